What follows belongs to an exercise in optimizing a design on an open flow for small area; a production flow would make more cautious choices. At most, simulation tests tie the RTL to the original design; equivalence was not proved. Runs are listed by start time; runs that overlapped did not see each other's results, and the first one shown may already differ from the original design. Some runs may be left out. An edit can pass the tests and still lose a function that they never use. Function not checked in runs 8 to 13 and 17: the RTL went through the layout flow alone. The flow treats the clock pin as an ideal source, which a real chip does not have. Power is estimated from default activity; no workload was simulated.

### run.sh
#!/bin/bash
# synth_recipe.tcl (not shown) runs the flow's synth.tcl, then flattens the netlist and writes it again
# the make line also repeats each setting of config.mk as NAME=value (left out here)
make -C /OpenROAD-flow-scripts/flow DESIGN_CONFIG=/design/flow/config.mk WORK_HOME=/design/flow/orfs CLKGATE_MAP_FILE= SYNTH_SCRIPT=/design/flow/synth_recipe.tcl finish
### config.mk
export PLATFORM = sky130hd
export DESIGN_NAME = sync_fifo
export DESIGN_NICKNAME = sync_fifo
export VERILOG_FILES = /design/flow/design.v
export SDC_FILE = /design/flow/constraint.sdc
export NUM_CORES = 4
export LEC_CHECK = 0
export CAP_MARGIN = 20
export CORE_MARGIN = 2
export CORE_UTILIZATION = 40
export SLEW_MARGIN = 20
### constraint.sdc
create_clock -name core_clock -period 4.0 [get_ports {clk}]
set_input_delay 0.8000 -clock core_clock [delete_from_list [all_inputs] [get_ports {clk}]]
set_output_delay 0.8000 -clock core_clock [all_outputs]
set_load 0.01 [all_outputs]
### design.v
module sync_dualport_ram #(parameter width = 8, depth = 16, addr_size = 4)(
    input [width-1:0]data_in, 
    input clk, rst, wr_en,rd_en,
    input [addr_size-1:0]wr_addr, rd_addr,
    output reg [width-1:0] data_out
);
reg [width-1:0] ram [depth-1:0]; 
reg [width-1:0] temp_wr, data_out1;
reg [depth-1:0] decode;
integer i;
always @(*) begin
    if(rd_en) begin
        data_out1 = ram[rd_addr];
    end
    else begin
        data_out1=data_out;
    end
end
always @(posedge clk) begin
    if(rst)begin
        data_out<='b0;
    end
    else data_out<= data_out1;
end
always @(*) begin
    if (wr_en) begin
        temp_wr= data_in;
    end
    else begin
        temp_wr = ram[wr_addr];
    end
end
always @(posedge clk) begin
    for (i =0 ;i<depth ;i=i+1 ) begin
        if (rst) begin
            ram[i]<='b0;
        end
        else if (decode[i]) begin
            ram[i]<=temp_wr;
        end
        else ram[i]<=ram[i];
    end
end
always @(*) begin
    case (wr_addr)
       4'b0000 :decode= 16'b0000000000000001;
       4'b0001 :decode= 16'b0000000000000010;
       4'b0010 :decode= 16'b0000000000000100;
       4'b0011 :decode= 16'b0000000000001000;
       4'b0100 :decode= 16'b0000000000010000;
       4'b0101 :decode= 16'b0000000000100000;
       4'b0110 :decode= 16'b0000000001000000;
       4'b0111 :decode= 16'b0000000010000000;
       4'b1000 :decode= 16'b0000000100000000;
       4'b1001 :decode= 16'b0000001000000000;
       4'b1010 :decode= 16'b0000010000000000;
       4'b1011 :decode= 16'b0000100000000000;
       4'b1100 :decode= 16'b0001000000000000;
       4'b1101 :decode= 16'b0010000000000000;
       4'b1110 :decode= 16'b0100000000000000;
       4'b1111 :decode= 16'b1000000000000000;
       default: decode= 16'bz;
    endcase
end
endmodule
module sync_fifo #(parameter width=8, depth=16, addr_size=4)(
    input [width-1:0] data_in,
    input rst, clk, rd_en, wr_en, 
    output fifo_full, fifo_empty,
    output [width-1:0] data_out
);
reg [addr_size:0] rd_ptr, wr_ptr;
reg [addr_size:0] rd,wr;
wire f,e;
assign fifo_full = {wr_ptr[addr_size], wr_ptr[addr_size-1:0]} == {~rd_ptr[addr_size], rd_ptr[addr_size-1:0]} ? 'b1 : 'b0;
assign fifo_empty = (wr_ptr == rd_ptr)?'b1:'b0;
assign f = fifo_full;
assign e = fifo_empty;
always @(*) begin
    if (rd_en && !e) begin
        rd=rd_ptr+'d1;
    end
    else begin
        rd=rd_ptr;
    end
end
always @(posedge clk) begin
    if (rst) begin
        rd_ptr<='b0;
    end
    else begin
        rd_ptr<=rd;
    end
end
sync_dualport_ram r1(data_in, clk, rst, wr_en && !f, rd_en && !e, wr_ptr[addr_size-1:0], rd_ptr[addr_size-1:0], data_out);
always @(*) begin
    if (wr_en && !f) begin
        wr=wr_ptr+'d1;
    end
    else begin
        wr=wr_ptr;
    end
end
always @(posedge clk) begin
    if (rst) begin
        wr_ptr<='b0;
    end
    else begin
        wr_ptr<=wr;
    end
end
endmodule
==> results of run 1 <==
==> per-layer routing <==
layer / track usage (%) / vias up / wire length, µm / part of all wire (%)
li1: - / 3482 / - / -
met2: 41.2 / 456 / 12800 / 44
met1: 36.0 / 3770 / 12300 / 42
met5: 0 / - / 0 / 0
met4: 14.0 / 0 / 1510 / 5.1
met3: 6.98 / 97 / 2770 / 9.4
==> critical path: stages, from the launching register on <==
cell	delay (ns)
dfxtp_1	0.43
inv_1	0.18
ha_1	0.46
o21ai_1	0.24
nand2_1	0.56
o2111ai_1	0.26
o221ai_2	0.73
a311oi_1	0.21
==> cell families after synthesis <==
group,Yosys count
flip-flops,162
adder cells (fa/ha/maj),8
multiplexers,22
XOR/XNOR,15
AND/OR/NAND/NOR,261
AO/OA/AOI/OAI,331
buffers and inverters,125
==> placed cells by master, fill, tap and decap left out, drive strengths merged, types with 7 or more instances in the layout <==
master,instances
a21oi,25
a221oi,26
buf,22
xnor2,12
dfxtp,162
and3,9
o21ai,17
nand2,52
a211oi,27
nor3b,17
o2111ai,7
a22o,12
a222oi,11
a311oi,100
a21o,20
a22oi,24
clkdlybuf4s50,20
clkbuf,18
inv,12
nor2,138
nand3,14
a31oi,9
ha,8
mux2,15
o221ai,11
==> cells in the mapped netlist, types with 5 or more instances <==
cell	number	area share, %
dfxtp_1	162	39
nor2_1	137	6.2
a311oi_1	100	11
clkbuf_1	55	2.5
nand2_1	47	2.1
buf_2	28	1.7
a221oi_1	26	2.7
a21oi_1	24	1.4
a22oi_1	24	2.2
buf_1	22	1.0
a21o_1	20	1.8
a211oi_1	17	1.5
nor3b_1	17	1.5
nand3_1	14	0.85
o21ai_0	13	0.79
a22o_1	12	1.3
xnor2_1	12	1.3
a222oi_1	11	1.3
a211oi_2	10	1.5
inv_1	10	0.45
a31oi_1	9	0.68
and3_1	9	0.68
mux2_2	9	1.2
ha_1	8	1.2
o2111ai_1	7	0.74
a32oi_1	6	0.63
and3b_1	6	0.63
buf_4	6	0.54
mux2_1	6	0.82
nor3_1	6	0.36
o211ai_1	6	0.54
o221ai_2	6	1.1
nand2_2	5	0.38
o221ai_1	5	0.53
==> layout make-up <==
| class | count | area, µm² | area share, % |
|---|---|---|---|
| Clock buffer | 18 | 439 | 4.79 |
| Inverter | 13 | 48.8 | 0.532 |
| Tap cell | 270 | 338 | 3.69 |
| Sequential cell | 162 | 3240 | 35.4 |
| Clock inverter | 13 | 210 | 2.29 |
| Multi-Input combinational cell | 637 | 4510 | 49.2 |
| Timing Repair Buffer | 42 | 378 | 4.12 |
==> flip-flops by register name, summed over array words and instances (netlist names) <==
name and count:
r1.decode 16, rd_ptr 5, r1.data_out 8, wr_ptr 5
r1.ram 128
==> through the flow <==
stage / worst slack, ns / hold WS [ns]
global placement: 0.739 / 0.442
finish: 0.729 / 0.452
global route: 0.511 / 0.488
CTS: 0.800 / 0.456
detailed placement: 0.734 / 0.447
floorplan: 1.59 / 0.466
==> power by group through the flow <==
stage,Combinational [W],Clock [W],Sequential (W)
floorplan,0.000435,0,0.00174
global placement,0.000660,0,0.00177
detailed placement,0.000660,0,0.00177
CTS,0.000662,0.00182,0.00174
global route,0.000715,0.00190,0.00175
finish,0.000678,0.00180,0.00174
==> final timing paths <==
check,start,endpoint,slack (ns),cells past startpoint
setup / recovery,wr_ptr[0]$_SDFFE_PP0P_,r1.ram[3][6]$_SDFFE_PP0P_,0.73,7
hold / removal,r1.data_out[5]$_SDFFE_PP0P_,r1.data_out[5]$_SDFFE_PP0P_,0.45,2
setup reg to reg,wr_ptr[0]$_SDFFE_PP0P_,r1.ram[3][6]$_SDFFE_PP0P_,0.73,7
hold reg to reg,r1.data_out[5]$_SDFFE_PP0P_,r1.data_out[5]$_SDFFE_PP0P_,0.45,2
==> flow_summary.yaml, run 1 <==
run_status:
  status: "finished clean"
timing:
  fmax_mhz: 306
  clock_skew_ns: 0.0109
  finalCritPeriodShare_pct: 81.8
  setup_viol_count_final: 0
  worst_pin_slew_ns: 1.02
  timing.setup.tns_ns: 0
  timing.final.hold_violations: 0
  timing_max_transition_violations_final: 0
  rsz0062_at_grt: "false"
  max-slew-margin-rel_pct: 31.9
  fin_crit_ns: 3.27
pwr:
  pwr_density_cell_mw_per_mm2: 460
  combPwrFrac_pct: 16.1
  max-vdd-ir-drop_uv: 344
  power.net_switching_w: 0.00124
  sequentialPowerShare_pct: 41.2
  static-leakage-power_nw: 2.91
  internal-power_w: 0.00298
  clockPowerShare_pct: 42.7
  total_power_w: 0.00422
  netSwitchingFraction_pct: 29.3
setup_path:
  critPathKind: "reg2reg"
  critical_path_required_ns: 4.25
  timing.critical_path.arrival_ns: 3.52
  path_max_fanout: 16
  cp-start-kind: "flip-flop"
  setup.worst_path.end_class: "flip-flop"
synthesis:
  syn_nets: 944
  yosys.area_share.adder_pct: 1.21
  synth-xor-area-share_pct: 1.68
  synth.ff_latch_count: 162
  synth-compound-area-share_pct: 33.5
  number_of_standard_cells_after_synthesis: 924
  yosys_most_used_dff: "dfxtp_1"
  synth_sequential_area_ratio_pct: 39.1
  total_number_of_yosys_warnings: 4
  synth_cell_types: 69
  combinational_family_with_the_most_area_after_synthesis: "compound AO/OA/AOI/OAI gates"
  area_fraction_in_and_or_nand_and_nor_cells_after_synthesis_pct: 14.5
  synth_enable_flop_cells: 0
  netlist_area_mm2: 0.00829
  multiplexer_share_of_the_synthesized_area_pct: 3.49
  synth_async_sr_flop_share_pct: 0
  post_synth.cell_area_avg_um2: 8.97
grt:
  initial_antenna_violation_count: 0
  grt_first_pass_wirelength_um: 45100
  grt_start_max_net_pins: 58
  gr-total-overflow: 0
  grt_pass1_vias: 7287
  global_route.usage.total_pct: 27.3
floorplan:
  design.die.area_mm2: 0.0219
  floorplan.io_pins: 22
  num_rows: 52
  start_util_pct: 40.8
  die-width_um: 148
  design.core.area_mm2: 0.0203
  die_h_um: 148
layout:
  drive_above_1_share_pct: 11.1
  design.final.nets: 893
  n_antenna_cell: 0
  final-instance-count-excl-fill: 1155
  num-fill-cells: 2021
  utilization_pct: 45.2
  layout_cell_area_excl_fill_mm2: 0.00917
  layout-area-overhead-vs-synth_pct: 10.6
placed_design:
  numPlacedInstances: 1124
  placedInstanceArea_mm2: 0.00852
  io_buffer_count: 21
  gp_congestion: 0.915
  dp_hpwl_um: 18000
drt:
  route.final.wire_length_um: 29300
  final_antenna_net_count: 0
  detail_route.vias_per_cell: 6.76
  dr.pass1.iters: 8
  detail_route.drc_violations: 0
  vias: 7805
  drt-initial-drc-count: 1109
  drt-wirelength-per-cell_um: 25.4
clock_tree:
  clockBufferDepth: 2
  tritoncts_num_sinks: 162
  cts_post_setup_buffers_inserted: 0
  clock_latency_ns: 0.44
  cts_inserted_buffers: 17
  postCtsResizedCells: 0
  cts-htree-levels: 4
  cts_root_buf: "clkbuf_16"
  cts_tree: "built"
  cts.hold.buffers_added: 0
  clkTransAtPathRegs_ns: 0.06
min_path:
  path_type_of_the_worst_min_delay_path: "reg2reg"
run:
  number_of_max_capacitance_violations_reported: 0
==> run 2, diff against run 1 <==
==> design.v (replaced) <==
module fifo_rdec (
    input rst, rd,
    input [3:0] a,
    output [15:0] sel,
    output hold
);
    wire g = rd & ~rst;
    wire [3:0] lo_n, hi_n;
    genvar k;
    generate for (k = 0; k < 4; k = k + 1) begin : pre
        assign lo_n[k] = ~(g & (a[1:0] == k));
        assign hi_n[k] = ~(a[3:2] == k);
    end endgenerate
    generate for (k = 0; k < 16; k = k + 1) begin : fin
        fifo_nor2 u (.a(lo_n[k % 4]), .b(hi_n[k / 4]), .y(sel[k]));
    end endgenerate
    assign hold = ~(rd | rst);
endmodule
module fifo_nor2 (input a, b, output y);
    assign y = ~(a | b);
endmodule
module fifo_aoi222 (input a0, b0, a1, b1, a2, b2, output y);
    assign y = ~((a0 & b0) | (a1 & b1) | (a2 & b2));
endmodule
module fifo_aoi22 (input a0, b0, a1, b1, output y);
    assign y = ~((a0 & b0) | (a1 & b1));
endmodule
module fifo_nand6 (input [5:0] x, output y);
    assign y = ~(&x);
endmodule
module sync_fifo #(parameter width=8, depth=16, addr_size=4)(
    input [width-1:0] data_in,
    input rst, clk, rd_en, wr_en,
    output fifo_full, fifo_empty,
    output [width-1:0] data_out
);
reg [4:0] p;
reg [7:0] ram [0:15];
reg [7:0] dout;
assign fifo_empty = p[4];
assign fifo_full  = ~p[4] & (&p[3:0]);
assign data_out   = dout;
wire wr = wr_en & ~fifo_full;
wire rd = rd_en & ~fifo_empty;
wire up = wr & ~rd;
wire dn = rd & ~wr;
wire [4:0] t;
assign t[0] = up | dn;
genvar k;
generate for (k = 1; k < 5; k = k + 1) begin : tog
    assign t[k] = (up & (&p[k-1:0])) | (dn & ~(|p[k-1:0]));
end endgenerate
always @(posedge clk) begin
    if (rst)
        p <= 5'b11111;
    else
        p <= p ^ t;
end
integer i;
always @(posedge clk) begin
    if (wr) begin
        ram[0] <= data_in;
        for (i = 1; i < 16; i = i + 1)
            ram[i] <= ram[i-1];
    end
end
wire [15:0] sel;
wire hold;
fifo_rdec u_dec (.rst(rst), .rd(rd), .a(p[3:0]), .sel(sel), .hold(hold));
genvar b;
generate for (b = 0; b < 8; b = b + 1) begin : bitslice
    wire [5:0] y;
    fifo_aoi222 u0 (.a0(sel[0]),  .b0(ram[0][b]),  .a1(sel[1]),  .b1(ram[1][b]),  .a2(sel[2]),  .b2(ram[2][b]),  .y(y[0]));
    fifo_aoi222 u1 (.a0(sel[3]),  .b0(ram[3][b]),  .a1(sel[4]),  .b1(ram[4][b]),  .a2(sel[5]),  .b2(ram[5][b]),  .y(y[1]));
    fifo_aoi222 u2 (.a0(sel[6]),  .b0(ram[6][b]),  .a1(sel[7]),  .b1(ram[7][b]),  .a2(sel[8]),  .b2(ram[8][b]),  .y(y[2]));
    fifo_aoi222 u3 (.a0(sel[9]),  .b0(ram[9][b]),  .a1(sel[10]), .b1(ram[10][b]), .a2(sel[11]), .b2(ram[11][b]), .y(y[3]));
    fifo_aoi222 u4 (.a0(sel[12]), .b0(ram[12][b]), .a1(sel[13]), .b1(ram[13][b]), .a2(sel[14]), .b2(ram[14][b]), .y(y[4]));
    fifo_aoi22  u5 (.a0(sel[15]), .b0(ram[15][b]), .a1(hold),    .b1(dout[b]),    .y(y[5]));
    wire d;
    fifo_nand6  u6 (.x(y), .y(d));
    always @(posedge clk)
        dout[b] <= d;
end endgenerate
endmodule
--- a/config.mk
+++ b/config.mk
@@ -9,3 +9,4 @@
 export CORE_MARGIN = 2
 export CORE_UTILIZATION = 40
 export SLEW_MARGIN = 20
+export SYNTH_HIERARCHICAL = 1
==> run 2 against run 1 <==
Effect of this change:
- still clean
- register-to-register slack better by 0.82 ns
- combinational power is 48% lower
- sequential power grew 24%
- largest cell class is now flip-flops and latches
==> flow_summary.yaml, run 2 <==
floorplan:
  die-width_um: 117
  design.die.area_mm2: 0.0136
  num_rows: 41
  die_h_um: 117
  start_util_pct: 40.5
  floorplan.io_pins: 22
  design.core.area_mm2: 0.0125
setup_path:
  cp-start-kind: "primary input"
  cp_cell_sequence: "clkdlybuf4s50_1, nand2b_1, inv_1, or4b_1, nor2_1, a222oi_1, and4_1, nand3_1"
  setup.worst_path.end_class: "flip-flop"
  cpPeakStageDelay_ns: 0.54
  timing.critical_path.arrival_ns: 3.11
  path_max_fanout: 8
  critPathKind: "in2reg"
  critical_path_required_ns: 4.34
  rr_worst_depth: 7
  reg2reg_setup_slack_ns: 1.55
  worst_path_max_delay_cell: "or4b_1"
drt:
  detail_route.vias_per_cell: 5.53
  detail_route.drc_violations: 0
  drt-initial-drc-count: 450
  route.final.wire_length_um: 9220
  vias: 2705
  dr.pass1.iters: 5
  final_antenna_net_count: 0
  drt-wirelength-per-cell_um: 18.8
synthesis:
  post-synth-top-area-cell: "edfxtp_1"
  yosys.area_share.adder_pct: 0.740
  synth_enable_flop_cells: 128
  multiplexer_share_of_the_synthesized_area_pct: 0.395
  synth_common_cells: "edfxtp_1 (128), a222oi_1 (40), nor2_1 (19)"
  synth.top_cells.by_area: "edfxtp_1 (76%), a222oi_1 (7.9%), dfxtp_1 (5.1%)"
  synth_async_sr_flop_share_pct: 0
  number_of_standard_cells_after_synthesis: 261
  post-synth-top-count-cell: "edfxtp_1"
  post_synth.cell_area_avg_um2: 19.4
  yosys.area.top_type_share_pct: 75.8
  synth_cell_types: 27
  synth.ff_latch_count: 141
  yosys_most_used_dff: "edfxtp_1"
  synth-compound-area-share_pct: 10.7
  synth-xor-area-share_pct: 0.345
  area_fraction_in_and_or_nand_and_nor_cells_after_synthesis_pct: 6.37
  netlist_area_mm2: 0.00507
  combinational_family_with_the_most_area_after_synthesis: "compound AO/OA/AOI/OAI gates"
  syn_nets: 276
  synth_sequential_area_ratio_pct: 80.9
  total_number_of_yosys_warnings: 9
placed_design:
  dp_slack_ns: 0.856
  dp_hpwl_um: 5810
  gp_congestion: 0.781
  placedInstanceArea_mm2: 0.00553
  io_buffer_count: 21
layout:
  largest_register_ffs: 128
  design.final.nets: 319
  n_antenna_cell: 0
  layout_commonest_cell: "edfxtp_1"
  layout_cell_area_excl_fill_mm2: 0.00614
  layout-area-overhead-vs-synth_pct: 21.0
  registers.top_by_ff_count: "ram"
  utilization_pct: 49.0
  layout_common_cells: "edfxtp_1 (128), a222oi_1 (40), clkdlybuf4s50_1 (21)"
  drive_above_1_share_pct: 13.6
grt:
  grt_start_max_net_pins: 110
  gr-total-overflow: 0
  grt_pass1_vias: 2640
  grt_first_pass_wirelength_um: 14500
  initial_antenna_violation_count: 0
  global_route.usage.total_pct: 14.5
min_path:
  path_type_of_the_worst_min_delay_path: "reg2reg"
  whs_path_depth: 0
clock_tree:
  cts_post_setup_buffers_inserted: 0
  cts_tree: "built"
  clock_latency_ns: 0.41
  cts-htree-levels: 4
  tritoncts_num_sinks: 141
  cts_root_buf: "clkbuf_16"
  cts.hold.buffers_added: 0
  postCtsResizedCells: 0
  clkTransAtPathRegs_ns: 0.05
  cts_inserted_buffers: 17
  clockBufferDepth: 2
timing:
  max-slew-margin-rel_pct: 33.5
  finalCritPeriodShare_pct: 69.1
  fin_crit_ns: 2.76
  setup_viol_count_final: 0
  final.setup.worst_slack_ns: 1.24
  rsz0062_at_grt: "false"
  clock_skew_ns: 0.00645
  worst_pin_slew_ns: 0.993
  fmax_mhz: 362
  timing.setup.tns_ns: 0
  timing.final.hold_violations: 0
  timing_max_transition_violations_final: 0
  smallest_hold_slack_ns: 0.447
pwr:
  max-vdd-ir-drop_uv: 253
  static-leakage-power_nw: 2.01
  pwr_density_cell_mw_per_mm2: 671
run:
  number_of_max_capacitance_violations_reported: 0
run_status:
  status: "finished clean"
## run 2: critical path: cells and delay by family
family,cells,cell delay [ns]
and+or+nand+nor,5,1.49
buffers and inverters,2,0.61
AOI/OAI and AO/OA,1,0.20
## run 2: cell type report
type	count	area, µm²
multi-input combinational	115	941
fill	1053	6380
inverter	4	18.8
tap	172	215
clock inverter	12	170
sequential	141	4100
timing repair buffer	25	253
clock buffer	20	437
## run 2: modules after synthesis, one instance, submodules excluded
module       area, µm²  flip-flops and latches
sync_fifo         4330                     141
fifo_rdec         67.6                       0
fifo_aoi22        12.5                       0
fifo_aoi222       10.0                       0
fifo_nand6        13.8                       0
fifo_nor2         3.75                       0
## run 2: cell families (layout without fill, tap and decap cells)
family                     after synthesis  in the layout
DFF                                    141            141
AOI/OAI and AO/OA                       54             54
and+or+nand+nor                         54             54
buffers and inverters                    5             61
adders and majority gates                3              3
xor gates and xnor gates                 2              2
muxes                                    2              2
## run 2: final timing paths
kind	from	to
worst max-delay path	rd_en	dout[7]$_DFF_P_
worst min-delay path	ram[4][1]$_DFFE_PN_	ram[5][1]$_DFFE_PN_
worst max register to register	p[0]$_SDFF_PP1_	p[1]$_SDFF_PP1_
worst min register to register	ram[4][1]$_DFFE_PN_	ram[5][1]$_DFFE_PN_
## run 2: stage by stage
stage / cells / power [W]
6_report: 489 / 0.00412
5_1_grt: 489 / 0.00427
4_1_cts: 489 / 0.00415
3_5_place_dp: 457 / 0.00254
3_3_place_gp: 457 / 0.00252
2_1_floorplan: 261 / 0.00237
## run 2: power breakdown
group | switching [W] | internal (W)
Clock | 0.000568 | 0.00104
Combinational | 0.000206 | 0.000145
Sequential | 0.000177 | 0.00199
## run 2: metal layers
metal  vias to the layer above  track usage [%]  part of all wire (%)
li1                       1242                -                     -
met1                      1362             20.7                    48
met2                        97             21.0                    46
met3                         4             4.26                   5.7
met4                         0             5.80                  0.64
met5                         -                0                     0
==> run 3, diff against run 2 <==
--- a/config.mk
+++ b/config.mk
@@ -7,6 +7,9 @@
 export LEC_CHECK = 0
 export CAP_MARGIN = 20
 export CORE_MARGIN = 2
-export CORE_UTILIZATION = 40
+export CORE_UTILIZATION = 60
+export CTS_BUF_LIST = sky130_fd_sc_hd__clkbuf_8
+export CTS_CLUSTER_DIAMETER = 200
+export CTS_CLUSTER_SIZE = 50
 export SLEW_MARGIN = 20
 export SYNTH_HIERARCHICAL = 1
==> run 3 against run 2 <==
Effect of this change:
- sequential power about the same
- critical path type unchanged
- critical endpoint is now dout[6]$_DFF_P_
- combinational power down 2%
- synthesized cell count unchanged
- clock power down 33%
==> flow_summary.yaml, run 3 <==
run_status:
  status: "finished clean"
drt:
  drt-initial-drc-count: 503
  dr.pass1.iters: 6
  maxUsedRoutingLayer: "met4"
  detail_route.vias_per_cell: 6.48
  detail_route.drc_violations: 0
  final_antenna_net_count: 0
  route.final.wire_length_um: 8840
  vias: 2726
  met2WireLength_um: 3930
  drt-wirelength-per-cell_um: 21.0
  met3_length_um: 640
  wl_met1_um: 4170
grt:
  grt_start_max_net_pins: 65
  initial_antenna_violation_count: 0
  global_route.usage.total_pct: 21.0
  grt_pass1_vias: 2547
  gr-total-overflow: 0
  grt_first_pass_wirelength_um: 13800
setup_path:
  path_max_fanout: 8
  setup.worst_path.end_class: "flip-flop"
  critical_path_required_ns: 4.35
  timing.critical_path.arrival_ns: 3.22
  critPathKind: "in2reg"
  cp-start-kind: "primary input"
floorplan:
  design.core.area_mm2: 0.00822
  num_rows: 33
  die-width_um: 95.9
  design.die.area_mm2: 0.00920
  start_util_pct: 61.7
  die_h_um: 95.9
  floorplan.io_pins: 22
clock_tree:
  cts_tree: "built"
  cts_inserted_buffers: 17
  cts.hold.buffers_added: 0
  postCtsResizedCells: 0
  clockBufferDepth: 2
  cts_post_setup_buffers_inserted: 0
  cts-htree-levels: 4
  clock_latency_ns: 0.42
  tritoncts_num_sinks: 141
  clkTransAtPathRegs_ns: 0.07
  cts_root_buf: "clkbuf_8"
layout:
  layout_commonest_cell: "edfxtp_1"
  registers.top_by_ff_count: "ram"
  design.final.nets: 318
  layout-area-overhead-vs-synth_pct: 14.6
  layout_common_cells: "edfxtp_1 (128), a222oi_1 (40), clkdlybuf4s50_1 (21)"
  largest_register_ffs: 128
  n_antenna_cell: 0
  drive_above_1_share_pct: 14.9
  layout_cell_area_excl_fill_mm2: 0.00581
  num-fill-cells: 527
synthesis:
  synth_common_cells: "edfxtp_1 (128), a222oi_1 (40), nor2_1 (19)"
  netlist_area_mm2: 0.00507
  synth.ff_latch_count: 141
  synth.top_cells.by_area: "edfxtp_1 (76%), a222oi_1 (7.9%), dfxtp_1 (5.1%)"
  yosys.area.top_type_share_pct: 75.8
  post-synth-top-count-cell: "edfxtp_1"
  synth_async_sr_flop_share_pct: 0
  synth_cell_types: 27
  number_of_standard_cells_after_synthesis: 261
  synth_enable_flop_cells: 128
  syn_nets: 276
  synth_sequential_area_ratio_pct: 80.9
  post-synth-top-area-cell: "edfxtp_1"
  total_number_of_yosys_warnings: 9
  yosys_most_used_dff: "edfxtp_1"
  post_synth.cell_area_avg_um2: 19.4
pwr:
  max-vdd-ir-drop_uv: 369
  netSwitchingFraction_pct: 25.4
  sequentialPowerShare_pct: 60.4
  internal-power_w: 0.00267
  clockPowerShare_pct: 30.0
  static-leakage-power_nw: 1.90
  power.net_switching_w: 0.000908
  pwr_density_cell_mw_per_mm2: 616
  combPwrFrac_pct: 9.6
timing:
  timing.setup.tns_ns: 0
  rsz0062_at_grt: "false"
  max-slew-margin-rel_pct: 27.5
  fin_crit_ns: 2.86
  timing.final.hold_violations: 0
  fmax_mhz: 349
  clock_skew_ns: 0.00918
  final.setup.worst_slack_ns: 1.14
  timing_max_transition_violations_final: 0
  worst_pin_slew_ns: 1.08
  finalCritPeriodShare_pct: 71.6
  setup_viol_count_final: 0
placed_design:
  dp_hpwl_um: 5750
  dp_slack_ns: 0.756
  io_buffer_count: 21
  gp_congestion: 0.856
  placedInstanceArea_mm2: 0.00543
run:
  number_of_max_capacitance_violations_reported: 0
min_path:
  path_type_of_the_worst_min_delay_path: "reg2reg"
-- run 3: changes by cell type in the layout (fill, tap and decap cells not counted), moves of 3 or more --
cell / change
clkbuf_8: +17
clkbuf_16: -17
clkinv_2: +3
clkbuf_1: -3
clkinvlp_4: +3
-- run 3: per-module statistics from Yosys, one instance, submodules excluded --
module       cells  times used  flip-flops and latches  area [µm²]
fifo_nand6       2           8                       0        13.8
fifo_nor2        1          16                       0        3.75
fifo_rdec        9           1                       0        67.6
sync_fifo      172           1                     141        4330
fifo_aoi222      1          40                       0        10.0
fifo_aoi22       1           8                       0        12.5
-- run 3: through the flow --
step           total power [W]  util [%]  hold WS [ns]  instances
2_1_floorplan          0.00237         -         0.425        261
3_3_place_gp           0.00251      66.1         0.427        389
3_5_place_dp           0.00253      66.1         0.433        389
4_1_cts                0.00359      70.7         0.448        421
5_1_grt                0.00373      70.7         0.458        421
6_report               0.00358      70.7         0.448        421
-- run 3: cell type report --
cell class | count | area (µm²) | area share [%]
Timing Repair Buffer | 24 | 233 | 4.01
Clock inverter | 15 | 149 | 2.56
Multi-Input combinational cell | 115 | 941 | 16.2
Sequential cell | 141 | 4100 | 70.6
Clock buffer | 17 | 234 | 4.03
Inverter | 4 | 18.8 | 0.323
Tap cell | 105 | 131 | 2.26
-- run 3: worst paths after layout --
path / from / to / slack, ns / depth (start not counted)
worst max-delay path: rd_en / dout[6]$_DFF_P_ / 1.14 / 8
worst min-delay path: ram[12][1]$_DFFE_PN_ / ram[13][1]$_DFFE_PN_ / 0.45 / 0
worst max register to register: p[4]$_SDFF_PP1_ / dout[6]$_DFF_P_ / 1.52 / 7
worst min register to register: ram[12][1]$_DFFE_PN_ / ram[13][1]$_DFFE_PN_ / 0.45 / 0
-- run 3: kinds of logic (layout without fill, tap and decap cells) --
kind of cell    Yosys count  count (layout)  synth area share, %
compound gates           54              54                 10.7
fa+ha+maj                 3               3                0.740
simple gates             54              54                 6.37
xor+xnor                  2               2                0.345
buf+inv                   5              60                0.518
mux                       2               2                0.395
flops                   141             141                 80.9
-- run 3: power by group through the flow --
stage	Sequential [W]	Combinational, W	Clock (W)
floorplan	0.00214	0.000230	0
global placement	0.00218	0.000336	0
detailed placement	0.00219	0.000344	0
CTS	0.00216	0.000346	0.00109
global route	0.00220	0.000379	0.00115
finish	0.00216	0.000344	0.00108
-- run 3: worst max-delay path: stages --
cell             delay, ns
clkdlybuf4s50_1       0.45
nand2b_1              0.09
inv_1                 0.16
or4b_1                0.55
nor2_1                0.52
a222oi_1              0.27
and4_1                0.26
nand3_1               0.10
-- run 3: routing by layer --
layer / GRT usage [%] / vias to the layer above
li1: - / 1234
met1: 32.4 / 1361
met2: 28.6 / 118
met3: 6.34 / 13
met4: 7.74 / 0
met5: 0 / -
==> run 4, diff against run 3 <==
--- a/config.mk
+++ b/config.mk
@@ -7,9 +7,9 @@
 export LEC_CHECK = 0
 export CAP_MARGIN = 20
 export CORE_MARGIN = 2
-export CORE_UTILIZATION = 60
-export CTS_BUF_LIST = sky130_fd_sc_hd__clkbuf_8
-export CTS_CLUSTER_DIAMETER = 200
-export CTS_CLUSTER_SIZE = 50
+export CORE_UTILIZATION = 40
+export CTS_BUF_LIST = sky130_fd_sc_hd__clkbuf_4
+export CTS_CLUSTER_DIAMETER = 100
+export CTS_CLUSTER_SIZE = 30
 export SLEW_MARGIN = 20
 export SYNTH_HIERARCHICAL = 1
==> run 4 against run 3 <==
Effect of this change:
- critical path depth down 5
- power down 2.3%
- still clean on timing, DRC and antenna
- die area up 48%
- combinational power up 1%
- sequential power about the same
- critical endpoint is now fifo_full
- clock-buffer cell count up 3
==> flow_summary.yaml, run 4 <==
floorplan:
  num_rows: 41
  design.core.area_mm2: 0.0125
  die_h_um: 117
  start_util_pct: 40.5
  design.die.area_mm2: 0.0136
  die-width_um: 117
  floorplan.io_pins: 22
drt:
  drt-initial-drc-count: 346
  detail_route.drc_violations: 0
  route.final.wire_length_um: 8970
  detail_route.vias_per_cell: 5.50
  dr.pass1.iters: 7
  final_antenna_net_count: 0
  vias: 2697
  drt-wirelength-per-cell_um: 18.3
layout:
  registers.top_by_ff_count: "ram"
  layout_cell_area_excl_fill_mm2: 0.00585
  layout_common_cells: "edfxtp_1 (128), a222oi_1 (40), clkdlybuf4s50_1 (21)"
  drive_above_1_share_pct: 14.5
  design.final.nets: 319
  largest_register_ffs: 128
  layout-area-overhead-vs-synth_pct: 15.4
  layout_commonest_cell: "edfxtp_1"
  num-fill-cells: 1090
  final-instance-count-excl-fill: 490
pwr:
  max-vdd-ir-drop_uv: 242
  total_power_w: 0.00350
  static-leakage-power_nw: 1.89
  pwr_density_cell_mw_per_mm2: 598
timing:
  fmax_mhz: 362
  fin_crit_ns: 2.76
  rsz0062_at_grt: "false"
  worst_pin_slew_ns: 0.948
  setup_viol_count_final: 0
  final.setup.worst_slack_ns: 1.24
  finalCritPeriodShare_pct: 69.0
  clock_skew_ns: 0.0162
  timing_max_transition_violations_final: 0
  timing.final.hold_violations: 0
  max-slew-margin-rel_pct: 36.6
  timing.setup.tns_ns: 0
synthesis:
  synth_common_cells: "edfxtp_1 (128), a222oi_1 (40), nor2_1 (19)"
  post-synth-top-count-cell: "edfxtp_1"
  yosys_most_used_dff: "edfxtp_1"
  syn_nets: 276
  number_of_standard_cells_after_synthesis: 261
  synth_cell_types: 27
  yosys.area.top_type_share_pct: 75.8
  post_synth.cell_area_avg_um2: 19.4
  synth.top_cells.by_area: "edfxtp_1 (76%), a222oi_1 (7.9%), dfxtp_1 (5.1%)"
  synth.ff_latch_count: 141
  post-synth-top-area-cell: "edfxtp_1"
  total_number_of_yosys_warnings: 9
  netlist_area_mm2: 0.00507
  synth_async_sr_flop_share_pct: 0
  synth_sequential_area_ratio_pct: 80.9
  synth_enable_flop_cells: 128
setup_path:
  reg2reg_setup_slack_ns: 1.54
  setup.worst_path.end_class: "output pin"
  worst_path_max_delay_cell: "dfxtp_1"
  cp_cell_sequence: "nand4_1, nor2_1, clkdlybuf4s50_1"
  cp_top_family: "flip-flops"
  path_max_fanout: 11
  timing.critical_path.arrival_ns: 1.96
  critical_path_required_ns: 3.20
  critPathBufInv: 1
  cpPeakStageDelay_ns: 0.56
  cp-start-kind: "flip-flop"
  critPathKind: "reg2out"
clock_tree:
  clock_latency_ns: 0.51
  cts_post_setup_buffers_inserted: 0
  tritoncts_num_sinks: 141
  cts-htree-levels: 4
  clockBufferDepth: 2
  clkTransAtPathRegs_ns: 0.12
  cts_tree: "built"
  cts_inserted_buffers: 17
  cts_root_buf: "clkbuf_4"
  cts.hold.buffers_added: 0
  postCtsResizedCells: 0
run:
  number_of_max_capacitance_violations_reported: 0
run_status:
  status: "finished clean"
placed_design:
  dp_hpwl_um: 5810
  io_buffer_count: 21
  dp_slack_ns: 0.856
  placedInstanceArea_mm2: 0.00553
  gp_congestion: 0.781
  numPlacedInstances: 457
grt:
  grt_start_max_net_pins: 110
  gr-total-overflow: 0
  grt_first_pass_wirelength_um: 14100
  global_route.usage.total_pct: 14.0
  initial_antenna_violation_count: 0
  grt_pass1_vias: 2610
min_path:
  path_type_of_the_worst_min_delay_path: "reg2reg"
## run 4: changes by cell type in the layout (fill, tap and decap cells not counted), sizes merged
cell,delta
buf,+1
bufinv,+2
clkbuf,+3
clkinv,-1
clkinvlp,-3
diode,+1
inv,-1
## run 4: where the power goes
part	leakage [nW]	internal (W)	switching, W
combinational	0.368	0.000145	0.000205
sequential	1.35	0.00198	0.000176
clock	0.170	0.000513	0.000481
## run 4: cell families after synthesis
family,share of synthesized area [%]
adders and majority gates,0.740
buffers and inverters,0.518
and+or+nand+nor,6.37
muxes,0.395
xor gates and xnor gates,0.345
DFF,80.9
AOI/OAI and AO/OA,10.7
## run 4: Yosys stat by module, one instance, submodules excluded
module | cells inside | flip-flops and latches
fifo_aoi22 | 1 | 0
fifo_rdec | 9 | 0
fifo_nand6 | 2 | 0
fifo_nor2 | 1 | 0
sync_fifo | 172 | 141
fifo_aoi222 | 1 | 0
## run 4: through the flow
step                util (%)  hold slack, ns
CTS                     46.8           0.454
floorplan                  -           0.425
global placement        44.2           0.426
finish                  46.8           0.455
detailed placement      44.2           0.434
global route            46.8           0.461
## run 4: layout make-up
| type | count | area [µm²] | share of cell area [%] |
|---|---|---|---|
| flip-flops and latches | 141 | 4100 | 70.1 |
| multi-input cells | 115 | 941 | 16.1 |
| inverters | 4 | 18.8 | 0.321 |
| repair buffers | 25 | 253 | 4.32 |
| clock buffers | 20 | 150 | 2.56 |
| well taps | 172 | 215 | 3.68 |
| diodes | 1 | 2.50 | 0.0427 |
| clock inverters | 12 | 170 | 2.91 |
## run 4: final timing paths
path,startpoint,endpoint,depth (start not counted)
min reg2reg,ram[5][7]$_DFFE_PN_,ram[6][7]$_DFFE_PN_,0
min,ram[5][7]$_DFFE_PN_,ram[6][7]$_DFFE_PN_,0
max,p[0]$_SDFF_PP1_,fifo_full,3
max reg2reg,p[0]$_SDFF_PP1_,p[1]$_SDFF_PP1_,7
## run 4: worst register-to-register path, cell delays in order (launching register included)
cell and delay [ns]:
dfxtp_1 0.56, nand4_1 0.23, o21ai_0 0.41, clkinvlp_4 0.43, ha_1 0.31, mux2i_1 0.19, xor2_1 0.17, nand2_1 0.06
## run 4: metal layers
metal  share of wire, %  vias to the layer above  GRT usage (%)
li1                   -                     1246              -
met1                 46                     1336           20.1
met2                 45                      107           19.9
met3                7.2                        8           4.46
met4                1.5                        0           5.96
met5                  0                        -              0
==> run 5, diff against run 4 <==
==> flow/run.sh (new file) <==
#!/bin/bash
# Standard ORFS layout, except: clock tree without dummy loads (they only
# balance skew between tree branches), and port buffers of the smallest size.
set -euo pipefail
export CTS_ARGS="-sink_clustering_enable -repair_clock_nets -dont_use_dummy_load -buf_list \"sky130_fd_sc_hd__clkbuf_4 sky130_fd_sc_hd__clkbuf_8\""
export BUFFER_PORTS_ARGS="-buffer_cell sky130_fd_sc_hd__buf_1"
bash standard.sh finish > standard.log 2>&1
==> standard.sh (new file) <==
#!/bin/bash
# synth_recipe.tcl (not shown) runs the flow's synth.tcl, then flattens the netlist and writes it again
# the make line also repeats each setting of config.mk as NAME=value (left out here)
make -C /OpenROAD-flow-scripts/flow DESIGN_CONFIG=/design/flow/config.mk WORK_HOME=/design/flow/orfs CLKGATE_MAP_FILE= SYNTH_SCRIPT=/design/flow/synth_recipe.tcl "${@:-finish}"
--- a/config.mk
+++ b/config.mk
@@ -8,8 +8,5 @@
 export CAP_MARGIN = 20
 export CORE_MARGIN = 2
 export CORE_UTILIZATION = 40
-export CTS_BUF_LIST = sky130_fd_sc_hd__clkbuf_4
-export CTS_CLUSTER_DIAMETER = 100
-export CTS_CLUSTER_SIZE = 30
 export SLEW_MARGIN = 20
 export SYNTH_HIERARCHICAL = 1
removed: run.sh
==> run 5 against run 4 <==
Effect of this change:
- still clean on timing, DRC and antenna
- die area did not move
- power fell by 6.0%
- critical endpoint is now dout[1]$_DFF_P_
- sequential share of layout area rose by 3.0 points
- cell area fell by 4.1%
- worst hold slack got worse by 0.024 ns
- clock-buffer cell count fell by 3
- critical path type is now reg2reg
==> flow_summary.yaml, run 5 <==
grt:
  grt_start_max_net_pins: 129
  gr-total-overflow: 0
  grt_pass1_vias: 2592
  global_route.usage.total_pct: 14.7
  initial_antenna_violation_count: 0
  grt_first_pass_wirelength_um: 14400
placed_design:
  placedInstanceArea_mm2: 0.00538
  dp_slack_ns: 1.16
  gp_congestion: 0.801
  io_buffer_count: 21
  dp_hpwl_um: 5990
setup_path:
  cp_cell_sequence: "nand2b_1, inv_1, or4b_1, nor2_1, a222oi_1, and4_1, nand3_1"
  timing.critical_path.arrival_ns: 2.78
  critical_path_required_ns: 4.36
  cp-start-kind: "flip-flop"
  setup.worst_path.end_class: "flip-flop"
  worst_path_max_delay_cell: "nor2_1"
  cpPeakStageDelay_ns: 0.56
  path_max_fanout: 8
  critPathKind: "reg2reg"
timing:
  fmax_mhz: 414
  timing.final.hold_violations: 0
  setup_viol_count_final: 0
  fin_crit_ns: 2.42
  max-slew-margin-rel_pct: 32.3
  timing.setup.tns_ns: 0
  final.setup.worst_slack_ns: 1.58
  timing_max_transition_violations_final: 0
  worst_pin_slew_ns: 1.01
  finalCritPeriodShare_pct: 60.4
  rsz0062_at_grt: "false"
  clock_skew_ns: 0.0213
synthesis:
  synth_common_cells: "edfxtp_1 (128), a222oi_1 (40), nor2_1 (19)"
  synth_cell_types: 27
  synth_sequential_area_ratio_pct: 80.9
  netlist_area_mm2: 0.00507
  synth.top_cells.by_area: "edfxtp_1 (76%), a222oi_1 (7.9%), dfxtp_1 (5.1%)"
  yosys.area.top_type_share_pct: 75.8
  post-synth-top-count-cell: "edfxtp_1"
  post-synth-top-area-cell: "edfxtp_1"
  yosys_most_used_dff: "edfxtp_1"
  total_number_of_yosys_warnings: 9
  post_synth.cell_area_avg_um2: 19.4
  synth.ff_latch_count: 141
  number_of_standard_cells_after_synthesis: 261
  synth_enable_flop_cells: 128
  synth_async_sr_flop_share_pct: 0
  syn_nets: 276
clock_tree:
  cts_tree: "built"
  cts.hold.buffers_added: 0
  cts_post_setup_buffers_inserted: 0
  clkTransAtPathRegs_ns: 0.08
  clock_latency_ns: 0.44
  tritoncts_num_sinks: 141
  cts-htree-levels: 4
  cts_root_buf: "clkbuf_8"
  postCtsResizedCells: 0
  clockBufferDepth: 2
  cts_inserted_buffers: 17
layout:
  regArea_mm2: 0.00410
  num-fill-cells: 1106
  total_area_of_multi_input_combinational_cells_um2: 941
  layout_commonest_cell: "edfxtp_1"
  layout_common_cells: "edfxtp_1 (128), a222oi_1 (40), buf_1 (21)"
  design.final.nets: 316
  drive_above_1_share_pct: 10.4
  registers.top_by_ff_count: "ram"
  layout-area-overhead-vs-synth_pct: 10.7
  layout_cell_area_excl_fill_mm2: 0.00561
  largest_register_ffs: 128
  utilization_pct: 44.8
  n_antenna_cell: 0
pwr:
  pwr_density_cell_mw_per_mm2: 586
  max-vdd-ir-drop_uv: 251
  static-leakage-power_nw: 1.77
floorplan:
  floorplan.io_pins: 22
  design.die.area_mm2: 0.0136
  num_rows: 41
  die-width_um: 117
  start_util_pct: 40.5
  design.core.area_mm2: 0.0125
  die_h_um: 117
run:
  number_of_max_capacitance_violations_reported: 0
drt:
  drt-wirelength-per-cell_um: 19.5
  detail_route.drc_violations: 0
  route.final.wire_length_um: 9180
  detail_route.vias_per_cell: 5.68
  final_antenna_net_count: 0
  dr.pass1.iters: 6
  vias: 2676
  drt-initial-drc-count: 408
run_status:
  status: "finished clean"
min_path:
  path_type_of_the_worst_min_delay_path: "reg2reg"
-- run 5: power breakdown --
group | switching, W | leakage (nW) | total (W) | internal [W]
clock network | 0.000444 | 0.122 | 0.000818 | 0.000373
logic | 0.000204 | 0.299 | 0.000309 | 0.000105
registers | 0.000178 | 1.35 | 0.00216 | 0.00199
-- run 5: Yosys stat by module, one instance, submodules excluded --
| module | copies in the design | flops+latches | cells inside |
|---|---|---|---|
| fifo_nor2 | 16 | 0 | 1 |
| sync_fifo | 1 | 141 | 172 |
| fifo_nand6 | 8 | 0 | 2 |
| fifo_aoi22 | 8 | 0 | 1 |
| fifo_rdec | 1 | 0 | 9 |
| fifo_aoi222 | 40 | 0 | 1 |
-- run 5: worst paths after layout --
check                             from              endpoint  slack, ns  cells after the start
setup / recovery       p[4]$_SDFF_PP1_       dout[1]$_DFF_P_       1.58                      7
hold / removal    ram[10][3]$_DFFE_PN_  ram[11][3]$_DFFE_PN_       0.43                      0
setup reg to reg       p[4]$_SDFF_PP1_       dout[1]$_DFF_P_       1.58                      7
hold reg to reg   ram[10][3]$_DFFE_PN_  ram[11][3]$_DFFE_PN_       0.43                      0
-- run 5: worst max-delay path, delay by kind of cell, from the launching register on --
kind,cells,cell delay (ns)
AND/OR/NAND/NOR,5,1.60
flip-flops,1,0.35
AO/OA/AOI/OAI,1,0.25
buffers and inverters,1,0.15
-- run 5: layout make-up --
class	instances	share of cell area (%)
multi-input combinational	115	16.8
tap	172	3.83
inverter	4	0.334
sequential	141	73.1
timing repair buffer	22	1.76
clock buffer	17	4.17
-- run 5: kinds of logic after synthesis --
logic type               after synthesis  synth area share [%]
AO/OA/AOI/OAI                         54                  10.7
XOR/XNOR                               2                 0.345
adder cells (fa/ha/maj)                3                 0.740
buffers and inverters                  5                 0.518
flip-flops                           141                  80.9
multiplexers                           2                 0.395
AND/OR/NAND/NOR                       54                  6.37
-- run 5: layer usage --
layer / up-vias / track usage [%] / part of all wire, %
met3: 17 / 6.59 / 6.8
met1: 1353 / 20.0 / 45
met4: 0 / 4.94 / 1.5
met5: - / 0 / 0
met2: 92 / 21.2 / 46
li1: 1214 / - / -
-- run 5: stage by stage --
stage               cells  hold WS (ns)  total power [W]
finish                471         0.430          0.00329
global route          471         0.447          0.00344
global placement      454         0.429          0.00248
CTS                   471         0.426          0.00331
floorplan             261         0.425          0.00237
detailed placement    454         0.433          0.00251
==> run 6, diff against run 5 <==
==> flow/run.sh (replaced) <==
#!/bin/bash
# Standard ORFS layout, except: clock tree without dummy loads (they only
# balance skew between tree branches), and port buffers of the smallest size.
set -euo pipefail
export CTS_ARGS="-sink_clustering_enable -repair_clock_nets -dont_use_dummy_load -buf_list sky130_fd_sc_hd__clkbuf_8"
export BUFFER_PORTS_ARGS="-buffer_cell sky130_fd_sc_hd__buf_1"
bash standard.sh finish > standard.log 2>&1
==> run 6 against run 5 <==
Effect of this change:
- worst setup slack stayed put
- global-route usage stayed put
- combinational power hardly changed
- power stayed put
- final cell count stayed put
- core utilization stayed put
- critical endpoint unchanged
- first-iteration DRC count stayed put
- clock power hardly changed
- still clean on timing, DRC and antenna
- sequential share of layout area stayed put
- clock-buffer cell count stayed put
- synthesized cell count stayed put
==> flow_summary.yaml, run 6 <==
setup_path:
  critPathBufInv: 1
  setup.worst_path.end_class: "flip-flop"
  timing.critical_path.arrival_ns: 2.78
  reg2reg_setup_slack_ns: 1.58
  path_max_fanout: 8
  worstReg2RegStart: "p[4]$_SDFF_PP1_"
  critPathKind: "reg2reg"
  critical_path_required_ns: 4.36
  worst-path-stages: 7
  startpoint_of_the_worst_setup_timing_path: "p[4]$_SDFF_PP1_"
  rr_worst_depth: 7
  worstSetupEndpoint: "dout[1]$_DFF_P_"
  worst_path_max_delay_cell: "nor2_1"
  cpPeakStageDelay_ns: 0.56
  cp_top_family: "simple AND/OR/NAND/NOR gates"
  r2r-end: "dout[1]$_DFF_P_"
  cp-start-kind: "flip-flop"
  cp_cell_sequence: "nand2b_1, inv_1, or4b_1, nor2_1, a222oi_1, and4_1, nand3_1"
pwr:
  clockPowerShare_pct: 24.8
  power.net_switching_w: 0.000827
  combPwrFrac_pct: 9.4
  netSwitchingFraction_pct: 25.1
  sequentialPowerShare_pct: 65.8
  internal-power_w: 0.00246
  pwr_density_cell_mw_per_mm2: 586
  static-leakage-power_nw: 1.77
  max-vdd-ir-drop_uv: 251
timing:
  clock_skew_ns: 0.0213
  timing_max_transition_violations_final: 0
  fin_crit_ns: 2.42
  final.setup.worst_slack_ns: 1.58
  finalCritPeriodShare_pct: 60.4
  rsz0062_at_grt: "false"
  smallest_hold_slack_ns: 0.430
  setup_viol_count_final: 0
  timing.final.hold_violations: 0
  fmax_mhz: 414
  max-slew-margin-rel_pct: 32.3
  worst_pin_slew_ns: 1.01
  timing.setup.tns_ns: 0
clock_tree:
  tritoncts_num_sinks: 141
  cts_tree: "built"
  clkTransAtPathRegs_ns: 0.08
  cts-htree-levels: 4
  clockBufferDepth: 2
  postCtsResizedCells: 0
  cts.hold.buffers_added: 0
  cts_inserted_buffers: 17
  cts_post_setup_buffers_inserted: 0
  cts_root_buf: "clkbuf_8"
  clock_latency_ns: 0.44
synthesis:
  synth_cell_types: 27
  synth_sequential_area_ratio_pct: 80.9
  synth_async_sr_flop_share_pct: 0
  synth_common_cells: "edfxtp_1 (128), a222oi_1 (40), nor2_1 (19)"
  post-synth-top-area-cell: "edfxtp_1"
  number_of_standard_cells_after_synthesis: 261
  synth.ff_latch_count: 141
  post_synth.cell_area_avg_um2: 19.4
  synth.top_cells.by_area: "edfxtp_1 (76%), a222oi_1 (7.9%), dfxtp_1 (5.1%)"
  post-synth-top-count-cell: "edfxtp_1"
  synth_enable_flop_cells: 128
  total_number_of_yosys_warnings: 9
  yosys.area.top_type_share_pct: 75.8
  syn_nets: 276
  yosys_most_used_dff: "edfxtp_1"
  netlist_area_mm2: 0.00507
placed_design:
  io_buffer_count: 21
  dp_slack_ns: 1.16
  dp_hpwl_um: 5990
  gp_congestion: 0.801
layout:
  layout_common_cells: "edfxtp_1 (128), a222oi_1 (40), buf_1 (21)"
  registers.top_by_ff_count: "ram"
  design.final.nets: 316
  largest_register_ffs: 128
  n_antenna_cell: 0
  num-fill-cells: 1106
  layout-area-overhead-vs-synth_pct: 10.7
  drive_above_1_share_pct: 10.4
  layout_commonest_cell: "edfxtp_1"
grt:
  grt_pass1_vias: 2592
  global_route.usage.total_pct: 14.7
  gr-total-overflow: 0
  grt_start_max_net_pins: 129
  grt_first_pass_wirelength_um: 14400
  initial_antenna_violation_count: 0
drt:
  dr.pass1.iters: 6
  detail_route.vias_per_cell: 5.68
  route.final.wire_length_um: 9180
  detail_route.drc_violations: 0
  drt-initial-drc-count: 408
  vias: 2676
  drt-wirelength-per-cell_um: 19.5
  final_antenna_net_count: 0
floorplan:
  num_rows: 41
  floorplan.io_pins: 22
  die_h_um: 117
  design.core.area_mm2: 0.0125
  start_util_pct: 40.5
  die-width_um: 117
  design.die.area_mm2: 0.0136
run_status:
  status: "finished clean"
min_path:
  whs_path_depth: 0
  worst_hold_startpoint: "ram[10][3]$_DFFE_PN_"
  path_type_of_the_worst_min_delay_path: "reg2reg"
run:
  number_of_max_capacitance_violations_reported: 0
## run 6: cell counts in the layout (fill, tap and decap cells not counted)
No cell type changed its count.
## run 6: Yosys stat by module (local to each module, per instance)
module / area [µm²] / cells / flip-flops and latches
fifo_aoi222: 10.0 / 1 / 0
fifo_aoi22: 12.5 / 1 / 0
fifo_nor2: 3.75 / 1 / 0
fifo_nand6: 13.8 / 2 / 0
sync_fifo: 4330 / 172 / 141
fifo_rdec: 67.6 / 9 / 0
## run 6: cells by family after synthesis
| group | count (synthesis) | synth area share, % |
|---|---|---|
| flops | 141 | 80.9 |
| mux | 2 | 0.395 |
| compound gates | 54 | 10.7 |
| buf+inv | 5 | 0.518 |
| simple gates | 54 | 6.37 |
| xor+xnor | 2 | 0.345 |
| fa+ha+maj | 3 | 0.740 |
## run 6: metrics by stage
stage	cell area (µm²)	utilization (%)	std cells	total power [W]
after global placement	5380	43.0	454	0.00248
after detailed placement	5380	43.0	454	0.00251
after CTS	5610	44.8	471	0.00331
final	5610	44.8	471	0.00329
after floorplan	5070	-	261	0.00237
after global routing	5610	44.8	471	0.00344
## run 6: how the worst min path moves through the flow
stage                                       to
after floorplan           ram[10][0]$_DFFE_PN_
after global placement    ram[11][4]$_DFFE_PN_
after detailed placement   ram[2][1]$_DFFE_PN_
after CTS                 ram[11][3]$_DFFE_PN_
after global routing      ram[12][2]$_DFFE_PN_
final                     ram[11][3]$_DFFE_PN_
## run 6: worst reg2reg max path, stage by stage, from the launching register on
cell	delay, ns
dfxtp_1	0.35
nand2b_1	0.19
inv_1	0.15
or4b_1	0.53
nor2_1	0.56
a222oi_1	0.25
and4_1	0.24
nand3_1	0.08
## run 6: layer usage
metal | wire, µm | GRT usage [%] | share of wire (%) | vias up
li1 | - | - | - | 1214
met1 | 4160 | 20.0 | 45 | 1353
met2 | 4260 | 21.2 | 46 | 92
met3 | 629 | 6.59 | 6.8 | 17
met4 | 138 | 4.94 | 1.5 | 0
met5 | 0 | 0 | 0 | -
## run 6: power by group through the flow
stage               Clock (W)  Sequential, W  Combinational, W
global route         0.000895        0.00220          0.000343
CTS                  0.000834        0.00217          0.000311
global placement            0        0.00218          0.000299
finish               0.000818        0.00216          0.000309
detailed placement          0        0.00220          0.000311
floorplan                   0        0.00214          0.000230
## run 6: area by class of cell
class | count | area (µm²) | share of cell area, %
clock buffer | 17 | 234 | 4.17
tap | 172 | 215 | 3.83
timing repair buffer | 22 | 98.8 | 1.76
multi-input combinational | 115 | 941 | 16.8
sequential | 141 | 4100 | 73.1
inverter | 4 | 18.8 | 0.334
==> run 7, diff against run 6 <==
==> flow/run.sh (replaced) <==
#!/bin/bash
# Standard ORFS layout, except: clock tree without dummy loads (they only
# balance skew between tree branches), and port buffers of the smallest size.
set -euo pipefail
export CTS_ARGS="-sink_clustering_enable -repair_clock_nets -dont_use_dummy_load -buf_list sky130_fd_sc_hd__clkbuf_4"
export BUFFER_PORTS_ARGS="-buffer_cell sky130_fd_sc_hd__buf_1"
export POST_CTS_TCL="$PWD/flow/postcts.tcl"
bash standard.sh finish > standard.log 2>&1
==> flow/postcts.tcl (new file) <==
# After CTS: a clkbuf_4 leaf whose sinks see a slow clock edge is swapped for
# a clkbuf_8, then the placement is legalised again.
estimate_parasitics -placement
set n 0
foreach inst [get_cells clkbuf_*] {
  if { [get_property $inst ref_name] ne "sky130_fd_sc_hd__clkbuf_4" } { continue }
  set net [get_nets -of_objects [get_pins [get_full_name $inst]/X]]
  set worst 0
  foreach l [get_pins -of_objects $net -filter "direction==input"] {
    set s [get_property $l slew_max]
    if { $s > $worst } { set worst $s }
  }
  if { $worst > 0.100 } {
    replace_cell $inst sky130_fd_sc_hd__clkbuf_8
    incr n
  }
}
puts "post-cts: upsized $n clock buffers"
if { $n > 0 } {
  detailed_placement
  estimate_parasitics -placement
}
==> run 7 against run 6 <==
Effect of this change:
- sequential share of layout area grew 0.91 points
- final cell count is the same
- register-to-register slack lost 0.02 ns
- clock skew grew 0.0044 ns
- global-route usage shrank 0.090 points
- non-clock buffer count is the same
- highest routed layer unchanged
==> flow_summary.yaml, run 7 <==
clock_tree:
  clkTransAtPathRegs_ns: 0.10
  tritoncts_num_sinks: 141
  clock_latency_ns: 0.42
  cts_tree: "built"
grt:
  grt_first_pass_wirelength_um: 14400
  global_route.usage.total_pct: 14.6
  grt_start_max_net_pins: 129
  initial_antenna_violation_count: 0
  gr-total-overflow: 0
  grt_pass1_vias: 2576
layout:
  layout_commonest_cell: "edfxtp_1"
  num-fill-cells: 1118
  drive_above_1_share_pct: 10.4
  design.final.nets: 316
  layout_common_cells: "edfxtp_1 (128), a222oi_1 (40), buf_1 (21)"
  n_antenna_cell: 0
  layout_cell_area_excl_fill_mm2: 0.00554
  registers.top_by_ff_count: "ram"
  largest_register_ffs: 128
  layout-area-overhead-vs-synth_pct: 9.30
pwr:
  pwr_density_cell_mw_per_mm2: 569
  static-leakage-power_nw: 1.75
  max-vdd-ir-drop_uv: 255
synthesis:
  synth_async_sr_flop_share_pct: 0
  synth.ff_latch_count: 141
  yosys.area.top_type_share_pct: 75.8
  number_of_standard_cells_after_synthesis: 261
  total_number_of_yosys_warnings: 9
  synth_enable_flop_cells: 128
  yosys_most_used_dff: "edfxtp_1"
  synth_sequential_area_ratio_pct: 80.9
  synth_cell_types: 27
  post-synth-top-area-cell: "edfxtp_1"
  post_synth.cell_area_avg_um2: 19.4
  synth_common_cells: "edfxtp_1 (128), a222oi_1 (40), nor2_1 (19)"
  syn_nets: 276
  synth.top_cells.by_area: "edfxtp_1 (76%), a222oi_1 (7.9%), dfxtp_1 (5.1%)"
  netlist_area_mm2: 0.00507
  post-synth-top-count-cell: "edfxtp_1"
drt:
  detail_route.drc_violations: 0
  dr.pass1.iters: 7
  final_antenna_net_count: 0
  vias: 2711
  drt-initial-drc-count: 373
  route.final.wire_length_um: 9210
  detail_route.vias_per_cell: 5.76
  drt-wirelength-per-cell_um: 19.6
placed_design:
  placedInstanceArea_mm2: 0.00538
  dp_slack_ns: 1.16
  io_buffer_count: 21
  gp_congestion: 0.801
  dp_hpwl_um: 5990
floorplan:
  die-width_um: 117
  design.core.area_mm2: 0.0125
  num_rows: 41
  die_h_um: 117
  design.die.area_mm2: 0.0136
  floorplan.io_pins: 22
  start_util_pct: 40.5
timing:
  max-slew-margin-rel_pct: 31.6
  worst_pin_slew_ns: 1.02
  clock_skew_ns: 0.0257
  timing_max_transition_violations_final: 0
  fin_crit_ns: 2.44
  smallest_hold_slack_ns: 0.439
  timing.setup.tns_ns: 0
  timing.final.hold_violations: 0
  rsz0062_at_grt: "false"
  final.setup.worst_slack_ns: 1.56
  finalCritPeriodShare_pct: 60.9
  setup_viol_count_final: 0
  fmax_mhz: 410
run:
  number_of_max_capacitance_violations_reported: 0
setup_path:
  reg2reg_setup_slack_ns: 1.56
  setup.worst_path.end_class: "flip-flop"
  critical_path_required_ns: 4.35
  critPathKind: "reg2reg"
  timing.critical_path.arrival_ns: 2.79
  path_max_fanout: 8
  cp-start-kind: "flip-flop"
run_status:
  status: "finished clean"
min_path:
  path_type_of_the_worst_min_delay_path: "reg2reg"
run 7: cell counts after synthesis:
No cell type changed its count.
run 7: cell type report:
type / count / area, µm² / share of cell area, %
multi-input combinational: 115 / 941 / 17.0
inverter: 4 / 18.8 / 0.339
clock buffer: 17 / 165 / 2.98
timing repair buffer: 22 / 98.8 / 1.78
tap: 172 / 215 / 3.88
sequential: 141 / 4100 / 74.0
run 7: layer usage:
layer	GRT usage, %	vias up	share of wire, %	routed length [µm]
met3	5.97	16	6.8	622
li1	-	1221	-	-
met2	21.1	108	46	4240
met5	0	-	0	0
met1	20.0	1366	46	4200
met4	5.41	0	1.6	149
run 7: final timing paths:
path | cells after the start | start | to
worst max-delay path | 7 | p[4]$_SDFF_PP1_ | dout[1]$_DFF_P_
worst min-delay path | 0 | ram[11][6]$_DFFE_PN_ | ram[12][6]$_DFFE_PN_
worst max register to register | 7 | p[4]$_SDFF_PP1_ | dout[1]$_DFF_P_
worst min register to register | 0 | ram[11][6]$_DFFE_PN_ | ram[12][6]$_DFFE_PN_
run 7: cells by family after synthesis:
kind of cell | after synthesis | synth area share, %
xor gates and xnor gates | 2 | 0.345
DFF | 141 | 80.9
muxes | 2 | 0.395
and+or+nand+nor | 54 | 6.37
adders and majority gates | 3 | 0.740
buffers and inverters | 5 | 0.518
AOI/OAI and AO/OA | 54 | 10.7
run 7: per-module statistics from Yosys, one instance, submodules excluded:
module | cells inside | times used | area (µm²) | flip-flops and latches
sync_fifo | 172 | 1 | 4330 | 141
fifo_nand6 | 2 | 8 | 13.8 | 0
fifo_nor2 | 1 | 16 | 3.75 | 0
fifo_aoi22 | 1 | 8 | 12.5 | 0
fifo_aoi222 | 1 | 40 | 10.0 | 0
fifo_rdec | 9 | 1 | 67.6 | 0
run 7: critical path, cell delays in order, from the launching register on:
cell and delay (ns):
dfxtp_1 0.36, nand2b_1 0.19, inv_1 0.15, or4b_1 0.53
nor2_1 0.57, a222oi_1 0.25, and4_1 0.24, nand3_1 0.08
run 7: through the flow:
| step | util (%) | total power (W) | std cells |
|---|---|---|---|
| final | 44.3 | 0.00315 | 471 |
| after global routing | 44.3 | 0.00330 | 471 |
| after detailed placement | 43.0 | 0.00251 | 454 |
| after global placement | 43.0 | 0.00248 | 454 |
| after floorplan | - | 0.00237 | 261 |
run 7: power by group:
part	switching (W)	internal [W]	total [W]
Combinational	0.000204	0.000105	0.000309
Clock	0.000421	0.000261	0.000682
Sequential	0.000179	0.00198	0.00216
==> run 8, diff against run 7 <==
--- a/design.v
+++ b/design.v
@@ -22,11 +22,8 @@
 module fifo_aoi222 (input a0, b0, a1, b1, a2, b2, output y);
     assign y = ~((a0 & b0) | (a1 & b1) | (a2 & b2));
 endmodule
-module fifo_aoi22 (input a0, b0, a1, b1, output y);
-    assign y = ~((a0 & b0) | (a1 & b1));
-endmodule
-module fifo_nand6 (input [5:0] x, output y);
-    assign y = ~(&x);
+module fifo_ao5 (input [4:0] y, input a0, b0, a1, b1, output x);
+    assign x = ~(&y) | (a0 & b0) | (a1 & b1);
 endmodule
 module sync_fifo #(parameter width=8, depth=16, addr_size=4)(
     input [width-1:0] data_in,
@@ -69,15 +66,14 @@
 fifo_rdec u_dec (.rst(rst), .rd(rd), .a(p[3:0]), .sel(sel), .hold(hold));
 genvar b;
 generate for (b = 0; b < 8; b = b + 1) begin : bitslice
-    wire [5:0] y;
+    wire [4:0] y;
     fifo_aoi222 u0 (.a0(sel[0]),  .b0(ram[0][b]),  .a1(sel[1]),  .b1(ram[1][b]),  .a2(sel[2]),  .b2(ram[2][b]),  .y(y[0]));
     fifo_aoi222 u1 (.a0(sel[3]),  .b0(ram[3][b]),  .a1(sel[4]),  .b1(ram[4][b]),  .a2(sel[5]),  .b2(ram[5][b]),  .y(y[1]));
     fifo_aoi222 u2 (.a0(sel[6]),  .b0(ram[6][b]),  .a1(sel[7]),  .b1(ram[7][b]),  .a2(sel[8]),  .b2(ram[8][b]),  .y(y[2]));
     fifo_aoi222 u3 (.a0(sel[9]),  .b0(ram[9][b]),  .a1(sel[10]), .b1(ram[10][b]), .a2(sel[11]), .b2(ram[11][b]), .y(y[3]));
     fifo_aoi222 u4 (.a0(sel[12]), .b0(ram[12][b]), .a1(sel[13]), .b1(ram[13][b]), .a2(sel[14]), .b2(ram[14][b]), .y(y[4]));
-    fifo_aoi22  u5 (.a0(sel[15]), .b0(ram[15][b]), .a1(hold),    .b1(dout[b]),    .y(y[5]));
     wire d;
-    fifo_nand6  u6 (.x(y), .y(d));
+    fifo_ao5 u5 (.y(y[4:0]), .a0(sel[15]), .b0(ram[15][b]), .a1(hold), .b1(dout[b]), .x(d));
     always @(posedge clk)
         dout[b] <= d;
 end endgenerate
--- a/flow/run.sh
+++ b/flow/run.sh
@@ -4,5 +4,6 @@
 set -euo pipefail
 export CTS_ARGS="-sink_clustering_enable -repair_clock_nets -dont_use_dummy_load -buf_list sky130_fd_sc_hd__clkbuf_4"
 export BUFFER_PORTS_ARGS="-buffer_cell sky130_fd_sc_hd__buf_1"
+export RECOVER_POWER=100
 export POST_CTS_TCL="$PWD/flow/postcts.tcl"
 bash standard.sh finish > standard.log 2>&1
--- a/flow/postcts.tcl
+++ b/flow/postcts.tcl
@@ -10,7 +10,7 @@
     set s [get_property $l slew_max]
     if { $s > $worst } { set worst $s }
   }
-  if { $worst > 0.100 } {
+  if { $worst > 0.115 } {
     replace_cell $inst sky130_fd_sc_hd__clkbuf_8
     incr n
   }
==> run 8 against run 7 <==
Effect of this change:
- the layout now fails its checks (capacitance limit, slew limit)
- core utilization decreased by 0.18 points
- combinational power decreased by 8.7%
- final cell count up 1.7%
- clock-buffer cell count unchanged
- worst setup slack worse by 0.50 ns
- first-iteration DRC count is 17% lower
- via count is 3.5% lower
- highest routed layer unchanged
==> flow_summary.yaml, run 8 <==
setup_path:
  rr_worst_depth: 4
  reg2reg_setup_slack_ns: 1.06
  r2r-end: "ram[3][0]$_DFFE_PN_"
  critical_path_required_ns: 3.80
  cpPeakStageDelay_ns: 0.83
  worstReg2RegStart: "p[0]$_SDFF_PP1_"
  setup.worst_path.end_class: "flip-flop"
  worst_path_max_delay_cell: "clkbuf_4"
  cp_cell_sequence: "nand4_1, o21ai_0, clkinvlp_4, clkbuf_4"
  cp-start-kind: "flip-flop"
  path_max_fanout: 128
  timing.critical_path.arrival_ns: 2.74
  critPathKind: "reg2reg"
layout:
  design.final.nets: 324
  registers.top_by_ff_count: "ram"
  layout-area-overhead-vs-synth_pct: 8.84
  regArea_mm2: 0.00410
  total_area_of_multi_input_combinational_cells_um2: 915
  n_antenna_cell: 0
  final-instance-count-excl-fill: 479
  num-fill-cells: 1102
  layout_commonest_cell: "edfxtp_1"
  layout_common_cells: "edfxtp_1 (128), a222oi_1 (40), buf_1 (21)"
  layout_cell_area_excl_fill_mm2: 0.00550
  drive_above_1_share_pct: 7.17
  largest_register_ffs: 128
drt:
  route.final.wire_length_um: 8420
  met2WireLength_um: 3680
  met3_length_um: 692
  vias: 2615
  drt-initial-drc-count: 309
  detail_route.drc_violations: 0
  dr.pass1.iters: 8
  wl_met1_um: 3970
  detail_route.vias_per_cell: 5.46
  maxUsedRoutingLayer: "met4"
  final_antenna_net_count: 0
  drt-wirelength-per-cell_um: 17.6
synthesis:
  yosys.area.top_type_share_pct: 76.1
  synth_async_sr_flop_share_pct: 0
  synth.ff_latch_count: 141
  syn_nets: 284
  yosys_most_used_dff: "edfxtp_1"
  post_synth.cell_area_avg_um2: 18.8
  total_number_of_yosys_warnings: 9
  synth_sequential_area_ratio_pct: 81.2
  netlist_area_mm2: 0.00505
  synth_enable_flop_cells: 128
  synth_cell_types: 27
  post-synth-top-area-cell: "edfxtp_1"
  number_of_standard_cells_after_synthesis: 269
  post-synth-top-count-cell: "edfxtp_1"
  synth_common_cells: "edfxtp_1 (128), a222oi_1 (40), nor2_1 (19)"
  synth.top_cells.by_area: "edfxtp_1 (76%), a222oi_1 (7.9%), dfxtp_1 (5.2%)"
grt:
  gr-total-overflow: 0
  grt_first_pass_wirelength_um: 13400
  grt_pass1_vias: 2485
  grt_start_max_net_pins: 129
  global_route.usage.total_pct: 13.5
  initial_antenna_violation_count: 0
min_path:
  path_type_of_the_worst_min_delay_path: "reg2reg"
  whs_path_depth: 0
  worst_hold_startpoint: "ram[3][3]$_DFFE_PN_"
  worst_hold_path.endpoint: "ram[4][3]$_DFFE_PN_"
timing:
  timing.setup.tns_ns: 0
  timing.final.hold_violations: 0
  setup_viol_count_final: 0
  max-slew-margin-rel_pct: -14.7
  rsz0062_at_grt: "false"
  finalCritPeriodShare_pct: 73.4
  clock_skew_ns: 0.0333
  final.setup.worst_slack_ns: 1.06
  smallest_hold_slack_ns: 0.434
  worst_pin_slew_ns: 1.72
  fin_crit_ns: 2.94
  fmax_mhz: 340
  timing_max_transition_violations_final: 129
run_status:
  violatedChecks: "capacitance limit, slew limit"
  status: "complete, but fails checks"
floorplan:
  num_rows: 41
  die-width_um: 116
  design.die.area_mm2: 0.0135
  start_util_pct: 40.5
  floorplan.io_pins: 22
  die_h_um: 116
  design.core.area_mm2: 0.0125
pwr:
  pwr_density_cell_mw_per_mm2: 564
  max-vdd-ir-drop_uv: 209
  static-leakage-power_nw: 1.86
placed_design:
  dp_hpwl_um: 5420
  numPlacedInstances: 462
  placedInstanceArea_mm2: 0.00536
  dp_slack_ns: 1.25
  io_buffer_count: 21
  gp_congestion: 0.778
clock_tree:
  tritoncts_num_sinks: 141
  clock_latency_ns: 0.41
  cts_tree: "built"
  clkTransAtPathRegs_ns: 0.09
run:
  number_of_max_capacitance_violations_reported: 1
run 8: critical path, delay by kind of cell (launching register included):
kind            cells  cell delay [ns]
compound gates      1             0.42
buf+inv             2             1.03
flops               1             0.55
simple gates        1             0.21
run 8: cell families (layout without fill, tap and decap cells):
kind of cell,after synthesis,count (layout),synth area share [%]
xor gates and xnor gates,2,2,0.347
and+or+nand+nor,62,62,6.59
adders and majority gates,3,3,0.743
muxes,2,2,0.396
DFF,141,141,81.2
buffers and inverters,5,43,0.520
AOI/OAI and AO/OA,54,54,10.2
run 8: through the flow:
stage	total power [W]	utilization (%)
global placement	0.00245	43.0
global route	0.00326	44.1
detailed placement	0.00247	43.0
finish	0.00310	44.1
floorplan	0.00236	-
run 8: layout make-up:
class                   count  share of cell area, %
clock buffers              17                   2.89
inverters                   4                  0.341
multi-input cells         123                   16.6
flip-flops and latches    141                   74.6
well taps                 172                   3.91
repair buffers             22                   1.57
run 8: routing by layer:
metal  vias up  GRT usage [%]
li1       1232              -
met2       103           18.0
met5         -              0
met3         8           5.55
met1      1272           20.1
met4         0           4.52
run 8: where the power goes:
part	internal, W	total, W	switching, W	leakage (nW)
Clock	0.000251	0.000666	0.000415	0.0912
Combinational	0.0000912	0.000282	0.000190	0.413
Sequential	0.00199	0.00215	0.000160	1.35
run 8: how the worst max path moves through the flow:
stage | start | to | slack [ns] | cells past startpoint
2_1_floorplan | p[0]$_SDFF_PP1_ | p[1]$_SDFF_PP1_ | 0.15 | 8
3_3_place_gp | rd_en | dout[7]$_DFF_P_ | 1.29 | 8
3_5_place_dp | rd_en | dout[4]$_DFF_P_ | 1.25 | 8
5_1_grt | p[0]$_SDFF_PP1_ | ram[3][0]$_DFFE_PN_ | 0.87 | 4
6_report | p[0]$_SDFF_PP1_ | ram[3][0]$_DFFE_PN_ | 1.06 | 4
run 8: per-module statistics from Yosys, one instance, submodules excluded:
module	flops+latches	cells inside	cell area [µm²]
fifo_ao5	0	4	23.8
fifo_aoi222	0	1	10.0
fifo_nor2	0	1	3.75
fifo_rdec	0	9	67.6
sync_fifo	141	172	4330
==> run 9, diff against run 8 <==
--- a/design.v
+++ b/design.v
@@ -25,6 +25,52 @@
 module fifo_ao5 (input [4:0] y, input a0, b0, a1, b1, output x);
     assign x = ~(&y) | (a0 & b0) | (a1 & b1);
 endmodule
+module fifo_ctl (
+    input rst, wr_en, rd_en,
+    input [4:0] p,
+    output full, empty, wr, rd,
+    output [4:0] pn
+);
+    wire n4, up, dn, rst_n;
+    wire a2, a3, a4, z2, z3, z4;
+    wire [4:0] t, x;
+    assign empty = p[4];
+    fifo_nand4 g_n4 (.a(p[0]), .b(p[1]), .c(p[2]), .d(p[3]), .y(n4));
+    fifo_nor2  g_fl (.a(n4), .b(p[4]), .y(full));
+    fifo_nor2b g_wr (.a(full), .b_n(wr_en), .y(wr));
+    fifo_nor2b g_rd (.a(p[4]), .b_n(rd_en), .y(rd));
+    fifo_nor2b g_up (.a(rd), .b_n(wr), .y(up));
+    fifo_nor2b g_dn (.a(wr), .b_n(rd), .y(dn));
+    fifo_inv   g_rn (.a(rst), .y(rst_n));
+    fifo_and2  g_a2 (.a(p[0]), .b(p[1]), .y(a2));
+    fifo_and3  g_a3 (.a(p[0]), .b(p[1]), .c(p[2]), .y(a3));
+    fifo_inv   g_a4 (.a(n4), .y(a4));
+    fifo_nor2  g_z2 (.a(p[0]), .b(p[1]), .y(z2));
+    fifo_nor3  g_z3 (.a(p[0]), .b(p[1]), .c(p[2]), .y(z3));
+    fifo_nor4  g_z4 (.a(p[0]), .b(p[1]), .c(p[2]), .d(p[3]), .y(z4));
+    fifo_or2   g_t0 (.a(up), .b(dn), .y(t[0]));
+    fifo_mux2  g_t1 (.s(p[0]), .a1(up), .a0(dn), .y(t[1]));
+    fifo_ao22  g_t2 (.a0(up), .b0(a2), .a1(dn), .b1(z2), .y(t[2]));
+    fifo_ao22  g_t3 (.a0(up), .b0(a3), .a1(dn), .b1(z3), .y(t[3]));
+    fifo_ao22  g_t4 (.a0(up), .b0(a4), .a1(dn), .b1(z4), .y(t[4]));
+    genvar k;
+    generate for (k = 0; k < 5; k = k + 1) begin : nx
+        fifo_xnor2 g_x (.a(p[k]), .b(t[k]), .y(x[k]));
+        fifo_nand2 g_n (.a(rst_n), .b(x[k]), .y(pn[k]));
+    end endgenerate
+endmodule
+module fifo_inv   (input a, output y);             assign y = ~a;                endmodule
+module fifo_nand2 (input a, b, output y);          assign y = ~(a & b);          endmodule
+module fifo_nand4 (input a, b, c, d, output y);    assign y = ~(a & b & c & d);  endmodule
+module fifo_nor2b (input a, b_n, output y);        assign y = ~(a | ~b_n);       endmodule
+module fifo_nor3  (input a, b, c, output y);       assign y = ~(a | b | c);      endmodule
+module fifo_nor4  (input a, b, c, d, output y);    assign y = ~(a | b | c | d);  endmodule
+module fifo_and2  (input a, b, output y);          assign y = a & b;             endmodule
+module fifo_and3  (input a, b, c, output y);       assign y = a & b & c;         endmodule
+module fifo_or2   (input a, b, output y);          assign y = a | b;             endmodule
+module fifo_xnor2 (input a, b, output y);          assign y = ~(a ^ b);          endmodule
+module fifo_mux2  (input s, a1, a0, output y);     assign y = s ? a1 : a0;       endmodule
+module fifo_ao22  (input a0, b0, a1, b1, output y); assign y = (a0 & b0) | (a1 & b1); endmodule
 module sync_fifo #(parameter width=8, depth=16, addr_size=4)(
     input [width-1:0] data_in,
     input rst, clk, rd_en, wr_en,
@@ -34,25 +80,13 @@
 reg [4:0] p;
 reg [7:0] ram [0:15];
 reg [7:0] dout;
-assign fifo_empty = p[4];
-assign fifo_full  = ~p[4] & (&p[3:0]);
-assign data_out   = dout;
-wire wr = wr_en & ~fifo_full;
-wire rd = rd_en & ~fifo_empty;
-wire up = wr & ~rd;
-wire dn = rd & ~wr;
-wire [4:0] t;
-assign t[0] = up | dn;
-genvar k;
-generate for (k = 1; k < 5; k = k + 1) begin : tog
-    assign t[k] = (up & (&p[k-1:0])) | (dn & ~(|p[k-1:0]));
-end endgenerate
-always @(posedge clk) begin
-    if (rst)
-        p <= 5'b11111;
-    else
-        p <= p ^ t;
-end
+wire wr, rd;
+wire [4:0] pn;
+fifo_ctl u_ctl (.rst(rst), .wr_en(wr_en), .rd_en(rd_en), .p(p),
+    .full(fifo_full), .empty(fifo_empty), .wr(wr), .rd(rd), .pn(pn));
+assign data_out = dout;
+always @(posedge clk)
+    p <= pn;
 integer i;
 always @(posedge clk) begin
     if (wr) begin
==> run 9 against run 8 <==
Effect of this change:
- global-route usage up 0.17 points
- the run now finishes clean
- clock skew down 0.0048 ns
- register-to-register slack better by 0.19 ns
- maximum frequency up 7.1%
- critical path type unchanged
- combinational power up 13%
==> flow_summary.yaml, run 9 <==
grt:
  grt_start_max_net_pins: 81
  grt_first_pass_wirelength_um: 13500
  gr-total-overflow: 0
  grt_pass1_vias: 2506
  initial_antenna_violation_count: 0
  global_route.usage.total_pct: 13.7
layout:
  largest_register_ffs: 128
  design.final.nets: 320
  regArea_mm2: 0.00410
  total_area_of_multi_input_combinational_cells_um2: 913
  num-fill-cells: 1093
  layout_commonest_cell: "edfxtp_1"
  registers.top_by_ff_count: "ram"
  final-instance-count-excl-fill: 478
  layout_common_cells: "edfxtp_1 (128), a222oi_1 (40), buf_1 (21)"
  layout-area-overhead-vs-synth_pct: 8.42
  n_antenna_cell: 0
  drive_above_1_share_pct: 7.52
run:
  number_of_max_capacitance_violations_reported: 0
setup_path:
  critPathKind: "reg2reg"
  critical_path_required_ns: 4.01
  setup.worst_path.end_class: "flip-flop"
  path_max_fanout: 27
  cp-start-kind: "flip-flop"
  timing.critical_path.arrival_ns: 2.75
synthesis:
  synth.top_cells.by_area: "edfxtp_1 (76%), a222oi_1 (7.9%), dfxtp_1 (5.2%)"
  post_synth.cell_area_avg_um2: 18.9
  synth.ff_latch_count: 141
  synth_enable_flop_cells: 128
  post-synth-top-area-cell: "edfxtp_1"
  synth_async_sr_flop_share_pct: 0
  total_number_of_yosys_warnings: 9
  syn_nets: 279
  netlist_area_mm2: 0.00505
  yosys_most_used_dff: "edfxtp_1"
  synth_common_cells: "edfxtp_1 (128), a222oi_1 (40), nor2_1 (19)"
  post-synth-top-count-cell: "edfxtp_1"
  synth_cell_types: 24
  number_of_standard_cells_after_synthesis: 267
  synth_sequential_area_ratio_pct: 81.2
  yosys.area.top_type_share_pct: 76.1
floorplan:
  start_util_pct: 40.5
  die-width_um: 116
  floorplan.io_pins: 22
  die_h_um: 116
  num_rows: 41
  design.die.area_mm2: 0.0135
  design.core.area_mm2: 0.0125
pwr:
  power.net_switching_w: 0.000768
  netSwitchingFraction_pct: 25.0
  static-leakage-power_nw: 1.82
  combPwrFrac_pct: 10.3
  max-vdd-ir-drop_uv: 201
  internal-power_w: 0.00231
  sequentialPowerShare_pct: 69.8
  pwr_density_cell_mw_per_mm2: 561
  clockPowerShare_pct: 19.8
placed_design:
  gp_congestion: 0.753
  numPlacedInstances: 461
  dp_hpwl_um: 5650
  io_buffer_count: 21
timing:
  finalCritPeriodShare_pct: 68.6
  clock_skew_ns: 0.0285
  worst_pin_slew_ns: 1.25
  rsz0062_at_grt: "false"
  timing_max_transition_violations_final: 0
  fin_crit_ns: 2.74
  timing.final.hold_violations: 0
  timing.setup.tns_ns: 0
  max-slew-margin-rel_pct: 16.9
  fmax_mhz: 365
  setup_viol_count_final: 0
  smallest_hold_slack_ns: 0.436
min_path:
  path_type_of_the_worst_min_delay_path: "reg2reg"
drt:
  final_antenna_net_count: 0
  drt-wirelength-per-cell_um: 17.8
  route.final.wire_length_um: 8510
  dr.pass1.iters: 7
  drt-initial-drc-count: 308
  detail_route.drc_violations: 0
  vias: 2632
  detail_route.vias_per_cell: 5.51
clock_tree:
  clock_latency_ns: 0.40
  clkTransAtPathRegs_ns: 0.10
  cts_tree: "built"
  tritoncts_num_sinks: 141
run_status:
  status: "finished clean"
## run 9: cell types whose count changed in the layout (fill, tap and decap cells not counted), moves of 2 or more
cell / delta
xor2_1: -2
a22o_1: +3
clkbuf_4: +3
o21ai_0: -3
a21boi_0: -2
and3b_1: -2
mux2i_1: -2
nand2_1: +3
xnor2_1: +5
ha_1: -3
clkbuf_8: -4
nor2b_4: +2
## run 9: logic make-up (layout without fill, tap and decap cells)
| family | Yosys count | after routing | synth area share (%) |
|---|---|---|---|
| mux | 1 | 1 | 0.297 |
| flops | 141 | 141 | 81.2 |
| compound gates | 51 | 51 | 9.83 |
| xor+xnor | 5 | 5 | 0.867 |
| buf+inv | 3 | 42 | 0.297 |
| simple gates | 66 | 66 | 7.46 |
## run 9: final timing paths
path	start	end	slack [ns]	cells after the start
setup / recovery	p[0]$_DFF_P_	ram[5][6]$_DFFE_PP_	1.26	4
hold / removal	ram[8][3]$_DFFE_PP_	ram[9][3]$_DFFE_PP_	0.44	0
setup reg to reg	p[0]$_DFF_P_	ram[5][6]$_DFFE_PP_	1.26	4
hold reg to reg	ram[8][3]$_DFFE_PP_	ram[9][3]$_DFFE_PP_	0.44	0
## run 9: Yosys stat by module, one instance, submodules excluded, excerpt
module | cell area [µm²] | flops+latches | times used
fifo_rdec | 67.6 | 0 | 1
fifo_or2 | 6.26 | 0 | 1
fifo_mux2 | 15.0 | 0 | 1
fifo_and2 | 6.26 | 0 | 1
fifo_ctl | 7.51 | 0 | 1
fifo_nor4 | 12.5 | 0 | 1
fifo_nor2b | 13.8 | 0 | 4
fifo_and3 | 6.26 | 0 | 1
fifo_nor2 | 3.75 | 0 | 18
fifo_ao5 | 23.8 | 0 | 8
fifo_inv | 3.75 | 0 | 2
fifo_aoi222 | 10.0 | 0 | 40
## run 9: metal layers
layer | part of all wire [%] | routed length (µm) | GRT usage (%)
met5 | 0 | 0 | 0
met3 | 8.2 | 700 | 4.93
met2 | 45 | 3810 | 18.7
met4 | 1.4 | 119 | 6.19
met1 | 46 | 3870 | 19.7
## run 9: final cells by class
cell class / count / area share [%]
Sequential cell: 141 / 74.9
Multi-Input combinational cell: 123 / 16.7
Tap cell: 172 / 3.93
Clock buffer: 17 / 2.44
Timing Repair Buffer: 23 / 1.87
Inverter: 2 / 0.137
## run 9: metrics by stage
step	utilization, %	setup WS [ns]	instance area, µm²	total power (W)
after floorplan	-	0.326	5050	0.00239
after global placement	43.0	1.26	5370	0.00249
after detailed placement	43.0	1.24	5370	0.00252
after global routing	43.9	0.985	5480	0.00323
final	43.9	1.26	5480	0.00307
## run 9: power by group through the flow
stage	logic (W)	registers, W	clock network [W]
after floorplan	0.000246	0.00214	0
after global placement	0.000324	0.00216	0
after detailed placement	0.000332	0.00218	0
after global routing	0.000356	0.00219	0.000692
final	0.000318	0.00215	0.000610
## run 9: worst max-delay path, cell delays in order (launching register included)
cell and delay [ns]:
dfxtp_1 0.45, nand4_1 0.17, nor2_1 0.09, nor2b_4 0.64
clkbuf_1 0.98
==> run 10, diff against run 9 <==
==> design.v: back to that of run 8 <==
--- a/flow/run.sh
+++ b/flow/run.sh
@@ -4,6 +4,5 @@
 set -euo pipefail
 export CTS_ARGS="-sink_clustering_enable -repair_clock_nets -dont_use_dummy_load -buf_list sky130_fd_sc_hd__clkbuf_4"
 export BUFFER_PORTS_ARGS="-buffer_cell sky130_fd_sc_hd__buf_1"
-export RECOVER_POWER=100
 export POST_CTS_TCL="$PWD/flow/postcts.tcl"
 bash standard.sh finish > standard.log 2>&1
==> run 10 against run 9 <==
Effect of this change:
- clock skew up 0.0040 ns
- routed wire length decreased by 0.94%
- sequential share of layout area shrank 0.54 points
- largest power group unchanged
- highest routed layer unchanged
==> flow_summary.yaml, run 10 <==
pwr:
  power.net_switching_w: 0.000768
  sequentialPowerShare_pct: 69.1
  max-vdd-ir-drop_uv: 209
  internal-power_w: 0.00233
  netSwitchingFraction_pct: 24.8
  clockPowerShare_pct: 21.4
  pwr_density_cell_mw_per_mm2: 562
  static-leakage-power_nw: 1.86
  total_power_w: 0.00310
  combPwrFrac_pct: 9.5
grt:
  grt_pass1_vias: 2485
  grt_first_pass_wirelength_um: 13400
  global_route.usage.total_pct: 13.5
  initial_antenna_violation_count: 0
  grt_start_max_net_pins: 129
  gr-total-overflow: 0
timing:
  fmax_mhz: 421
  timing.final.hold_violations: 0
  worst_pin_slew_ns: 0.772
  clock_skew_ns: 0.0325
  timing_max_transition_violations_final: 0
  setup_viol_count_final: 0
  max-slew-margin-rel_pct: 48.4
  finalCritPeriodShare_pct: 59.3
  fin_crit_ns: 2.37
  timing.setup.tns_ns: 0
  final.setup.worst_slack_ns: 1.63
  rsz0062_at_grt: "false"
setup_path:
  critical_path_required_ns: 4.31
  cpPeakStageDelay_ns: 0.55
  timing.critical_path.arrival_ns: 2.68
  critPathKind: "reg2reg"
  cp-start-kind: "flip-flop"
  worst_path_max_delay_cell: "dfxtp_1"
  path_max_fanout: 11
  setup.worst_path.end_class: "flip-flop"
  cp_cell_sequence: "nand4_1, o21ai_0, ha_1, or4b_4, o22ai_2, mux2i_1"
layout:
  registers.top_by_ff_count: "ram"
  layout_common_cells: "edfxtp_1 (128), a222oi_1 (40), buf_1 (21)"
  largest_register_ffs: 128
  drive_above_1_share_pct: 7.49
  n_antenna_cell: 0
  layout-area-overhead-vs-synth_pct: 9.21
  utilization_pct: 44.3
  design.final.nets: 324
  layout_cell_area_excl_fill_mm2: 0.00552
  layout_commonest_cell: "edfxtp_1"
floorplan:
  design.die.area_mm2: 0.0135
  num_rows: 41
  design.core.area_mm2: 0.0125
  start_util_pct: 40.5
  die_h_um: 116
  die-width_um: 116
  floorplan.io_pins: 22
drt:
  detail_route.drc_violations: 0
  route.final.wire_length_um: 8430
  drt-wirelength-per-cell_um: 17.6
  dr.pass1.iters: 6
  drt-initial-drc-count: 306
  detail_route.vias_per_cell: 5.42
  vias: 2598
  final_antenna_net_count: 0
synthesis:
  post_synth.cell_area_avg_um2: 18.8
  synth.ff_latch_count: 141
  yosys_most_used_dff: "edfxtp_1"
  synth.top_cells.by_area: "edfxtp_1 (76%), a222oi_1 (7.9%), dfxtp_1 (5.2%)"
  synth_common_cells: "edfxtp_1 (128), a222oi_1 (40), nor2_1 (19)"
  total_number_of_yosys_warnings: 9
  synth_sequential_area_ratio_pct: 81.2
  netlist_area_mm2: 0.00505
  number_of_standard_cells_after_synthesis: 269
  synth_cell_types: 27
  post-synth-top-count-cell: "edfxtp_1"
  synth_async_sr_flop_share_pct: 0
  syn_nets: 284
  post-synth-top-area-cell: "edfxtp_1"
  yosys.area.top_type_share_pct: 76.1
  synth_enable_flop_cells: 128
placed_design:
  gp_congestion: 0.778
  io_buffer_count: 21
  dp_hpwl_um: 5420
  placedInstanceArea_mm2: 0.00536
  dp_slack_ns: 1.25
clock_tree:
  clock_latency_ns: 0.41
  cts_tree: "built"
  clkTransAtPathRegs_ns: 0.10
  tritoncts_num_sinks: 141
run_status:
  status: "finished clean"
run:
  number_of_max_capacitance_violations_reported: 0
min_path:
  path_type_of_the_worst_min_delay_path: "reg2reg"
[run 10: cell types whose count changed after synthesis, sizes merged, moves of 2 or more]
cell	previous run	this run
nand2	14	11
xor2	0	2
ha	0	3
xnor2	5	0
a22o	11	8
nor2b	4	1
and3b	0	2
mux2i	0	2
a21boi	0	2
o21ai	0	3
inv	2	4
[run 10: power groups by stage]
stage	Clock [W]	Combinational [W]	Sequential, W
6_report	0.000664	0.000293	0.00214
3_5_place_dp	0	0.000299	0.00218
2_1_floorplan	0	0.000219	0.00214
5_1_grt	0.000761	0.000329	0.00218
3_3_place_gp	0	0.000289	0.00216
[run 10: per-stage QoR]
step	hold slack, ns	std cells
2_1_floorplan	0.425	269
3_3_place_gp	0.430	462
3_5_place_dp	0.433	462
5_1_grt	0.439	479
6_report	0.437	479
[run 10: path summary, 6_finish.rpt]
check / startpoint / end / slack (ns) / depth (start not counted)
setup / recovery: p[0]$_SDFF_PP1_ / p[4]$_SDFF_PP1_ / 1.63 / 6
setup reg to reg: p[0]$_SDFF_PP1_ / p[4]$_SDFF_PP1_ / 1.63 / 6
hold / removal: ram[11][1]$_DFFE_PN_ / ram[12][1]$_DFFE_PN_ / 0.44 / 0
hold reg to reg: ram[11][1]$_DFFE_PN_ / ram[12][1]$_DFFE_PN_ / 0.44 / 0
[run 10: per-layer routing]
metal  vias up  wire, µm  track usage [%]
met4         0        73             4.52
li1       1232         -                -
met5         -         0                0
met3         6       637             5.55
met1      1269      4010             20.1
met2        91      3700             18.0
[run 10: cells by family after synthesis]
group | share of synthesized area [%]
flops | 81.2
simple gates | 6.59
compound gates | 10.2
buf+inv | 0.520
fa+ha+maj | 0.743
xor+xnor | 0.347
mux | 0.396
[run 10: area by class of cell]
type                            count  area [µm²]
Fill cell                        1098        6950
Sequential cell                   141        4100
Multi-Input combinational cell    123         921
Tap cell                          172         215
Clock buffer                       17         159
Timing Repair Buffer               22        98.8
Inverter                            4        18.8
[run 10: critical path: cells and delay by family, from the launching register on]
kind,cells,cell delay (ns)
multiplexers,1,0.18
AO/OA/AOI/OAI,2,0.58
flip-flops,1,0.55
AND/OR/NAND/NOR,2,0.71
adder cells (fa/ha/maj),1,0.28
[run 10: per-module statistics from Yosys, one instance, submodules excluded]
module,cells inside,area (µm²),copies in the design
fifo_rdec,9,67.6,1
sync_fifo,172,4330,1
fifo_nor2,1,3.75,16
fifo_aoi222,1,10.0,40
fifo_ao5,4,23.8,8
==> run 11, diff against run 10 <==
==> design.v: back to that of run 9 <==
==> run 11 against run 10 <==
Effect of this change:
- critical path type is now reg2out
- largest cell class unchanged
- largest power group unchanged
- clock power down 8.0%
- global-route usage grew 0.17 points
- first-iteration DRC count is 2.6% higher
- die area unchanged
- register-to-register slack better by 0.15 ns
==> flow_summary.yaml, run 11 <==
setup_path:
  worstReg2RegStart: "p[4]$_DFF_P_"
  cp_cell_sequence: "nand4_1, nor2_1, buf_1"
  path_max_fanout: 12
  cpPeakStageDelay_ns: 0.61
  critPathBufInv: 1
  critPathKind: "reg2out"
  timing.critical_path.arrival_ns: 1.61
  reg2reg_setup_slack_ns: 1.78
  cp_top_family: "flip-flops"
  critical_path_required_ns: 3.20
  cp-start-kind: "flip-flop"
  r2r-end: "dout[2]$_DFF_P_"
  setup.worst_path.end_class: "output pin"
  rr_worst_depth: 6
  worst_path_max_delay_cell: "dfxtp_1"
pwr:
  static-leakage-power_nw: 1.84
  power.net_switching_w: 0.000773
  internal-power_w: 0.00231
  max-vdd-ir-drop_uv: 200
  clockPowerShare_pct: 19.8
  sequentialPowerShare_pct: 69.6
  pwr_density_cell_mw_per_mm2: 561
  netSwitchingFraction_pct: 25.0
  total_power_w: 0.00309
  combPwrFrac_pct: 10.6
grt:
  grt_use_met2_pct: 18.7
  gr-total-overflow: 0
  grt_first_pass_wirelength_um: 13500
  grt.met3_usage_pct: 4.93
  initial_antenna_violation_count: 0
  gr-max-usage-layer: "met1"
  grt_start_max_net_pins: 81
  global_route.usage.total_pct: 13.7
  grt_use_met1_pct: 19.7
  grt_pass1_vias: 2506
timing:
  timing.final.hold_violations: 0
  smallest_hold_slack_ns: 0.441
  finalCritPeriodShare_pct: 60.2
  fin_crit_ns: 2.41
  clock_skew_ns: 0.0284
  rsz0062_at_grt: "false"
  timing_max_transition_violations_final: 0
  setup_viol_count_final: 0
  max-slew-margin-rel_pct: 45.0
  fmax_mhz: 415
  timing.setup.tns_ns: 0
  worst_pin_slew_ns: 0.823
synthesis:
  yosys.area.top_type_share_pct: 76.1
  synth_cell_types: 24
  synth.ff_latch_count: 141
  synth_sequential_area_ratio_pct: 81.2
  netlist_area_mm2: 0.00505
  synth.top_cells.by_area: "edfxtp_1 (76%), a222oi_1 (7.9%), dfxtp_1 (5.2%)"
  post-synth-top-area-cell: "edfxtp_1"
  synth_common_cells: "edfxtp_1 (128), a222oi_1 (40), nor2_1 (19)"
  total_number_of_yosys_warnings: 9
  synth_async_sr_flop_share_pct: 0
  post-synth-top-count-cell: "edfxtp_1"
  synth_enable_flop_cells: 128
  post_synth.cell_area_avg_um2: 18.9
  syn_nets: 279
  yosys_most_used_dff: "edfxtp_1"
  number_of_standard_cells_after_synthesis: 267
floorplan:
  floorplan.io_pins: 22
  die-width_um: 116
  design.core.area_mm2: 0.0125
  num_rows: 41
  design.die.area_mm2: 0.0135
  start_util_pct: 40.5
  die_h_um: 116
layout:
  layout_commonest_cell: "edfxtp_1"
  layout_common_cells: "edfxtp_1 (128), a222oi_1 (40), buf_1 (21)"
  design.final.nets: 320
  drive_above_1_share_pct: 8.82
  n_antenna_cell: 0
  registers.top_by_ff_count: "ram"
  layout-area-overhead-vs-synth_pct: 8.87
  utilization_pct: 44.1
  largest_register_ffs: 128
  final-instance-count-excl-fill: 478
placed_design:
  numPlacedInstances: 461
  io_buffer_count: 21
  gp_congestion: 0.753
  dp_hpwl_um: 5650
drt:
  detail_route.drc_violations: 0
  final_antenna_net_count: 0
  vias: 2622
  route.final.wire_length_um: 8550
  dr.pass1.iters: 5
  detail_route.vias_per_cell: 5.49
  drt-wirelength-per-cell_um: 17.9
  drt-initial-drc-count: 314
clock_tree:
  clock_latency_ns: 0.40
  clkTransAtPathRegs_ns: 0.10
  tritoncts_num_sinks: 141
  cts_tree: "built"
min_path:
  worst_hold_path.endpoint: "ram[9][3]$_DFFE_PP_"
  worst_hold_startpoint: "ram[8][3]$_DFFE_PP_"
  path_type_of_the_worst_min_delay_path: "reg2reg"
  whs_path_depth: 0
run:
  number_of_max_capacitance_violations_reported: 0
run_status:
  status: "finished clean"
[run 11: cell families after synthesis]
family	count (synthesis)	synth area share, %
flops	141	81.2
buf+inv	3	0.297
compound gates	51	9.83
simple gates	66	7.46
xor+xnor	5	0.867
mux	1	0.297
[run 11: worst reg2reg max path: stages, from the launching register on]
cell	delay [ns]
dfxtp_1	0.37
nor2b_4	0.21
or4b_1	0.53
nor2_1	0.51
a222oi_1	0.27
nand2_1	0.17
or3_1	0.12
[run 11: routing by layer]
| metal | up-vias | routed length, µm |
|---|---|---|
| met4 | 0 | 123 |
| met3 | 12 | 632 |
| met1 | 1300 | 3940 |
| met5 | - | 0 |
| li1 | 1225 | - |
| met2 | 85 | 3850 |
[run 11: Yosys stat by module (local to each module, per instance), a selection]
module       times used  cell area [µm²]
sync_fifo             1             4100
fifo_rdec             1             67.6
fifo_nor2b            4             13.8
fifo_aoi222          40             10.0
fifo_nor3             1             10.0
fifo_ao22             3             8.76
fifo_xnor2            5             8.76
fifo_nand4            1             6.26
fifo_nand2            5             3.75
fifo_nor2            18             3.75
[run 11: area by class of cell]
cell class              instances  area (µm²)
clock buffers                  17         134
fillers                      1087        6970
inverters                       2        7.51
multi-input cells             123         932
flip-flops and latches        141        4100
well taps                     172         215
repair buffers                 23         106
[run 11: power by group through the flow]
stage          logic [W]  clock network [W]  registers [W]
5_1_grt         0.000367           0.000692        0.00219
2_1_floorplan   0.000246                  0        0.00214
6_report        0.000328           0.000611        0.00215
3_5_place_dp    0.000332                  0        0.00218
3_3_place_gp    0.000324                  0        0.00216
[run 11: worst max-delay path by stage]
stage               cells after the start               to          from  slack, ns
finish                                  3        fifo_full  p[0]$_DFF_P_       1.59
global route                            3        fifo_full  p[0]$_DFF_P_       1.46
detailed placement                      7  dout[7]$_DFF_P_         rd_en       1.24
global placement                        7  dout[1]$_DFF_P_         rd_en       1.26
floorplan                               5     p[4]$_DFF_P_         wr_en       0.33
[run 11: stage by stage]
step	setup WS, ns	area [µm²]
detailed placement	1.24	5370
global route	1.46	5500
floorplan	0.326	5050
global placement	1.26	5370
finish	1.59	5500
==> run 12, diff against run 11 <==
==> design.v: back to that of run 8 <==
--- a/flow/run.sh
+++ b/flow/run.sh
@@ -4,5 +4,6 @@
 set -euo pipefail
 export CTS_ARGS="-sink_clustering_enable -repair_clock_nets -dont_use_dummy_load -buf_list sky130_fd_sc_hd__clkbuf_4"
 export BUFFER_PORTS_ARGS="-buffer_cell sky130_fd_sc_hd__buf_1"
+export POST_FLOORPLAN_TCL="$PWD/flow/downsize.tcl"
 export POST_CTS_TCL="$PWD/flow/postcts.tcl"
 bash standard.sh finish > standard.log 2>&1
==> flow/downsize.tcl (new file) <==
# After floorplan: every combinational cell that synthesis sized above drive
# strength 1 goes back to its _1 variant; the placement and routing repairs
# later upsize or buffer whatever then needs it for slew, load or timing.
set n 0
foreach inst [get_cells *] {
  set ref [get_property $inst ref_name]
  if { ![regexp {^(sky130_fd_sc_hd__[a-z0-9]+)_([0-9]+)$} $ref -> base drive] } { continue }
  if { $drive <= 1 } { continue }
  if { [regexp {__(df|dl|sdf|edf|sedf|clk|tap|fill|conb|dly|lpflow|probe)} $base] } { continue }
  if { [get_lib_cells -quiet */${base}_1] eq "" } { continue }
  replace_cell [get_full_name $inst] ${base}_1
  incr n
}
puts "downsize: $n cells set to drive strength 1"
==> run 12 against run 11 <==
Effect of this change:
- still clean on timing, DRC and antenna
- routed wire length up 0.15%
- flip-flop and latch count unchanged
- die area unchanged
- global-route usage up 0.59 points
- core utilization about the same
- critical path type is now reg2reg
- critical endpoint is now p[4]$_SDFF_PP1_
- largest power group unchanged
==> flow_summary.yaml, run 12 <==
layout:
  layout-area-overhead-vs-synth_pct: 8.79
  design.final.nets: 325
  layout_common_cells: "edfxtp_1 (128), a222oi_1 (40), buf_1 (21)"
  n_antenna_cell: 0
  drive_above_1_share_pct: 6.49
  registers.top_by_ff_count: "ram"
  largest_register_ffs: 128
  layout_commonest_cell: "edfxtp_1"
setup_path:
  worst_path_max_delay_cell: "dfxtp_1"
  cpPeakStageDelay_ns: 0.55
  cp-start-kind: "flip-flop"
  critPathKind: "reg2reg"
  cp_cell_sequence: "nand4_1, o21ai_0, ha_1, or4b_1, o22ai_1, mux2i_1"
  critical_path_required_ns: 4.32
  path_max_fanout: 11
  setup.worst_path.end_class: "flip-flop"
  timing.critical_path.arrival_ns: 2.75
  reg2reg_setup_slack_ns: 1.57
grt:
  grt_start_max_net_pins: 99
  global_route.usage.total_pct: 14.3
  initial_antenna_violation_count: 0
  gr-total-overflow: 0
  grt_pass1_vias: 2615
  grt_first_pass_wirelength_um: 14200
timing:
  fmax_mhz: 412
  rsz0062_at_grt: "false"
  timing.setup.tns_ns: 0
  worst_pin_slew_ns: 0.738
  setup_viol_count_final: 0
  clock_skew_ns: 0.0324
  timing.final.hold_violations: 0
  fin_crit_ns: 2.43
  finalCritPeriodShare_pct: 60.7
  timing_max_transition_violations_final: 0
  max-slew-margin-rel_pct: 50.6
synthesis:
  synth.ff_latch_count: 141
  netlist_area_mm2: 0.00505
  synth.top_cells.by_area: "edfxtp_1 (76%), a222oi_1 (7.9%), dfxtp_1 (5.2%)"
  total_number_of_yosys_warnings: 9
  synth_sequential_area_ratio_pct: 81.2
  yosys_most_used_dff: "edfxtp_1"
  synth_async_sr_flop_share_pct: 0
  post-synth-top-area-cell: "edfxtp_1"
  yosys.area.top_type_share_pct: 76.1
  post-synth-top-count-cell: "edfxtp_1"
  synth_enable_flop_cells: 128
  syn_nets: 284
  synth_cell_types: 27
  post_synth.cell_area_avg_um2: 18.8
  synth_common_cells: "edfxtp_1 (128), a222oi_1 (40), nor2_1 (19)"
  number_of_standard_cells_after_synthesis: 269
floorplan:
  design.core.area_mm2: 0.0125
  start_util_pct: 40.5
  floorplan.io_pins: 22
  design.die.area_mm2: 0.0135
  num_rows: 41
  die_h_um: 116
  die-width_um: 116
drt:
  drt-wirelength-per-cell_um: 17.8
  detail_route.vias_per_cell: 5.46
  detail_route.drc_violations: 0
  drt-initial-drc-count: 347
  vias: 2619
  dr.pass1.iters: 6
  final_antenna_net_count: 0
  route.final.wire_length_um: 8560
pwr:
  pwr_density_cell_mw_per_mm2: 557
  total_power_w: 0.00306
  max-vdd-ir-drop_uv: 168
  static-leakage-power_nw: 1.86
clock_tree:
  tritoncts_num_sinks: 141
  clock_latency_ns: 0.42
  clkTransAtPathRegs_ns: 0.10
  cts_tree: "built"
run:
  number_of_max_capacitance_violations_reported: 0
run_status:
  status: "finished clean"
placed_design:
  io_buffer_count: 21
  dp_hpwl_um: 5550
  gp_congestion: 0.745
min_path:
  path_type_of_the_worst_min_delay_path: "reg2reg"
## run 12: through the flow
stage          utilization, %  setup WS (ns)  std cells  hold slack, ns  cell area, µm²
5_1_grt                  44.1           1.35        480           0.448            5500
3_3_place_gp             43.0           1.29        463           0.429            5360
6_report                 44.1           1.57        480           0.426            5500
2_1_floorplan               -          0.152        269           0.425            5050
3_5_place_dp             43.0           1.22        463           0.436            5360
## run 12: worst paths after layout
path	end	cells past startpoint	from
setup / recovery	p[4]$_SDFF_PP1_	6	p[0]$_SDFF_PP1_
hold / removal	ram[2][7]$_DFFE_PN_	0	ram[1][7]$_DFFE_PN_
setup reg to reg	p[4]$_SDFF_PP1_	6	p[0]$_SDFF_PP1_
hold reg to reg	ram[2][7]$_DFFE_PN_	0	ram[1][7]$_DFFE_PN_
## run 12: power breakdown
part	switching [W]	internal, W	leakage, nW
Sequential	0.000160	0.00198	1.35
Clock	0.000410	0.000219	0.0834
Combinational	0.000192	0.0000991	0.420
Total	0.000762	0.00230	1.86
## run 12: layout make-up
type	count	area [µm²]
tap	172	215
multi-input combinational	123	911
timing repair buffer	23	106
fill	1108	6970
sequential	141	4100
inverter	4	18.8
clock buffer	17	140
## run 12: cell families (layout without fill, tap and decap cells)
| family | count (synthesis) | count (layout) | synth area share [%] |
|---|---|---|---|
| muxes | 2 | 2 | 0.396 |
| DFF | 141 | 141 | 81.2 |
| adders and majority gates | 3 | 3 | 0.743 |
| buffers and inverters | 5 | 44 | 0.520 |
| and+or+nand+nor | 62 | 62 | 6.59 |
| AOI/OAI and AO/OA | 54 | 54 | 10.2 |
| xor gates and xnor gates | 2 | 2 | 0.347 |
## run 12: metal layers
layer	track usage, %	wire, µm	vias up
met3	4.77	542	12
met2	19.4	3790	94
met5	0	0	-
met1	20.9	4090	1274
li1	-	-	1239
met4	6.43	146	0
## run 12: worst max-delay path: cells and delay by family, from the launching register on
family	cells	cell delay [ns]
muxes	1	0.19
and+or+nand+nor	2	0.70
AOI/OAI and AO/OA	2	0.62
adders and majority gates	1	0.28
DFF	1	0.55
## run 12: modules after synthesis, one instance, submodules excluded
module	cell area (µm²)	flip-flops and latches	times used	cells
sync_fifo	4330	141	1	172
fifo_rdec	67.6	0	1	9
fifo_ao5	23.8	0	8	4
fifo_aoi222	10.0	0	40	1
fifo_nor2	3.75	0	16	1
==> run 13, diff against run 12 <==
==> design.v: back to that of run 9 <==
==> run 13 against run 12 <==
Effect of this change:
- final cell count shrank 0.42%
- combinational power grew 7.9%
- critical endpoint is now dout[2]$_DFF_P_
- worst setup slack lost 0.019 ns
- power grew 1.0%
- highest routed layer unchanged
- still clean
- cell area shrank 0.73%
==> flow_summary.yaml, run 13 <==
run_status:
  status: "finished clean"
synthesis:
  post-synth-top-area-cell: "edfxtp_1"
  synth.ff_latch_count: 141
  netlist_area_mm2: 0.00505
  total_number_of_yosys_warnings: 9
  yosys.area.top_type_share_pct: 76.1
  synth_enable_flop_cells: 128
  yosys_most_used_dff: "edfxtp_1"
  synth.top_cells.by_area: "edfxtp_1 (76%), a222oi_1 (7.9%), dfxtp_1 (5.2%)"
  synth_cell_types: 24
  post_synth.cell_area_avg_um2: 18.9
  post-synth-top-count-cell: "edfxtp_1"
  synth_async_sr_flop_share_pct: 0
  number_of_standard_cells_after_synthesis: 267
  syn_nets: 279
  synth_sequential_area_ratio_pct: 81.2
  synth_common_cells: "edfxtp_1 (128), a222oi_1 (40), nor2_1 (19)"
clock_tree:
  cts_tree: "built"
  clkTransAtPathRegs_ns: 0.09
  tritoncts_num_sinks: 141
  clock_latency_ns: 0.41
placed_design:
  dp_hpwl_um: 5710
  io_buffer_count: 21
  gp_congestion: 0.751
pwr:
  max-vdd-ir-drop_uv: 179
  static-leakage-power_nw: 1.82
  pwr_density_cell_mw_per_mm2: 567
  total_power_w: 0.00309
floorplan:
  die_h_um: 116
  die-width_um: 116
  design.core.area_mm2: 0.0125
  floorplan.io_pins: 22
  design.die.area_mm2: 0.0135
  num_rows: 41
  start_util_pct: 40.5
drt:
  detail_route.drc_violations: 0
  drt-wirelength-per-cell_um: 18.2
  drt-initial-drc-count: 407
  detail_route.vias_per_cell: 5.53
  final_antenna_net_count: 0
  vias: 2642
  route.final.wire_length_um: 8690
  dr.pass1.iters: 6
layout:
  drive_above_1_share_pct: 6.54
  layout-area-overhead-vs-synth_pct: 8.00
  n_antenna_cell: 0
  registers.top_by_ff_count: "ram"
  layout_common_cells: "edfxtp_1 (128), a222oi_1 (40), buf_1 (21)"
  num-fill-cells: 1089
  regArea_mm2: 0.00410
  largest_register_ffs: 128
  design.final.nets: 320
  layout_commonest_cell: "edfxtp_1"
  total_area_of_multi_input_combinational_cells_um2: 895
setup_path:
  setup.worst_path.end_class: "flip-flop"
  timing.critical_path.arrival_ns: 2.80
  critPathKind: "in2reg"
  cp-start-kind: "primary input"
  path_max_fanout: 8
  cp_top_family: "simple AND/OR/NAND/NOR gates"
  cpPeakStageDelay_ns: 0.56
  critical_path_required_ns: 4.35
  worst_path_max_delay_cell: "or4b_1"
  critPathBufInv: 1
  cp_cell_sequence: "buf_1, nor2b_1, or4b_1, nor2_1, a222oi_1, nand2_1, or3_1"
min_path:
  path_type_of_the_worst_min_delay_path: "reg2reg"
timing:
  fmax_mhz: 409
  timing.final.hold_violations: 0
  rsz0062_at_grt: "false"
  clock_skew_ns: 0.0303
  fin_crit_ns: 2.45
  timing_max_transition_violations_final: 0
  finalCritPeriodShare_pct: 61.1
  worst_pin_slew_ns: 1.00
  max-slew-margin-rel_pct: 33.3
  timing.setup.tns_ns: 0
  setup_viol_count_final: 0
grt:
  global_route.usage.total_pct: 14.2
  initial_antenna_violation_count: 0
  grt_first_pass_wirelength_um: 14000
  gr-total-overflow: 0
  grt_start_max_net_pins: 81
  grt_pass1_vias: 2572
run:
  number_of_max_capacitance_violations_reported: 0
[run 13: cell types whose count changed in the layout (fill, tap and decap cells not counted), sizes merged, moves of 3 or more]
cell | previous run | this run
xnor2 | 0 | 5
o21ai | 3 | 0
nand2 | 11 | 14
ha | 3 | 0
a22o | 8 | 11
nor2b | 1 | 4
[run 13: Yosys stat by module, one instance, submodules excluded, a selection]
module,cells,copies in the design
fifo_nor2b,1,4
fifo_aoi222,1,40
fifo_nor2,1,18
fifo_nor3,1,1
fifo_mux2,1,1
fifo_ctl,1,1
fifo_inv,1,2
[run 13: kinds of logic after synthesis]
kind of cell | share of synthesized area [%]
DFF | 81.2
and+or+nand+nor | 7.46
AOI/OAI and AO/OA | 9.83
xor gates and xnor gates | 0.867
buffers and inverters | 0.297
muxes | 0.297
[run 13: path summary, 6_finish.rpt]
kind | slack (ns) | endpoint | start | cells past startpoint
setup / recovery | 1.55 | dout[2]$_DFF_P_ | rd_en | 7
hold / removal | 0.44 | ram[12][6]$_DFFE_PP_ | ram[11][6]$_DFFE_PP_ | 0
setup reg to reg | 1.66 | dout[2]$_DFF_P_ | p[4]$_DFF_P_ | 6
hold reg to reg | 0.44 | ram[12][6]$_DFFE_PP_ | ram[11][6]$_DFFE_PP_ | 0
[run 13: routing by layer]
metal	vias up	wire length (µm)	GRT usage (%)	part of all wire, %
li1	1226	-	-	-
met3	8	669	5.03	7.7
met4	0	82	5.24	0.94
met5	-	0	0	0
met1	1315	4080	20.8	47
met2	93	3860	19.5	44
[run 13: area by class of cell]
| cell class | count | share of cell area (%) |
|---|---|---|
| Tap cell | 172 | 3.94 |
| Sequential cell | 141 | 75.2 |
| Multi-Input combinational cell | 123 | 16.4 |
| Clock buffer | 17 | 2.57 |
| Inverter | 2 | 0.138 |
| Timing Repair Buffer | 23 | 1.72 |
[run 13: metrics by stage]
stage | std cells | util [%] | setup slack (ns) | hold slack [ns] | area [µm²]
6_report | 478 | 43.8 | 1.55 | 0.439 | 5460
5_1_grt | 478 | 43.8 | 1.33 | 0.437 | 5460
3_5_place_dp | 461 | 42.6 | 1.10 | 0.433 | 5320
3_3_place_gp | 461 | 42.6 | 1.17 | 0.428 | 5320
2_1_floorplan | 267 | - | 0.326 | 0.425 | 5050
[run 13: worst reg2reg max path: cells and delay by family (launching register included)]
kind / cells / cell delay [ns]
simple gates: 5 / 1.70
flops: 1 / 0.35
compound gates: 1 / 0.24
[run 13: power by group]
group          internal (W)  total (W)  switching [W]
registers           0.00198    0.00215       0.000167
logic              0.000114   0.000314       0.000200
clock network      0.000219   0.000630       0.000411
==> run 14, diff against run 13 <==
--- a/design.v
+++ b/design.v
@@ -4,17 +4,21 @@
     output [15:0] sel,
     output hold
 );
-    wire g = rd & ~rst;
-    wire [3:0] lo_n, hi_n;
+    wire g;
+    wire [3:0] an, lo_n, hi_n;
+    fifo_nor2b g_g (.a(rst), .b_n(rd), .y(g));
+    fifo_nor2  g_h (.a(rd), .b(rst), .y(hold));
     genvar k;
+    generate for (k = 0; k < 4; k = k + 1) begin : inv
+        fifo_inv g_i (.a(a[k]), .y(an[k]));
+    end endgenerate
     generate for (k = 0; k < 4; k = k + 1) begin : pre
-        assign lo_n[k] = ~(g & (a[1:0] == k));
-        assign hi_n[k] = ~(a[3:2] == k);
+        fifo_nand3 g_lo (.a(g), .b(k & 1 ? a[0] : an[0]), .c(k & 2 ? a[1] : an[1]), .y(lo_n[k]));
+        fifo_nand2 g_hi (.a(k & 1 ? a[2] : an[2]), .b(k & 2 ? a[3] : an[3]), .y(hi_n[k]));
     end endgenerate
     generate for (k = 0; k < 16; k = k + 1) begin : fin
-        fifo_nor2 u (.a(lo_n[k % 4]), .b(hi_n[k / 4]), .y(sel[k]));
+        fifo_nor2 g_s (.a(lo_n[k % 4]), .b(hi_n[k / 4]), .y(sel[k]));
     end endgenerate
-    assign hold = ~(rd | rst);
 endmodule
 module fifo_nor2 (input a, b, output y);
     assign y = ~(a | b);
@@ -23,7 +27,10 @@
     assign y = ~((a0 & b0) | (a1 & b1) | (a2 & b2));
 endmodule
 module fifo_ao5 (input [4:0] y, input a0, b0, a1, b1, output x);
-    assign x = ~(&y) | (a0 & b0) | (a1 & b1);
+    wire c1, c;
+    fifo_and4  g_c1 (.a(y[0]), .b(y[1]), .c(y[2]), .d(y[3]), .y(c1));
+    fifo_nand2 g_c  (.a(c1), .b(y[4]), .y(c));
+    fifo_a221o g_x  (.a1(a0), .a2(b0), .b1(a1), .b2(b1), .c1(c), .x(x));
 endmodule
 module fifo_ctl (
     input rst, wr_en, rd_en,
@@ -71,6 +78,9 @@
 module fifo_xnor2 (input a, b, output y);          assign y = ~(a ^ b);          endmodule
 module fifo_mux2  (input s, a1, a0, output y);     assign y = s ? a1 : a0;       endmodule
 module fifo_ao22  (input a0, b0, a1, b1, output y); assign y = (a0 & b0) | (a1 & b1); endmodule
+module fifo_nand3 (input a, b, c, output y);       assign y = ~(a & b & c);      endmodule
+module fifo_and4  (input a, b, c, d, output y);    assign y = a & b & c & d;     endmodule
+module fifo_a221o (input a1, a2, b1, b2, c1, output x); assign x = (a1 & a2) | (b1 & b2) | c1; endmodule
 module sync_fifo #(parameter width=8, depth=16, addr_size=4)(
     input [width-1:0] data_in,
     input rst, clk, rd_en, wr_en,
==> flow/run.sh (replaced) <==
#!/bin/bash
# Standard ORFS layout, except: clock tree without dummy loads (they only
# balance skew between tree branches), and port buffers of the smallest size.
set -euo pipefail
export CTS_ARGS="-sink_clustering_enable -repair_clock_nets -dont_use_dummy_load -sink_clustering_size 24 -sink_clustering_max_diameter 60 -sink_clustering_levels 1 -buf_list sky130_fd_sc_hd__clkbuf_8"
export BUFFER_PORTS_ARGS="-buffer_cell sky130_fd_sc_hd__buf_1"
export POST_FLOORPLAN_TCL="$PWD/flow/downsize.tcl"
export POST_CTS_TCL="$PWD/flow/postcts.tcl"
bash standard.sh finish > standard.log 2>&1
==> run 14 against run 13 <==
Effect of this change:
- sequential power hardly changed
- first-iteration DRC count is 15% higher
- routed wire length is 2.5% lower
- register-to-register slack worse by 0.02 ns
- flip-flop and latch count stayed put
- worst setup slack worse by 0.0059 ns
- still clean on timing, DRC and antenna
- die area is 0.20% lower
- via count is 0.91% lower
- critical path type unchanged
==> flow_summary.yaml, run 14 <==
setup_path:
  cp_cell_sequence: "buf_1, nor2b_1, nor2b_1, nand3_1, nor2_1, a222oi_1, and4_1, nand2_1, a221o_1"
  critical_path_required_ns: 4.36
  critPathKind: "in2reg"
  critPathBufInv: 1
  path_max_fanout: 8
  critical-path-top-cell-by-count: "nor2b_1"
  timing.critical_path.arrival_ns: 2.81
  cp-start-kind: "primary input"
  setup.worst_path.end_class: "flip-flop"
  worst_path_max_delay_cell: "nor2_1"
  cpPeakStageDelay_ns: 0.56
  cp_top_family: "simple AND/OR/NAND/NOR gates"
grt:
  initial_antenna_violation_count: 0
  grt_start_max_net_pins: 129
  global_route.usage.total_pct: 13.4
  grt_pass1_vias: 2464
  gr-total-overflow: 0
  grt_first_pass_wirelength_um: 13300
synthesis:
  yosys.area_share.adder_pct: 0
  syn_nets: 276
  synth.ff_latch_count: 141
  synth_sequential_area_ratio_pct: 81.4
  area_fraction_in_and_or_nand_and_nor_cells_after_synthesis_pct: 6.78
  synth_enable_flop_cells: 128
  yosys_most_used_dff: "edfxtp_1"
  multiplexer_share_of_the_synthesized_area_pct: 0.298
  post-synth-top-area-cell: "edfxtp_1"
  post_synth.cell_area_avg_um2: 19.1
  synth.top_cells.by_area: "edfxtp_1 (76%), a222oi_1 (7.9%), dfxtp_1 (5.2%)"
  netlist_area_mm2: 0.00504
  number_of_standard_cells_after_synthesis: 264
  synth_common_cells: "edfxtp_1 (128), a222oi_1 (40), nor2_1 (19)"
  synth_async_sr_flop_share_pct: 0
  synth_cell_types: 20
  combinational_family_with_the_most_area_after_synthesis: "compound AO/OA/AOI/OAI gates"
  synth-compound-area-share_pct: 10.1
  post-synth-top-count-cell: "edfxtp_1"
  total_number_of_yosys_warnings: 9
  synth-xor-area-share_pct: 0.869
  yosys.area.top_type_share_pct: 76.2
pwr:
  internal-power_w: 0.00247
  sequentialPowerShare_pct: 65.3
  netSwitchingFraction_pct: 24.7
  static-leakage-power_nw: 1.80
  max-vdd-ir-drop_uv: 255
  clockPowerShare_pct: 25.0
  pwr_density_cell_mw_per_mm2: 592
  power.net_switching_w: 0.000810
  combPwrFrac_pct: 9.6
drt:
  vias: 2618
  route.final.wire_length_um: 8470
  final_antenna_net_count: 0
  drt-initial-drc-count: 470
  detail_route.vias_per_cell: 5.52
  detail_route.drc_violations: 0
  dr.pass1.iters: 6
  drt-wirelength-per-cell_um: 17.9
layout:
  layout-area-overhead-vs-synth_pct: 9.83
  num-fill-cells: 1098
  utilization_pct: 44.4
  layout_commonest_cell: "edfxtp_1"
  registers.top_by_ff_count: "ram"
  largest_register_ffs: 128
  layout_common_cells: "edfxtp_1 (128), a222oi_1 (40), buf_1 (21)"
  design.final.nets: 316
  n_antenna_cell: 0
  drive_above_1_share_pct: 6.29
placed_design:
  io_buffer_count: 21
  gp_congestion: 0.761
  dp_hpwl_um: 5300
clock_tree:
  cts_tree: "built"
  clock_latency_ns: 0.43
  tritoncts_num_sinks: 141
  clkTransAtPathRegs_ns: 0.07
timing:
  setup_viol_count_final: 0
  fmax_mhz: 408
  clock_skew_ns: 0.0209
  finalCritPeriodShare_pct: 61.3
  timing_max_transition_violations_final: 0
  fin_crit_ns: 2.45
  timing.setup.tns_ns: 0
  timing.final.hold_violations: 0
  rsz0062_at_grt: "false"
  worst_pin_slew_ns: 0.714
  max-slew-margin-rel_pct: 52.2
floorplan:
  start_util_pct: 40.4
  num_rows: 41
  design.die.area_mm2: 0.0135
  die-width_um: 116
  floorplan.io_pins: 22
  die_h_um: 116
  design.core.area_mm2: 0.0125
run_status:
  status: "finished clean"
run:
  number_of_max_capacitance_violations_reported: 0
min_path:
  path_type_of_the_worst_min_delay_path: "reg2reg"
[run 14: worst reg2reg max path, delay by kind of cell, from the launching register on]
| kind | cells | cell delay, ns |
|---|---|---|
| and+or+nand+nor | 6 | 1.61 |
| DFF | 1 | 0.35 |
| AOI/OAI and AO/OA | 2 | 0.35 |
[run 14: layout make-up]
type                    instances  area, µm²  share of cell area, %
multi-input cells             116        862                   15.6
repair buffers                 22       98.8                   1.79
flip-flops and latches        141       4100                   74.1
clock buffers                  17        234                   4.23
well taps                     172        215                   3.89
inverters                       6       22.5                  0.407
[run 14: stage by stage]
stage | std cells | hold slack, ns | setup slack [ns] | cell area, µm² | total power (W)
3_3_place_gp | 457 | 0.430 | 1.15 | 5300 | 0.00246
3_5_place_dp | 457 | 0.435 | 1.10 | 5300 | 0.00249
5_1_grt | 474 | 0.446 | 1.39 | 5540 | 0.00344
6_report | 474 | 0.436 | 1.55 | 5540 | 0.00328
2_1_floorplan | 264 | 0.425 | 0.326 | 5040 | 0.00239
[run 14: final timing paths]
kind,start,endpoint,slack [ns],cells after the start
setup / recovery,rd_en,dout[0]$_DFF_P_,1.55,9
hold / removal,ram[12][5]$_DFFE_PP_,ram[13][5]$_DFFE_PP_,0.44,0
setup reg to reg,p[4]$_DFF_P_,dout[0]$_DFF_P_,1.64,8
hold reg to reg,ram[12][5]$_DFFE_PP_,ram[13][5]$_DFFE_PP_,0.44,0
[run 14: per-layer routing]
layer / global-route usage [%] / part of all wire, %
met1: 19.4 / 50
met2: 17.8 / 44
met3: 5.24 / 5.8
met5: 0 / 0
met4: 5.71 / 0.85
[run 14: Yosys stat by module (local to each module, per instance), a selection]
| module | area, µm² | copies in the design | flops+latches | cells |
|---|---|---|---|---|
| fifo_and2 | 6.26 | 1 | 0 | 1 |
| fifo_and3 | 6.26 | 1 | 0 | 1 |
| fifo_and4 | 8.76 | 8 | 0 | 1 |
| fifo_ao22 | 8.76 | 3 | 0 | 1 |
| fifo_aoi222 | 10.0 | 40 | 0 | 1 |
| fifo_ctl | 7.51 | 1 | 0 | 1 |
| fifo_inv | 3.75 | 6 | 0 | 1 |
| fifo_mux2 | 15.0 | 1 | 0 | 1 |
| fifo_nand3 | 5.00 | 4 | 0 | 1 |
| fifo_nand4 | 6.26 | 1 | 0 | 1 |
| fifo_nor2 | 3.75 | 19 | 0 | 1 |
| fifo_nor2b | 13.8 | 5 | 0 | 1 |
| fifo_nor4 | 12.5 | 1 | 0 | 1 |
| fifo_or2 | 6.26 | 1 | 0 | 1 |
| fifo_xnor2 | 8.76 | 5 | 0 | 1 |
| sync_fifo | 4100 | 1 | 141 | 141 |
[run 14: cells by family after synthesis]
| family | after synthesis |
|---|---|
| AO/OA/AOI/OAI | 51 |
| buffers and inverters | 7 |
| XOR/XNOR | 5 |
| AND/OR/NAND/NOR | 59 |
| multiplexers | 1 |
| flip-flops | 141 |
[run 14: power groups by stage]
stage / logic, W / clock network [W] / registers, W
after floorplan: 0.000249 / 0 / 0.00214
after global placement: 0.000310 / 0 / 0.00215
after detailed placement: 0.000319 / 0 / 0.00217
after global routing: 0.000355 / 0.000896 / 0.00218
final: 0.000316 / 0.000821 / 0.00214
==> run 15, diff against run 14 <==
==> flow/run.sh (replaced) <==
#!/bin/bash
# Standard ORFS layout, except: clock tree without dummy loads (they only
# balance skew between tree branches), and port buffers of the smallest size.
set -euo pipefail
export CTS_ARGS="-sink_clustering_enable -repair_clock_nets -dont_use_dummy_load -buf_list sky130_fd_sc_hd__clkbuf_4"
export BUFFER_PORTS_ARGS="-buffer_cell sky130_fd_sc_hd__buf_1"
export POST_FLOORPLAN_TCL="$PWD/flow/downsize.tcl"
export POST_CTS_TCL="$PWD/flow/postcts.tcl"
bash standard.sh finish > standard.log 2>&1
==> run 15 against run 14 <==
Effect of this change:
- still clean
- worst hold slack hardly changed
- flip-flop and latch count stayed put
- combinational power hardly changed
- worst setup slack worse by 0.050 ns
- clock skew is 0.0053 ns higher
- non-clock buffer count stayed put
- final cell count stayed put
- via count is 0.69% higher
- clock power is 23% lower
- area after synthesis stayed put
- maximum frequency is 2.0% lower
- core utilization is 0.75 points lower
==> flow_summary.yaml, run 15 <==
pwr:
  pwr_density_cell_mw_per_mm2: 567
  static-leakage-power_nw: 1.76
  max-vdd-ir-drop_uv: 192
clock_tree:
  cts_tree: "built"
  clock_latency_ns: 0.40
  clkTransAtPathRegs_ns: 0.09
  tritoncts_num_sinks: 141
setup_path:
  timing.critical_path.arrival_ns: 2.83
  cpPeakStageDelay_ns: 0.51
  path_max_fanout: 8
  worstReg2RegStart: "p[4]$_DFF_P_"
  critPathBufInv: 1
  critical_path_required_ns: 4.32
  setup.worst_path.end_class: "flip-flop"
  reg2reg_setup_slack_ns: 1.60
  worst_path_max_delay_cell: "nor2_1"
  r2r-end: "dout[3]$_DFF_P_"
  critical-path-top-cell-by-count: "nor2b_1"
  cp_cell_sequence: "buf_1, nor2b_1, nor2b_1, nand3_1, nor2_1, a222oi_1, and4_1, nand2_1, a221o_1"
  cp_top_family: "simple AND/OR/NAND/NOR gates"
  rr_worst_depth: 8
  cp-start-kind: "primary input"
  critPathKind: "in2reg"
placed_design:
  dp_hpwl_um: 5300
  gp_congestion: 0.761
  placedInstanceArea_mm2: 0.00530
  io_buffer_count: 21
synthesis:
  netlist_area_mm2: 0.00504
  synth.ff_latch_count: 141
  syn_nets: 276
  synth_cell_types: 20
  synth_common_cells: "edfxtp_1 (128), a222oi_1 (40), nor2_1 (19)"
  post_synth.cell_area_avg_um2: 19.1
  post-synth-top-area-cell: "edfxtp_1"
  synth_async_sr_flop_share_pct: 0
  total_number_of_yosys_warnings: 9
  synth_enable_flop_cells: 128
  number_of_standard_cells_after_synthesis: 264
  synth.top_cells.by_area: "edfxtp_1 (76%), a222oi_1 (7.9%), dfxtp_1 (5.2%)"
  yosys.area.top_type_share_pct: 76.2
  post-synth-top-count-cell: "edfxtp_1"
  yosys_most_used_dff: "edfxtp_1"
  synth_sequential_area_ratio_pct: 81.4
timing:
  timing_max_transition_violations_final: 0
  timing.final.hold_violations: 0
  fin_crit_ns: 2.50
  finalCritPeriodShare_pct: 62.6
  clock_skew_ns: 0.0262
  rsz0062_at_grt: "false"
  max-slew-margin-rel_pct: 52.1
  timing.setup.tns_ns: 0
  worst_pin_slew_ns: 0.716
  setup_viol_count_final: 0
  fmax_mhz: 400
grt:
  grt_first_pass_wirelength_um: 13100
  grt_pass1_vias: 2442
  global_route.usage.total_pct: 13.1
  gr-total-overflow: 0
  grt_start_max_net_pins: 129
  initial_antenna_violation_count: 0
floorplan:
  start_util_pct: 40.4
  design.die.area_mm2: 0.0135
  num_rows: 41
  die-width_um: 116
  design.core.area_mm2: 0.0125
  floorplan.io_pins: 22
  die_h_um: 116
layout:
  n_antenna_cell: 0
  registers.top_by_ff_count: "ram"
  drive_above_1_share_pct: 6.29
  largest_register_ffs: 128
  layout-area-overhead-vs-synth_pct: 7.97
  layout_common_cells: "edfxtp_1 (128), a222oi_1 (40), buf_1 (21)"
  layout_commonest_cell: "edfxtp_1"
  layout_cell_area_excl_fill_mm2: 0.00544
  design.final.nets: 316
  utilization_pct: 43.7
drt:
  dr.pass1.iters: 6
  detail_route.drc_violations: 0
  route.final.wire_length_um: 8340
  detail_route.vias_per_cell: 5.56
  final_antenna_net_count: 0
  drt-wirelength-per-cell_um: 17.6
  vias: 2636
  drt-initial-drc-count: 438
min_path:
  worst_hold_path.endpoint: "ram[5][4]$_DFFE_PP_"
  path_type_of_the_worst_min_delay_path: "reg2reg"
  whs_path_depth: 0
  worst_hold_startpoint: "ram[4][4]$_DFFE_PP_"
run:
  number_of_max_capacitance_violations_reported: 0
run_status:
  status: "finished clean"
## run 15: cell families (layout without fill, tap and decap cells)
family / after synthesis / count (layout) / synth area share, %
xor gates and xnor gates: 5 / 5 / 0.869
buffers and inverters: 7 / 45 / 0.596
DFF: 141 / 141 / 81.4
AOI/OAI and AO/OA: 51 / 51 / 10.1
and+or+nand+nor: 59 / 59 / 6.78
muxes: 1 / 1 / 0.298
## run 15: layout make-up
class / instances / area (µm²)
clock buffers: 17 / 140
fillers: 1110 / 7020
inverters: 6 / 22.5
multi-input cells: 116 / 862
flip-flops and latches: 141 / 4100
well taps: 172 / 215
repair buffers: 22 / 98.8
## run 15: how the worst max path moves through the flow
stage	start	end	cells past startpoint
2_1_floorplan	wr_en	p[4]$_DFF_P_	5
3_3_place_gp	rd_en	dout[4]$_DFF_P_	9
3_5_place_dp	rd_en	dout[1]$_DFF_P_	9
5_1_grt	rd_en	dout[6]$_DFF_P_	9
6_report	rd_en	dout[3]$_DFF_P_	9
## run 15: metrics by stage
stage / std cells / total power [W] / hold WS (ns) / setup slack (ns)
global placement: 457 / 0.00246 / 0.430 / 1.15
finish: 474 / 0.00309 / 0.436 / 1.50
floorplan: 264 / 0.00239 / 0.425 / 0.326
detailed placement: 457 / 0.00249 / 0.435 / 1.10
global route: 474 / 0.00325 / 0.445 / 1.35
## run 15: layer usage
| layer | wire length [µm] | vias to the layer above | global-route usage, % |
|---|---|---|---|
| met5 | 0 | - | 0 |
| met2 | 3560 | 104 | 17.6 |
| met1 | 4150 | 1303 | 19.5 |
| met4 | 113 | 0 | 4.76 |
| li1 | - | 1217 | - |
| met3 | 515 | 12 | 4.93 |
## run 15: power by group
group          switching, W  total, W  internal (W)  leakage [nW]
Clock              0.000414  0.000633      0.000219        0.0834
Combinational      0.000202  0.000315      0.000113         0.327
Sequential         0.000161   0.00214       0.00198          1.35
Total              0.000777   0.00309       0.00231          1.76
## run 15: modules after synthesis (local to each module, per instance), a selection
module,cells inside,copies in the design,area [µm²]
sync_fifo,141,1,4100
fifo_nor2b,1,5,13.8
fifo_xnor2,1,5,8.76
fifo_and3,1,1,6.26
fifo_nand2,1,17,3.75
fifo_inv,1,6,3.75
==> run 16, diff against run 15 <==
==> flow/postcts.tcl (replaced) <==
# After CTS: size each clkbuf_4 leaf of the clock tree to the smallest of
# clkbuf_2, clkbuf_4 and clkbuf_8 whose sinks still see a fast clock edge,
# then legalise the placement again.
proc leaf_worst_slew { inst } {
  set net [get_nets -of_objects [get_pins [get_full_name $inst]/X]]
  set worst 0
  foreach l [get_pins -of_objects $net -filter "direction==input"] {
    set s [get_property $l slew_max]
    if { $s > $worst } { set worst $s }
  }
  return $worst
}
estimate_parasitics -placement
set n 0
foreach inst [get_cells clkbuf_*] {
  if { [get_property $inst ref_name] ne "sky130_fd_sc_hd__clkbuf_4" } { continue }
  set name [get_full_name $inst]
  # only leaves: every load is a register clock pin
  set net [get_nets -of_objects [get_pins $name/X]]
  set leaf 1
  foreach l [get_pins -of_objects $net -filter "direction==input"] {
    if { [string match "sky130_fd_sc_hd__clkbuf*" [get_property [get_cells -of_objects $l] ref_name]] } { set leaf 0 }
  }
  if { !$leaf } { continue }
  set chosen sky130_fd_sc_hd__clkbuf_4
  foreach cell {sky130_fd_sc_hd__clkbuf_2 sky130_fd_sc_hd__clkbuf_4 sky130_fd_sc_hd__clkbuf_8} {
    replace_cell $name $cell
    set chosen $cell
    if { [leaf_worst_slew $inst] <= 0.110 } { break }
  }
  puts "post-cts: $name -> $chosen ([leaf_worst_slew $inst])"
  incr n
}
detailed_placement
estimate_parasitics -placement
==> run 16 against run 15 <==
Effect of this change:
- still clean
- clock power hardly changed
- cell area stayed put
- core utilization stayed put
- via count is 1.3% lower
- sequential share of layout area stayed put
- final cell count stayed put
- clock skew is 0.0050 ns higher
- register-to-register slack hardly changed
- critical path type is now reg2out
==> flow_summary.yaml, run 16 <==
synthesis:
  yosys_most_used_dff: "edfxtp_1"
  synth_async_sr_flop_share_pct: 0
  netlist_area_mm2: 0.00504
  number_of_standard_cells_after_synthesis: 264
  total_number_of_yosys_warnings: 9
  synth_common_cells: "edfxtp_1 (128), a222oi_1 (40), nor2_1 (19)"
  syn_nets: 276
  post-synth-top-area-cell: "edfxtp_1"
  post-synth-top-count-cell: "edfxtp_1"
  post_synth.cell_area_avg_um2: 19.1
  synth.top_cells.by_area: "edfxtp_1 (76%), a222oi_1 (7.9%), dfxtp_1 (5.2%)"
  synth_cell_types: 20
  synth.ff_latch_count: 141
  synth_sequential_area_ratio_pct: 81.4
  synth_enable_flop_cells: 128
  yosys.area.top_type_share_pct: 76.2
drt:
  dr.pass1.iters: 5
  detail_route.drc_violations: 0
  detail_route.vias_per_cell: 5.49
  final_antenna_net_count: 0
  vias: 2601
  drt-wirelength-per-cell_um: 17.6
  drt-initial-drc-count: 495
  route.final.wire_length_um: 8340
grt:
  global_route.usage.total_pct: 13.2
  grt_pass1_vias: 2447
  gr-total-overflow: 0
  initial_antenna_violation_count: 0
  grt_start_max_net_pins: 129
  grt_first_pass_wirelength_um: 13200
setup_path:
  worstReg2RegStart: "p[4]$_DFF_P_"
  startpoint_of_the_worst_setup_timing_path: "p[0]$_DFF_P_"
  setup.worst_path.end_class: "output pin"
  timing.critical_path.arrival_ns: 1.65
  path_max_fanout: 11
  cp-start-kind: "flip-flop"
  critical_path_required_ns: 3.20
  critPathKind: "reg2out"
floorplan:
  die_h_um: 116
  design.die.area_mm2: 0.0135
  design.core.area_mm2: 0.0125
  floorplan.io_pins: 22
  num_rows: 41
  start_util_pct: 40.4
  die-width_um: 116
layout:
  final-instance-count-excl-fill: 474
  n_antenna_cell: 0
  layout-area-overhead-vs-synth_pct: 7.97
  layout_common_cells: "edfxtp_1 (128), a222oi_1 (40), buf_1 (21)"
  layout_commonest_cell: "edfxtp_1"
  largest_register_ffs: 128
  design.final.nets: 316
  drive_above_1_share_pct: 6.29
  registers.top_by_ff_count: "ram"
placed_design:
  dp_slack_ns: 1.10
  dp_hpwl_um: 5300
  gp_congestion: 0.761
  io_buffer_count: 21
  numPlacedInstances: 457
timing:
  timing.setup.tns_ns: 0
  finalCritPeriodShare_pct: 61.3
  timing_max_transition_violations_final: 0
  final.setup.worst_slack_ns: 1.55
  timing.final.hold_violations: 0
  max-slew-margin-rel_pct: 53.1
  smallest_hold_slack_ns: 0.434
  setup_viol_count_final: 0
  clock_skew_ns: 0.0311
  fin_crit_ns: 2.45
  rsz0062_at_grt: "false"
  fmax_mhz: 408
  worst_pin_slew_ns: 0.700
run:
  number_of_max_capacitance_violations_reported: 0
clock_tree:
  clkTransAtPathRegs_ns: 0.09
  tritoncts_num_sinks: 141
  cts_tree: "built"
  clock_latency_ns: 0.51
pwr:
  max-vdd-ir-drop_uv: 231
  pwr_density_cell_mw_per_mm2: 567
  static-leakage-power_nw: 1.76
min_path:
  path_type_of_the_worst_min_delay_path: "reg2reg"
  worst_hold_startpoint: "ram[2][1]$_DFFE_PP_"
run_status:
  status: "finished clean"
run 16: final timing paths:
check,endpoint,slack (ns),cells after the start
setup / recovery,fifo_full,1.55,3
hold / removal,ram[3][1]$_DFFE_PP_,0.43,0
setup reg to reg,dout[3]$_DFF_P_,1.60,8
hold reg to reg,ram[3][1]$_DFFE_PP_,0.43,0
run 16: logic make-up (layout without fill, tap and decap cells):
| logic type | Yosys count | count (layout) | share of synthesized area [%] |
|---|---|---|---|
| flip-flops | 141 | 141 | 81.4 |
| buffers and inverters | 7 | 45 | 0.596 |
| AND/OR/NAND/NOR | 59 | 59 | 6.78 |
| AO/OA/AOI/OAI | 51 | 51 | 10.1 |
| XOR/XNOR | 5 | 5 | 0.869 |
| multiplexers | 1 | 1 | 0.298 |
run 16: layer usage:
metal  track usage, %  vias up  wire, µm
met5                0        -         0
met4             4.76        0        83
met3             5.24        6       458
met2             17.6       85      3610
met1             19.5     1296      4190
li1                 -     1214         -
run 16: area by class of cell:
cell class | count | area, µm²
clock buffers | 17 | 140
fillers | 1113 | 7020
inverters | 6 | 22.5
multi-input cells | 116 | 862
flip-flops and latches | 141 | 4100
well taps | 172 | 215
repair buffers | 22 | 98.8
run 16: critical path: stages (launching register included):
cell and delay (ns):
dfxtp_1 0.54, nand4_1 0.17, nor2_1 0.25, buf_1 0.18
run 16: metrics by stage:
stage               utilization [%]  area [µm²]  total power (W)
floorplan                         -        5040          0.00239
global placement               42.5        5300          0.00246
detailed placement             42.5        5300          0.00249
global route                   43.7        5440          0.00324
finish                         43.7        5440          0.00309
run 16: power breakdown:
part	switching, W	internal, W	leakage (nW)
combinational	0.000201	0.000113	0.327
clock	0.000418	0.000215	0.0834
sequential	0.000160	0.00198	1.35
run 16: Yosys stat by module (local to each module, per instance), excerpt:
module	flip-flops and latches	copies in the design	cells	area, µm²
fifo_ctl	0	1	1	7.51
fifo_inv	0	6	1	3.75
fifo_and2	0	1	1	6.26
fifo_and4	0	8	1	8.76
fifo_and3	0	1	1	6.26
fifo_nand2	0	17	1	3.75
fifo_a221o	0	8	1	10.0
fifo_nor2b	0	5	1	13.8
==> run 17, diff against run 16 <==
--- a/design.v
+++ b/design.v
@@ -36,6 +36,7 @@
     input rst, wr_en, rd_en,
     input [4:0] p,
     output full, empty, wr, rd,
+    output [3:0] wrq,
     output [4:0] pn
 );
     wire n4, up, dn, rst_n;
@@ -45,6 +46,10 @@
     fifo_nand4 g_n4 (.a(p[0]), .b(p[1]), .c(p[2]), .d(p[3]), .y(n4));
     fifo_nor2  g_fl (.a(n4), .b(p[4]), .y(full));
     fifo_nor2b g_wr (.a(full), .b_n(wr_en), .y(wr));
+    genvar q;
+    generate for (q = 0; q < 4; q = q + 1) begin : wq
+        fifo_nor2b g_wq (.a(full), .b_n(wr_en), .y(wrq[q]));
+    end endgenerate
     fifo_nor2b g_rd (.a(p[4]), .b_n(rd_en), .y(rd));
     fifo_nor2b g_up (.a(rd), .b_n(wr), .y(up));
     fifo_nor2b g_dn (.a(wr), .b_n(rd), .y(dn));
@@ -91,19 +96,20 @@
 reg [7:0] ram [0:15];
 reg [7:0] dout;
 wire wr, rd;
+wire [3:0] wrq;    
 wire [4:0] pn;
 fifo_ctl u_ctl (.rst(rst), .wr_en(wr_en), .rd_en(rd_en), .p(p),
-    .full(fifo_full), .empty(fifo_empty), .wr(wr), .rd(rd), .pn(pn));
+    .full(fifo_full), .empty(fifo_empty), .wr(wr), .wrq(wrq), .rd(rd), .pn(pn));
 assign data_out = dout;
 always @(posedge clk)
     p <= pn;
 integer i;
 always @(posedge clk) begin
-    if (wr) begin
+    if (wrq[0])
         ram[0] <= data_in;
-        for (i = 1; i < 16; i = i + 1)
+    for (i = 1; i < 16; i = i + 1)
+        if (wrq[i/4])
             ram[i] <= ram[i-1];
-    end
 end
 wire [15:0] sel;
 wire hold;
==> run 17 against run 16 <==
Effect of this change:
- sequential power about the same
- power rose by 0.11%
- critical path type unchanged
- routed wire length rose by 0.86%
- clock skew grew 0.0010 ns
- area after synthesis grew 1.1%
- sequential share of layout area fell by 0.52 points
- final cell count increased by 1.5%
- clock power decreased by 1%
- still clean on timing, DRC and antenna
==> flow_summary.yaml, run 17 <==
floorplan:
  die_h_um: 117
  start_util_pct: 40.7
  die-width_um: 117
  num_rows: 41
  design.core.area_mm2: 0.0125
  design.die.area_mm2: 0.0137
  floorplan.io_pins: 22
synthesis:
  post-synth-top-area-cell: "edfxtp_1"
  syn_nets: 280
  post_synth.cell_area_avg_um2: 19.0
  netlist_area_mm2: 0.00510
  yosys_most_used_dff: "edfxtp_1"
  number_of_standard_cells_after_synthesis: 268
  synth.top_cells.by_area: "edfxtp_1 (75%), a222oi_1 (7.9%), dfxtp_1 (5.1%)"
  synth_common_cells: "edfxtp_1 (128), a222oi_1 (40), nor2_1 (19)"
  synth_cell_types: 20
  post-synth-top-count-cell: "edfxtp_1"
  synth.ff_latch_count: 141
  total_number_of_yosys_warnings: 9
  synth_sequential_area_ratio_pct: 80.5
  synth_enable_flop_cells: 128
  synth_async_sr_flop_share_pct: 0
  yosys.area.top_type_share_pct: 75.4
layout:
  final-instance-count-excl-fill: 481
  n_antenna_cell: 0
  layout_common_cells: "edfxtp_1 (128), a222oi_1 (40), buf_1 (21)"
  layout-area-overhead-vs-synth_pct: 7.54
  registers.top_by_ff_count: "ram"
  utilization_pct: 43.8
  layout_commonest_cell: "edfxtp_1"
  largest_register_ffs: 128
  design.final.nets: 323
  drive_above_1_share_pct: 8.09
pwr:
  max-vdd-ir-drop_uv: 251
  static-leakage-power_nw: 1.78
  pwr_density_cell_mw_per_mm2: 564
timing:
  rsz0062_at_grt: "false"
  fmax_mhz: 374
  timing.final.hold_violations: 0
  timing_max_transition_violations_final: 0
  clock_skew_ns: 0.0321
  timing.setup.tns_ns: 0
  finalCritPeriodShare_pct: 66.9
  worst_pin_slew_ns: 0.739
  setup_viol_count_final: 0
  fin_crit_ns: 2.67
  final.setup.worst_slack_ns: 1.33
  max-slew-margin-rel_pct: 50.6
run:
  number_of_max_capacitance_violations_reported: 0
placed_design:
  dp_hpwl_um: 5660
  io_buffer_count: 21
  gp_congestion: 0.776
  numPlacedInstances: 464
  dp_slack_ns: 1.07
drt:
  detail_route.vias_per_cell: 5.48
  wl_met1_um: 4210
  vias: 2638
  detail_route.drc_violations: 0
  maxUsedRoutingLayer: "met4"
  met2WireLength_um: 3640
  drt-initial-drc-count: 404
  route.final.wire_length_um: 8410
  drt-wirelength-per-cell_um: 17.5
  met3_length_um: 467
  final_antenna_net_count: 0
  dr.pass1.iters: 6
clock_tree:
  clock_latency_ns: 0.49
  clkTransAtPathRegs_ns: 0.11
  tritoncts_num_sinks: 141
  cts_tree: "built"
setup_path:
  cp-start-kind: "flip-flop"
  critical_path_required_ns: 3.20
  reg2reg_setup_slack_ns: 1.47
  critPathKind: "reg2out"
  rr_worst_depth: 8
  timing.critical_path.arrival_ns: 1.87
  setup.worst_path.end_class: "output pin"
  r2r-end: "dout[3]$_DFF_P_"
  worstReg2RegStart: "p[4]$_DFF_P_"
  path_max_fanout: 11
grt:
  global_route.usage.total_pct: 13.2
  gr-total-overflow: 0
  grt_start_max_net_pins: 33
  grt_first_pass_wirelength_um: 13200
  initial_antenna_violation_count: 0
  grt_pass1_vias: 2442
run_status:
  status: "finished clean"
min_path:
  whs_path_depth: 0
  worst_hold_startpoint: "ram[4][3]$_DFFE_PP_"
  path_type_of_the_worst_min_delay_path: "reg2reg"
  worst_hold_path.endpoint: "ram[5][3]$_DFFE_PP_"
-- run 17: cells by family (layout without fill, tap and decap cells) --
logic type / count (synthesis) / after routing / synth area share [%]
flip-flops: 141 / 141 / 80.5
buffers and inverters: 7 / 48 / 0.589
AO/OA/AOI/OAI: 51 / 51 / 9.94
AND/OR/NAND/NOR: 63 / 63 / 7.78
multiplexers: 1 / 1 / 0.295
XOR/XNOR: 5 / 5 / 0.859
-- run 17: layout make-up --
cell class	instances	area, µm²
Timing Repair Buffer	25	109
Tap cell	172	215
Inverter	6	22.5
Multi-Input combinational cell	120	890
Sequential cell	141	4100
Fill cell	1113	7040
Clock buffer	17	140
-- run 17: power breakdown --
group | switching, W | internal, W | total (W)
Clock | 0.000408 | 0.000216 | 0.000624
Combinational | 0.000207 | 0.000118 | 0.000325
Sequential | 0.000165 | 0.00198 | 0.00214
Total | 0.000779 | 0.00231 | 0.00309
-- run 17: worst max path at each step --
stage,from,to,slack (ns),cells after the start
final,p[0]$_DFF_P_,fifo_full,1.33,3
after global placement,rd_en,dout[0]$_DFF_P_,1.15,9
after detailed placement,rd_en,dout[3]$_DFF_P_,1.07,9
after floorplan,rd_en,dout[0]$_DFF_P_,1.77,8
after global routing,p[0]$_DFF_P_,fifo_full,1.13,3
-- run 17: critical path, cell delays in order (launching register included) --
cell and delay, ns:
dfxtp_1 0.55, nand4_1 0.19, nor2_1 0.44, buf_1 0.20
-- run 17: through the flow --
stage	hold slack, ns	instance area (µm²)	power, W
final	0.429	5480	0.00309
after detailed placement	0.433	5340	0.00250
after global placement	0.428	5340	0.00247
after global routing	0.416	5480	0.00324
after floorplan	0.425	5100	0.00240
-- run 17: modules after synthesis (local to each module, per instance), excerpt --
module	copies in the design	cells inside	cell area (µm²)
fifo_a221o	8	1	10.0
fifo_and2	1	1	6.26
fifo_and4	8	1	8.76
fifo_ao22	3	1	8.76
fifo_aoi222	40	1	10.0
fifo_ctl	1	1	7.51
fifo_inv	6	1	3.75
fifo_mux2	1	1	15.0
fifo_nand2	17	1	3.75
fifo_nand4	1	1	6.26
fifo_nor2	19	1	3.75
fifo_nor2b	9	1	13.8
fifo_nor4	1	1	12.5
fifo_or2	1	1	6.26
fifo_xnor2	5	1	8.76
sync_fifo	1	141	4100
-- run 17: routing by layer --
metal	vias to the layer above	global-route usage, %
li1	1231	-
met1	1308	19.8
met2	92	18.1
met3	7	4.38
met4	0	4.24
met5	-	0
==> run 18, diff against run 17 <==
--- a/design.v
+++ b/design.v
@@ -36,7 +36,6 @@
     input rst, wr_en, rd_en,
     input [4:0] p,
     output full, empty, wr, rd,
-    output [3:0] wrq,
     output [4:0] pn
 );
     wire n4, up, dn, rst_n;
@@ -46,10 +45,6 @@
     fifo_nand4 g_n4 (.a(p[0]), .b(p[1]), .c(p[2]), .d(p[3]), .y(n4));
     fifo_nor2  g_fl (.a(n4), .b(p[4]), .y(full));
     fifo_nor2b g_wr (.a(full), .b_n(wr_en), .y(wr));
-    genvar q;
-    generate for (q = 0; q < 4; q = q + 1) begin : wq
-        fifo_nor2b g_wq (.a(full), .b_n(wr_en), .y(wrq[q]));
-    end endgenerate
     fifo_nor2b g_rd (.a(p[4]), .b_n(rd_en), .y(rd));
     fifo_nor2b g_up (.a(rd), .b_n(wr), .y(up));
     fifo_nor2b g_dn (.a(wr), .b_n(rd), .y(dn));
@@ -96,20 +91,19 @@
 reg [7:0] ram [0:15];
 reg [7:0] dout;
 wire wr, rd;
-wire [3:0] wrq;    
 wire [4:0] pn;
 fifo_ctl u_ctl (.rst(rst), .wr_en(wr_en), .rd_en(rd_en), .p(p),
-    .full(fifo_full), .empty(fifo_empty), .wr(wr), .wrq(wrq), .rd(rd), .pn(pn));
+    .full(fifo_full), .empty(fifo_empty), .wr(wr), .rd(rd), .pn(pn));
 assign data_out = dout;
 always @(posedge clk)
     p <= pn;
 integer i;
 always @(posedge clk) begin
-    if (wrq[0])
+    if (wr) begin
         ram[0] <= data_in;
-    for (i = 1; i < 16; i = i + 1)
-        if (wrq[i/4])
+        for (i = 1; i < 16; i = i + 1)
             ram[i] <= ram[i-1];
+    end
 end
 wire [15:0] sel;
 wire hold;
==> flow/postcts.tcl (replaced) <==
# After CTS: a clkbuf_4 leaf whose sinks see a slow clock edge is swapped for
# a clkbuf_8, then the placement is legalised again.
estimate_parasitics -placement
set n 0
foreach inst [get_cells clkbuf_*] {
  if { [get_property $inst ref_name] ne "sky130_fd_sc_hd__clkbuf_4" } { continue }
  set net [get_nets -of_objects [get_pins [get_full_name $inst]/X]]
  set worst 0
  foreach l [get_pins -of_objects $net -filter "direction==input"] {
    set s [get_property $l slew_max]
    if { $s > $worst } { set worst $s }
  }
  if { $worst > 0.115 } {
    replace_cell $inst sky130_fd_sc_hd__clkbuf_8
    incr n
  }
}
puts "post-cts: upsized $n clock buffers"
if { $n > 0 } {
  detailed_placement
  estimate_parasitics -placement
}
--- a/config.mk
+++ b/config.mk
@@ -7,6 +7,6 @@
 export LEC_CHECK = 0
 export CAP_MARGIN = 20
 export CORE_MARGIN = 2
-export CORE_UTILIZATION = 40
+export CORE_UTILIZATION = 55
 export SLEW_MARGIN = 20
 export SYNTH_HIERARCHICAL = 1
==> run 18 against run 17 <==
Effect of this change:
- largest power group unchanged
- maximum frequency up 4.6%
- die area is 27% lower
- sequential power hardly changed
- clock power is 4.2% higher
- flip-flop and latch count did not move
- critical endpoint is now dout[3]$_DFF_P_
- via count is 1.7% higher
- area after synthesis fell by 1.1%
- cell area down 1.9%
- register-to-register slack better by 0.09 ns
- sequential share of layout area rose by 1.5 points
- routed wire length increased by 2.1%
==> flow_summary.yaml, run 18 <==
placed_design:
  dp_slack_ns: 1.13
  io_buffer_count: 21
  gp_congestion: 0.791
  dp_hpwl_um: 5530
min_path:
  whs_path_depth: 0
  path_type_of_the_worst_min_delay_path: "reg2reg"
timing:
  timing_max_transition_violations_final: 0
  clock_skew_ns: 0.0279
  setup_viol_count_final: 0
  fin_crit_ns: 2.56
  final.setup.worst_slack_ns: 1.44
  fmax_mhz: 391
  timing.setup.tns_ns: 0
  max-slew-margin-rel_pct: 54.1
  finalCritPeriodShare_pct: 64.0
  timing.final.hold_violations: 0
  rsz0062_at_grt: "false"
  worst_pin_slew_ns: 0.688
synthesis:
  synth.ff_latch_count: 141
  yosys_most_used_dff: "edfxtp_1"
  yosys.area.top_type_share_pct: 76.2
  synth_enable_flop_cells: 128
  netlist_area_mm2: 0.00504
  post_synth.cell_area_avg_um2: 19.1
  synth_sequential_area_ratio_pct: 81.4
  synth_cell_types: 20
  number_of_standard_cells_after_synthesis: 264
  synth_async_sr_flop_share_pct: 0
  post-synth-top-area-cell: "edfxtp_1"
  synth.top_cells.by_area: "edfxtp_1 (76%), a222oi_1 (7.9%), dfxtp_1 (5.2%)"
  post-synth-top-count-cell: "edfxtp_1"
  total_number_of_yosys_warnings: 9
  syn_nets: 276
  synth_common_cells: "edfxtp_1 (128), a222oi_1 (40), nor2_1 (19)"
layout:
  n_antenna_cell: 0
  design.final.nets: 316
  largest_register_ffs: 128
  layout-area-overhead-vs-synth_pct: 6.63
  registers.top_by_ff_count: "ram"
  drive_above_1_share_pct: 6.29
  num-fill-cells: 639
  layout_commonest_cell: "edfxtp_1"
  layout_common_cells: "edfxtp_1 (128), a222oi_1 (40), buf_1 (21)"
floorplan:
  floorplan.io_pins: 22
  design.core.area_mm2: 0.00881
  design.die.area_mm2: 0.00995
  die-width_um: 99.7
  num_rows: 34
  die_h_um: 99.7
  start_util_pct: 57.2
setup_path:
  critPathBufInv: 1
  worst_path_max_delay_cell: "nor2_1"
  setup.worst_path.end_class: "flip-flop"
  rr_worst_depth: 8
  path_max_fanout: 8
  cp_cell_sequence: "buf_1, nor2b_1, nor2b_1, nand3_1, nor2_1, a222oi_1, and4_1, nand2_1, a221o_1"
  critical-path-top-cell-by-count: "nor2b_1"
  cp_top_family: "simple AND/OR/NAND/NOR gates"
  critical_path_required_ns: 4.34
  timing.critical_path.arrival_ns: 2.90
  worst-path-stages: 9
  cpPeakStageDelay_ns: 0.57
  critPathKind: "in2reg"
  cp-start-kind: "primary input"
clock_tree:
  clkTransAtPathRegs_ns: 0.10
  cts_tree: "built"
  clock_latency_ns: 0.40
  tritoncts_num_sinks: 141
drt:
  drt-wirelength-per-cell_um: 20.9
  detail_route.drc_violations: 0
  detail_route.vias_per_cell: 6.54
  vias: 2682
  route.final.wire_length_um: 8580
  final_antenna_net_count: 0
  dr.pass1.iters: 7
  drt-initial-drc-count: 352
run:
  number_of_max_capacitance_violations_reported: 0
grt:
  grt_first_pass_wirelength_um: 13600
  initial_antenna_violation_count: 0
  grt_start_max_net_pins: 129
  gr-total-overflow: 0
  grt_pass1_vias: 2447
  global_route.usage.total_pct: 18.3
run_status:
  status: "finished clean"
pwr:
  pwr_density_cell_mw_per_mm2: 580
  static-leakage-power_nw: 1.77
  max-vdd-ir-drop_uv: 345
  total_power_w: 0.00312
==> run 18: cell count changes after synthesis, sizes merged <==
cell,previous run,this run
nor2b,9,5
==> run 18: per-module statistics from Yosys (local to each module, per instance), a selection <==
module | times used | flip-flops and latches | cell area (µm²)
fifo_a221o | 8 | 0 | 10.0
fifo_and2 | 1 | 0 | 6.26
fifo_and3 | 1 | 0 | 6.26
fifo_aoi222 | 40 | 0 | 10.0
fifo_mux2 | 1 | 0 | 15.0
fifo_nand2 | 17 | 0 | 3.75
fifo_nand3 | 4 | 0 | 5.00
fifo_nand4 | 1 | 0 | 6.26
fifo_nor2 | 19 | 0 | 3.75
fifo_nor2b | 5 | 0 | 13.8
fifo_nor3 | 1 | 0 | 10.0
fifo_or2 | 1 | 0 | 6.26
fifo_xnor2 | 5 | 0 | 8.76
==> run 18: routing by layer <==
metal,share of wire [%],wire length [µm],up-vias,track usage (%)
met5,0,0,-,0
met2,44,3790,125,25.4
met4,0.54,46,0,3.90
li1,-,-,1209,-
met1,48,4100,1342,28.4
met3,7.5,646,6,6.54
==> run 18: where the power goes <==
part	internal [W]	total [W]	switching [W]
sequential	0.00198	0.00215	0.000173
combinational	0.000113	0.000314	0.000201
clock	0.000241	0.000650	0.000410
==> run 18: logic make-up after synthesis <==
group | share of synthesized area (%)
flops | 81.4
simple gates | 6.78
compound gates | 10.1
buf+inv | 0.596
xor+xnor | 0.869
mux | 0.298
==> run 18: layout make-up <==
class | count | area (µm²) | share of cell area (%)
flip-flops and latches | 141 | 4100 | 76.4
clock buffers | 17 | 153 | 2.84
well taps | 108 | 135 | 2.51
multi-input cells | 116 | 862 | 16.0
repair buffers | 22 | 98.8 | 1.84
inverters | 6 | 22.5 | 0.419
==> run 18: worst register-to-register path: cells and delay by family (launching register included) <==
family | cells | cell delay, ns
AOI/OAI and AO/OA | 2 | 0.34
DFF | 1 | 0.35
and+or+nand+nor | 6 | 1.70
==> run 18: metrics by stage <==
stage               instances  hold WS (ns)  cell area (µm²)  util, %
finish                    410         0.422             5380     61.0
global route              410         0.426             5380     61.0
detailed placement        393         0.433             5220     59.3
global placement          393         0.427             5220     59.3
floorplan                 264         0.425             5040        -
==> run 18: final timing paths <==
check	start	end	slack [ns]
min reg2reg	ram[10][1]$_DFFE_PP_	ram[11][1]$_DFFE_PP_	0.42
max reg2reg	p[4]$_DFF_P_	dout[3]$_DFF_P_	1.56
min	ram[10][1]$_DFFE_PP_	ram[11][1]$_DFFE_PP_	0.42
max	rd_en	dout[3]$_DFF_P_	1.44
==> run 19, diff against run 18 <==
--- a/config.mk
+++ b/config.mk
@@ -7,6 +7,6 @@
 export LEC_CHECK = 0
 export CAP_MARGIN = 20
 export CORE_MARGIN = 2
-export CORE_UTILIZATION = 55
+export CORE_UTILIZATION = 30
 export SLEW_MARGIN = 20
 export SYNTH_HIERARCHICAL = 1
==> run 19 against run 18 <==
Effect of this change:
- still clean
- worst hold slack worse by 0.011 ns
- sequential share of layout area down 1.8 points
- clock power down 3.2%
- worst setup slack better by 0.046 ns
- die area up 80%
- core utilization down 28 points
- via count down 1.5%
- critical path type unchanged
- critical endpoint is now dout[6]$_DFF_P_
==> flow_summary.yaml, run 19 <==
placed_design:
  gp_congestion: 0.744
  dp_hpwl_um: 5540
  dp_slack_ns: 1.11
  io_buffer_count: 21
  placedInstanceArea_mm2: 0.00536
grt:
  grt_pass1_vias: 2584
  grt_first_pass_wirelength_um: 13900
  initial_antenna_violation_count: 0
  grt_start_max_net_pins: 129
  global_route.usage.total_pct: 10.1
  gr-total-overflow: 0
setup_path:
  critPathKind: "in2reg"
  setup.worst_path.end_class: "flip-flop"
  critical_path_required_ns: 4.34
  critPathBufInv: 1
  worst-path-stages: 9
  critical-path-top-cell-by-count: "nor2b_1"
  rr_worst_depth: 8
  cpPeakStageDelay_ns: 0.54
  timing.critical_path.arrival_ns: 2.85
  cp-start-kind: "primary input"
  cp_cell_sequence: "buf_1, nor2b_1, nor2b_1, nand3_1, nor2_1, a222oi_1, and4_1, nand2_1, a221o_1"
  cp_top_family: "simple AND/OR/NAND/NOR gates"
  worst_path_max_delay_cell: "nor2_1"
  path_max_fanout: 8
min_path:
  whs_path_depth: 0
  path_type_of_the_worst_min_delay_path: "reg2reg"
synthesis:
  number_of_standard_cells_after_synthesis: 264
  synth.top_cells.by_area: "edfxtp_1 (76%), a222oi_1 (7.9%), dfxtp_1 (5.2%)"
  synth_common_cells: "edfxtp_1 (128), a222oi_1 (40), nor2_1 (19)"
  synth_async_sr_flop_share_pct: 0
  synth_enable_flop_cells: 128
  synth_sequential_area_ratio_pct: 81.4
  yosys_most_used_dff: "edfxtp_1"
  synth.ff_latch_count: 141
  total_number_of_yosys_warnings: 9
  netlist_area_mm2: 0.00504
  synth_cell_types: 20
  syn_nets: 276
  post-synth-top-count-cell: "edfxtp_1"
  post_synth.cell_area_avg_um2: 19.1
  yosys.area.top_type_share_pct: 76.2
  post-synth-top-area-cell: "edfxtp_1"
timing:
  timing_max_transition_violations_final: 0
  clock_skew_ns: 0.0395
  worst_pin_slew_ns: 0.697
  timing.final.hold_violations: 0
  timing.setup.tns_ns: 0
  setup_viol_count_final: 0
  fin_crit_ns: 2.51
  finalCritPeriodShare_pct: 62.8
  rsz0062_at_grt: "false"
  fmax_mhz: 398
  max-slew-margin-rel_pct: 53.3
  final.setup.worst_slack_ns: 1.49
pwr:
  total_power_w: 0.00309
  pwr_density_cell_mw_per_mm2: 561
  max-vdd-ir-drop_uv: 171
  static-leakage-power_nw: 1.76
layout:
  registers.top_by_ff_count: "ram"
  largest_register_ffs: 128
  n_antenna_cell: 0
  layout_cell_area_excl_fill_mm2: 0.00550
  layout-area-overhead-vs-synth_pct: 9.16
  layout_common_cells: "edfxtp_1 (128), a222oi_1 (40), buf_1 (21)"
  layout_commonest_cell: "edfxtp_1"
  design.final.nets: 316
  num-fill-cells: 1575
  drive_above_1_share_pct: 6.29
drt:
  dr.pass1.iters: 7
  detail_route.vias_per_cell: 5.06
  vias: 2642
  drt-initial-drc-count: 516
  drt-wirelength-per-cell_um: 16.3
  detail_route.drc_violations: 0
  route.final.wire_length_um: 8490
  final_antenna_net_count: 0
clock_tree:
  clock_latency_ns: 0.40
  tritoncts_num_sinks: 141
  clkTransAtPathRegs_ns: 0.11
  cts_tree: "built"
floorplan:
  die_h_um: 134
  start_util_pct: 30.5
  design.die.area_mm2: 0.0179
  floorplan.io_pins: 22
  design.core.area_mm2: 0.0165
  num_rows: 47
  die-width_um: 134
run:
  number_of_max_capacitance_violations_reported: 0
run_status:
  status: "finished clean"
## run 19: layout make-up
cell class	instances	area, µm²	share of cell area [%]
tap	220	275	5.00
timing repair buffer	22	98.8	1.80
sequential	141	4100	74.6
multi-input combinational	116	862	15.7
clock buffer	17	140	2.55
inverter	6	22.5	0.409
## run 19: logic make-up after synthesis
family	Yosys count	synth area share [%]
xor+xnor	5	0.869
flops	141	81.4
compound gates	51	10.1
mux	1	0.298
buf+inv	7	0.596
simple gates	59	6.78
## run 19: path summary, 6_finish.rpt
path / startpoint / endpoint / slack (ns)
min: ram[11][1]$_DFFE_PP_ / ram[12][1]$_DFFE_PP_ / 0.41
max: rd_en / dout[6]$_DFF_P_ / 1.49
min reg2reg: ram[11][1]$_DFFE_PP_ / ram[12][1]$_DFFE_PP_ / 0.41
max reg2reg: p[4]$_DFF_P_ / dout[6]$_DFF_P_ / 1.59
## run 19: per-module statistics from Yosys, one instance, submodules excluded, a selection
| module | area, µm² | flip-flops and latches | cells | copies in the design |
|---|---|---|---|---|
| sync_fifo | 4100 | 141 | 141 | 1 |
| fifo_and3 | 6.26 | 0 | 1 | 1 |
| fifo_a221o | 10.0 | 0 | 1 | 8 |
| fifo_and2 | 6.26 | 0 | 1 | 1 |
| fifo_nor2 | 3.75 | 0 | 1 | 19 |
| fifo_ctl | 7.51 | 0 | 1 | 1 |
| fifo_and4 | 8.76 | 0 | 1 | 8 |
| fifo_nand4 | 6.26 | 0 | 1 | 1 |
## run 19: power by group
group	leakage, nW	internal (W)	switching [W]
combinational	0.327	0.000113	0.000208
sequential	1.35	0.00198	0.000161
clock	0.0834	0.000220	0.000409
## run 19: routing by layer
layer	track usage [%]	part of all wire [%]	up-vias
li1	-	-	1212
met2	13.9	43	99
met1	14.6	50	1329
met3	4.26	6.2	2
met5	0	0	-
met4	2.84	0.53	0
## run 19: metrics by stage
stage,util [%],hold WS (ns),std cells
6_report,33.3,0.411,522
5_1_grt,33.3,0.429,522
3_5_place_dp,32.5,0.435,505
3_3_place_gp,32.5,0.429,505
2_1_floorplan,-,0.425,264
==> run 20, diff against run 19 <==
--- a/design.v
+++ b/design.v
@@ -26,11 +26,13 @@
 module fifo_aoi222 (input a0, b0, a1, b1, a2, b2, output y);
     assign y = ~((a0 & b0) | (a1 & b1) | (a2 & b2));
 endmodule
-module fifo_ao5 (input [4:0] y, input a0, b0, a1, b1, output x);
-    wire c1, c;
-    fifo_and4  g_c1 (.a(y[0]), .b(y[1]), .c(y[2]), .d(y[3]), .y(c1));
-    fifo_nand2 g_c  (.a(c1), .b(y[4]), .y(c));
-    fifo_a221o g_x  (.a1(a0), .a2(b0), .b1(a1), .b2(b1), .c1(c), .x(x));
+module fifo_nand6 (input [5:0] y, output x);
+    wire c;
+    fifo_and4  g_c (.a(y[0]), .b(y[1]), .c(y[2]), .d(y[3]), .y(c));
+    fifo_nand3 g_x (.a(c), .b(y[4]), .c(y[5]), .y(x));
+endmodule
+module fifo_aoi22 (input a0, b0, a1, b1, output y);
+    assign y = ~((a0 & b0) | (a1 & b1));
 endmodule
 module fifo_ctl (
     input rst, wr_en, rd_en,
@@ -80,7 +82,6 @@
 module fifo_ao22  (input a0, b0, a1, b1, output y); assign y = (a0 & b0) | (a1 & b1); endmodule
 module fifo_nand3 (input a, b, c, output y);       assign y = ~(a & b & c);      endmodule
 module fifo_and4  (input a, b, c, d, output y);    assign y = a & b & c & d;     endmodule
-module fifo_a221o (input a1, a2, b1, b2, c1, output x); assign x = (a1 & a2) | (b1 & b2) | c1; endmodule
 module sync_fifo #(parameter width=8, depth=16, addr_size=4)(
     input [width-1:0] data_in,
     input rst, clk, rd_en, wr_en,
@@ -110,14 +111,15 @@
 fifo_rdec u_dec (.rst(rst), .rd(rd), .a(p[3:0]), .sel(sel), .hold(hold));
 genvar b;
 generate for (b = 0; b < 8; b = b + 1) begin : bitslice
-    wire [4:0] y;
+    wire [5:0] y;
     fifo_aoi222 u0 (.a0(sel[0]),  .b0(ram[0][b]),  .a1(sel[1]),  .b1(ram[1][b]),  .a2(sel[2]),  .b2(ram[2][b]),  .y(y[0]));
     fifo_aoi222 u1 (.a0(sel[3]),  .b0(ram[3][b]),  .a1(sel[4]),  .b1(ram[4][b]),  .a2(sel[5]),  .b2(ram[5][b]),  .y(y[1]));
     fifo_aoi222 u2 (.a0(sel[6]),  .b0(ram[6][b]),  .a1(sel[7]),  .b1(ram[7][b]),  .a2(sel[8]),  .b2(ram[8][b]),  .y(y[2]));
     fifo_aoi222 u3 (.a0(sel[9]),  .b0(ram[9][b]),  .a1(sel[10]), .b1(ram[10][b]), .a2(sel[11]), .b2(ram[11][b]), .y(y[3]));
     fifo_aoi222 u4 (.a0(sel[12]), .b0(ram[12][b]), .a1(sel[13]), .b1(ram[13][b]), .a2(sel[14]), .b2(ram[14][b]), .y(y[4]));
+    fifo_aoi22  u5 (.a0(sel[15]), .b0(ram[15][b]), .a1(hold), .b1(dout[b]), .y(y[5]));
     wire d;
-    fifo_ao5 u5 (.y(y[4:0]), .a0(sel[15]), .b0(ram[15][b]), .a1(hold), .b1(dout[b]), .x(d));
+    fifo_nand6  u6 (.y(y), .x(d));
     always @(posedge clk)
         dout[b] <= d;
 end endgenerate
--- a/config.mk
+++ b/config.mk
@@ -5,8 +5,8 @@
 export SDC_FILE = /design/flow/constraint.sdc
 export NUM_CORES = 4
 export LEC_CHECK = 0
-export CAP_MARGIN = 20
+export CAP_MARGIN = 0
 export CORE_MARGIN = 2
-export CORE_UTILIZATION = 30
-export SLEW_MARGIN = 20
+export CORE_UTILIZATION = 40
+export SLEW_MARGIN = 0
 export SYNTH_HIERARCHICAL = 1
==> run 20 against run 19 <==
Effect of this change:
- cell area is 1.2% lower
- still clean on timing, DRC and antenna
- clock power increased by 0.8%
- maximum frequency rose by 1.1%
- clock-buffer cell count is the same
- register-to-register slack improved by 0.07 ns
- via count fell by 0.23%
- critical path depth decreased by 1
- combinational power down 2%
==> flow_summary.yaml, run 20 <==
placed_design:
  gp_congestion: 0.796
  numPlacedInstances: 457
  io_buffer_count: 21
  dp_hpwl_um: 5450
  placedInstanceArea_mm2: 0.00529
layout:
  largest_register_ffs: 128
  drive_above_1_share_pct: 6.29
  layout_common_cells: "edfxtp_1 (128), a222oi_1 (40), buf_1 (21)"
  registers.top_by_ff_count: "ram"
  design.final.nets: 316
  layout_cell_area_excl_fill_mm2: 0.00544
  n_antenna_cell: 0
  layout_commonest_cell: "edfxtp_1"
  layout-area-overhead-vs-synth_pct: 7.25
  final-instance-count-excl-fill: 474
floorplan:
  floorplan.io_pins: 22
  die-width_um: 117
  die_h_um: 117
  num_rows: 41
  design.die.area_mm2: 0.0136
  start_util_pct: 40.5
  design.core.area_mm2: 0.0125
setup_path:
  timing.critical_path.arrival_ns: 2.80
  path_max_fanout: 8
  reg2reg_setup_slack_ns: 1.66
  rr_worst_depth: 7
  critPathKind: "in2reg"
  worstReg2RegStart: "p[4]$_DFF_P_"
  worstSetupEndpoint: "dout[7]$_DFF_P_"
  cp-start-kind: "primary input"
  critical_path_required_ns: 4.32
  setup.worst_path.end_class: "flip-flop"
  r2r-end: "dout[7]$_DFF_P_"
  startpoint_of_the_worst_setup_timing_path: "rd_en"
timing:
  finalCritPeriodShare_pct: 62.1
  timing.final.hold_violations: 0
  timing.setup.tns_ns: 0
  max-slew-margin-rel_pct: 50.4
  timing_max_transition_violations_final: 0
  setup_viol_count_final: 0
  fin_crit_ns: 2.48
  rsz0062_at_grt: "false"
  clock_skew_ns: 0.0341
  worst_pin_slew_ns: 0.742
  fmax_mhz: 403
drt:
  route.final.wire_length_um: 8390
  dr.pass1.iters: 6
  wl_met1_um: 3920
  drt-initial-drc-count: 426
  final_antenna_net_count: 0
  met2WireLength_um: 3840
  vias: 2636
  detail_route.vias_per_cell: 5.56
  detail_route.drc_violations: 0
  met3_length_um: 568
  drt-wirelength-per-cell_um: 17.7
  maxUsedRoutingLayer: "met4"
run_status:
  status: "finished clean"
grt:
  grt_start_max_net_pins: 129
  global_route.usage.total_pct: 13.2
  initial_antenna_violation_count: 0
  grt_first_pass_wirelength_um: 13200
  grt_pass1_vias: 2480
  gr-total-overflow: 0
clock_tree:
  tritoncts_num_sinks: 141
  clock_latency_ns: 0.41
  cts_tree: "built"
  clkTransAtPathRegs_ns: 0.11
run:
  number_of_max_capacitance_violations_reported: 0
synthesis:
  synth_async_sr_flop_share_pct: 0
  synth.top_cells.by_area: "edfxtp_1 (76%), a222oi_1 (7.9%), dfxtp_1 (5.1%)"
  post_synth.cell_area_avg_um2: 19.2
  synth_cell_types: 20
  synth_enable_flop_cells: 128
  number_of_standard_cells_after_synthesis: 264
  netlist_area_mm2: 0.00507
  total_number_of_yosys_warnings: 9
  post-synth-top-count-cell: "edfxtp_1"
  synth_sequential_area_ratio_pct: 80.9
  yosys_most_used_dff: "edfxtp_1"
  synth.ff_latch_count: 141
  syn_nets: 276
  synth_common_cells: "edfxtp_1 (128), a222oi_1 (40), nor2_1 (19)"
  post-synth-top-area-cell: "edfxtp_1"
  yosys.area.top_type_share_pct: 75.8
pwr:
  pwr_density_cell_mw_per_mm2: 568
  static-leakage-power_nw: 1.73
  max-vdd-ir-drop_uv: 186
min_path:
  worst_hold_startpoint: "ram[11][5]$_DFFE_PP_"
  path_type_of_the_worst_min_delay_path: "reg2reg"
-- run 20: area by class of cell --
type	instances	area, µm²
clock buffers	17	146
fillers	1115	7080
inverters	6	22.5
multi-input cells	116	852
flip-flops and latches	141	4100
well taps	172	215
repair buffers	22	98.8
-- run 20: per-module statistics from Yosys, one instance, submodules excluded, a selection --
module	copies in the design	cells inside	flops+latches	cell area, µm²
sync_fifo	1	141	141	4100
fifo_mux2	1	1	0	15.0
fifo_nor2b	5	1	0	13.8
fifo_aoi22	8	1	0	12.5
fifo_xnor2	5	1	0	8.76
fifo_ctl	1	1	0	7.51
fifo_or2	1	1	0	6.26
fifo_and3	1	1	0	6.26
fifo_nor2	19	1	0	3.75
-- run 20: layer usage --
layer  vias up  global-route usage [%]
li1       1219                       -
met1      1319                    18.9
met2        91                    18.4
met3         7                    5.29
met4         0                    4.47
met5         -                       0
-- run 20: cells by family after synthesis --
kind of cell	after synthesis	synth area share [%]
xor+xnor	5	0.864
compound gates	51	10.4
simple gates	59	6.93
flops	141	80.9
buf+inv	7	0.592
mux	1	0.296
-- run 20: per-stage QoR --
| stage | setup slack, ns | power [W] | util, % | hold slack [ns] |
|---|---|---|---|---|
| after global placement | 1.23 | 0.00246 | 42.3 | 0.428 |
| final | 1.52 | 0.00309 | 43.5 | 0.424 |
| after floorplan | 0.326 | 0.00240 | - | 0.425 |
| after detailed placement | 1.19 | 0.00250 | 42.3 | 0.434 |
| after global routing | 1.47 | 0.00325 | 43.5 | 0.435 |
-- run 20: power breakdown --
group | internal (W) | switching, W | leakage (nW)
Sequential | 0.00198 | 0.000163 | 1.35
Clock | 0.000230 | 0.000404 | 0.0860
Combinational | 0.000110 | 0.000206 | 0.295
Total | 0.00232 | 0.000773 | 1.73
-- run 20: worst min path at each step --
stage                                end  slack, ns  depth (start not counted)
global route         ram[3][4]$_DFFE_PP_       0.44                          0
floorplan           ram[10][0]$_DFFE_PP_       0.43                          0
finish              ram[12][5]$_DFFE_PP_       0.42                          0
detailed placement  ram[10][4]$_DFFE_PP_       0.43                          0
global placement     ram[6][5]$_DFFE_PP_       0.43                          0
-- run 20: critical path, cell delays in order --
cell	delay, ns
buf_1	0.06
nor2b_1	0.28
nor2b_1	0.31
nand3_1	0.21
nor2_1	0.56
a222oi_1	0.24
and4_1	0.25
nand3_1	0.08
==> run 21, diff against run 20 <==
--- a/config.mk
+++ b/config.mk
@@ -5,8 +5,9 @@
 export SDC_FILE = /design/flow/constraint.sdc
 export NUM_CORES = 4
 export LEC_CHECK = 0
-export CAP_MARGIN = 0
+export CAP_MARGIN = 20
 export CORE_MARGIN = 2
 export CORE_UTILIZATION = 40
-export SLEW_MARGIN = 0
+export GPL_TIMING_DRIVEN = 0
+export SLEW_MARGIN = 20
 export SYNTH_HIERARCHICAL = 1
==> run 21 against run 20 <==
Effect of this change:
- flip-flop and latch count stayed put
- clock power rose by 0.9%
- non-clock buffer count up 5
- maximum frequency down 3.4%
- critical path type is now reg2reg
- critical endpoint is now ram[6][5]$_DFFE_PP_
- largest cell class unchanged
- highest routed layer unchanged
==> flow_summary.yaml, run 21 <==
run_status:
  status: "finished clean"
synthesis:
  synth_cell_types: 20
  total_number_of_yosys_warnings: 9
  synth_common_cells: "edfxtp_1 (128), a222oi_1 (40), nor2_1 (19)"
  synth_async_sr_flop_share_pct: 0
  yosys.area.top_type_share_pct: 75.8
  post-synth-top-area-cell: "edfxtp_1"
  yosys_most_used_dff: "edfxtp_1"
  post_synth.cell_area_avg_um2: 19.2
  synth_enable_flop_cells: 128
  synth_sequential_area_ratio_pct: 80.9
  number_of_standard_cells_after_synthesis: 264
  syn_nets: 276
  post-synth-top-count-cell: "edfxtp_1"
  netlist_area_mm2: 0.00507
  synth.ff_latch_count: 141
  synth.top_cells.by_area: "edfxtp_1 (76%), a222oi_1 (7.9%), dfxtp_1 (5.1%)"
timing:
  fmax_mhz: 389
  timing_max_transition_violations_final: 0
  setup_viol_count_final: 0
  rsz0062_at_grt: "false"
  final.setup.worst_slack_ns: 1.43
  timing.final.hold_violations: 0
  fin_crit_ns: 2.57
  clock_skew_ns: 0.0350
  max-slew-margin-rel_pct: 58.8
  worst_pin_slew_ns: 0.616
  timing.setup.tns_ns: 0
  finalCritPeriodShare_pct: 64.3
  smallest_hold_slack_ns: 0.421
pwr:
  static-leakage-power_nw: 1.78
  max-vdd-ir-drop_uv: 161
  pwr_density_cell_mw_per_mm2: 567
floorplan:
  die-width_um: 117
  design.core.area_mm2: 0.0125
  start_util_pct: 40.5
  design.die.area_mm2: 0.0136
  die_h_um: 117
  floorplan.io_pins: 22
  num_rows: 41
setup_path:
  cp_cell_sequence: "nand4_1, nor2_1, nor2b_4, buf_16, buf_12, buf_16, buf_16, buf_12"
  worstReg2RegStart: "p[0]$_DFF_P_"
  cpPeakStageDelay_ns: 0.50
  startpoint_of_the_worst_setup_timing_path: "p[0]$_DFF_P_"
  cp-start-kind: "flip-flop"
  critPathBufInv: 5
  path_max_fanout: 30
  critPathKind: "reg2reg"
  critical-path-top-cell-by-count: "buf_16"
  timing.critical_path.arrival_ns: 2.64
  worst_path_max_delay_cell: "nor2b_4"
  setup.worst_path.end_class: "flip-flop"
  critical_path_required_ns: 4.07
  cp_top_family: "buffers and inverters"
layout:
  regArea_mm2: 0.00410
  layout_commonest_cell: "edfxtp_1"
  registers.top_by_ff_count: "ram"
  total_area_of_multi_input_combinational_cells_um2: 852
  num-fill-cells: 1116
  layout_common_cells: "edfxtp_1 (128), a222oi_1 (40), buf_1 (22)"
  n_antenna_cell: 0
  design.final.nets: 321
  largest_register_ffs: 128
  final-instance-count-excl-fill: 479
  layout-area-overhead-vs-synth_pct: 9.35
  layout_cell_area_excl_fill_mm2: 0.00555
  drive_above_1_share_pct: 7.49
drt:
  vias: 2629
  detail_route.vias_per_cell: 5.49
  detail_route.drc_violations: 0
  final_antenna_net_count: 0
  dr.pass1.iters: 8
  drt-wirelength-per-cell_um: 17.8
  route.final.wire_length_um: 8540
  drt-initial-drc-count: 372
clock_tree:
  clock_latency_ns: 0.39
  clkTransAtPathRegs_ns: 0.10
  cts_tree: "built"
  tritoncts_num_sinks: 141
placed_design:
  io_buffer_count: 21
  placedInstanceArea_mm2: 0.00540
  dp_slack_ns: 1.18
  gp_congestion: 0.747
  dp_hpwl_um: 5830
  numPlacedInstances: 462
grt:
  grt_first_pass_wirelength_um: 13900
  grt_start_max_net_pins: 31
  global_route.usage.total_pct: 13.7
  gr-total-overflow: 0
  initial_antenna_violation_count: 0
  grt_pass1_vias: 2602
min_path:
  path_type_of_the_worst_min_delay_path: "reg2reg"
  worst_hold_startpoint: "ram[8][7]$_DFFE_PP_"
run:
  number_of_max_capacitance_violations_reported: 0
==> run 21: cell families after synthesis <==
kind of cell	after synthesis	synth area share (%)
mux	1	0.296
buf+inv	7	0.592
flops	141	80.9
xor+xnor	5	0.864
simple gates	59	6.93
compound gates	51	10.4
==> run 21: final timing paths <==
path / cells past startpoint / slack [ns] / to
worst max-delay path: 8 / 1.43 / ram[6][5]$_DFFE_PP_
worst min-delay path: 0 / 0.42 / ram[9][7]$_DFFE_PP_
worst max register to register: 8 / 1.43 / ram[6][5]$_DFFE_PP_
worst min register to register: 0 / 0.42 / ram[9][7]$_DFFE_PP_
==> run 21: modules after synthesis (local to each module, per instance), a selection <==
module	cell area (µm²)	flops+latches	cells
fifo_aoi22	12.5	0	1
fifo_nor4	12.5	0	1
fifo_and2	6.26	0	1
fifo_nor2	3.75	0	1
sync_fifo	4100	141	141
fifo_ao22	8.76	0	1
fifo_mux2	15.0	0	1
fifo_nand4	6.26	0	1
==> run 21: final cells by class <==
cell class | instances | share of cell area (%)
Sequential cell | 141 | 74.0
Timing Repair Buffer | 26 | 3.63
Tap cell | 172 | 3.88
Clock buffer | 17 | 2.64
Buffer | 1 | 0.0677
Inverter | 6 | 0.406
Multi-Input combinational cell | 116 | 15.4
==> run 21: layer usage <==
layer	vias up	GRT usage [%]	share of wire, %
met5	-	0	0
met4	0	4.24	0.37
met3	2	4.26	5.6
met2	82	19.8	46
met1	1321	20.0	48
li1	1224	-	-
==> run 21: worst reg2reg max path, cell delays in order (launching register included) <==
cell,delay [ns]
dfxtp_1,0.43
nand4_1,0.17
nor2_1,0.09
nor2b_4,0.50
buf_16,0.25
buf_12,0.21
buf_16,0.19
buf_16,0.19
buf_12,0.22
==> run 21: power breakdown <==
part           switching (W)  internal, W  leakage, nW
clock network       0.000410     0.000230       0.0860
logic               0.000221     0.000149        0.344
registers           0.000162      0.00197         1.35
total               0.000793      0.00235         1.78
==> run 21: per-stage QoR <==
step                      util (%)  power [W]
after floorplan                  -    0.00240
after global placement        42.1    0.00250
after detailed placement      43.1    0.00255
after global routing          44.3    0.00333
final                         44.3    0.00315
==> run 22, diff against run 21 <==
--- a/config.mk
+++ b/config.mk
@@ -8,6 +8,5 @@
 export CAP_MARGIN = 20
 export CORE_MARGIN = 2
 export CORE_UTILIZATION = 40
-export GPL_TIMING_DRIVEN = 0
 export SLEW_MARGIN = 20
 export SYNTH_HIERARCHICAL = 1
==> run 22 against run 21 <==
Effect of this change:
- still clean
- worst hold slack better by 0.0029 ns
- register-to-register slack better by 0.23 ns
- core utilization fell by 0.85 points
- maximum frequency increased by 3.5%
- first-iteration DRC count grew 15%
- clock-buffer cell count is the same
- final cell count is 1.0% lower
- critical path type is now in2reg
- critical endpoint is now dout[7]$_DFF_P_
- highest routed layer unchanged
==> flow_summary.yaml, run 22 <==
run_status:
  status: "finished clean"
grt:
  gr-total-overflow: 0
  grt_first_pass_wirelength_um: 13200
  global_route.usage.total_pct: 13.2
  grt_start_max_net_pins: 129
  grt_pass1_vias: 2480
  initial_antenna_violation_count: 0
drt:
  detail_route.drc_violations: 0
  drt-wirelength-per-cell_um: 17.7
  detail_route.vias_per_cell: 5.56
  route.final.wire_length_um: 8390
  final_antenna_net_count: 0
  dr.pass1.iters: 6
  vias: 2636
  drt-initial-drc-count: 426
setup_path:
  cp_cell_sequence: "buf_1, nor2b_1, nor2b_1, nand3_1, nor2_1, a222oi_1, and4_1, nand3_1"
  cpPeakStageDelay_ns: 0.56
  reg2reg_setup_slack_ns: 1.66
  critPathKind: "in2reg"
  r2r-end: "dout[7]$_DFF_P_"
  path_max_fanout: 8
  rr_worst_depth: 7
  worstReg2RegStart: "p[4]$_DFF_P_"
  critical_path_required_ns: 4.32
  setup.worst_path.end_class: "flip-flop"
  worst_path_max_delay_cell: "nor2_1"
  cp-start-kind: "primary input"
  startpoint_of_the_worst_setup_timing_path: "rd_en"
  timing.critical_path.arrival_ns: 2.80
layout:
  layout_cell_area_excl_fill_mm2: 0.00544
  layout_common_cells: "edfxtp_1 (128), a222oi_1 (40), buf_1 (21)"
  n_antenna_cell: 0
  registers.top_by_ff_count: "ram"
  drive_above_1_share_pct: 6.29
  largest_register_ffs: 128
  layout_commonest_cell: "edfxtp_1"
  layout-area-overhead-vs-synth_pct: 7.25
  utilization_pct: 43.5
  design.final.nets: 316
pwr:
  static-leakage-power_nw: 1.73
  clockPowerShare_pct: 20.5
  internal-power_w: 0.00232
  max-vdd-ir-drop_uv: 186
  power.net_switching_w: 0.000773
  pwr_density_cell_mw_per_mm2: 568
  combPwrFrac_pct: 10.2
  netSwitchingFraction_pct: 25.0
  sequentialPowerShare_pct: 69.3
synthesis:
  post-synth-top-area-cell: "edfxtp_1"
  syn_nets: 276
  synth-compound-area-share_pct: 10.4
  synth_async_sr_flop_share_pct: 0
  synth.top_cells.by_area: "edfxtp_1 (76%), a222oi_1 (7.9%), dfxtp_1 (5.1%)"
  combinational_family_with_the_most_area_after_synthesis: "compound AO/OA/AOI/OAI gates"
  synth_sequential_area_ratio_pct: 80.9
  yosys.area.top_type_share_pct: 75.8
  post-synth-top-count-cell: "edfxtp_1"
  synth-xor-area-share_pct: 0.864
  multiplexer_share_of_the_synthesized_area_pct: 0.296
  yosys_most_used_dff: "edfxtp_1"
  post_synth.cell_area_avg_um2: 19.2
  total_number_of_yosys_warnings: 9
  synth.ff_latch_count: 141
  synth_common_cells: "edfxtp_1 (128), a222oi_1 (40), nor2_1 (19)"
  yosys.area_share.adder_pct: 0
  area_fraction_in_and_or_nand_and_nor_cells_after_synthesis_pct: 6.93
  synth_cell_types: 20
  synth_enable_flop_cells: 128
  number_of_standard_cells_after_synthesis: 264
  netlist_area_mm2: 0.00507
min_path:
  worst_hold_path.endpoint: "ram[12][5]$_DFFE_PP_"
  worst_hold_startpoint: "ram[11][5]$_DFFE_PP_"
  path_type_of_the_worst_min_delay_path: "reg2reg"
  whs_path_depth: 0
clock_tree:
  clkTransAtPathRegs_ns: 0.11
  tritoncts_num_sinks: 141
  cts_tree: "built"
  clock_latency_ns: 0.41
timing:
  timing_max_transition_violations_final: 0
  timing.final.hold_violations: 0
  setup_viol_count_final: 0
  worst_pin_slew_ns: 0.742
  fmax_mhz: 403
  fin_crit_ns: 2.48
  final.setup.worst_slack_ns: 1.52
  finalCritPeriodShare_pct: 62.1
  rsz0062_at_grt: "false"
  timing.setup.tns_ns: 0
  clock_skew_ns: 0.0341
  max-slew-margin-rel_pct: 50.4
floorplan:
  design.die.area_mm2: 0.0136
  start_util_pct: 40.5
  design.core.area_mm2: 0.0125
  num_rows: 41
  floorplan.io_pins: 22
  die-width_um: 117
  die_h_um: 117
run:
  number_of_max_capacitance_violations_reported: 0
placed_design:
  io_buffer_count: 21
  dp_slack_ns: 1.19
  gp_congestion: 0.796
  placedInstanceArea_mm2: 0.00529
  dp_hpwl_um: 5450
run 22: cell counts after synthesis:
Identical to the previous run, type by type.
run 22: worst max-delay path by stage:
stage | to | slack, ns | cells after the start
detailed placement | dout[5]$_DFF_P_ | 1.19 | 8
global placement | dout[7]$_DFF_P_ | 1.23 | 8
finish | dout[7]$_DFF_P_ | 1.52 | 8
floorplan | p[4]$_DFF_P_ | 0.33 | 5
global route | fifo_full | 1.47 | 3
run 22: cell families after synthesis:
kind of cell,count (synthesis)
AOI/OAI and AO/OA,51
and+or+nand+nor,59
buffers and inverters,7
xor gates and xnor gates,5
DFF,141
muxes,1
run 22: power groups by stage:
stage                     clock network [W]  registers (W)  logic, W
after floorplan                           0        0.00215  0.000253
after global placement                    0        0.00215  0.000308
after detailed placement                  0        0.00217  0.000322
after global routing               0.000721        0.00218  0.000353
final                              0.000634        0.00214  0.000316
run 22: per-layer routing:
| metal | up-vias | GRT usage, % | share of wire [%] |
|---|---|---|---|
| met4 | 0 | 4.47 | 0.75 |
| met3 | 7 | 5.29 | 6.8 |
| li1 | 1219 | - | - |
| met2 | 91 | 18.4 | 46 |
| met1 | 1319 | 18.9 | 47 |
| met5 | - | 0 | 0 |
run 22: worst max-delay path: cells and delay by family:
family | cells | cell delay, ns
simple gates | 6 | 1.69
buf+inv | 1 | 0.06
compound gates | 1 | 0.24
run 22: layout make-up:
class / count / area [µm²]
tap: 172 / 215
multi-input combinational: 116 / 852
timing repair buffer: 22 / 98.8
fill: 1115 / 7080
sequential: 141 / 4100
clock buffer: 17 / 146
inverter: 6 / 22.5
run 22: stage by stage:
step                total power [W]  instances  hold slack, ns
global placement            0.00246        457           0.428
finish                      0.00309        474           0.424
floorplan                   0.00240        264           0.425
detailed placement          0.00250        457           0.434
global route                0.00325        474           0.435
run 22: per-module statistics from Yosys, one instance, submodules excluded, excerpt:
module / times used / cells inside
fifo_and3: 1 / 1
fifo_inv: 6 / 1
fifo_nand4: 1 / 1
fifo_nor2b: 5 / 1
fifo_nor3: 1 / 1
fifo_or2: 1 / 1
fifo_xnor2: 5 / 1
==> run 23, diff against run 22 <==
--- a/design.v
+++ b/design.v
@@ -41,8 +41,9 @@
     output [4:0] pn
 );
     wire n4, up, dn, rst_n;
-    wire a2, a3, a4, z2, z3, z4;
-    wire [4:0] t, x;
+    wire t0, t1_n, t2, t3_n, t4;
+    wire x0, x1_n, x2, x3_n;
+    wire [4:0] y;
     assign empty = p[4];
     fifo_nand4 g_n4 (.a(p[0]), .b(p[1]), .c(p[2]), .d(p[3]), .y(n4));
     fifo_nor2  g_fl (.a(n4), .b(p[4]), .y(full));
@@ -51,21 +52,23 @@
     fifo_nor2b g_up (.a(rd), .b_n(wr), .y(up));
     fifo_nor2b g_dn (.a(wr), .b_n(rd), .y(dn));
     fifo_inv   g_rn (.a(rst), .y(rst_n));
-    fifo_and2  g_a2 (.a(p[0]), .b(p[1]), .y(a2));
-    fifo_and3  g_a3 (.a(p[0]), .b(p[1]), .c(p[2]), .y(a3));
-    fifo_inv   g_a4 (.a(n4), .y(a4));
-    fifo_nor2  g_z2 (.a(p[0]), .b(p[1]), .y(z2));
-    fifo_nor3  g_z3 (.a(p[0]), .b(p[1]), .c(p[2]), .y(z3));
-    fifo_nor4  g_z4 (.a(p[0]), .b(p[1]), .c(p[2]), .d(p[3]), .y(z4));
-    fifo_or2   g_t0 (.a(up), .b(dn), .y(t[0]));
-    fifo_mux2  g_t1 (.s(p[0]), .a1(up), .a0(dn), .y(t[1]));
-    fifo_ao22  g_t2 (.a0(up), .b0(a2), .a1(dn), .b1(z2), .y(t[2]));
-    fifo_ao22  g_t3 (.a0(up), .b0(a3), .a1(dn), .b1(z3), .y(t[3]));
-    fifo_ao22  g_t4 (.a0(up), .b0(a4), .a1(dn), .b1(z4), .y(t[4]));
+    fifo_or2   g_t0 (.a(up), .b(dn), .y(t0));
+    fifo_xor2  g_x0 (.a(p[0]), .b(dn), .y(x0));
+    fifo_nand2 g_t1 (.a(t0), .b(x0), .y(t1_n));
+    fifo_xnor2 g_x1 (.a(p[1]), .b(dn), .y(x1_n));
+    fifo_nor2  g_t2 (.a(t1_n), .b(x1_n), .y(t2));
+    fifo_xor2  g_x2 (.a(p[2]), .b(dn), .y(x2));
+    fifo_nand2 g_t3 (.a(t2), .b(x2), .y(t3_n));
+    fifo_xnor2 g_x3 (.a(p[3]), .b(dn), .y(x3_n));
+    fifo_nor2  g_t4 (.a(t3_n), .b(x3_n), .y(t4));
+    fifo_xnor2 g_y0 (.a(p[0]), .b(t0),   .y(y[0]));
+    fifo_xor2  g_y1 (.a(p[1]), .b(t1_n), .y(y[1]));
+    fifo_xnor2 g_y2 (.a(p[2]), .b(t2),   .y(y[2]));
+    fifo_xor2  g_y3 (.a(p[3]), .b(t3_n), .y(y[3]));
+    fifo_xnor2 g_y4 (.a(p[4]), .b(t4),   .y(y[4]));
     genvar k;
     generate for (k = 0; k < 5; k = k + 1) begin : nx
-        fifo_xnor2 g_x (.a(p[k]), .b(t[k]), .y(x[k]));
-        fifo_nand2 g_n (.a(rst_n), .b(x[k]), .y(pn[k]));
+        fifo_nand2 g_n (.a(rst_n), .b(y[k]), .y(pn[k]));
     end endgenerate
 endmodule
 module fifo_inv   (input a, output y);             assign y = ~a;                endmodule
@@ -82,6 +85,7 @@
 module fifo_ao22  (input a0, b0, a1, b1, output y); assign y = (a0 & b0) | (a1 & b1); endmodule
 module fifo_nand3 (input a, b, c, output y);       assign y = ~(a & b & c);      endmodule
 module fifo_and4  (input a, b, c, d, output y);    assign y = a & b & c & d;     endmodule
+module fifo_xor2  (input a, b, output y);          assign y = a ^ b;             endmodule
 module sync_fifo #(parameter width=8, depth=16, addr_size=4)(
     input [width-1:0] data_in,
     input rst, clk, rd_en, wr_en,
==> run 23 against run 22 <==
Effect of this change:
- clock power shrank 1%
- global-route usage grew 0.44 points
- still clean on timing, DRC and antenna
- highest routed layer unchanged
- worst hold slack lost 0.0063 ns
- largest power group unchanged
- worst setup slack gained 0.037 ns
- clock-buffer cell count is the same
- final cell count shrank 1.1%
- maximum frequency grew 1.5%
- critical endpoint is now p[4]$_DFF_P_
- via count shrank 0.64%
- synthesized cell count shrank 0.76%
- flip-flop and latch count is the same
==> flow_summary.yaml, run 23 <==
run_status:
  status: "finished clean"
layout:
  n_antenna_cell: 0
  registers.top_by_ff_count: "ram"
  largest_register_ffs: 128
  design.final.nets: 315
  layout_commonest_cell: "edfxtp_1"
  drive_above_1_share_pct: 6.64
  layout-area-overhead-vs-synth_pct: 7.28
  final-instance-count-excl-fill: 469
  layout_common_cells: "edfxtp_1 (128), a222oi_1 (40), buf_1 (21)"
  utilization_pct: 44.4
drt:
  dr.pass1.iters: 8
  route.final.wire_length_um: 8540
  detail_route.vias_per_cell: 5.58
  drt-wirelength-per-cell_um: 18.2
  final_antenna_net_count: 0
  vias: 2619
  detail_route.drc_violations: 0
  drt-initial-drc-count: 423
synthesis:
  synth.top_cells.by_area: "edfxtp_1 (76%), a222oi_1 (7.9%), dfxtp_1 (5.2%)"
  post-synth-top-count-cell: "edfxtp_1"
  synth_cell_types: 15
  synth.ff_latch_count: 141
  synth_sequential_area_ratio_pct: 81.5
  syn_nets: 274
  synth_enable_flop_cells: 128
  post_synth.cell_area_avg_um2: 19.2
  total_number_of_yosys_warnings: 9
  synth_async_sr_flop_share_pct: 0
  synth_common_cells: "edfxtp_1 (128), a222oi_1 (40), nor2_1 (20)"
  netlist_area_mm2: 0.00504
  post-synth-top-area-cell: "edfxtp_1"
  yosys.area.top_type_share_pct: 76.3
  yosys_most_used_dff: "edfxtp_1"
  number_of_standard_cells_after_synthesis: 262
grt:
  grt_start_max_net_pins: 77
  global_route.usage.total_pct: 13.6
  grt_pass1_vias: 2519
  gr-total-overflow: 0
  initial_antenna_violation_count: 0
  grt_first_pass_wirelength_um: 13600
timing:
  timing.setup.tns_ns: 0
  fin_crit_ns: 2.45
  finalCritPeriodShare_pct: 61.2
  clock_skew_ns: 0.0363
  rsz0062_at_grt: "false"
  final.setup.worst_slack_ns: 1.55
  max-slew-margin-rel_pct: 37.5
  smallest_hold_slack_ns: 0.417
  setup_viol_count_final: 0
  timing.final.hold_violations: 0
  worst_pin_slew_ns: 0.937
  fmax_mhz: 409
  timing_max_transition_violations_final: 0
pwr:
  max-vdd-ir-drop_uv: 179
  power.net_switching_w: 0.000804
  combPwrFrac_pct: 11.2
  netSwitchingFraction_pct: 25.8
  sequentialPowerShare_pct: 68.8
  internal-power_w: 0.00231
  clockPowerShare_pct: 20.1
  static-leakage-power_nw: 1.73
  pwr_density_cell_mw_per_mm2: 576
floorplan:
  die_h_um: 116
  design.core.area_mm2: 0.0122
  num_rows: 40
  floorplan.io_pins: 22
  design.die.area_mm2: 0.0135
  start_util_pct: 41.4
  die-width_um: 116
setup_path:
  critical_path_required_ns: 4.31
  worst_path_max_delay_cell: "dfxtp_1"
  cpPeakStageDelay_ns: 0.47
  timing.critical_path.arrival_ns: 2.75
  path_max_fanout: 20
  cp-start-kind: "flip-flop"
  setup.worst_path.end_class: "flip-flop"
  critPathKind: "reg2reg"
  cp_cell_sequence: "nand4_1, nor2_1, nor2b_4, nor2b_1, xor2_1, nand2_1, nor2_1, nand2_1, nor2_1, xnor2_1, nand2_1"
placed_design:
  io_buffer_count: 21
  numPlacedInstances: 452
  dp_slack_ns: 1.22
  dp_hpwl_um: 5690
  gp_congestion: 0.799
min_path:
  path_type_of_the_worst_min_delay_path: "reg2reg"
clock_tree:
  tritoncts_num_sinks: 141
  cts_tree: "built"
  clkTransAtPathRegs_ns: 0.11
  clock_latency_ns: 0.41
run:
  number_of_max_capacitance_violations_reported: 0
==> run 23: changes by cell type after synthesis <==
cell	change
a22o_1	-3
and2_1	-1
and3_1	-1
inv_1	-1
mux2_4	-1
nand2_1	+2
nor2_1	+1
nor3_2	-1
nor4_2	-1
xor2_1	+4
==> run 23: final timing paths <==
path | from | end | slack (ns) | cells past startpoint
max | p[0]$_DFF_P_ | p[4]$_DFF_P_ | 1.55 | 11
min | ram[2][0]$_DFFE_PP_ | ram[3][0]$_DFFE_PP_ | 0.42 | 0
min reg2reg | ram[2][0]$_DFFE_PP_ | ram[3][0]$_DFFE_PP_ | 0.42 | 0
max reg2reg | p[0]$_DFF_P_ | p[4]$_DFF_P_ | 1.55 | 11
==> run 23: power by group through the flow <==
stage | Combinational [W] | Sequential, W | Clock, W
after detailed placement | 0.000351 | 0.00218 | 0
after global routing | 0.000390 | 0.00218 | 0.000714
after global placement | 0.000337 | 0.00216 | 0
after floorplan | 0.000280 | 0.00215 | 0
final | 0.000348 | 0.00214 | 0.000625
==> run 23: final cells by class <==
class                           instances  area (µm²)
Fill cell                            1059        6760
Inverter                                5        18.8
Sequential cell                       141        4100
Tap cell                              168         210
Multi-Input combinational cell        115         837
Clock buffer                           17         140
Timing Repair Buffer                   23        93.8
==> run 23: routing by layer <==
layer,vias up,global-route usage (%),part of all wire (%)
li1,1200,-,-
met1,1326,20.3,49
met2,84,19.1,44
met3,9,3.58,5.7
met4,0,5.71,0.94
met5,-,0,0
==> run 23: kinds of logic after synthesis <==
group                  count (synthesis)  share of synthesized area (%)
AND/OR/NAND/NOR                       58                           6.51
flip-flops                           141                           81.5
XOR/XNOR                               9                           1.56
AO/OA/AOI/OAI                         48                           9.94
buffers and inverters                  6                          0.522
==> run 23: critical path, delay by kind of cell (launching register included) <==
family,cells,cell delay (ns)
simple gates,9,1.55
flops,1,0.47
xor+xnor,2,0.33
==> run 23: per-stage QoR <==
step	power, W	area, µm²
2_1_floorplan	0.00243	5040
3_3_place_gp	0.00249	5260
3_5_place_dp	0.00253	5260
5_1_grt	0.00329	5400
6_report	0.00311	5400
==> run 23: modules after synthesis, one instance, submodules excluded, a selection <==
| module | flops+latches | cells inside | times used |
|---|---|---|---|
| fifo_and4 | 0 | 1 | 8 |
| fifo_aoi222 | 0 | 1 | 40 |
| sync_fifo | 141 | 141 | 1 |
| fifo_nor2 | 0 | 1 | 20 |
| fifo_nand4 | 0 | 1 | 1 |
| fifo_xor2 | 0 | 1 | 4 |
==> run 24, diff against run 23 <==
--- a/design.v
+++ b/design.v
@@ -40,7 +40,7 @@
     output full, empty, wr, rd,
     output [4:0] pn
 );
-    wire n4, up, dn, rst_n;
+    wire n4, rst_n;
     wire t0, t1_n, t2, t3_n, t4;
     wire x0, x1_n, x2, x3_n;
     wire [4:0] y;
@@ -49,17 +49,15 @@
     fifo_nor2  g_fl (.a(n4), .b(p[4]), .y(full));
     fifo_nor2b g_wr (.a(full), .b_n(wr_en), .y(wr));
     fifo_nor2b g_rd (.a(p[4]), .b_n(rd_en), .y(rd));
-    fifo_nor2b g_up (.a(rd), .b_n(wr), .y(up));
-    fifo_nor2b g_dn (.a(wr), .b_n(rd), .y(dn));
     fifo_inv   g_rn (.a(rst), .y(rst_n));
-    fifo_or2   g_t0 (.a(up), .b(dn), .y(t0));
-    fifo_xor2  g_x0 (.a(p[0]), .b(dn), .y(x0));
+    fifo_xor2  g_t0 (.a(wr), .b(rd), .y(t0));
+    fifo_xor2  g_x0 (.a(p[0]), .b(rd), .y(x0));
     fifo_nand2 g_t1 (.a(t0), .b(x0), .y(t1_n));
-    fifo_xnor2 g_x1 (.a(p[1]), .b(dn), .y(x1_n));
+    fifo_xnor2 g_x1 (.a(p[1]), .b(rd), .y(x1_n));
     fifo_nor2  g_t2 (.a(t1_n), .b(x1_n), .y(t2));
-    fifo_xor2  g_x2 (.a(p[2]), .b(dn), .y(x2));
+    fifo_xor2  g_x2 (.a(p[2]), .b(rd), .y(x2));
     fifo_nand2 g_t3 (.a(t2), .b(x2), .y(t3_n));
-    fifo_xnor2 g_x3 (.a(p[3]), .b(dn), .y(x3_n));
+    fifo_xnor2 g_x3 (.a(p[3]), .b(rd), .y(x3_n));
     fifo_nor2  g_t4 (.a(t3_n), .b(x3_n), .y(t4));
     fifo_xnor2 g_y0 (.a(p[0]), .b(t0),   .y(y[0]));
     fifo_xor2  g_y1 (.a(p[1]), .b(t1_n), .y(y[1]));
==> run 24 against run 23 <==
Effect of this change:
- synthesized cell count decreased by 0.76%
- power is 3.2% lower
- critical path depth is 3 lower
- routed wire length shrank 1.8%
- maximum frequency decreased by 9.1%
- highest routed layer unchanged
- largest power group unchanged
- via count shrank 4.2%
- non-clock buffer count shrank 1
- global-route usage fell by 0.46 points
- still clean on timing, DRC and antenna
==> flow_summary.yaml, run 24 <==
floorplan:
  start_util_pct: 41.4
  design.core.area_mm2: 0.0121
  design.die.area_mm2: 0.0134
  die_h_um: 116
  floorplan.io_pins: 22
  die-width_um: 116
  num_rows: 40
clock_tree:
  tritoncts_num_sinks: 141
  cts_tree: "built"
  clock_latency_ns: 0.40
  clkTransAtPathRegs_ns: 0.10
layout:
  largest_register_ffs: 128
  registers.top_by_ff_count: "ram"
  regArea_mm2: 0.00410
  num-fill-cells: 1088
  layout_commonest_cell: "edfxtp_1"
  drive_above_1_share_pct: 6.38
  design.final.nets: 312
  utilization_pct: 44.5
  layout_common_cells: "edfxtp_1 (128), a222oi_1 (40), buf_1 (21)"
  layout-area-overhead-vs-synth_pct: 7.59
  total_area_of_multi_input_combinational_cells_um2: 827
  n_antenna_cell: 0
grt:
  gr-total-overflow: 0
  grt_first_pass_wirelength_um: 12900
  grt_pass1_vias: 2429
  initial_antenna_violation_count: 0
  grt_start_max_net_pins: 129
  global_route.usage.total_pct: 13.2
drt:
  vias: 2508
  detail_route.drc_violations: 0
  route.final.wire_length_um: 8390
  drt-wirelength-per-cell_um: 18.0
  drt-initial-drc-count: 492
  final_antenna_net_count: 0
  detail_route.vias_per_cell: 5.38
  dr.pass1.iters: 6
pwr:
  internal-power_w: 0.00225
  power.net_switching_w: 0.000764
  clockPowerShare_pct: 20.5
  max-vdd-ir-drop_uv: 239
  combPwrFrac_pct: 10.4
  netSwitchingFraction_pct: 25.3
  sequentialPowerShare_pct: 69.1
  pwr_density_cell_mw_per_mm2: 559
  static-leakage-power_nw: 1.72
run_status:
  status: "finished clean"
synthesis:
  syn_nets: 272
  synth-compound-area-share_pct: 9.99
  synth-xor-area-share_pct: 1.75
  yosys.area_share.adder_pct: 0
  combinational_family_with_the_most_area_after_synthesis: "compound AO/OA/AOI/OAI gates"
  synth.ff_latch_count: 141
  post-synth-top-area-cell: "edfxtp_1"
  synth_async_sr_flop_share_pct: 0
  post_synth.cell_area_avg_um2: 19.3
  yosys_most_used_dff: "edfxtp_1"
  number_of_standard_cells_after_synthesis: 260
  multiplexer_share_of_the_synthesized_area_pct: 0
  netlist_area_mm2: 0.00501
  total_number_of_yosys_warnings: 9
  area_fraction_in_and_or_nand_and_nor_cells_after_synthesis_pct: 5.87
  yosys.area.top_type_share_pct: 76.7
  synth_common_cells: "edfxtp_1 (128), a222oi_1 (40), nor2_1 (20)"
  synth_cell_types: 14
  synth_enable_flop_cells: 128
  synth.top_cells.by_area: "edfxtp_1 (77%), a222oi_1 (8.0%), dfxtp_1 (5.2%)"
  post-synth-top-count-cell: "edfxtp_1"
  synth_sequential_area_ratio_pct: 81.9
placed_design:
  io_buffer_count: 21
  dp_hpwl_um: 5280
  gp_congestion: 0.752
setup_path:
  path_max_fanout: 8
  cpPeakStageDelay_ns: 0.55
  cp-start-kind: "primary input"
  cp_cell_sequence: "buf_1, nor2b_1, nor2b_1, nand3_1, nor2_1, a222oi_1, and4_1, nand3_1"
  timing.critical_path.arrival_ns: 3.03
  setup.worst_path.end_class: "flip-flop"
  critical_path_required_ns: 4.34
  critPathKind: "in2reg"
  worst_path_max_delay_cell: "nor2_1"
timing:
  timing_max_transition_violations_final: 0
  smallest_hold_slack_ns: 0.438
  setup_viol_count_final: 0
  fmax_mhz: 372
  timing.final.hold_violations: 0
  fin_crit_ns: 2.69
  finalCritPeriodShare_pct: 67.3
  timing.setup.tns_ns: 0
  clock_skew_ns: 0.0357
  rsz0062_at_grt: "false"
  max-slew-margin-rel_pct: 48.4
  worst_pin_slew_ns: 0.771
run:
  number_of_max_capacitance_violations_reported: 0
min_path:
  path_type_of_the_worst_min_delay_path: "reg2reg"
-- run 24: critical path: cells and delay by family --
| kind | cells | cell delay, ns |
|---|---|---|
| AND/OR/NAND/NOR | 6 | 1.92 |
| AO/OA/AOI/OAI | 1 | 0.25 |
| buffers and inverters | 1 | 0.06 |
-- run 24: final cells by class --
type	instances	area share, %
repair buffers	22	1.83
multi-input cells	113	15.3
clock buffers	17	2.48
flip-flops and latches	141	76.1
inverters	5	0.348
well taps	168	3.90
-- run 24: metrics by stage --
step / total power (W) / area, µm² / worst slack, ns / cells
3_5_place_dp: 0.00243 / 5260 / 0.890 / 449
5_1_grt: 0.00316 / 5390 / 1.12 / 466
2_1_floorplan: 0.00233 / 5010 / 0.267 / 260
6_report: 0.00301 / 5390 / 1.31 / 466
3_3_place_gp: 0.00240 / 5260 / 0.979 / 449
-- run 24: final timing paths --
kind,from,end,slack (ns),cells past startpoint
setup / recovery,rd_en,dout[5]$_DFF_P_,1.31,8
hold / removal,ram[1][4]$_DFFE_PP_,ram[2][4]$_DFFE_PP_,0.44,0
setup reg to reg,p[4]$_DFF_P_,dout[5]$_DFF_P_,1.46,7
hold reg to reg,ram[1][4]$_DFFE_PP_,ram[2][4]$_DFFE_PP_,0.44,0
-- run 24: modules after synthesis, one instance, submodules excluded, excerpt --
module | copies in the design | cells inside | flip-flops and latches
fifo_aoi22 | 8 | 1 | 0
fifo_aoi222 | 40 | 1 | 0
fifo_ctl | 1 | 1 | 0
fifo_inv | 5 | 1 | 0
fifo_nand2 | 11 | 1 | 0
fifo_nand3 | 12 | 1 | 0
fifo_nand4 | 1 | 1 | 0
fifo_nor2 | 20 | 1 | 0
fifo_nor2b | 3 | 1 | 0
fifo_xnor2 | 5 | 1 | 0
fifo_xor2 | 5 | 1 | 0
sync_fifo | 1 | 141 | 141
-- run 24: cell families after synthesis --
kind of cell    count (synthesis)
flops                         141
simple gates                   55
compound gates                 48
xor+xnor                       10
buf+inv                         6
-- run 24: routing by layer --
| metal | global-route usage (%) | part of all wire [%] | vias to the layer above |
|---|---|---|---|
| met5 | 0 | 0 | - |
| met4 | 5.87 | 0.70 | 0 |
| met3 | 4.92 | 7.5 | 5 |
| met2 | 17.2 | 43 | 101 |
| met1 | 19.6 | 49 | 1212 |
| li1 | - | - | 1190 |
-- run 24: power by group through the flow --
stage	Sequential, W	Combinational (W)	Clock, W
finish	0.00208	0.000313	0.000619
global route	0.00211	0.000351	0.000699
detailed placement	0.00212	0.000315	0
global placement	0.00210	0.000304	0
floorplan	0.00209	0.000241	0
==> run 25, diff against run 24 <==
--- a/flow/run.sh
+++ b/flow/run.sh
@@ -5,5 +5,6 @@
 export CTS_ARGS="-sink_clustering_enable -repair_clock_nets -dont_use_dummy_load -buf_list sky130_fd_sc_hd__clkbuf_4"
 export BUFFER_PORTS_ARGS="-buffer_cell sky130_fd_sc_hd__buf_1"
 export POST_FLOORPLAN_TCL="$PWD/flow/downsize.tcl"
+export POST_RESIZE_TCL="$PWD/flow/shrink.tcl"
 export POST_CTS_TCL="$PWD/flow/postcts.tcl"
 bash standard.sh finish > standard.log 2>&1
==> flow/shrink.tcl (new file) <==
# After the placement repairs: each buffer or gate the repairs sized above
# drive strength 1 is set to the smallest size of its kind whose net still
# sees slews under 0.9 ns (the library limit is 1.5 ns). Clock buffers,
# registers and port buffers are left alone.
estimate_parasitics -placement
proc net_worst_slew { inst } {
  set worst 0
  foreach p [get_pins -of_objects $inst -filter "direction==output"] {
    set net [get_nets -quiet -of_objects $p]
    if { $net eq "" } { continue }
    foreach l [get_pins -of_objects $net] {
      set s [get_property $l slew_max]
      if { $s > $worst } { set worst $s }
    }
  }
  return $worst
}
set n 0
foreach inst [get_cells *] {
  set name [get_full_name $inst]
  if { [string match clk* $name] } { continue }
  set ref [get_property $inst ref_name]
  if { ![regexp {^(sky130_fd_sc_hd__[a-z0-9]+)_([0-9]+)$} $ref -> base drive] } { continue }
  if { $drive <= 1 } { continue }
  if { [regexp {__(df|dl|sdf|edf|sedf|clk|tap|fill|conb|dly|lpflow|probe)} $base] } { continue }
  foreach d {1 2 3 4 6 8 12 16} {
    if { $d >= $drive } { break }
    if { [get_lib_cells -quiet */${base}_$d] eq "" } { continue }
    replace_cell $name ${base}_$d
    if { [net_worst_slew $inst] <= 0.9 } {
      puts "shrink: $name $ref -> ${base}_$d"
      incr n
      break
    }
    replace_cell $name $ref
  }
}
puts "shrink: $n cells made smaller"
==> run 25 against run 24 <==
Effect of this change:
- core utilization did not move
- power is 0.43% higher
- clock-buffer cell count unchanged
- worst hold slack better by 0.0016 ns
- routed wire length down 0.43%
- critical endpoint is now dout[4]$_DFF_P_
==> flow_summary.yaml, run 25 <==
drt:
  vias: 2556
  drt-wirelength-per-cell_um: 17.9
  route.final.wire_length_um: 8350
  detail_route.vias_per_cell: 5.48
  detail_route.drc_violations: 0
  drt-initial-drc-count: 437
  final_antenna_net_count: 0
  dr.pass1.iters: 5
setup_path:
  path_max_fanout: 8
  worst_path_max_delay_cell: "nor2_1"
  cpPeakStageDelay_ns: 0.52
  startpoint_of_the_worst_setup_timing_path: "rd_en"
  rr_worst_depth: 7
  cp-start-kind: "primary input"
  cp_cell_sequence: "buf_1, nor2b_1, nor2b_1, nand3_1, nor2_1, a222oi_1, and4_1, nand3_1"
  setup.worst_path.end_class: "flip-flop"
  critical_path_required_ns: 4.32
  timing.critical_path.arrival_ns: 3.00
  worstReg2RegStart: "p[4]$_DFF_P_"
  critPathKind: "in2reg"
clock_tree:
  clkTransAtPathRegs_ns: 0.10
  cts_tree: "built"
  tritoncts_num_sinks: 141
  clock_latency_ns: 0.40
placed_design:
  dp_hpwl_um: 5290
  gp_congestion: 0.752
  io_buffer_count: 21
min_path:
  whs_path_depth: 0
  worst_hold_startpoint: "ram[1][5]$_DFFE_PP_"
  path_type_of_the_worst_min_delay_path: "reg2reg"
synthesis:
  synth.top_cells.by_area: "edfxtp_1 (77%), a222oi_1 (8.0%), dfxtp_1 (5.2%)"
  synth_cell_types: 14
  netlist_area_mm2: 0.00501
  post-synth-top-area-cell: "edfxtp_1"
  synth_async_sr_flop_share_pct: 0
  synth_enable_flop_cells: 128
  number_of_standard_cells_after_synthesis: 260
  synth_sequential_area_ratio_pct: 81.9
  synth_common_cells: "edfxtp_1 (128), a222oi_1 (40), nor2_1 (20)"
  total_number_of_yosys_warnings: 9
  syn_nets: 272
  post-synth-top-count-cell: "edfxtp_1"
  yosys.area.top_type_share_pct: 76.7
  post_synth.cell_area_avg_um2: 19.3
  yosys_most_used_dff: "edfxtp_1"
  synth.ff_latch_count: 141
run:
  number_of_max_capacitance_violations_reported: 0
pwr:
  static-leakage-power_nw: 1.72
  pwr_density_cell_mw_per_mm2: 561
  max-vdd-ir-drop_uv: 295
floorplan:
  design.core.area_mm2: 0.0121
  design.die.area_mm2: 0.0134
  floorplan.io_pins: 22
  die_h_um: 116
  start_util_pct: 41.4
  num_rows: 40
  die-width_um: 116
timing:
  finalCritPeriodShare_pct: 67.0
  fin_crit_ns: 2.68
  rsz0062_at_grt: "false"
  max-slew-margin-rel_pct: 38.4
  timing.setup.tns_ns: 0
  worst_pin_slew_ns: 0.924
  timing.final.hold_violations: 0
  fmax_mhz: 373
  timing_max_transition_violations_final: 0
  smallest_hold_slack_ns: 0.439
  clock_skew_ns: 0.0246
  setup_viol_count_final: 0
layout:
  layout_commonest_cell: "edfxtp_1"
  drive_above_1_share_pct: 6.04
  n_antenna_cell: 0
  design.final.nets: 312
  num-fill-cells: 1092
  layout-area-overhead-vs-synth_pct: 7.59
  largest_register_ffs: 128
  registers.top_by_ff_count: "ram"
  layout_common_cells: "edfxtp_1 (128), a222oi_1 (40), buf_1 (21)"
grt:
  grt_first_pass_wirelength_um: 13100
  global_route.usage.total_pct: 13.4
  grt_pass1_vias: 2516
  initial_antenna_violation_count: 0
  gr-total-overflow: 0
  grt_start_max_net_pins: 129
run_status:
  status: "finished clean"
[run 25: power breakdown]
part	internal, W	switching, W
Sequential	0.00194	0.000142
Clock	0.000230	0.000407
Combinational	0.0000953	0.000209
[run 25: path summary, 6_finish.rpt]
check / endpoint / slack [ns]
worst max-delay path: dout[4]$_DFF_P_ / 1.32
worst min register to register: ram[2][5]$_DFFE_PP_ / 0.44
worst max register to register: dout[4]$_DFF_P_ / 1.42
worst min-delay path: ram[2][5]$_DFFE_PP_ / 0.44
[run 25: logic make-up after synthesis]
kind of cell / after synthesis / synth area share [%]
and+or+nand+nor: 55 / 5.87
xor gates and xnor gates: 10 / 1.75
DFF: 141 / 81.9
buffers and inverters: 6 / 0.524
AOI/OAI and AO/OA: 48 / 9.99
[run 25: per-module statistics from Yosys (local to each module, per instance), excerpt]
module / flip-flops and latches / cells / copies in the design
fifo_and4: 0 / 1 / 8
fifo_aoi22: 0 / 1 / 8
fifo_aoi222: 0 / 1 / 40
fifo_ctl: 0 / 1 / 1
fifo_inv: 0 / 1 / 5
fifo_nand2: 0 / 1 / 11
fifo_nand3: 0 / 1 / 12
fifo_nand4: 0 / 1 / 1
fifo_nor2: 0 / 1 / 20
fifo_nor2b: 0 / 1 / 3
fifo_xnor2: 0 / 1 / 5
fifo_xor2: 0 / 1 / 5
sync_fifo: 141 / 141 / 1
[run 25: layout make-up]
class	count	area (µm²)	area share, %
inverters	5	18.8	0.348
clock buffers	17	146	2.71
flip-flops and latches	141	4100	76.1
repair buffers	22	93.8	1.74
well taps	168	210	3.90
multi-input cells	113	820	15.2
[run 25: metal layers]
| metal | track usage, % | up-vias | share of wire (%) |
|---|---|---|---|
| met5 | 0 | - | 0 |
| met4 | 5.24 | 0 | 1.3 |
| met3 | 5.44 | 12 | 8.0 |
| met2 | 18.2 | 98 | 43 |
| met1 | 19.2 | 1258 | 48 |
| li1 | - | 1188 | - |
[run 25: critical path, delay by kind of cell]
family	cells	cell delay (ns)
and+or+nand+nor	6	1.87
AOI/OAI and AO/OA	1	0.28
buffers and inverters	1	0.06
[run 25: stage by stage]
step | setup slack, ns | util [%] | area (µm²) | cells | total power (W)
global route | 1.05 | 44.5 | 5390 | 466 | 0.00319
floorplan | 0.267 | - | 5010 | 260 | 0.00233
finish | 1.32 | 44.5 | 5390 | 466 | 0.00303
global placement | 0.979 | 43.4 | 5260 | 449 | 0.00240
detailed placement | 0.888 | 43.3 | 5250 | 449 | 0.00243
==> run 26, diff against run 25 <==
--- a/flow/postcts.tcl
+++ b/flow/postcts.tcl
@@ -10,7 +10,7 @@
     set s [get_property $l slew_max]
     if { $s > $worst } { set worst $s }
   }
-  if { $worst > 0.115 } {
+  if { $worst > 0.118 } {
     replace_cell $inst sky130_fd_sc_hd__clkbuf_8
     incr n
   }
==> run 26 against run 25 <==
Effect of this change:
- worst hold slack is the same
- sequential share of layout area unchanged
- power unchanged
- highest routed layer unchanged
- area after synthesis is the same
- maximum frequency did not move
- clock-buffer cell count unchanged
- clock skew did not move
- final cell count unchanged
- still clean on timing, DRC and antenna
- clock power about the same
- register-to-register slack hardly changed
- critical path depth unchanged
- worst setup slack unchanged
==> flow_summary.yaml, run 26 <==
run_status:
  status: "finished clean"
setup_path:
  cp-start-kind: "primary input"
  path_max_fanout: 8
  critPathKind: "in2reg"
  setup.worst_path.end_class: "flip-flop"
  critical_path_required_ns: 4.32
  timing.critical_path.arrival_ns: 3.00
layout:
  registers.top_by_ff_count: "ram"
  final-instance-count-excl-fill: 466
  utilization_pct: 44.5
  design.final.nets: 312
  drive_above_1_share_pct: 6.04
  regArea_mm2: 0.00410
  layout_commonest_cell: "edfxtp_1"
  total_area_of_multi_input_combinational_cells_um2: 820
  layout_common_cells: "edfxtp_1 (128), a222oi_1 (40), buf_1 (21)"
  layout-area-overhead-vs-synth_pct: 7.59
  largest_register_ffs: 128
  num-fill-cells: 1092
  n_antenna_cell: 0
  layout_cell_area_excl_fill_mm2: 0.00539
clock_tree:
  tritoncts_num_sinks: 141
  clock_latency_ns: 0.40
  clkTransAtPathRegs_ns: 0.10
  cts_tree: "built"
timing:
  finalCritPeriodShare_pct: 67.0
  setup_viol_count_final: 0
  fin_crit_ns: 2.68
  fmax_mhz: 373
  rsz0062_at_grt: "false"
  max-slew-margin-rel_pct: 38.4
  timing_max_transition_violations_final: 0
  worst_pin_slew_ns: 0.924
  timing.setup.tns_ns: 0
  clock_skew_ns: 0.0246
  timing.final.hold_violations: 0
placed_design:
  placedInstanceArea_mm2: 0.00525
  io_buffer_count: 21
  dp_hpwl_um: 5290
  numPlacedInstances: 449
  gp_congestion: 0.752
synthesis:
  yosys.area.top_type_share_pct: 76.7
  post-synth-top-count-cell: "edfxtp_1"
  total_number_of_yosys_warnings: 9
  number_of_standard_cells_after_synthesis: 260
  synth_common_cells: "edfxtp_1 (128), a222oi_1 (40), nor2_1 (20)"
  post_synth.cell_area_avg_um2: 19.3
  netlist_area_mm2: 0.00501
  synth.top_cells.by_area: "edfxtp_1 (77%), a222oi_1 (8.0%), dfxtp_1 (5.2%)"
  synth_enable_flop_cells: 128
  synth.ff_latch_count: 141
  post-synth-top-area-cell: "edfxtp_1"
  synth_async_sr_flop_share_pct: 0
  syn_nets: 272
  synth_sequential_area_ratio_pct: 81.9
  yosys_most_used_dff: "edfxtp_1"
  synth_cell_types: 14
drt:
  detail_route.drc_violations: 0
  detail_route.vias_per_cell: 5.48
  vias: 2556
  drt-initial-drc-count: 437
  dr.pass1.iters: 5
  maxUsedRoutingLayer: "met4"
  final_antenna_net_count: 0
  met2WireLength_um: 3580
  wl_met1_um: 3990
  route.final.wire_length_um: 8350
  drt-wirelength-per-cell_um: 17.9
  met3_length_um: 667
run:
  number_of_max_capacitance_violations_reported: 0
floorplan:
  start_util_pct: 41.4
  design.die.area_mm2: 0.0134
  die-width_um: 116
  die_h_um: 116
  num_rows: 40
  floorplan.io_pins: 22
  design.core.area_mm2: 0.0121
pwr:
  combPwrFrac_pct: 10.1
  netSwitchingFraction_pct: 25.0
  clockPowerShare_pct: 21.0
  power.net_switching_w: 0.000758
  internal-power_w: 0.00227
  max-vdd-ir-drop_uv: 295
  sequentialPowerShare_pct: 68.9
  pwr_density_cell_mw_per_mm2: 561
  static-leakage-power_nw: 1.72
grt:
  grt_first_pass_wirelength_um: 13100
  initial_antenna_violation_count: 0
  global_route.usage.total_pct: 13.4
  grt_pass1_vias: 2516
  gr-total-overflow: 0
  grt_start_max_net_pins: 129
min_path:
  path_type_of_the_worst_min_delay_path: "reg2reg"
[run 26: cell counts in the layout (fill, tap and decap cells not counted)]
No cell type changed its count.
[run 26: kinds of logic (layout without fill, tap and decap cells)]
family / count (synthesis) / after routing / share of synthesized area, %
simple gates: 55 / 55 / 5.87
xor+xnor: 10 / 10 / 1.75
buf+inv: 6 / 44 / 0.524
compound gates: 48 / 48 / 9.99
flops: 141 / 141 / 81.9
[run 26: cell type report]
class                   instances  share of cell area [%]
clock buffers                  17                    2.71
inverters                       5                   0.348
multi-input cells             113                    15.2
well taps                     168                    3.90
repair buffers                 22                    1.74
flip-flops and latches        141                    76.1
[run 26: Yosys stat by module, one instance, submodules excluded, excerpt]
module,area [µm²],copies in the design
fifo_aoi22,12.5,8
fifo_nand2,3.75,11
fifo_inv,3.75,5
fifo_ctl,7.51,1
fifo_and4,8.76,8
fifo_nand3,5.00,12
fifo_xnor2,8.76,5
fifo_nand4,6.26,1
fifo_xor2,8.76,5
fifo_aoi222,10.0,40
[run 26: worst max-delay path, cell delays in order]
cell      delay [ns]
buf_1           0.06
nor2b_1         0.49
nor2b_1         0.34
nand3_1         0.20
nor2_1          0.52
a222oi_1        0.28
and4_1          0.24
nand3_1         0.08
[run 26: path summary, 6_finish.rpt]
path | start | end | slack, ns | depth (start not counted)
worst max-delay path | rd_en | dout[4]$_DFF_P_ | 1.32 | 8
worst min-delay path | ram[1][5]$_DFFE_PP_ | ram[2][5]$_DFFE_PP_ | 0.44 | 0
worst max register to register | p[4]$_DFF_P_ | dout[4]$_DFF_P_ | 1.42 | 7
worst min register to register | ram[1][5]$_DFFE_PP_ | ram[2][5]$_DFFE_PP_ | 0.44 | 0
[run 26: per-layer routing]
layer / vias up / track usage [%]
li1: 1188 / -
met1: 1258 / 19.2
met2: 98 / 18.2
met3: 12 / 5.44
met4: 0 / 5.24
met5: - / 0
[run 26: stage by stage]
stage | hold WS [ns] | setup WS, ns | power [W]
floorplan | 0.425 | 0.267 | 0.00233
global placement | 0.428 | 0.979 | 0.00240
detailed placement | 0.435 | 0.888 | 0.00243
global route | 0.455 | 1.05 | 0.00319
finish | 0.439 | 1.32 | 0.00303
[run 26: power by group through the flow]
stage               combinational (W)  clock (W)  sequential, W
floorplan                    0.000241          0        0.00209
global placement             0.000304          0        0.00210
detailed placement           0.000307          0        0.00212
global route                 0.000344   0.000723        0.00212
finish                       0.000305   0.000637        0.00209
==> run 27, diff against run 26 <==
==> flow/postcts.tcl (replaced) <==
estimate_parasitics -placement
set n 0
foreach inst [get_cells clkbuf_*] {
  if { [get_property $inst ref_name] ne "sky130_fd_sc_hd__clkbuf_4" } { continue }
  set name [get_full_name $inst]
  set net [get_nets -of_objects [get_pins $name/X]]
  set leaf 1
  set worst 0
  foreach l [get_pins -of_objects $net -filter "direction==input"] {
    if { [string match "sky130_fd_sc_hd__clkbuf*" [get_property [get_cells -of_objects $l] ref_name]] } { set leaf 0 }
    set s [get_property $l slew_max]
    if { $s > $worst } { set worst $s }
  }
  if { $leaf && $worst > 0.118 } {
    replace_cell $name sky130_fd_sc_hd__clkbuf_8
    incr n
  }
}
puts "post-cts: upsized $n clock buffers"
if { $n > 0 } {
  detailed_placement
  estimate_parasitics -placement
}
==> run 27 against run 26 <==
Effect of this change:
- still clean
- final cell count is the same
- global-route usage down 0.068 points
- worst setup slack improved by 0.068 ns
- clock-buffer cell count unchanged
- core utilization shrank 0.052 points
- combinational power about the same
- non-clock buffer count unchanged
- clock power down 2%
- largest cell class unchanged
==> flow_summary.yaml, run 27 <==
layout:
  layout-area-overhead-vs-synth_pct: 7.46
  utilization_pct: 44.5
  n_antenna_cell: 0
  design.final.nets: 312
  layout_commonest_cell: "edfxtp_1"
  registers.top_by_ff_count: "ram"
  layout_common_cells: "edfxtp_1 (128), a222oi_1 (40), buf_1 (21)"
  final-instance-count-excl-fill: 466
  drive_above_1_share_pct: 6.04
  largest_register_ffs: 128
synthesis:
  post-synth-top-count-cell: "edfxtp_1"
  yosys_most_used_dff: "edfxtp_1"
  synth_enable_flop_cells: 128
  synth_async_sr_flop_share_pct: 0
  total_number_of_yosys_warnings: 9
  synth_common_cells: "edfxtp_1 (128), a222oi_1 (40), nor2_1 (20)"
  synth_cell_types: 14
  syn_nets: 272
  post-synth-top-area-cell: "edfxtp_1"
  synth_sequential_area_ratio_pct: 81.9
  yosys.area.top_type_share_pct: 76.7
  synth.ff_latch_count: 141
  post_synth.cell_area_avg_um2: 19.3
  netlist_area_mm2: 0.00501
  number_of_standard_cells_after_synthesis: 260
  synth.top_cells.by_area: "edfxtp_1 (77%), a222oi_1 (8.0%), dfxtp_1 (5.2%)"
drt:
  detail_route.drc_violations: 0
  detail_route.vias_per_cell: 5.42
  route.final.wire_length_um: 8240
  dr.pass1.iters: 9
  drt-wirelength-per-cell_um: 17.7
  final_antenna_net_count: 0
  drt-initial-drc-count: 448
  vias: 2528
grt:
  global_route.usage.total_pct: 13.3
  grt_start_max_net_pins: 129
  grt_pass1_vias: 2501
  grt_first_pass_wirelength_um: 13100
  initial_antenna_violation_count: 0
  gr-total-overflow: 0
run:
  number_of_max_capacitance_violations_reported: 0
setup_path:
  cpPeakStageDelay_ns: 0.52
  setup.worst_path.end_class: "flip-flop"
  worst_path_max_delay_cell: "nor2_1"
  rr_worst_depth: 7
  cp-start-kind: "primary input"
  critPathKind: "in2reg"
  cp_cell_sequence: "buf_1, nor2b_1, nor2b_1, nand3_1, nor2_1, a222oi_1, and4_1, nand3_1"
  r2r-end: "dout[4]$_DFF_P_"
  timing.critical_path.arrival_ns: 3.03
  worstReg2RegStart: "p[4]$_DFF_P_"
  path_max_fanout: 8
  critical_path_required_ns: 4.42
  reg2reg_setup_slack_ns: 1.40
placed_design:
  gp_congestion: 0.752
  numPlacedInstances: 449
  dp_slack_ns: 0.888
  dp_hpwl_um: 5290
  io_buffer_count: 21
floorplan:
  start_util_pct: 41.4
  design.die.area_mm2: 0.0134
  die-width_um: 116
  num_rows: 40
  design.core.area_mm2: 0.0121
  die_h_um: 116
  floorplan.io_pins: 22
pwr:
  max-vdd-ir-drop_uv: 294
  pwr_density_cell_mw_per_mm2: 559
  static-leakage-power_nw: 1.72
run_status:
  status: "finished clean"
clock_tree:
  clkTransAtPathRegs_ns: 0.10
  cts_tree: "built"
  tritoncts_num_sinks: 141
  clock_latency_ns: 0.50
timing:
  timing_max_transition_violations_final: 0
  final.setup.worst_slack_ns: 1.39
  max-slew-margin-rel_pct: 37.9
  fin_crit_ns: 2.61
  clock_skew_ns: 0.0275
  timing.final.hold_violations: 0
  timing.setup.tns_ns: 0
  fmax_mhz: 383
  worst_pin_slew_ns: 0.931
  setup_viol_count_final: 0
  rsz0062_at_grt: "false"
  finalCritPeriodShare_pct: 65.3
min_path:
  worst_hold_path.endpoint: "ram[2][5]$_DFFE_PP_"
  path_type_of_the_worst_min_delay_path: "reg2reg"
  worst_hold_startpoint: "ram[1][5]$_DFFE_PP_"
  whs_path_depth: 0
[run 27: changes by cell type in the layout (fill, tap and decap cells not counted)]
| cell | previous run | this run |
|---|---|---|
| clkbuf_4 | 14 | 15 |
| clkbuf_8 | 3 | 2 |
[run 27: worst max path at each step]
stage / startpoint / slack [ns] / cells past startpoint / to
detailed placement: rd_en / 0.89 / 8 / dout[2]$_DFF_P_
global placement: rd_en / 0.98 / 8 / dout[0]$_DFF_P_
floorplan: wr_en / 0.27 / 8 / p[4]$_DFF_P_
finish: rd_en / 1.39 / 8 / dout[4]$_DFF_P_
global route: p[4]$_DFF_P_ / 1.10 / 7 / dout[5]$_DFF_P_
[run 27: through the flow]
step	power [W]	area (µm²)	hold WS, ns
floorplan	0.00233	5010	0.425
global placement	0.00240	5260	0.428
detailed placement	0.00243	5250	0.435
global route	0.00317	5390	0.402
finish	0.00301	5390	0.440
[run 27: cells by family after synthesis]
family | count (synthesis) | share of synthesized area, %
buf+inv | 6 | 0.524
compound gates | 48 | 9.99
xor+xnor | 10 | 1.75
flops | 141 | 81.9
simple gates | 55 | 5.87
[run 27: Yosys stat by module, one instance, submodules excluded, a selection]
module / cells inside / times used / cell area (µm²) / flops+latches
fifo_xnor2: 1 / 5 / 8.76 / 0
fifo_inv: 1 / 5 / 3.75 / 0
fifo_aoi22: 1 / 8 / 12.5 / 0
sync_fifo: 141 / 1 / 4100 / 141
fifo_nor2: 1 / 20 / 3.75 / 0
fifo_xor2: 1 / 5 / 8.76 / 0
fifo_nor2b: 1 / 3 / 13.8 / 0
fifo_ctl: 1 / 1 / 7.51 / 0
fifo_and4: 1 / 8 / 8.76 / 0
[run 27: layout make-up]
cell class | count | area [µm²]
Tap cell | 168 | 210
Sequential cell | 141 | 4100
Fill cell | 1092 | 6730
Multi-Input combinational cell | 113 | 820
Clock buffer | 17 | 140
Timing Repair Buffer | 22 | 93.8
Inverter | 5 | 18.8
[run 27: critical path: cells and delay by family]
kind                   cells  cell delay (ns)
buffers and inverters      1             0.06
and+or+nand+nor            6             1.90
AOI/OAI and AO/OA          1             0.28
[run 27: layer usage]
layer / global-route usage (%) / part of all wire, % / vias to the layer above
met5: 0 / 0 / -
met3: 5.75 / 7.6 / 2
met2: 18.1 / 44 / 96
met4: 4.76 / 0.42 / 0
li1: - / - / 1187
met1: 19.2 / 48 / 1243
[run 27: power by group]
part / switching [W] / internal (W) / leakage, nW
Clock: 0.000408 / 0.000216 / 0.0834
Combinational: 0.000207 / 0.0000954 / 0.282
Sequential: 0.000141 / 0.00194 / 1.35
==> run 28, diff against run 27 <==
==> flow/run.sh (replaced) <==
#!/bin/bash
# The standard ORFS layout (standard.sh, standard synthesis), with:
#  - port buffers of the smallest size (buf_1);
#  - a clock tree of clkbuf_4 without dummy loads (they only balance skew
#    between tree branches), where flow/postcts.tcl swaps a leaf for a clkbuf_8
#    if its register clock pins see a slow edge;
#  - flow/downsize.tcl after floorplan: gates synthesis sized above drive
#    strength 1 go back to size 1 before placement and its repairs;
#  - flow/shrink.tcl after the placement repairs: gates and buffers those
#    repairs sized up go to the smallest size that keeps slews low.
# Each tool's full output is in orfs/logs/; make's output is in standard.log.
set -euo pipefail
export CTS_ARGS="-sink_clustering_enable -repair_clock_nets -dont_use_dummy_load -buf_list sky130_fd_sc_hd__clkbuf_4"
export BUFFER_PORTS_ARGS="-buffer_cell sky130_fd_sc_hd__buf_1"
export POST_FLOORPLAN_TCL="$PWD/flow/downsize.tcl"
export POST_RESIZE_TCL="$PWD/flow/shrink.tcl"
export POST_CTS_TCL="$PWD/flow/postcts.tcl"
bash standard.sh finish > standard.log 2>&1
==> run 28 against run 27 <==
Effect of this change:
- final cell count is the same
- power unchanged
- routed wire length did not move
- critical endpoint unchanged
- global-route usage is the same
- first-iteration DRC count is the same
- via count unchanged
==> flow_summary.yaml, run 28 <==
synthesis:
  synth_sequential_area_ratio_pct: 81.9
  netlist_area_mm2: 0.00501
  post-synth-top-count-cell: "edfxtp_1"
  total_number_of_yosys_warnings: 9
  post_synth.cell_area_avg_um2: 19.3
  number_of_standard_cells_after_synthesis: 260
  yosys_most_used_dff: "edfxtp_1"
  synth_common_cells: "edfxtp_1 (128), a222oi_1 (40), nor2_1 (20)"
  syn_nets: 272
  post-synth-top-area-cell: "edfxtp_1"
  synth_cell_types: 14
  synth_async_sr_flop_share_pct: 0
  yosys.area.top_type_share_pct: 76.7
  synth.ff_latch_count: 141
  synth.top_cells.by_area: "edfxtp_1 (77%), a222oi_1 (8.0%), dfxtp_1 (5.2%)"
  synth_enable_flop_cells: 128
timing:
  setup_viol_count_final: 0
  worst_pin_slew_ns: 0.931
  timing.setup.tns_ns: 0
  fin_crit_ns: 2.61
  timing_max_transition_violations_final: 0
  timing.final.hold_violations: 0
  clock_skew_ns: 0.0275
  max-slew-margin-rel_pct: 37.9
  rsz0062_at_grt: "false"
  fmax_mhz: 383
  finalCritPeriodShare_pct: 65.3
  final.setup.worst_slack_ns: 1.39
setup_path:
  path_max_fanout: 8
  cp_cell_sequence: "buf_1, nor2b_1, nor2b_1, nand3_1, nor2_1, a222oi_1, and4_1, nand3_1"
  worst_path_max_delay_cell: "nor2_1"
  setup.worst_path.end_class: "flip-flop"
  critPathKind: "in2reg"
  critPathBufInv: 1
  cpPeakStageDelay_ns: 0.52
  critical_path_required_ns: 4.42
  timing.critical_path.arrival_ns: 3.03
  cp-start-kind: "primary input"
  cp_top_family: "simple AND/OR/NAND/NOR gates"
floorplan:
  die_h_um: 116
  start_util_pct: 41.4
  num_rows: 40
  floorplan.io_pins: 22
  design.core.area_mm2: 0.0121
  die-width_um: 116
  design.die.area_mm2: 0.0134
grt:
  gr-max-usage-layer: "met1"
  grt_start_max_net_pins: 129
  grt_use_met2_pct: 18.1
  gr-total-overflow: 0
  grt.met3_usage_pct: 5.75
  grt_use_met1_pct: 19.2
  global_route.usage.total_pct: 13.3
  grt_first_pass_wirelength_um: 13100
  initial_antenna_violation_count: 0
  grt_pass1_vias: 2501
pwr:
  combPwrFrac_pct: 10.1
  static-leakage-power_nw: 1.72
  internal-power_w: 0.00225
  clockPowerShare_pct: 20.7
  sequentialPowerShare_pct: 69.2
  max-vdd-ir-drop_uv: 294
  pwr_density_cell_mw_per_mm2: 559
  power.net_switching_w: 0.000756
  netSwitchingFraction_pct: 25.1
min_path:
  path_type_of_the_worst_min_delay_path: "reg2reg"
layout:
  drive_above_1_share_pct: 6.04
  num-fill-cells: 1092
  layout-area-overhead-vs-synth_pct: 7.46
  n_antenna_cell: 0
  utilization_pct: 44.5
  layout_commonest_cell: "edfxtp_1"
  design.final.nets: 312
  largest_register_ffs: 128
  layout_common_cells: "edfxtp_1 (128), a222oi_1 (40), buf_1 (21)"
  registers.top_by_ff_count: "ram"
drt:
  detail_route.vias_per_cell: 5.42
  dr.pass1.iters: 9
  final_antenna_net_count: 0
  drt-initial-drc-count: 448
  vias: 2528
  route.final.wire_length_um: 8240
  detail_route.drc_violations: 0
  drt-wirelength-per-cell_um: 17.7
run:
  number_of_max_capacitance_violations_reported: 0
clock_tree:
  clkTransAtPathRegs_ns: 0.10
  cts_tree: "built"
  tritoncts_num_sinks: 141
  clock_latency_ns: 0.50
placed_design:
  dp_slack_ns: 0.888
  dp_hpwl_um: 5290
  io_buffer_count: 21
  gp_congestion: 0.752
run_status:
  status: "finished clean"
run 28: per-layer routing:
layer	wire length [µm]	vias up
li1	-	1187
met1	3940	1243
met2	3630	96
met3	628	2
met4	35	0
met5	0	-
run 28: layout make-up:
class	instances	area, µm²	area share [%]
multi-input combinational	113	820	15.2
clock buffer	17	140	2.60
sequential	141	4100	76.2
timing repair buffer	22	93.8	1.74
inverter	5	18.8	0.348
tap	168	210	3.90
run 28: logic make-up after synthesis:
family,Yosys count,share of synthesized area [%]
buf+inv,6,0.524
simple gates,55,5.87
xor+xnor,10,1.75
compound gates,48,9.99
flops,141,81.9
run 28: modules after synthesis (local to each module, per instance), a selection:
| module | times used | flip-flops and latches | area (µm²) |
|---|---|---|---|
| fifo_nor2 | 20 | 0 | 3.75 |
| fifo_nor2b | 3 | 0 | 13.8 |
| fifo_xor2 | 5 | 0 | 8.76 |
| fifo_nand4 | 1 | 0 | 6.26 |
| fifo_ctl | 1 | 0 | 7.51 |
| fifo_aoi222 | 40 | 0 | 10.0 |
run 28: path summary, 6_finish.rpt:
kind | startpoint | to | slack [ns] | depth (start not counted)
setup / recovery | rd_en | dout[4]$_DFF_P_ | 1.39 | 8
hold / removal | ram[1][5]$_DFFE_PP_ | ram[2][5]$_DFFE_PP_ | 0.44 | 0
setup reg to reg | p[4]$_DFF_P_ | dout[4]$_DFF_P_ | 1.40 | 7
hold reg to reg | ram[1][5]$_DFFE_PP_ | ram[2][5]$_DFFE_PP_ | 0.44 | 0
run 28: power groups by stage:
stage / clock network (W) / logic [W] / registers [W]
2_1_floorplan: 0 / 0.000241 / 0.00209
3_3_place_gp: 0 / 0.000304 / 0.00210
3_5_place_dp: 0 / 0.000307 / 0.00212
5_1_grt: 0.000709 / 0.000344 / 0.00212
6_report: 0.000623 / 0.000303 / 0.00208
run 28: through the flow:
step                      hold WS (ns)  std cells  total power, W  area, µm²
final                            0.440        466         0.00301       5390
after global routing             0.402        466         0.00317       5390
after detailed placement         0.435        449         0.00243       5250
after global placement           0.428        449         0.00240       5260
after floorplan                  0.425        260         0.00233       5010
==> run 29, diff against run 28 <==
--- a/flow/run.sh
+++ b/flow/run.sh
@@ -10,7 +10,7 @@
 #    repairs sized up go to the smallest size that keeps slews low.
 # Each tool's full output is in orfs/logs/; make's output is in standard.log.
 set -euo pipefail
-export CTS_ARGS="-sink_clustering_enable -repair_clock_nets -dont_use_dummy_load -buf_list sky130_fd_sc_hd__clkbuf_4"
+export CTS_ARGS="-sink_clustering_enable -repair_clock_nets -dont_use_dummy_load -distance_between_buffers 200 -branching_point_buffers_distance 200 -buf_list sky130_fd_sc_hd__clkbuf_4"
 export BUFFER_PORTS_ARGS="-buffer_cell sky130_fd_sc_hd__buf_1"
 export POST_FLOORPLAN_TCL="$PWD/flow/downsize.tcl"
 export POST_RESIZE_TCL="$PWD/flow/shrink.tcl"
==> run 29 against run 28 <==
Effect of this change:
- sequential power about the same
- flip-flop and latch count unchanged
- still clean on timing, DRC and antenna
- critical path depth decreased by 1
- synthesized cell count unchanged
- largest cell class unchanged
- clock power increased by 0.8%
- power increased by 0.17%
- global-route usage increased by 0.090 points
- via count increased by 0.67%
==> flow_summary.yaml, run 29 <==
synthesis:
  yosys.area.top_type_share_pct: 76.7
  synth_enable_flop_cells: 128
  yosys_most_used_dff: "edfxtp_1"
  synth_sequential_area_ratio_pct: 81.9
  total_number_of_yosys_warnings: 9
  synth_common_cells: "edfxtp_1 (128), a222oi_1 (40), nor2_1 (20)"
  synth.ff_latch_count: 141
  syn_nets: 272
  post-synth-top-count-cell: "edfxtp_1"
  synth_async_sr_flop_share_pct: 0
  number_of_standard_cells_after_synthesis: 260
  post-synth-top-area-cell: "edfxtp_1"
  synth_cell_types: 14
  synth.top_cells.by_area: "edfxtp_1 (77%), a222oi_1 (8.0%), dfxtp_1 (5.2%)"
  post_synth.cell_area_avg_um2: 19.3
  netlist_area_mm2: 0.00501
floorplan:
  die-width_um: 116
  design.core.area_mm2: 0.0121
  floorplan.io_pins: 22
  start_util_pct: 41.4
  design.die.area_mm2: 0.0134
  die_h_um: 116
  num_rows: 40
timing:
  timing_max_transition_violations_final: 0
  fin_crit_ns: 2.60
  rsz0062_at_grt: "false"
  final.setup.worst_slack_ns: 1.40
  setup_viol_count_final: 0
  timing.final.hold_violations: 0
  clock_skew_ns: 0.0271
  smallest_hold_slack_ns: 0.436
  finalCritPeriodShare_pct: 65.0
  max-slew-margin-rel_pct: 37.1
  worst_pin_slew_ns: 0.943
  timing.setup.tns_ns: 0
  fmax_mhz: 385
clock_tree:
  clock_latency_ns: 0.53
  cts_tree: "built"
  clkTransAtPathRegs_ns: 0.10
  tritoncts_num_sinks: 141
placed_design:
  io_buffer_count: 21
  dp_slack_ns: 0.888
  dp_hpwl_um: 5290
  gp_congestion: 0.752
  numPlacedInstances: 449
layout:
  layout_common_cells: "edfxtp_1 (128), a222oi_1 (40), buf_1 (21)"
  layout_commonest_cell: "edfxtp_1"
  largest_register_ffs: 128
  drive_above_1_share_pct: 6.04
  layout-area-overhead-vs-synth_pct: 7.46
  registers.top_by_ff_count: "ram"
  n_antenna_cell: 0
  design.final.nets: 312
  final-instance-count-excl-fill: 466
pwr:
  netSwitchingFraction_pct: 25.2
  sequentialPowerShare_pct: 69.1
  combPwrFrac_pct: 10.1
  power.net_switching_w: 0.000761
  clockPowerShare_pct: 20.8
  max-vdd-ir-drop_uv: 193
  pwr_density_cell_mw_per_mm2: 560
  static-leakage-power_nw: 1.72
  internal-power_w: 0.00225
  total_power_w: 0.00302
setup_path:
  critPathKind: "reg2reg"
  reg2reg_setup_slack_ns: 1.40
  worstReg2RegStart: "p[4]$_DFF_P_"
  timing.critical_path.arrival_ns: 3.04
  cp-start-kind: "flip-flop"
  rr_worst_depth: 7
  critical_path_required_ns: 4.44
  setup.worst_path.end_class: "flip-flop"
  r2r-end: "dout[5]$_DFF_P_"
  path_max_fanout: 8
drt:
  vias: 2545
  dr.pass1.iters: 5
  detail_route.vias_per_cell: 5.46
  drt-wirelength-per-cell_um: 17.8
  final_antenna_net_count: 0
  drt-initial-drc-count: 478
  route.final.wire_length_um: 8310
  detail_route.drc_violations: 0
grt:
  global_route.usage.total_pct: 13.4
  gr-total-overflow: 0
  grt_pass1_vias: 2486
  initial_antenna_violation_count: 0
  grt_first_pass_wirelength_um: 13000
  grt_start_max_net_pins: 129
min_path:
  whs_path_depth: 0
  path_type_of_the_worst_min_delay_path: "reg2reg"
  worst_hold_path.endpoint: "ram[2][5]$_DFFE_PP_"
  worst_hold_startpoint: "ram[1][5]$_DFFE_PP_"
run_status:
  status: "finished clean"
run:
  number_of_max_capacitance_violations_reported: 0
run 29: logic make-up (layout without fill, tap and decap cells):
group / Yosys count / count (layout) / synth area share (%)
simple gates: 55 / 55 / 5.87
xor+xnor: 10 / 10 / 1.75
compound gates: 48 / 48 / 9.99
buf+inv: 6 / 44 / 0.524
flops: 141 / 141 / 81.9
run 29: layer usage:
layer | vias to the layer above | track usage [%] | wire, µm
li1 | 1186 | - | -
met5 | - | 0 | 0
met2 | 86 | 17.7 | 3660
met3 | 4 | 4.97 | 540
met4 | 0 | 7.14 | 53
met1 | 1269 | 19.3 | 4060
run 29: worst max path at each step:
stage	endpoint	start	slack (ns)	depth (start not counted)
2_1_floorplan	p[4]$_DFF_P_	wr_en	0.27	8
3_3_place_gp	dout[0]$_DFF_P_	rd_en	0.98	8
3_5_place_dp	dout[2]$_DFF_P_	rd_en	0.89	8
5_1_grt	dout[5]$_DFF_P_	p[4]$_DFF_P_	1.10	7
6_report	dout[5]$_DFF_P_	p[4]$_DFF_P_	1.40	7
run 29: per-stage QoR:
stage / util [%] / cell area [µm²]
5_1_grt: 44.5 / 5390
2_1_floorplan: - / 5010
3_5_place_dp: 43.3 / 5250
6_report: 44.5 / 5390
3_3_place_gp: 43.4 / 5260
run 29: modules after synthesis, one instance, submodules excluded, excerpt:
module	copies in the design	flip-flops and latches
fifo_nor2b	3	0
fifo_aoi22	8	0
fifo_aoi222	40	0
fifo_and4	8	0
fifo_xnor2	5	0
fifo_nand4	1	0
fifo_nand3	12	0
fifo_nor2	20	0
fifo_inv	5	0
run 29: worst max-delay path, stage by stage, from the launching register on:
cell and delay [ns]:
dfxtp_1 0.35, nor2b_1 0.48, nor2b_1 0.36, nand3_1 0.20
nor2_1 0.52, a222oi_1 0.29, and4_1 0.24, nand3_1 0.07
run 29: area by class of cell:
cell class	count	area, µm²
fill	1087	6730
sequential	141	4100
multi-input combinational	113	820
tap	168	210
clock buffer	17	140
timing repair buffer	22	93.8
inverter	5	18.8
run 29: power by group through the flow:
stage / Combinational (W) / Clock [W] / Sequential (W)
after floorplan: 0.000241 / 0 / 0.00209
after global placement: 0.000304 / 0 / 0.00210
after detailed placement: 0.000307 / 0 / 0.00212
after global routing: 0.000343 / 0.000713 / 0.00212
final: 0.000304 / 0.000628 / 0.00208
==> run 30, diff against run 29 <==
--- a/flow/run.sh
+++ b/flow/run.sh
@@ -10,7 +10,7 @@
 #    repairs sized up go to the smallest size that keeps slews low.
 # Each tool's full output is in orfs/logs/; make's output is in standard.log.
 set -euo pipefail
-export CTS_ARGS="-sink_clustering_enable -repair_clock_nets -dont_use_dummy_load -distance_between_buffers 200 -branching_point_buffers_distance 200 -buf_list sky130_fd_sc_hd__clkbuf_4"
+export CTS_ARGS="-sink_clustering_enable -repair_clock_nets -dont_use_dummy_load -sink_clustering_size 18 -sink_clustering_max_diameter 100 -sink_clustering_levels 1 -sink_clustering_buffer sky130_fd_sc_hd__clkbuf_8 -buf_list sky130_fd_sc_hd__clkbuf_4"
 export BUFFER_PORTS_ARGS="-buffer_cell sky130_fd_sc_hd__buf_1"
 export POST_FLOORPLAN_TCL="$PWD/flow/downsize.tcl"
 export POST_RESIZE_TCL="$PWD/flow/shrink.tcl"
==> run 30 against run 29 <==
Effect of this change:
- still clean
- first-iteration DRC count is 6.3% lower
- via count shrank 0.67%
- final cell count unchanged
- sequential power about the same
- highest routed layer unchanged
==> flow_summary.yaml, run 30 <==
synthesis:
  post-synth-top-count-cell: "edfxtp_1"
  synth-xor-area-share_pct: 1.75
  post_synth.cell_area_avg_um2: 19.3
  yosys.area.top_type_share_pct: 76.7
  synth_sequential_area_ratio_pct: 81.9
  synth-compound-area-share_pct: 9.99
  multiplexer_share_of_the_synthesized_area_pct: 0
  synth.ff_latch_count: 141
  yosys_most_used_dff: "edfxtp_1"
  total_number_of_yosys_warnings: 9
  synth.top_cells.by_area: "edfxtp_1 (77%), a222oi_1 (8.0%), dfxtp_1 (5.2%)"
  post-synth-top-area-cell: "edfxtp_1"
  syn_nets: 272
  number_of_standard_cells_after_synthesis: 260
  combinational_family_with_the_most_area_after_synthesis: "compound AO/OA/AOI/OAI gates"
  yosys.area_share.adder_pct: 0
  synth_cell_types: 14
  netlist_area_mm2: 0.00501
  synth_async_sr_flop_share_pct: 0
  area_fraction_in_and_or_nand_and_nor_cells_after_synthesis_pct: 5.87
  synth_enable_flop_cells: 128
  synth_common_cells: "edfxtp_1 (128), a222oi_1 (40), nor2_1 (20)"
min_path:
  path_type_of_the_worst_min_delay_path: "reg2reg"
  worst_hold_startpoint: "ram[1][5]$_DFFE_PP_"
  whs_path_depth: 0
  worst_hold_path.endpoint: "ram[2][5]$_DFFE_PP_"
pwr:
  clockPowerShare_pct: 20.7
  internal-power_w: 0.00225
  max-vdd-ir-drop_uv: 294
  sequentialPowerShare_pct: 69.2
  static-leakage-power_nw: 1.72
  total_power_w: 0.00301
  combPwrFrac_pct: 10.1
  netSwitchingFraction_pct: 25.1
  pwr_density_cell_mw_per_mm2: 559
  power.net_switching_w: 0.000756
floorplan:
  die-width_um: 116
  design.core.area_mm2: 0.0121
  design.die.area_mm2: 0.0134
  start_util_pct: 41.4
  die_h_um: 116
  floorplan.io_pins: 22
  num_rows: 40
run:
  number_of_max_capacitance_violations_reported: 0
grt:
  grt_pass1_vias: 2501
  global_route.usage.total_pct: 13.3
  grt_first_pass_wirelength_um: 13100
  initial_antenna_violation_count: 0
  gr-total-overflow: 0
  grt_start_max_net_pins: 129
timing:
  fin_crit_ns: 2.61
  finalCritPeriodShare_pct: 65.3
  timing_max_transition_violations_final: 0
  setup_viol_count_final: 0
  timing.final.hold_violations: 0
  worst_pin_slew_ns: 0.931
  fmax_mhz: 383
  rsz0062_at_grt: "false"
  timing.setup.tns_ns: 0
  smallest_hold_slack_ns: 0.440
  max-slew-margin-rel_pct: 37.9
  clock_skew_ns: 0.0275
drt:
  drt-initial-drc-count: 448
  route.final.wire_length_um: 8240
  drt-wirelength-per-cell_um: 17.7
  detail_route.drc_violations: 0
  detail_route.vias_per_cell: 5.42
  dr.pass1.iters: 9
  final_antenna_net_count: 0
  vias: 2528
setup_path:
  path_max_fanout: 8
  r2r-end: "dout[4]$_DFF_P_"
  setup.worst_path.end_class: "flip-flop"
  rr_worst_depth: 7
  reg2reg_setup_slack_ns: 1.40
  critPathKind: "in2reg"
  worstReg2RegStart: "p[4]$_DFF_P_"
  timing.critical_path.arrival_ns: 3.03
  critical_path_required_ns: 4.42
  cp-start-kind: "primary input"
layout:
  registers.top_by_ff_count: "ram"
  n_antenna_cell: 0
  num-fill-cells: 1092
  drive_above_1_share_pct: 6.04
  layout_common_cells: "edfxtp_1 (128), a222oi_1 (40), buf_1 (21)"
  layout_cell_area_excl_fill_mm2: 0.00539
  layout-area-overhead-vs-synth_pct: 7.46
  design.final.nets: 312
  largest_register_ffs: 128
  layout_commonest_cell: "edfxtp_1"
placed_design:
  placedInstanceArea_mm2: 0.00525
  dp_hpwl_um: 5290
  io_buffer_count: 21
  gp_congestion: 0.752
clock_tree:
  tritoncts_num_sinks: 141
  clock_latency_ns: 0.50
  cts_tree: "built"
  clkTransAtPathRegs_ns: 0.10
run_status:
  status: "finished clean"
==> run 30: cell counts after synthesis <==
No cell type changed its count.
==> run 30: modules after synthesis, one instance, submodules excluded, excerpt <==
| module | copies in the design | flops+latches | area, µm² |
|---|---|---|---|
| fifo_xnor2 | 5 | 0 | 8.76 |
| fifo_xor2 | 5 | 0 | 8.76 |
| fifo_nand2 | 11 | 0 | 3.75 |
| fifo_aoi222 | 40 | 0 | 10.0 |
| fifo_and4 | 8 | 0 | 8.76 |
| fifo_aoi22 | 8 | 0 | 12.5 |
| fifo_nand3 | 12 | 0 | 5.00 |
| fifo_nor2b | 3 | 0 | 13.8 |
| fifo_ctl | 1 | 0 | 7.51 |
| fifo_nand4 | 1 | 0 | 6.26 |
| fifo_nor2 | 20 | 0 | 3.75 |
==> run 30: cell families after synthesis <==
kind of cell / count (synthesis)
and+or+nand+nor: 55
AOI/OAI and AO/OA: 48
xor gates and xnor gates: 10
buffers and inverters: 6
DFF: 141
==> run 30: metal layers <==
metal  part of all wire (%)  wire (µm)  up-vias  GRT usage, %
li1                       -          -     1187             -
met4                   0.42         35        0          4.76
met1                     48       3940     1243          19.2
met3                    7.6        628        2          5.75
met5                      0          0        -             0
met2                     44       3630       96          18.1
==> run 30: power by group through the flow <==
stage          combinational (W)  clock (W)  sequential (W)
2_1_floorplan           0.000241          0         0.00209
3_3_place_gp            0.000304          0         0.00210
3_5_place_dp            0.000307          0         0.00212
5_1_grt                 0.000344   0.000709         0.00212
6_report                0.000303   0.000623         0.00208
==> run 30: area by class of cell <==
cell class / instances / area [µm²] / area share [%]
flip-flops and latches: 141 / 4100 / 76.2
clock buffers: 17 / 140 / 2.60
well taps: 168 / 210 / 3.90
multi-input cells: 113 / 820 / 15.2
repair buffers: 22 / 93.8 / 1.74
inverters: 5 / 18.8 / 0.348
==> run 30: worst max path at each step <==
| stage | start | endpoint | slack [ns] | cells after the start |
|---|---|---|---|---|
| after detailed placement | rd_en | dout[2]$_DFF_P_ | 0.89 | 8 |
| final | rd_en | dout[4]$_DFF_P_ | 1.39 | 8 |
| after global placement | rd_en | dout[0]$_DFF_P_ | 0.98 | 8 |
| after global routing | p[4]$_DFF_P_ | dout[5]$_DFF_P_ | 1.10 | 7 |
| after floorplan | wr_en | p[4]$_DFF_P_ | 0.27 | 8 |
==> run 30: metrics by stage <==
step                      util (%)  setup slack (ns)  cells
after floorplan                  -             0.267    260
after global placement        43.4             0.979    449
after detailed placement      43.3             0.888    449
after global routing          44.5              1.10    466
final                         44.5              1.39    466
==> run 30: critical path, cell delays in order <==
cell and delay, ns:
buf_1 0.06, nor2b_1 0.49, nor2b_1 0.36, nand3_1 0.20, nor2_1 0.52, a222oi_1 0.28, and4_1 0.25, nand3_1 0.08

==> afterwards: timing with drivers on the ports <==
No port has a modelled driver above. Below, the same layouts with a new extraction and two added sets of constraints. Step 1 (the two cells are an assumption about what drives the block):
set clk [get_ports {clk}]
set_driving_cell -lib_cell sky130_fd_sc_hd__clkbuf_16 $clk
set_driving_cell -lib_cell sky130_fd_sc_hd__buf_2 [delete_from_list [all_inputs] $clk]
Step 2 moves the port delays by t, midway between the first and last clock arrival at a register: inputs arrive t later, outputs are due t later. That takes back most of the time a late clock gives input paths. a / b / c = ideal ports / drivers / drivers and shift; a / b = the first two.
run | t (ns) | slack for setup (ns) | slew at the worst register clock pin (ns)
run 1 | 0.477 | 0.729 / 0.729 / 0.663 | 0.07 / 0.07
run 2 | 0.443 | 1.237 / 1.252 / 0.810 | 0.06 / 0.06
run 3 | 0.452 | 1.136 / 1.139 / 0.688 | 0.08 / 0.08
run 4 | 0.535 | 1.241 / 1.206 / 0.827 | 0.12 / 0.12
run 5 | 0.461 | 1.584 / 1.584 / 1.139 | 0.08 / 0.08
run 6 | 0.461 | 1.584 / 1.584 / 1.139 | 0.08 / 0.08
run 7 | 0.442 | 1.564 / 1.564 / 1.140 | 0.10 / 0.10
run 8 | 0.421 | 1.063 / 1.063 / 1.050 | 0.10 / 0.10
run 9 | 0.424 | 1.257 / 1.257 / 1.060 | 0.11 / 0.11
run 10 | 0.420 | 1.627 / 1.627 / 1.217 | 0.10 / 0.10
run 11 | 0.425 | 1.592 / 1.561 / 1.244 | 0.11 / 0.11
run 12 | 0.429 | 1.573 / 1.573 / 1.259 | 0.11 / 0.11
run 13 | 0.426 | 1.554 / 1.558 / 1.131 | 0.11 / 0.11
run 14 | 0.459 | 1.548 / 1.560 / 1.102 | 0.08 / 0.08
run 15 | 0.420 | 1.498 / 1.507 / 1.087 | 0.10 / 0.10
run 16 | 0.530 | 1.548 / 1.514 / 1.082 | 0.10 / 0.10
run 17 | 0.509 | 1.325 / 1.294 / 0.955 | 0.11 / 0.11
run 18 | 0.412 | 1.442 / 1.447 / 1.035 | 0.10 / 0.10
run 19 | 0.412 | 1.488 / 1.494 / 1.082 | 0.11 / 0.11
run 20 | 0.424 | 1.516 / 1.527 / 1.103 | 0.11 / 0.11
run 21 | 0.407 | 1.430 / 1.430 / 1.157 | 0.11 / 0.11
run 22 | 0.424 | 1.516 / 1.527 / 1.103 | 0.11 / 0.11
run 23 | 0.420 | 1.553 / 1.553 / 1.208 | 0.11 / 0.11
run 24 | 0.419 | 1.309 / 1.320 / 0.901 | 0.11 / 0.11
run 25 | 0.421 | 1.321 / 1.330 / 0.908 | 0.10 / 0.10
run 26 | 0.421 | 1.321 / 1.330 / 0.908 | 0.10 / 0.10
run 27 | 0.517 | 1.389 / 1.397 / 0.880 | 0.10 / 0.10
run 28 | 0.517 | 1.389 / 1.397 / 0.880 | 0.10 / 0.10
run 29 | 0.541 | 1.401 / 1.401 / 0.886 | 0.10 / 0.10
run 30 | 0.517 | 1.389 / 1.397 / 0.880 | 0.10 / 0.10
For run 29, which loses most, drivers alone change the setup slack by 0.000 ns; drivers and shift together by -0.515 ns.
